This is an optimization exercise on Yosys and OpenROAD, whose aim is a short achievable clock period and few clock cycles, not a production implementation.
RTL that was checked went through simulation tests only; none was proved equivalent to the original.
Runs are listed by start time; runs that overlapped did not see each other's results, and the first one shown may already differ from the original design.
The series may have gaps, and a smaller design here may also do less where the tests do not look.
Only the layout flow was run in run 2; the RTL was not checked for function there.
Power figures rest on the tool's default switching activity, not on a simulated workload.

$ cat flow/config.mk
export PLATFORM = sky130hd
export DESIGN_NAME = mips_cpu
export DESIGN_NICKNAME = mips_cpu
export VERILOG_FILES = /design/flow/design.v
export SDC_FILE = /design/flow/constraint.sdc
export NUM_CORES = 4
export LEC_CHECK = 0
export CAP_MARGIN = 20
export CORE_MARGIN = 2
export CORE_UTILIZATION = 40
export SLEW_MARGIN = 20
$ cat flow/constraint.sdc
create_clock -name core_clock -period 12.0 [get_ports {clk}]
set_input_delay 2.4000 -clock core_clock [delete_from_list [all_inputs] [get_ports {clk}]]
set_output_delay 2.4000 -clock core_clock [all_outputs]
set_load 0.01 [all_outputs]
$ cat flow/design.v
module Adder(
	input [31:0] in1,
	input [31:0] in2, 
	output [31:0] out);
	assign out = in1+in2;
endmodule 
module And(
	input a,
	input b,
	output c);
	assign c = a&b;
endmodule 
module BranchPC (
	input [31:0] pcPlus4,
	input [31:0] imm,
	output reg [31:0] branchPc);
	always @(pcPlus4 or imm) begin
		branchPc = pcPlus4 + (imm<<2);
	end
endmodule
module JumpPC(
	input [31:0] nextPc,
	input [31:0] inst,
	output reg [31:0] jumpPc);
	always @(nextPc or inst) begin
		jumpPc[1:0] = 2'b00;
		jumpPc[27:2] = inst[25:0];
		jumpPc[31:28] = nextPc[31:28];
	end 
endmodule 
module Mux5 (
	input [4:0] in1,
	input [4:0] in2, 
	input sel,
	output reg [4:0] out);
	always @(in1 or in2 or sel) begin
		if(sel == 0) begin out = in1; end
		else begin out = in2; end
	end
endmodule 
module Mux32 (
	input [31:0] in1,
	input [31:0] in2, 
	input sel,
	output reg [31:0] out);
	always @(in1 or in2 or sel) begin
		if(sel == 0) begin out = in1; end
		else begin out = in2; end
	end
endmodule 
module SignExtend16(
	input [15:0] in,
	output reg [31:0] out);
	always @(in) begin
		out[15:0] = in;
		out[31:16] = {32{in[15]}};
	end
endmodule
module ALU (
	input signed [31:0] in1,
	input signed [31:0] in2,
	input [5:0] CONTROL_ALU_BITS,
	output reg[31:0] out, 
	output reg zero);
	always @(*) begin
		out = 32'd0; zero = 1'b0;
		case(CONTROL_ALU_BITS) 
			6'b100000:    
				begin out = in1 + in2; zero = 1'b0; end
			6'b100001:    
				begin out = in1 + in2; zero = 1'b0; end 
			6'b100100:    
				begin out = in1 & in2; zero = 1'b0; end
			6'b100101:    
				begin out = in1 | in2; zero = 1'b0; end
			6'b100110:    
				begin out = in1 ^ in2; zero = 1'b0; end
			6'b100010:    
				begin out = in1 - in2; zero = 1'b0; end
			6'b100011:    
				begin out = in1 - in2; zero = 1'b0; end
			6'b000000, 6'b000100:    
				begin out = in1 << in2; zero = 1'b0; end
			6'b000011:    
				begin out = in1 >> in2; zero = 1'b0; end
			6'b000010:    
				begin out = in1 >> in2; zero = 1'b0; end
			6'b000110:    
				begin out = in1 >> in2; zero = 1'b0; end
			6'b101010:   
				begin if (in1<in2) begin out = 32'd1; end else begin out = 32'd0; end zero=1'b0; end
			6'b101011:    
				begin if ($unsigned(in1)<$unsigned(in2)) begin out = 32'd1; end else begin out = 32'd0; end zero=1'b0; end
			6'b001000:  
				begin out = in1; zero=1'b0; end
			6'b111000:  
				begin out = in2; zero=1'b0; end
			6'b110000:  
				begin out = 32'd0; zero = in1 == in2; end
			6'b110001:  
				begin out = 32'd0; zero = in1 != in2; end
			6'b110010:  
				begin out = 32'd0; zero = in1 > 32'd0; end
			6'b110011:  
				begin out = 32'd0; zero = in1 <= 32'd0; end
			6'b110100:  
				begin out = 32'd0; zero = in1 >= 32'd0; end
			6'b110101:  
				begin out = 32'd0; zero = in1 < 32'd0; end
			default: begin out = 32'd0; zero = 1'b0; end
		endcase
	end
endmodule 
module ALU_Control(
	input [5:0] opcode,
	input [5:0] funct,
	output reg[5:0] CONTROL_ALU_BITS);
	always @(opcode or funct) begin
		case(opcode)
			6'b000000:  
				begin CONTROL_ALU_BITS = funct; end
			6'b001000:  
				begin CONTROL_ALU_BITS = 6'b100000; end
			6'b001001:  
				begin CONTROL_ALU_BITS = 6'b100001; end
			6'b001100:  
				begin CONTROL_ALU_BITS = 6'b100100; end
			6'b001101:  
				begin CONTROL_ALU_BITS = 6'b100101; end
			6'b001010:  
				begin CONTROL_ALU_BITS = 6'b101010; end
			6'b001011:  
				begin CONTROL_ALU_BITS = 6'b101011; end
			6'b001110:  
				begin CONTROL_ALU_BITS = 6'b100110; end
			6'b100000, 6'b100011, 6'b101000, 6'b101011:  
				begin CONTROL_ALU_BITS = 6'b100001; end
			6'b001111:  
				begin CONTROL_ALU_BITS = 6'b111000; end
			6'b000100:  
				begin CONTROL_ALU_BITS = 6'b110000; end
			6'b000101:  
				begin CONTROL_ALU_BITS = 6'b110001; end
			6'b000111:  
				begin CONTROL_ALU_BITS = 6'b110010; end
			6'b000110:  
				begin CONTROL_ALU_BITS = 6'b110011; end
			6'b000001:  
				begin CONTROL_ALU_BITS = funct; end
			default: CONTROL_ALU_BITS = 6'b111111;
		endcase
	end
endmodule
module RegisterFile(
	input Clk,
	input [4:0] readReg1,
	input [4:0] readReg2,
	input [4:0] writeReg,
	input [31:0] writeData,
	input CONTROL_REG_WRITE,
	output reg[31:0] readData1,
	output reg[31:0] readData2);
	reg [31:0] memory[31:1];
	always @(*) begin
		readData1 = (readReg1 == 5'd0) ? 32'd0 : memory[readReg1];
		readData2 = (readReg2 == 5'd0) ? 32'd0 : memory[readReg2];
	end
	always @(posedge Clk) begin
		if(CONTROL_REG_WRITE == 1 && writeReg != 5'd0) begin memory[writeReg] <= writeData; end
	end
endmodule 
module Core
(
  input Clk,
  input Reset,
  input [31:0] instruction,
  input [31:0] regData1,
  input [31:0] regData2,
  input [31:0] ramOutput,
  output reg CONTROL_REG_WRITE,
  output reg CONTROL_MEM_READ,
  output reg CONTROL_MEM_WRITE,
  output reg CONTROL_BRANCH,
  output reg [4:0] readReg1,
  output reg [4:0] readReg2,
  output [4:0] writeReg,
  output [31:0] aluOutput,
  output [31:0] writeRegData,
  output reg [31:0] PC
);
	reg CONTROL_REG_DST, CONTROL_ALU_SRC, CONTROL_MEM_TO_REG;
	reg CONTROL_JUMP, CONTROL_JUMP_REGISTER, CONTROL_LINK;
	wire CONTROL_BRANCH_SELECT;
	wire [5:0] CONTROL_ALU_BITS;
	reg [5:0] funct;
	wire [31:0] aluInput1;
	wire [31:0] aluInput2;
	wire aluZero;
	wire [31:0] pcPlus4;
	wire [31:0] jumpPc;
	wire [31:0] branchPc;
	wire [31:0] afterBranchPc;
	wire [31:0] nextPc;
	wire [31:0] afterJumpPc;
	reg [5:0]opcode;reg [4:0]s;reg [4:0]t;reg [4:0]d;reg [15:0]immediate;reg [4:0] shift;
	wire [31:0] signExtendedImmediate;
	Mux5 writeRegMux(t, d, CONTROL_REG_DST, writeReg);
	Mux32 alu1Mux(regData1, 32'd0, 1'b0, aluInput1);
	Mux32 alu2Mux(regData2, signExtendedImmediate, CONTROL_ALU_SRC, aluInput2);
	SignExtend16 immSignExtend(immediate, signExtendedImmediate);
	ALU_Control aluControl(opcode, funct, CONTROL_ALU_BITS);
	ALU alu(aluInput1, aluInput2, CONTROL_ALU_BITS, aluOutput, aluZero);
	wire [31:0] tempPc = PC;
	wire [31:0] tempIns = instruction;
	Adder pcAdder(tempPc, 32'h00000004, pcPlus4);
	JumpPC gettingJumpPc(pcPlus4, tempIns, jumpPc);
	BranchPC gettingBranchPc(pcPlus4, signExtendedImmediate, branchPc);
	And branchAnd(aluZero, CONTROL_BRANCH, CONTROL_BRANCH_SELECT);
	Mux32 branchSelectPC(pcPlus4, branchPc, CONTROL_BRANCH_SELECT, afterBranchPc);
	Mux32 jumpSelectPC(afterBranchPc, jumpPc, CONTROL_JUMP, afterJumpPc);
	Mux32 jumpRegisterSelectPC(afterJumpPc, aluOutput, CONTROL_JUMP_REGISTER, nextPc);
	wire[31:0] afterMemOutput;
	Mux32 writeRegDataMux(aluOutput, ramOutput, CONTROL_MEM_TO_REG, afterMemOutput);
	Mux32 writeLinkPCMux(afterMemOutput, nextPc, CONTROL_LINK, writeRegData);
	always @(*) begin
		opcode = instruction[31:26];
		s = instruction[25:21];
		readReg1 = instruction[25:21];
		readReg2 = instruction[20:16];
		t = instruction[20:16];
		d = instruction[15:11];
		immediate = instruction[15:0];
		shift = instruction[10:6];
		funct = instruction[5:0];
		CONTROL_REG_DST = 0;
		CONTROL_ALU_SRC = 0;
		CONTROL_REG_WRITE = 0;
		CONTROL_MEM_TO_REG = 0;
		CONTROL_MEM_READ = 0;
		CONTROL_MEM_WRITE = 0;
		CONTROL_BRANCH = 0;
		CONTROL_JUMP = 0;
		CONTROL_LINK = 0;
		CONTROL_JUMP_REGISTER = 0;
		case(opcode)
			6'b000000:  begin      
				CONTROL_REG_DST = 1;
				CONTROL_ALU_SRC = 0;
				CONTROL_REG_WRITE = 1;
				CONTROL_MEM_TO_REG = 0;
				CONTROL_MEM_READ = 0;
				CONTROL_MEM_WRITE = 0;
				CONTROL_BRANCH = 0;
				CONTROL_JUMP = 0;
				CONTROL_LINK = 0;
				if(funct == 6'b001000) begin CONTROL_JUMP_REGISTER = 1'b1; CONTROL_REG_WRITE = 1'b0; end
				else begin CONTROL_JUMP_REGISTER = 1'b0; CONTROL_REG_WRITE = 1'b1; end
				end
			6'b001000, 6'b001001, 6'b001100, 6'b001101, 6'b001010, 6'b001011, 6'b001110:  begin      
				CONTROL_REG_DST = 0;
				CONTROL_ALU_SRC = 1;
				CONTROL_REG_WRITE = 1;
				CONTROL_MEM_TO_REG = 0;
				CONTROL_MEM_READ = 0;
				CONTROL_MEM_WRITE = 0;
				CONTROL_BRANCH = 0;
				CONTROL_JUMP = 0;
				CONTROL_LINK = 0;
				CONTROL_JUMP_REGISTER = 0;
				end
			6'b100000, 6'b100011: begin   
				CONTROL_REG_DST = 0;
				CONTROL_ALU_SRC = 1;
				CONTROL_REG_WRITE = 1;
				CONTROL_MEM_TO_REG = 1;
				CONTROL_MEM_READ = 1;
				CONTROL_MEM_WRITE = 0;
				CONTROL_BRANCH = 0;
				CONTROL_JUMP = 0;
				CONTROL_LINK = 0;
				CONTROL_JUMP_REGISTER = 0;
				end
			6'b101000, 6'b101011: begin   
				CONTROL_REG_DST = 0;
				CONTROL_ALU_SRC = 1;
				CONTROL_REG_WRITE = 0;
				CONTROL_MEM_TO_REG = 0;
				CONTROL_MEM_READ = 0;
				CONTROL_MEM_WRITE = 1;
				CONTROL_BRANCH = 0;
				CONTROL_JUMP = 0;
				CONTROL_LINK = 0;
				CONTROL_JUMP_REGISTER = 0;
				end
			6'b001111: begin   
				CONTROL_REG_DST = 0;
				CONTROL_ALU_SRC = 1;
				CONTROL_REG_WRITE = 1;
				CONTROL_MEM_TO_REG = 0;
				CONTROL_MEM_READ = 0;
				CONTROL_MEM_WRITE = 0;
				CONTROL_BRANCH = 0;
				CONTROL_JUMP = 0;
				CONTROL_LINK = 0;
				CONTROL_JUMP_REGISTER = 0;
				end
			6'b000010: begin   
				CONTROL_REG_DST = 0;
				CONTROL_ALU_SRC = 0;
				CONTROL_REG_WRITE = 0;
				CONTROL_MEM_TO_REG = 0;
				CONTROL_MEM_READ = 0;
				CONTROL_MEM_WRITE = 0;
				CONTROL_BRANCH = 0;
				CONTROL_JUMP = 1;
				CONTROL_LINK = 0;
				CONTROL_JUMP_REGISTER = 0;
				end
			6'b000011: begin  
				d = 5'h1f;
				CONTROL_REG_DST = 1;
				CONTROL_ALU_SRC = 0;
				CONTROL_REG_WRITE = 1;
				CONTROL_MEM_TO_REG = 0;
				CONTROL_MEM_READ = 0;
				CONTROL_MEM_WRITE = 0;
				CONTROL_BRANCH = 0;
				CONTROL_JUMP = 1;
				CONTROL_LINK = 1;
				CONTROL_JUMP_REGISTER = 0;
				end
			6'b000100, 6'b000111, 6'b000110, 6'b000101: begin  
				CONTROL_REG_DST = 0;
				CONTROL_ALU_SRC = 0;
				CONTROL_REG_WRITE = 0;
				CONTROL_MEM_TO_REG = 0;
				CONTROL_MEM_READ = 0;
				CONTROL_MEM_WRITE = 0;
				CONTROL_BRANCH = 1;
				CONTROL_JUMP = 0;
				CONTROL_LINK = 0;
				CONTROL_JUMP_REGISTER = 0;
				end
			6'b000001: begin  
				CONTROL_REG_DST = 0;
				CONTROL_ALU_SRC = 0;
				CONTROL_REG_WRITE = 0;
				CONTROL_MEM_TO_REG = 0;
				CONTROL_MEM_READ = 0;
				CONTROL_MEM_WRITE = 0;
				CONTROL_BRANCH = 1;
				CONTROL_JUMP = 0;
				CONTROL_LINK = 0;
				CONTROL_JUMP_REGISTER = 0;
				if (t==5'b00000) begin funct=6'b110100; end
				if (t==5'b00001) begin funct=6'b110101; end
				end
			default: ;
		endcase
	end
	always @(posedge Clk) begin
		if (Reset) PC <= 32'h00000000;
		else PC <= nextPc;
	end
endmodule
module mips_cpu (
	input         clk,
	input         rst,
	output [31:0] imem_addr,
	input  [31:0] imem_data,
	output [31:0] dmem_addr,
	output [31:0] dmem_wdata,
	output        dmem_we,
	output        dmem_re,
	input  [31:0] dmem_rdata
);
	wire [31:0] PC;
	wire [31:0] instruction = imem_data;
	wire [4:0] readReg1;
	wire [4:0] readReg2;
	wire [4:0] writeReg;
	wire [31:0] writeRegData;
	wire [31:0] regData1;
	wire [31:0] regData2; 
	wire [31:0] aluOutput;
	wire CONTROL_MEM_READ, CONTROL_MEM_WRITE, CONTROL_REG_WRITE, CONTROL_BRANCH;
	RegisterFile register(clk, readReg1, readReg2, writeReg, writeRegData, CONTROL_REG_WRITE, regData1, regData2);
	Core core(clk, rst, instruction, regData1, regData2, dmem_rdata, CONTROL_REG_WRITE, CONTROL_MEM_READ, CONTROL_MEM_WRITE,
  		CONTROL_BRANCH, readReg1, readReg2, writeReg, aluOutput, writeRegData, PC);
	assign imem_addr  = PC;
	assign dmem_addr  = aluOutput;
	assign dmem_wdata = regData2;
	assign dmem_we    = CONTROL_MEM_WRITE;
	assign dmem_re    = CONTROL_MEM_READ;
endmodule
$ cat flow/run.sh
#!/bin/bash
# synth_recipe.tcl (not shown) runs the flow's synth.tcl, then flattens the netlist and writes it again
# the make line also repeats each setting of config.mk as NAME=value (left out here)
make -C /OpenROAD-flow-scripts/flow DESIGN_CONFIG=/design/flow/config.mk WORK_HOME=/design/flow/orfs CLKGATE_MAP_FILE= SYNTH_SCRIPT=/design/flow/synth_recipe.tcl finish
==> results of run 1 <==
==> stage by stage <==
step / area (um2) / cells / setup WS, ns / util / total power, mW
floorplan: 61100 / 5018 / 1.27 / - / 5.21
global placement: 66900 / 7166 / 0.533 / 0.441 / 6.08
detailed placement: 67100 / 7170 / 0.573 / 0.441 / 6.06
CTS: 70400 / 7366 / 0.577 / 0.464 / 9.28
global route: 70500 / 7368 / 0.147 / 0.464 / 9.58
finish: 70500 / 7375 / 0.425 / 0.464 / 9.35
==> area by class of cell <==
type / count / area, um2 / share of cell area
Sequential cell: 1024 / 30400 / 0.432
Multi-Input combinational cell: 3470 / 29000 / 0.411
Timing Repair Buffer: 518 / 4650 / 0.0660
Clock buffer: 134 / 2800 / 0.0397
Tap cell: 2030 / 2540 / 0.0360
Clock inverter: 62 / 569 / 0.00808
Inverter: 129 / 484 / 0.00687
Antenna cell: 8 / 20.0 / 0.000284
==> power by group through the flow <==
stage	clock network (mW)	registers, mW	logic [mW]
2_1_floorplan	0	4.03	1.18
3_5_place_dp	0	4.03	2.03
4_1_cts	3.29	3.96	2.04
3_3_place_gp	0	4.03	2.04
6_report	3.27	3.96	2.13
5_1_grt	3.42	3.96	2.20
==> layout by cell type, fill, tap and decap left out, types with 35 or more instances in the layout <==
master                            instances
sky130_fd_sc_hd__a211oi_1                89
sky130_fd_sc_hd__a21o_1                  43
sky130_fd_sc_hd__a21oi_1                249
sky130_fd_sc_hd__a22o_1                  35
sky130_fd_sc_hd__a22oi_1                245
sky130_fd_sc_hd__a31oi_1                 39
sky130_fd_sc_hd__and3_1                  50
sky130_fd_sc_hd__buf_4                  331
sky130_fd_sc_hd__clkbuf_16              108
sky130_fd_sc_hd__clkdlybuf4s50_1        155
sky130_fd_sc_hd__edfxtp_1               992
sky130_fd_sc_hd__ha_1                   126
sky130_fd_sc_hd__inv_1                  120
sky130_fd_sc_hd__mux2_2                  37
sky130_fd_sc_hd__mux2i_1                479
sky130_fd_sc_hd__mux4_2                 264
sky130_fd_sc_hd__nand2_1                232
sky130_fd_sc_hd__nand3_1                152
sky130_fd_sc_hd__nand4_1                 50
sky130_fd_sc_hd__nor2_1                 276
sky130_fd_sc_hd__nor2_4                  35
sky130_fd_sc_hd__nor3_1                 100
sky130_fd_sc_hd__o211ai_1                47
sky130_fd_sc_hd__o21ai_0                194
sky130_fd_sc_hd__o22ai_1                 53
sky130_fd_sc_hd__xnor2_1                 55
==> cell families (layout without fill, tap and decap cells) <==
family | after synthesis | after routing
mux | 780 | 780
buf+inv | 524 | 843
fa+ha+maj | 129 | 129
xor+xnor | 69 | 69
compound gates | 1345 | 1345
simple gates | 1147 | 1147
flops | 1024 | 1024
other cells | 0 | 8
==> flip-flops by register name (all words and copies together) (netlist names) <==
name,flops
register.memory,992
core.PC,32
==> worst paths after layout <==
path / start / end / cells after the start
worst max-delay path: imem_data[16] / dmem_addr[8] / 18
worst min-delay path: core.PC[0]$_SDFF_PP0_ / core.PC[0]$_SDFF_PP0_ / 2
worst max register to register: register.memory[7][0]$_DFFE_PP_ / register.memory[18][14]$_DFFE_PP_ / 24
worst min register to register: core.PC[0]$_SDFF_PP0_ / core.PC[0]$_SDFF_PP0_ / 2
==> worst min-delay path: stages, from the launching register on <==
cell	delay [ns]
sky130_fd_sc_hd__dfxtp_1	0.31
sky130_fd_sc_hd__nand4b_1	0.08
sky130_fd_sc_hd__o21ai_0	0.08
==> layer usage <==
layer,vias to the layer above,wire length (um)
li1,20600,-
met1,25800,105000
met2,3806,125000
met3,926,32600
met4,18,20600
met5,-,126
==> run notes, run 1 <==
Yosys:
- The net count of the mapped netlist is 5213.
- Of the total synthesized cell area, the portion taken by AND, OR, NAND and NOR gates is 0.0931.
- The most numerous cell in the Yosys netlist is sky130_fd_sc_hd__edfxtp_1.
- Of the total synthesized cell area, the portion taken by XOR and XNOR cells is 0.00988.
- The commonest cells after synthesis are sky130_fd_sc_hd__edfxtp_1, sky130_fd_sc_hd__mux2i_1, sky130_fd_sc_hd__nor2_1, sky130_fd_sc_hd__mux4_2, sky130_fd_sc_hd__a21oi_1.
- The async set-or-reset flop fraction in the synthesized netlist is 0.
- Summed over all instances, the cell type with the most area after synthesis is sky130_fd_sc_hd__edfxtp_1.
- The synthesized-area fraction occupied by ao, oa, aoi and oai cells came to 0.152.
- Synthesis inferred 1024 register bits.
- In the synthesized netlist the dominant register cell turns out to be sky130_fd_sc_hd__edfxtp_1.
- The share of the Yosys chip area taken by registers is 0.498.
- The area of the mapped netlist is 0.0611 mm2.
- For this run, the number of Yosys warnings is 9.
- The proportion of synthesized area in mux cells is 0.182.
- The average footprint of a synthesized cell is 12.2 um2.
- Yosys mapped a number of flops with a built-in enable equal to 992.
- The post-synthesis share of cell area spent on full adders, half adders and majority gates is 0.0268.
- The count of mapped cells out of synthesis is 5018.
- After synthesis, the largest family of logic cells by area is multiplexers.
- The share of synthesized area in the top cell type comes to 0.487.
- After synthesis, the cell types taking the most area are sky130_fd_sc_hd__edfxtp_1, sky130_fd_sc_hd__mux4_2, sky130_fd_sc_hd__mux2i_1.
- The distinct cell type count of the synthesized netlist is 99.

Pwr:
- The total leakage power is 24.9 nW.
- The internal portion of total power is 6.42 mW.
- The power density over the cells is 133 mW/mm2.
- The share of total power dissipated in the clock network is 0.349.
- Of the total power, registers draw 0.423.
- The power share of the combinational group is 0.227.
- In this run the power spent charging and discharging nets is 2.93 mW.
- The maximum ir drop on the vdd rail is 0.000124 V.
- Of the total power, the share spent switching nets is 0.313.

Die:
- The die footprint is 0.156 mm2.
- For this design the top-level I/O count stands at 164.
- The width of the die is 395 um.
- The cell row count is 143.
- The overall die height is 395 um.
- For this configuration, the core starts out at a cell density of 0.403.
- The placeable core area is 0.152 mm2.

Place:
- The number of port buffers is 163.
- Detailed placement ended at an HPWL of 199 mm.
- At the end of routability-driven placement, the weighted congestion stood at 1.07.

Drt:
- The number of search-and-repair iterations in the first detailed-routing pass is 9.
- The wire length reported by the detailed router is 283 mm.
- The number of DRC violations after detailed-routing iteration 0 is 7704.
- The via density per instance is 6.93.
- The detail route stage leaves a number of antenna-violating nets equal to 0.
- In the routed design, unresolved DRC markers number 0.
- Dividing the detail-routed wire length by the instance count gives 38.4 um.
- The total number of vias is 51100.

Timing:
- The final max-slew violation count is 0.
- The setup TNS is 0 ns.
- The tightest hold path in the finished design has a slack of 0.525 ns.
- Dividing the final minimum period by the clock period gives 0.965.
- The worst pin sits at a relative slew slack of 0.137.
- The clock arrives with 0.0752 ns of skew.
- Setup repair after global routing left no endpoint under its margin.
- The post-layout minimum cycle time is 11.58 ns.
- For the pin with the worst max-slew slack, the measured transition is 1.30 ns.
- The maximum frequency from static timing analysis is 86.4 MHz.
- The final-report hold violation count is 0.
- The setup-violating endpoint count in the final report is 0.

Final layout:
- The area added between synthesis and finish is 15.3%.
- For this run, the post-layout net count is 5446.
- In the final layout, the share of cells above drive strength 1 is 0.180.
- After filler insertion, the fill cell instance count of the layout stands at 13600.

Worst setup path:
- For this design, the slowest cell found on the critical path is sky130_fd_sc_hd__or4_1.
- The most numerous cell type found on the critical path is sky130_fd_sc_hd__buf_4.
- The largest fanout of any net on the critical path is 60.
- Traced cell by cell, the critical path runs through buf_8 -> buf_12 -> buf_12 -> buf_4 -> mux2i_1 -> a22oi_1 -> and3_1 -> a31oi_1 -> buf_4 -> a31oi_1 -> or4b_1 -> or4_1 -> nor2_2 -> buf_4 -> a31oi_1 -> o41ai_1 -> buf_4 -> clkdlybuf4s50_1.
- The biggest cell delay along the critical path is 0.90 ns.
- The worst setup path is captured at a primary output.
- At the worst endpoint, the arrival time is 9.18 ns.
- The data required time of the worst path is 9.60 ns.
- The kind of cell with the highest combined delay on the critical path is buffers and inverters.
- The startpoint type of the worst setup path is an input pin.
- The critical path in this run is classified as input pin to primary output.
- The buffering stage count on the worst path with inverters included is 8.
- The slack of the worst reg-to-reg path is 4.93 ns.

Global route:
- The initial antenna violation count is 20.
- The global-route met2 utilization is 0.541.
- The first global-routing pass estimated 388 mm of wire.
- After global routing the overflow that remains totals 0.
- The fraction of met1 tracks used by global routing is 0.452.
- The number of global-route vias before repair was 48600.
- The busiest layer in global routing is met2.
- The met3 demand-to-capacity share in global routing is 0.0875.
- The total global-route track usage is 0.353.
- Entering global routing, the biggest net connects 80 pins.

Status:
- The flow ran to the end and the layout has no timing, DRC or antenna violations.

Clock tree:
- In this run, CTS created clock tree buffers numbering 108.
- At the later pin of the worst-skew pair, clock insertion delay measures 0.78 ns.
- The post-cts gate resize count is 0.
- After clock tree synthesis, the clock-pin slew on the worst setup and hold paths is 0.07 ns.
- The number of post-CTS setup repair buffers is 0.
- CTS saw 1024 sinks.
- The maximum level of the CTS H-tree is 3.
- The clock tree from TritonCTS is done.
- CTS placed an instance of sky130_fd_sc_hd__clkbuf_16 at the clock tree root.
- The maximum buffer depth of the clock tree is 3.
- The number of hold buffers added after CTS is 0.

Worst hold path:
- The class of the tightest hold or removal check is register to register.

Run:
- Max-cap violations in this run came to 0.
Testbench counts, summed over its fixed seeds: cycles 42,260.
==> run 2, diff against run 1 <==
==> flow/design.v (replaced) <==
module mips_cpu (
	input         clk,
	input         rst,
	output [31:0] imem_addr,
	input  [31:0] imem_data,
	output [31:0] dmem_addr,
	output [31:0] dmem_wdata,
	output        dmem_we,
	output        dmem_re,
	input  [31:0] dmem_rdata
);
	reg [31:0] pc;                  
	reg [31:0] ir, pcx, pc4x;       
	reg        vx, predx;           
	reg [31:0] m_res, m_wd;         
	reg        m_we, m_re, m_wen;   
	reg [4:0]  m_rd;                
	reg        btb_v;
	reg [31:0] btb_pc, btb_tgt;
	reg [31:0] rf [1:31];
	wire [5:0] op = ir[31:26];
	wire [5:0] fn = ir[5:0];
	wire [4:0] rs = ir[25:21];
	wire [4:0] rt = ir[20:16];
	wire [4:0] rd = ir[15:11];
	wire [31:0] se = {{16{ir[15]}}, ir[15:0]};
	wire is_r    = (op == 6'h00);
	wire is_jr   = is_r && (fn == 6'h08);
	wire is_ialu = (op[5:3] == 3'b001);
	wire is_lui  = (op == 6'h0F);
	wire is_ld   = (op == 6'h20) || (op == 6'h23);
	wire is_st   = (op == 6'h28) || (op == 6'h2B);
	wire is_b4   = (op[5:2] == 4'b0001);         
	wire is_bri  = (op == 6'h01);
	wire is_j    = (op == 6'h02);
	wire is_jal  = (op == 6'h03);
	wire [2:0] iop = op[2:0];
	wire r_add  = is_r && (fn == 6'h20 || fn == 6'h21 || fn == 6'h22 || fn == 6'h23);
	wire r_sub  = is_r && (fn == 6'h22 || fn == 6'h23 || fn == 6'h2A || fn == 6'h2B);
	wire sel_add  = r_add || (is_ialu && iop[2:1] == 2'b00) || is_ld || is_st;
	wire sel_slt  = (is_r && fn == 6'h2A) || (is_ialu && iop == 3'b010);
	wire sel_sltu = (is_r && fn == 6'h2B) || (is_ialu && iop == 3'b011);
	wire do_sub   = r_sub || (is_ialu && iop[2:1] == 2'b01);
	wire sel_and  = (is_r && fn == 6'h24) || (is_ialu && iop == 3'b100);
	wire sel_or   = (is_r && fn == 6'h25) || (is_ialu && iop == 3'b101);
	wire sel_xor  = (is_r && fn == 6'h26) || (is_ialu && iop == 3'b110);
	wire sel_sll  = is_r && (fn == 6'h00 || fn == 6'h04);
	wire sel_srl  = is_r && (fn == 6'h02 || fn == 6'h03 || fn == 6'h06);
	wire sel_b    = (is_r && fn == 6'h38) || is_lui;
	wire use_imm  = is_ialu || is_ld || is_st;
	wire use_rs = is_r || (is_ialu && !is_lui) || is_ld || is_st || is_b4 || is_bri;
	wire use_rt = is_r || (op == 6'h04) || (op == 6'h05) || is_bri;
	wire [4:0] dst = is_jal ? 5'd31 : (is_r ? rd : rt);
	wire wen = ((is_r && !is_jr) || is_ialu || is_ld || is_jal) && (dst != 5'd0);
	wire m_fwd = m_wen && !m_re;
	wire [31:0] rf_rs = (rs == 5'd0) ? 32'd0 : rf[rs];
	wire [31:0] rf_rt = (rt == 5'd0) ? 32'd0 : rf[rt];
	wire [31:0] a  = (m_fwd && m_rd == rs) ? m_res : rf_rs;
	wire [31:0] bv = (m_fwd && m_rd == rt) ? m_res : rf_rt;
	wire [31:0] b  = use_imm ? se : bv;
	wire ld_hit_rs = m_wen && m_re && (m_rd == rs);
	wire ld_hit_rt = m_wen && m_re && (m_rd == rt);
	wire stall = vx && ((use_rs && ld_hit_rs) || (use_rt && ld_hit_rt));
	wire [31:0] b_x = do_sub ? ~b : b;
	wire [32:0] sum = {1'b0, a} + {1'b0, b_x} + {32'd0, do_sub};
	wire lt_s = (a[31] != b[31]) ? a[31] : sum[31];
	wire lt_u = !sum[32];
	wire sh_big = |bv[31:5];
	wire [31:0] shl = a << bv[4:0];
	wire [31:0] shr = a >> bv[4:0];
	wire [31:0] jt = {pc4x[31:28], ir[25:0], 2'b00};
	wire [31:0] bt = pc4x + {se[29:0], 2'b00};
	wire [31:0] result =
		({32{sel_add}} & sum[31:0]) |
		({32{sel_and}} & (a & b)) |
		({32{sel_or}}  & (a | b)) |
		({32{sel_xor}} & (a ^ b)) |
		({32{sel_sll && !sh_big}} & shl) |
		({32{sel_srl && !sh_big}} & shr) |
		({32{sel_b}}   & b) |
		({32{is_jal}}  & jt) |
		{31'd0, (sel_slt && lt_s) || (sel_sltu && lt_u)};
	wire eq = (a == bv);
	wire nz = |a;
	reg cond;
	always @(*) begin
		case (op)
			6'h04: cond = eq;
			6'h05: cond = !eq;
			6'h07: cond = nz;
			6'h06: cond = !nz;
			6'h01:
				if (rt == 5'd0) cond = 1'b1;
				else if (rt == 5'd1) cond = 1'b0;
				else case (fn)
					6'h30: cond = eq;
					6'h31: cond = !eq;
					6'h32: cond = nz;
					6'h33: cond = !nz;
					6'h34: cond = 1'b1;
					default: cond = 1'b0;
				endcase
			default: cond = 1'b0;
		endcase
	end
	wire br_taken = (is_b4 || is_bri) && cond;
	wire taken = br_taken || is_j || is_jal || is_jr;
	wire [31:0] target = is_jr ? a : ((is_j || is_jal) ? jt : bt);
	wire redirect = vx && !stall && (taken != predx);
	wire [31:0] redirect_pc = taken ? target : pc4x;
	wire btb_hit = btb_v && (pc == btb_pc);
	wire [31:0] pc4 = pc + 32'd4;
	wire [31:0] st_data = (m_wen && m_re && m_rd == rt) ? dmem_rdata : bv;
	always @(posedge clk) begin
		if (rst) begin
			pc <= 32'd0;
			vx <= 1'b0;
			predx <= 1'b0;
			btb_v <= 1'b0;
			m_we <= 1'b0;
			m_re <= 1'b0;
			m_wen <= 1'b0;
		end else begin
			if (!stall) begin
				if (redirect) begin
					pc <= redirect_pc;
					vx <= 1'b0;
				end else begin
					pc <= btb_hit ? btb_tgt : pc4;
					ir <= imem_data;
					pcx <= pc;
					pc4x <= pc4;
					vx <= 1'b1;
					predx <= btb_hit;
				end
			end
			if (vx && !stall) begin
				m_res <= result;
				m_wd <= st_data;
				m_we <= is_st;
				m_re <= is_ld;
				m_wen <= wen;
				m_rd <= dst;
			end else begin
				m_we <= 1'b0;
				m_re <= 1'b0;
				m_wen <= 1'b0;
			end
			if (vx && !stall && br_taken && ir[15] && !predx) begin
				btb_v <= 1'b1;
				btb_pc <= pcx;
				btb_tgt <= bt;
			end
		end
	end
	always @(posedge clk) begin
		if (m_wen) rf[m_rd] <= m_re ? dmem_rdata : m_res;
	end
	assign imem_addr  = pc;
	assign dmem_addr  = m_res;
	assign dmem_wdata = m_wd;
	assign dmem_we    = m_we;
	assign dmem_re    = m_re;
endmodule
==> run notes, run 2 <==
Final layout:
- The area of all placed cells without fillers was 0.0776 mm2 (was 0.0705 mm2).
- The number of flip-flops in the largest register is 992 (unchanged).
- The register containing the most flip-flops in the final layout was rf (was register.memory).
- The area added between synthesis and finish was 13.0% (was 15.3%).
- The fraction of final layout cells sized beyond drive strength 1 was 0.192 (was 0.180).
- The most common library cell in the layout ignoring fill and taps is sky130_fd_sc_hd__edfxtp_1 (unchanged).
- The number of fill cells in the layout came to 15100 (was 13600).
- The non-filler instance count after layout is 7496 (was 7375).
- The layout net count is 5341 (was 5446).
- Most used cells in the layout excluding fill and tap cells: sky130_fd_sc_hd__edfxtp_1, sky130_fd_sc_hd__mux4_2, sky130_fd_sc_hd__nand2_1 (was sky130_fd_sc_hd__edfxtp_1, sky130_fd_sc_hd__mux2i_1, sky130_fd_sc_hd__buf_4).

Worst setup path:
- The largest fanout of any net on the critical path came to 73 (was 60).
- The biggest cell delay along the critical path was 1.09 ns (was 0.90 ns).
- The worst setup path category was register to register (was input pin to primary output).
- The data required time of the worst path is 12.69 ns (was 9.60 ns).
- The startpoint type of the worst setup path is a register (was input pin).
- The data arrival time of the worst path came to 8.94 ns (was 9.18 ns).
- The type of destination of the critical path is a register (was primary output).
- The cell with the largest stage delay on the worst path is sky130_fd_sc_hd__a2111oi_0 (was sky130_fd_sc_hd__or4_1).
- The slack of the worst reg-to-reg path came to 3.75 ns (was 4.93 ns).
- The most frequent cell on the critical path is sky130_fd_sc_hd__buf_4 (unchanged).
- Cells along the critical path: buf_4 -> nor2b_1 -> buf_4 -> a22oi_1 -> a21oi_1 -> a2111oi_0 -> a22o_1 -> xnor2_1 -> nand4_1 -> or4_4 -> o31ai_1 -> nand4b_1 -> nor2_4 -> buf_4 -> xnor2_4 -> a21oi_4 -> buf_4 -> mux2_2 (was buf_8 -> buf_12 -> buf_12 -> buf_4 -> mux2i_1 -> a22oi_1 -> and3_1 -> a31oi_1 -> buf_4 -> a31oi_1 -> or4b_1 -> or4_1 -> nor2_2 -> buf_4 -> a31oi_1 -> o41ai_1 -> buf_4 -> clkdlybuf4s50_1).
- The depth of the worst register-to-register path is 18 (was 24).

Place:
- The pre-CTS setup slack is 4.20 ns (was 0.573 ns).
- The routability congestion estimate is 1.00 (was 1.07).
- The detailed-placement wirelength estimate is 181 mm (was 199 mm).
- The number of placed cells counting well taps is 7238 (was 7170).
- The number of port buffers is 163 (unchanged).
- The cell area after placement is 0.0732 mm2 (was 0.0671 mm2).

Clock tree:
- The number of post-CTS setup repair buffers is 0 (unchanged).
- The clock slew seen by the registers of the worst setup and hold paths is 0.06 ns (was 0.07 ns).
- The maximum level of the CTS H-tree is 4 (was 3).
- The clock latency reported for the late side of the worst-skew pair was 0.81 ns (was 0.78 ns).
- The clock root buffer was sky130_fd_sc_hd__clkbuf_16 (unchanged).
- The number of buffers created by CTS was 138 (was 108).
- The maximum buffer depth of the clock tree is 3 (unchanged).
- The number of hold buffers added after CTS is 0 (unchanged).
- The post-cts gate resize count is 0 (unchanged).
- The clock tree from TritonCTS is done (unchanged).
- The total clock sinks is 1265 (was 1024).

Timing:
- The setup-violating endpoint count in the final report was 0 (unchanged).
- The post-route clock period utilization was 0.687 (was 0.965).
- The final-report hold violation count came to 0 (unchanged).
- The actual slew at the worst max-slew pin is 1.35 ns (was 1.30 ns).
- The largest clock skew in the final design was 0.0299 ns (was 0.0752 ns).
- The worst path setup slack after routing is 3.75 ns (was 0.425 ns).
- Setup repair after global routing missed its margin: false (unchanged).
- The maximum frequency from static timing analysis is 121 MHz (was 86.4 MHz).
- The post-layout minimum cycle time came to 8.25 ns (was 11.58 ns).
- The setup TNS is 0 ns (unchanged).
- The headroom to the max-slew limit came to 0.0990 (was 0.137).
- The final max-slew violation count is 0 (unchanged).

Drt:
- The post-detailed-route count of antenna-violating nets came to 0 (unchanged).
- The number of search-and-repair iterations in the first detailed-routing pass was 8 (was 9).
- The wire length reported by the detailed router is 277 mm (was 283 mm).
- The post-detailed-route wirelength per cell is 37.0 um (was 38.4 um).
- The via density per instance is 6.72 (was 6.93).
- The total number of vias is 50400 (was 51100).
- The number of remaining DRC errors is 0 (unchanged).
- The number of DRC violations after detailed-routing iteration 0 is 7546 (was 7704).

Die:
- The placeable core area is 0.171 mm2 (was 0.152 mm2).
- The overall die height is 418 um (was 395 um).
- The die footprint was 0.175 mm2 (was 0.156 mm2).
- The number of top-level pins came to 164 (unchanged).
- The cell row count is 152 (was 143).
- The initial cell density of the core was 0.401 (was 0.403).
- The width of the die came to 418 um (was 395 um).

Yosys:
- The leading register cell type out of synthesis was sky130_fd_sc_hd__edfxtp_1 (unchanged).
- Top cells by area in the synthesized netlist: sky130_fd_sc_hd__edfxtp_1, sky130_fd_sc_hd__mux4_2, sky130_fd_sc_hd__mux2i_1 (unchanged).
- The fraction of post-synthesis cell area in the top cell type by area is 0.532 (was 0.487).
- The cell type contributing the most total cell area after synthesis is sky130_fd_sc_hd__edfxtp_1 (unchanged).
- The number of synthesized flops with an enable pin was 1217 (was 992).
- The count of mapped cells out of synthesis is 5004 (was 5018).
- The register area share after synthesis is 0.546 (was 0.498).
- The average footprint of a synthesized cell is 13.7 um2 (was 12.2 um2).
- The net count of the mapped netlist is 5198 (was 5213).
- The async set-or-reset flop fraction in the synthesized netlist was 0 (unchanged).
- The most numerous cell in the Yosys netlist is sky130_fd_sc_hd__edfxtp_1 (unchanged).
- Synth top cells by count: sky130_fd_sc_hd__edfxtp_1, sky130_fd_sc_hd__mux4_2, sky130_fd_sc_hd__nor2_1, sky130_fd_sc_hd__nand2_1, sky130_fd_sc_hd__mux2i_1 (was sky130_fd_sc_hd__edfxtp_1, sky130_fd_sc_hd__mux2i_1, sky130_fd_sc_hd__nor2_1, sky130_fd_sc_hd__mux4_2, sky130_fd_sc_hd__a21oi_1).
- The distinct cell type count of the synthesized netlist is 98 (was 99).
- The area of the mapped netlist is 0.0687 mm2 (was 0.0611 mm2).
- The number of warnings issued by yosys is 1 (was 9).
- The register bit total from synthesis came to 1265 (was 1024).

Pwr:
- The total leakage power is 26.5 nW (was 24.9 nW).
- The total power draw is 12.2 mW (was 9.35 mW).
- The switching power came to 3.84 mW (was 2.93 mW).
- The internal portion of total power is 8.31 mW (was 6.42 mW).
- The power density over the cells is 157 mW/mm2 (was 133 mW/mm2).
- The fraction of power spent switching nets is 0.316 (was 0.313).
- The clock share of power is 0.346 (was 0.349).
- The portion of total power attributed to sequential cells was 0.417 (was 0.423).
- The maximum ir drop on the vdd rail is 0.000164 V (was 0.000124 V).
- The power share of the combinational group came to 0.238 (was 0.227).

Global route:
- The initial antenna violation count came to 10 (was 20).
- The total global-route track usage came to 0.312 (was 0.353).
- The residual overflow from global routing is 0 (unchanged).
- The global-route wire length before repair came to 381 mm (was 388 mm).
- The number of global-route vias before repair was 48200 (was 48600).
- The pin count of the biggest net entering global routing is 104 (was 80).

Worst hold path:
- The class of the tightest hold or removal check was register to register (unchanged).

Status:
- Status: timing/DRC/antenna clean (unchanged).

Run:
- The number of violations of the max-capacitance limit is 0 (unchanged).
## run 2: critical path: cells and delay by family, from the launching register on
family / cells / cell delay [ns]
xor+xnor: 2 / 0.39
mux: 1 / 0.45
buf+inv: 4 / 2.16
simple gates: 5 / 1.25
compound gates: 6 / 2.86
flops: 1 / 0.77
## run 2: cells by family after synthesis
family	Yosys count	synth area share
and+or+nand+nor	1098	0.0742
buffers and inverters	460	0.0320
AOI/OAI and AO/OA	1078	0.107
xor gates and xnor gates	180	0.0232
muxes	795	0.194
adders and majority gates	128	0.0235
DFF	1265	0.546
## run 2: power by group through the flow
stage	registers, mW	logic (mW)	clock network, mW
2_1_floorplan	5.07	1.79	0
3_3_place_gp	5.15	2.77	0
3_5_place_dp	5.15	2.78	0
4_1_cts	5.06	2.79	4.23
5_1_grt	5.06	3.01	4.40
6_report	5.06	2.89	4.20
## run 2: layout make-up
cell class,instances,area (um2),share of cell area
inverter,122,459,0.00592
antenna,10,25.0,0.000323
clock inverter,66,687,0.00885
timing repair buffer,341,3060,0.0394
sequential,1265,37500,0.484
multi-input combinational,3279,29400,0.379
clock buffer,180,3660,0.0472
tap,2233,2790,0.0360
## run 2: worst min-delay path by stage
| stage | slack [ns] | endpoint | start | cells after the start |
|---|---|---|---|---|
| floorplan | 0.40 | btb_pc[10]$_DFFE_PP_ | pcx[10]$_DFFE_PP_ | 0 |
| global placement | 0.40 | btb_pc[9]$_DFFE_PP_ | pcx[9]$_DFFE_PP_ | 0 |
| detailed placement | 0.40 | btb_pc[11]$_DFFE_PP_ | pcx[11]$_DFFE_PP_ | 0 |
| CTS | 0.42 | btb_pc[15]$_DFFE_PP_ | pcx[15]$_DFFE_PP_ | 0 |
| global route | 0.42 | btb_pc[18]$_DFFE_PP_ | pcx[18]$_DFFE_PP_ | 0 |
| finish | 0.41 | btb_pc[15]$_DFFE_PP_ | pcx[15]$_DFFE_PP_ | 0 |
## run 2: per-stage QoR
stage / util / hold slack [ns]
after floorplan: - / 0.400
after global placement: 0.427 / 0.400
after detailed placement: 0.428 / 0.405
after CTS: 0.453 / 0.417
final: 0.453 / 0.415
after global routing: 0.453 / 0.424
## run 2: per-layer routing
layer | global-route usage | wire, um | vias to the layer above
met3 | 0.0793 | 30700 | 884
met5 | 0 | 0 | -
met1 | 0.388 | 98900 | 25700
met4 | 0.206 | 21600 | 0
met2 | 0.482 | 126000 | 3546
li1 | - | - | 20300
==> run 3, diff against run 2 <==
==> flow/design.v (replaced) <==
module mips_cpu (
	input         clk,
	input         rst,
	output [31:0] imem_addr,
	input  [31:0] imem_data,
	output [31:0] dmem_addr,
	output [31:0] dmem_wdata,
	output        dmem_we,
	output        dmem_re,
	input  [31:0] dmem_rdata
);
	localparam BEQ = 0, BNE = 1, BNZ = 2, BZ = 3, BALW = 4;
	reg [31:0] pc;
	reg        vx;                        
	reg [31:0] xa, xb, xi;                
	reg        xa_m, xb_m;                
	reg        xa_use, xb_use;            
	reg        xb_imm;                    
	reg        sb_m, sb_r;                
	reg [31:0] x_pc4;
	reg        x_pred, x_br, x_jr;
	reg [4:0]  x_bk;
	reg        x_wen, x_st, x_ld;
	reg [4:0]  x_rd;
	reg        x_add, x_sub, x_slt, x_sltu, x_and, x_or, x_xor, x_sll, x_srl, x_b;
	reg [31:0] m_res, m_wd;
	reg        m_we, m_re, m_wen;
	reg [4:0]  m_rd;
	reg [31:0] rf [1:31];
	wire [31:0] ins = imem_data;
	wire [5:0] op = ins[31:26];
	wire [5:0] fn = ins[5:0];
	wire [4:0] rs = ins[25:21];
	wire [4:0] rt = ins[20:16];
	wire [4:0] rd = ins[15:11];
	wire [31:0] se = {{16{ins[15]}}, ins[15:0]};
	wire is_r    = (op == 6'h00);
	wire is_jr   = is_r && (fn == 6'h08);
	wire is_ialu = (op[5:3] == 3'b001);
	wire is_lui  = (op == 6'h0F);
	wire is_ld   = (op == 6'h20) || (op == 6'h23);
	wire is_st   = (op == 6'h28) || (op == 6'h2B);
	wire is_bri  = (op == 6'h01);
	wire is_br   = (op[5:2] == 4'b0001) || is_bri;
	wire is_j    = (op == 6'h02);
	wire is_jal  = (op == 6'h03);
	wire [2:0] iop = op[2:0];
	wire f_add  = (is_r && (fn == 6'h20 || fn == 6'h21 || fn == 6'h22 || fn == 6'h23)) ||
	              (is_ialu && iop[2:1] == 2'b00) || is_ld || is_st;
	wire f_sub  = (is_r && (fn == 6'h22 || fn == 6'h23 || fn == 6'h2A || fn == 6'h2B)) ||
	              (is_ialu && iop[2:1] == 2'b01);
	wire f_slt  = (is_r && fn == 6'h2A) || (is_ialu && iop == 3'b010);
	wire f_sltu = (is_r && fn == 6'h2B) || (is_ialu && iop == 3'b011);
	wire f_and  = (is_r && fn == 6'h24) || (is_ialu && iop == 3'b100);
	wire f_or   = (is_r && fn == 6'h25) || (is_ialu && iop == 3'b101);
	wire f_xor  = (is_r && fn == 6'h26) || (is_ialu && iop == 3'b110);
	wire f_sll  = is_r && (fn == 6'h00 || fn == 6'h04);
	wire f_srl  = is_r && (fn == 6'h02 || fn == 6'h03 || fn == 6'h06);
	wire f_b    = (is_r && fn == 6'h38) || is_lui || is_jal;
	wire use_imm = is_ialu || is_ld || is_st || is_jal;
	wire use_rs  = is_r || (is_ialu && !is_lui) || is_ld || is_st || is_br;
	wire use_rtb = is_r || (op == 6'h04) || (op == 6'h05) || (is_bri && rt[4:1] != 4'd0);    
	wire [4:0] dst = is_jal ? 5'd31 : (is_r ? rd : rt);
	wire f_wen = ((is_r && !is_jr) || is_ialu || is_ld || is_jal) && (dst != 5'd0);
	reg [4:0] bk;
	always @(*) begin
		bk = 5'd0;
		case (op)
			6'h04: bk[BEQ] = 1'b1;
			6'h05: bk[BNE] = 1'b1;
			6'h07: bk[BNZ] = 1'b1;
			6'h06: bk[BZ]  = 1'b1;
			6'h01:
				if (rt == 5'd0) bk[BALW] = 1'b1;
				else if (rt != 5'd1) case (fn)
					6'h30: bk[BEQ] = 1'b1;
					6'h31: bk[BNE] = 1'b1;
					6'h32: bk[BNZ] = 1'b1;
					6'h33: bk[BZ]  = 1'b1;
					6'h34: bk[BALW] = 1'b1;
					default: ;
				endcase
			default: ;
		endcase
	end
	wire same = (rs == rt);
	wire rs0  = (rs == 5'd0);
	wire [4:0] bkf;
	assign bkf[BEQ]  = bk[BEQ] && !same;
	assign bkf[BNE]  = bk[BNE] && !same;
	assign bkf[BNZ]  = bk[BNZ] && !rs0;
	assign bkf[BZ]   = bk[BZ]  && !rs0;
	assign bkf[BALW] = bk[BALW] || (bk[BEQ] && same) || (bk[BZ] && rs0);
	wire pred_br = is_br && (bkf[BALW] || ((|bkf[BZ:BEQ]) && (ins[15] || bkf[BNE] || bkf[BNZ])));
	wire [31:0] pc4 = pc + 32'd4;
	wire [23:0] hi   = pc4[31:8];
	wire [23:0] hi_p = hi + 24'd1;
	wire [23:0] hi_m = hi - 24'd1;
	wire pos_small = (ins[15:6] == 10'h000);
	wire neg_small = (ins[15:6] == 10'h3FF);
	wire [6:0] lo = {1'b0, pc4[7:2]} + {1'b0, ins[5:0]};
	wire [23:0] bt_hi = pos_small ? (lo[6] ? hi_p : hi) : (lo[6] ? hi : hi_m);
	wire [31:0] bt  = {bt_hi, lo[5:0], pc4[1:0]};
	wire [31:0] jt  = {pc4[31:28], ins[25:0], 2'b00};
	wire f_pred = pred_br && (pos_small || neg_small);
	wire f_selj = is_j || is_jal;
	wire f_selb = f_pred && !f_selj;
	wire f_sel4 = !f_selj && !f_pred;
	wire [31:0] m_val = m_re ? dmem_rdata : m_res;
	wire [31:0] rd_rs = (rs == 5'd0) ? 32'd0 : ((m_wen && m_rd == rs) ? m_val : rf[rs]);
	wire [31:0] rd_rt = (rt == 5'd0) ? 32'd0 : ((m_wen && m_rd == rt) ? m_val : rf[rt]);
	wire x_fw = vx && x_wen;
	wire fa_m = x_fw && (x_rd == rs);
	wire fb_m = x_fw && (x_rd == rt);
	wire [31:0] a  = xa_m ? m_res : xa;
	wire [31:0] bv = xb_m ? m_res : xb;
	wire [31:0] b  = ({32{xb_imm}} & xi) | ({32{sb_m}} & m_res) | ({32{sb_r}} & xb);
	wire stall = vx && m_re && ((xa_m && xa_use) || (xb_m && xb_use));
	wire [31:0] b_x = x_sub ? ~b : b;
	wire [32:0] sum = {1'b0, a} + {1'b0, b_x} + {32'd0, x_sub};
	wire lt_s = (a[31] != b[31]) ? a[31] : sum[31];
	wire lt_u = !sum[32];
	wire sh_big = |b[31:5];
	wire [31:0] shl = a << b[4:0];
	wire [31:0] shr = a >> b[4:0];
	wire [31:0] result =
		({32{x_add}} & sum[31:0]) |
		({32{x_and}} & (a & b)) |
		({32{x_or}}  & (a | b)) |
		({32{x_xor}} & (a ^ b)) |
		({32{x_sll && !sh_big}} & shl) |
		({32{x_srl && !sh_big}} & shr) |
		({32{x_b}}   & b) |
		{31'd0, (x_slt && lt_s) || (x_sltu && lt_u)};
	wire eq = (a == bv);
	wire nz = |a;
	wire cond = (x_bk[BEQ] && eq) || (x_bk[BNE] && !eq) || (x_bk[BNZ] && nz) ||
	            (x_bk[BZ] && !nz) || x_bk[BALW];
	wire redirect = vx && !stall && (x_jr || (x_br && (cond != x_pred)));
	wire [31:0] x_bt = x_pc4 + {xi[29:0], 2'b00};
	wire [31:0] redirect_pc = x_jr ? a : (x_pred ? x_pc4 : x_bt);
	wire go = !stall && !redirect;
	wire [31:0] pc_next = ({32{redirect}} & redirect_pc) | ({32{stall}} & pc) |
		({32{go && f_selj}} & jt) | ({32{go && f_selb}} & bt) | ({32{go && f_sel4}} & pc4);
	wire [31:0] st_data = xb_m ? m_val : xb;
	always @(posedge clk) begin
		if (rst) begin
			pc <= 32'd0;
			vx <= 1'b0;
			m_we <= 1'b0;
			m_re <= 1'b0;
			m_wen <= 1'b0;
		end else begin
			pc <= pc_next;
			if (stall) begin
				if (xa_m) xa <= dmem_rdata;
				if (xb_m) xb <= dmem_rdata;
				xa_m <= 1'b0;
				xb_m <= 1'b0;
				sb_r <= sb_r || sb_m;
				sb_m <= 1'b0;
			end else begin
				vx <= !redirect;
				xa <= rd_rs;
				xb <= rd_rt;
				xi <= is_jal ? jt : se;
				xa_m <= fa_m;
				xb_m <= fb_m;
				xa_use <= use_rs;
				xb_use <= use_rtb;
				xb_imm <= use_imm;
				sb_m <= !use_imm && fb_m;
				sb_r <= !use_imm && !fb_m;
				x_pc4 <= pc4;
				x_pred <= f_pred;
				x_br <= is_br;
				x_jr <= is_jr;
				x_bk <= bkf;
				x_wen <= f_wen;
				x_rd <= dst;
				x_st <= is_st;
				x_ld <= is_ld;
				x_add <= f_add;
				x_sub <= f_sub;
				x_slt <= f_slt;
				x_sltu <= f_sltu;
				x_and <= f_and;
				x_or <= f_or;
				x_xor <= f_xor;
				x_sll <= f_sll;
				x_srl <= f_srl;
				x_b <= f_b;
			end
			m_res <= result;
			m_wd <= st_data;
			m_rd <= x_rd;
			if (vx && !stall) begin
				m_we <= x_st;
				m_re <= x_ld;
				m_wen <= x_wen;
			end else begin
				m_we <= 1'b0;
				m_re <= 1'b0;
				m_wen <= 1'b0;
			end
		end
	end
	always @(posedge clk) begin
		if (m_wen) rf[m_rd] <= m_val;
	end
	assign imem_addr  = pc;
	assign dmem_addr  = m_res;
	assign dmem_wdata = m_wd;
	assign dmem_we    = m_we;
	assign dmem_re    = m_re;
endmodule
==> flow/flow/run.sh (new file) <==
#!/bin/bash
# The standard layout (standard synthesis, floorplan, placement, CTS, routing),
# with timing repair aimed at a shorter period than the constraint's: the
# constraint is unchanged, only the repair's setup margin is larger.
set -euo pipefail
bash standard.sh SETUP_SLACK_MARGIN=8.3 TNS_END_PERCENT=5 ABC_CLOCK_PERIOD_IN_PS=1000 finish > standard.log 2>&1
==> flow/standard.sh (new file) <==
#!/bin/bash
# synth_recipe.tcl (not shown) runs the flow's synth.tcl, then flattens the netlist and writes it again
# the make line also repeats each setting of config.mk as NAME=value (left out here)
make -C /OpenROAD-flow-scripts/flow DESIGN_CONFIG=/design/flow/config.mk WORK_HOME=/design/flow/orfs CLKGATE_MAP_FILE= SYNTH_SCRIPT=/design/flow/synth_recipe.tcl "${@:-finish}"
removed: flow/run.sh
==> run notes, run 3 <==
Worst setup path:
- The cell with the largest stage delay on the worst path is sky130_fd_sc_hd__edfxtp_1 (was sky130_fd_sc_hd__a2111oi_0).
- The startpoint of the lowest-slack register-to-register path is xa_m$_SDFFCE_PP0N_.
- The startpoint type of the worst setup path is a register (unchanged).
- The data arrival time of the worst path is 2.14 ns (was 8.94 ns).
- Cells along the critical path: clkdlybuf4s50_1 (was buf_4 -> nor2b_1 -> buf_4 -> a22oi_1 -> a21oi_1 -> a2111oi_0 -> a22o_1 -> xnor2_1 -> nand4_1 -> or4_4 -> o31ai_1 -> nand4b_1 -> nor2_4 -> buf_4 -> xnor2_4 -> a21oi_4 -> buf_4 -> mux2_2).
- The buffering stage count on the worst path with inverters included was 1 (was 4).
- The endpoint identified for the worst register-to-register timing path is m_res[4]$_DFFE_PN_.
- The slack of the worst reg-to-reg path is 7.65 ns (was 3.75 ns).
- The depth of the worst register-to-register path was 11 (was 18).
- The data required time of the worst path is 9.60 ns (was 12.69 ns).
- The worst setup path category was register to primary output (was register to register).
- The biggest cell delay along the critical path is 0.71 ns (was 1.09 ns).
- The type of destination of the critical path is a primary output (was register).
- The kind of cell with the highest combined delay on the critical path is flip-flops (was compound AO/OA/AOI/OAI gates).
- The largest fanout of any net on the critical path is 6 (was 73).

Drt:
- The number of search-and-repair iterations in the first detailed-routing pass is 10 (was 8).
- The total number of vias came to 54500 (was 50400).
- The number of DRC violations after detailed-routing iteration 0 is 8463 (was 7546).
- The number of remaining DRC errors is 0 (unchanged).
- The post-detailed-route wirelength per cell came to 36.7 um (was 37.0 um).
- The via density per instance was 6.75 (was 6.72).
- The post-detailed-route count of antenna-violating nets is 0 (unchanged).
- The wire length reported by the detailed router is 296 mm (was 277 mm).

Yosys:
- Top cells by area in the synthesized netlist: sky130_fd_sc_hd__edfxtp_1, sky130_fd_sc_hd__mux4_2, sky130_fd_sc_hd__mux2i_1 (unchanged).
- The register bit total from synthesis is 1258 (was 1265).
- The area of the mapped netlist was 0.0702 mm2 (was 0.0687 mm2).
- Synth top cells by count: sky130_fd_sc_hd__edfxtp_1, sky130_fd_sc_hd__mux4_2, sky130_fd_sc_hd__nand2_1, sky130_fd_sc_hd__a21oi_1, sky130_fd_sc_hd__nor2_1 (was sky130_fd_sc_hd__edfxtp_1, sky130_fd_sc_hd__mux4_2, sky130_fd_sc_hd__nor2_1, sky130_fd_sc_hd__nand2_1, sky130_fd_sc_hd__mux2i_1).
- The number of synthesized flops with an enable pin was 1222 (was 1217).
- The number of warnings issued by yosys is 1 (unchanged).
- The most numerous cell in the Yosys netlist is sky130_fd_sc_hd__edfxtp_1 (unchanged).
- The count of mapped cells out of synthesis came to 5280 (was 5004).
- The average footprint of a synthesized cell is 13.3 um2 (was 13.7 um2).
- The net count of the mapped netlist is 5488 (was 5198).
- The cell type contributing the most total cell area after synthesis is sky130_fd_sc_hd__edfxtp_1 (unchanged).
- The distinct cell type count of the synthesized netlist came to 94 (was 98).
- The leading register cell type out of synthesis was sky130_fd_sc_hd__edfxtp_1 (unchanged).
- The register area share after synthesis came to 0.533 (was 0.546).
- The async set-or-reset flop fraction in the synthesized netlist is 0 (unchanged).
- The fraction of post-synthesis cell area in the top cell type by area is 0.523 (was 0.532).

Pwr:
- The power share of the combinational group came to 0.224 (was 0.238).
- The switching power was 3.69 mW (was 3.84 mW).
- The maximum ir drop on the vdd rail is 0.000129 V (was 0.000164 V).
- The portion of total power attributed to sequential cells came to 0.427 (was 0.417).
- The power density over the cells is 145 mW/mm2 (was 157 mW/mm2).
- The fraction of power spent switching nets is 0.303 (was 0.316).
- The total power draw is 12.2 mW (about the same).
- The total leakage power is 28.9 nW (was 26.5 nW).
- The clock share of power is 0.349 (was 0.346).
- The internal portion of total power is 8.50 mW (was 8.31 mW).

Clock tree:
- The clock latency reported for the late side of the worst-skew pair is 0.78 ns (was 0.81 ns).
- The total clock sinks is 1258 (was 1265).
- The clock tree from TritonCTS is done (unchanged).
- The maximum level of the CTS H-tree was 4 (unchanged).
- The number of hold buffers added after CTS was 0 (unchanged).
- The maximum buffer depth of the clock tree came to 3 (unchanged).
- The clock slew seen by the registers of the worst setup and hold paths is 0.06 ns (about the same).
- The clock root buffer was sky130_fd_sc_hd__clkbuf_16 (unchanged).
- The number of buffers created by CTS was 140 (was 138).

Die:
- The placeable core area is 0.174 mm2 (was 0.171 mm2).
- The cell row count is 153 (was 152).
- The overall die height was 423 um (was 418 um).
- The width of the die is 423 um (was 418 um).
- The number of top-level pins came to 164 (unchanged).
- The die footprint came to 0.179 mm2 (was 0.175 mm2).
- The initial cell density of the core is 0.403 (was 0.401).

Global route:
- The total global-route track usage is 0.314 (was 0.312).
- The global-route wire length before repair came to 398 mm (was 381 mm).
- The pin count of the biggest net entering global routing is 78 (was 104).
- The residual overflow from global routing was 0 (unchanged).
- The initial antenna violation count is 20 (was 10).
- The number of global-route vias before repair is 51200 (was 48200).

Timing:
- The headroom to the max-slew limit came to 0.200 (was 0.0990).
- Setup repair after global routing missed its margin: true (was false).
- The post-layout minimum cycle time came to 4.54 ns (was 8.25 ns).
- The actual slew at the worst max-slew pin is 1.20 ns (was 1.35 ns).
- The maximum frequency from static timing analysis is 220 MHz (was 121 MHz).
- The setup-violating endpoint count in the final report is 0 (unchanged).
- The post-route clock period utilization is 0.379 (was 0.687).
- The final max-slew violation count is 0 (unchanged).
- The final hold slack is 0.456 ns (was 0.415 ns).
- The final-report hold violation count is 0 (unchanged).
- The largest clock skew in the final design is 0.0331 ns (was 0.0299 ns).
- The setup TNS came to 0 ns (unchanged).

Worst hold path:
- The end point of the worst hold path is x_pc4[0]$_DFFE_PP_ (was btb_pc[15]$_DFFE_PP_).
- The launch point of the worst hold path is pc[0]$_SDFF_PP0_ (was pcx[15]$_DFFE_PP_).
- The class of the tightest hold or removal check is register to register (unchanged).
- The hold-critical path depth came to 0 (unchanged).

Final layout:
- Most used cells in the layout excluding fill and tap cells: sky130_fd_sc_hd__edfxtp_1, sky130_fd_sc_hd__mux4_2, sky130_fd_sc_hd__nand2_1 (unchanged).
- The number of flip-flops in the largest register came to 992 (unchanged).
- The register containing the most flip-flops in the final layout is rf (unchanged).
- The area added between synthesis and finish is 20.2% (was 13.0%).
- The fraction of final layout cells sized beyond drive strength 1 is 0.246 (was 0.192).
- The most common library cell in the layout ignoring fill and taps was sky130_fd_sc_hd__edfxtp_1 (unchanged).
- The layout net count was 5825 (was 5341).

Status:
- Status: timing/DRC/antenna clean (unchanged).

Place:
- The detailed-placement wirelength estimate was 174 mm (was 181 mm).
- The number of port buffers is 163 (unchanged).
- The routability congestion estimate is 1.01 (was 1.00).

Run:
- The number of violations of the max-capacitance limit came to 0 (unchanged).
-- run 3: changes by cell type after synthesis, moves of 45 or more --
cell and delta:
sky130_fd_sc_hd__a21oi_1 +108, sky130_fd_sc_hd__buf_1 +59, sky130_fd_sc_hd__clkbuf_1 +80, sky130_fd_sc_hd__mux2i_1 +47
sky130_fd_sc_hd__o21ai_0 +144, sky130_fd_sc_hd__o221ai_1 +71, sky130_fd_sc_hd__o22ai_1 -59, sky130_fd_sc_hd__xnor2_1 +45
-- run 3: power groups by stage --
stage	registers (mW)	logic [mW]	clock network, mW
3_5_place_dp	5.33	2.18	0
2_1_floorplan	5.22	1.40	0
3_3_place_gp	5.33	2.17	0
4_1_cts	5.19	2.56	4.27
5_1_grt	5.20	2.84	4.46
6_report	5.20	2.73	4.26
-- run 3: cells by family after synthesis --
logic type      share of synthesized area
buf+inv                            0.0292
fa+ha+maj                          0.0256
compound gates                      0.109
simple gates                       0.0715
xor+xnor                           0.0266
mux                                 0.205
flops                               0.533
-- run 3: worst max path at each step --
stage,start,endpoint,depth (start not counted)
4_1_cts,imem_data[0],pc[17]$_SDFF_PP0_,17
2_1_floorplan,imem_data[0],pc[28]$_SDFF_PP0_,13
3_3_place_gp,imem_data[16],pc[21]$_SDFF_PP0_,11
6_report,m_res[22]$_DFFE_PN_,dmem_addr[22],1
3_5_place_dp,imem_data[21],pc[3]$_SDFF_PP0_,12
5_1_grt,imem_data[0],pc[17]$_SDFF_PP0_,17
-- run 3: cell type report --
| class | instances | area (um2) |
|---|---|---|
| Antenna cell | 13 | 32.5 |
| Fill cell | 15000 | 89700 |
| Multi-Input combinational cell | 3509 | 32100 |
| Sequential cell | 1258 | 37400 |
| Tap cell | 2325 | 2910 |
| Clock inverter | 69 | 702 |
| Timing Repair inverter | 1 | 8.76 |
| Timing Repair Buffer | 580 | 6940 |
| Clock buffer | 182 | 3730 |
| Inverter | 127 | 529 |
-- run 3: per-stage QoR --
stage / util / instance area [um2] / std cells / setup slack [ns]
after floorplan: - / 70300 / 5280 / 7.14
after global placement: 0.428 / 74600 / 7507 / 5.56
after detailed placement: 0.429 / 74600 / 7510 / 5.51
after CTS: 0.477 / 83000 / 7976 / 7.52
after global routing: 0.485 / 84300 / 8059 / 7.41
final: 0.485 / 84300 / 8064 / 7.46
-- run 3: per-layer routing --
metal,global-route usage,share of wire,up-vias
met5,0,0.00033,-
met4,0.196,0.076,14
met3,0.0807,0.12,993
met2,0.487,0.45,4090
met1,0.394,0.35,27600
li1,-,-,21800
-- run 3: timing repair --
item	4_1_cts	5_1_grt
setup endpoints to repair	413	369
pin swaps	93	39
cloned	41	23
setup buffers	174	52
resized for setup	342	108
Testbench counts for the RTL of run 3, summed over its fixed seeds: cycles 44,254.
==> run 4, diff against run 3 <==
==> flow/design.v (replaced) <==
module mips_cpu (
	input         clk,
	input         rst,
	output [31:0] imem_addr,
	input  [31:0] imem_data,
	output [31:0] dmem_addr,
	output [31:0] dmem_wdata,
	output        dmem_we,
	output        dmem_re,
	input  [31:0] dmem_rdata
);
	localparam BEQ = 0, BNE = 1, BNZ = 2, BZ = 3, BALW = 4;
	reg [31:0] pc;
	reg        vx;                        
	reg [31:0] xa, xb, xi;                
	reg        xa_m, xb_m;                
	reg        xb_imm;                    
	reg        sb_m, sb_r;                
	reg [31:0] x_pc4;
	reg        x_pred, x_br, x_jr;
	reg [4:0]  x_bk;
	reg        x_wen, x_st, x_ld;
	reg [4:0]  x_rd;
	reg        x_add, x_sub, x_slt, x_sltu, x_and, x_or, x_xor, x_sll, x_srl, x_b;
	reg [31:0] m_res, m_wd;
	reg        m_we, m_re, m_wen;
	reg [4:0]  m_rd;
	reg [31:0] rf [1:31];
	wire [31:0] ins = imem_data;
	wire [5:0] op = ins[31:26];
	wire [5:0] fn = ins[5:0];
	wire [4:0] rs = ins[25:21];
	wire [4:0] rt = ins[20:16];
	wire [4:0] rd = ins[15:11];
	wire [31:0] se = {{16{ins[15]}}, ins[15:0]};
	wire is_r    = (op == 6'h00);
	wire is_jr   = is_r && (fn == 6'h08);
	wire is_ialu = (op[5:3] == 3'b001);
	wire is_lui  = (op == 6'h0F);
	wire is_ld   = (op == 6'h20) || (op == 6'h23);
	wire is_st   = (op == 6'h28) || (op == 6'h2B);
	wire is_bri  = (op == 6'h01);
	wire is_br   = (op[5:2] == 4'b0001) || is_bri;
	wire is_j    = (op == 6'h02);
	wire is_jal  = (op == 6'h03);
	wire [2:0] iop = op[2:0];
	wire f_add  = (is_r && (fn == 6'h20 || fn == 6'h21 || fn == 6'h22 || fn == 6'h23)) ||
	              (is_ialu && iop[2:1] == 2'b00) || is_ld || is_st;
	wire f_sub  = (is_r && (fn == 6'h22 || fn == 6'h23 || fn == 6'h2A || fn == 6'h2B)) ||
	              (is_ialu && iop[2:1] == 2'b01);
	wire f_slt  = (is_r && fn == 6'h2A) || (is_ialu && iop == 3'b010);
	wire f_sltu = (is_r && fn == 6'h2B) || (is_ialu && iop == 3'b011);
	wire f_and  = (is_r && fn == 6'h24) || (is_ialu && iop == 3'b100);
	wire f_or   = (is_r && fn == 6'h25) || (is_ialu && iop == 3'b101);
	wire f_xor  = (is_r && fn == 6'h26) || (is_ialu && iop == 3'b110);
	wire f_sll  = is_r && (fn == 6'h00 || fn == 6'h04);
	wire f_srl  = is_r && (fn == 6'h02 || fn == 6'h03 || fn == 6'h06);
	wire f_b    = (is_r && fn == 6'h38) || is_lui || is_jal;
	wire use_imm = is_ialu || is_ld || is_st || is_jal;
	wire [4:0] dst = is_jal ? 5'd31 : (is_r ? rd : rt);
	wire f_wen = ((is_r && !is_jr) || is_ialu || is_ld || is_jal) && (dst != 5'd0);
	wire [31:0] pc4 = pc + 32'd4;
	wire [23:0] hi_p = pc4[31:8] + 24'd1;
	wire [23:0] hi_m = pc4[31:8] - 24'd1;
	wire [31:0] jt  = {pc4[31:28], ins[25:0], 2'b00};
	wire [4:0] bkf;
	wire f_pred;
	wire [31:0] pc_next;
	wire [31:0] m_val = m_re ? dmem_rdata : m_res;
	wire [31:0] rd_rs = (rs == 5'd0) ? 32'd0 : ((m_wen && m_rd == rs) ? m_val : rf[rs]);
	wire [31:0] rd_rt = (rt == 5'd0) ? 32'd0 : ((m_wen && m_rd == rt) ? m_val : rf[rt]);
	wire x_fw = vx && x_wen;
	wire fa_m = x_fw && (x_rd == rs);
	wire fb_m = x_fw && (x_rd == rt);
	wire [31:0] a  = xa_m ? m_res : xa;
	wire [31:0] bv = xb_m ? m_res : xb;
	wire [31:0] b  = ({32{xb_imm}} & xi) | ({32{sb_m}} & m_res) | ({32{sb_r}} & xb);
	wire [31:0] b_x = x_sub ? ~b : b;
	wire [32:0] sum = {1'b0, a} + {1'b0, b_x} + {32'd0, x_sub};
	wire lt_s = (a[31] != b[31]) ? a[31] : sum[31];
	wire lt_u = !sum[32];
	wire sh_big = |b[31:5];
	wire [31:0] shl = a << b[4:0];
	wire [31:0] shr = a >> b[4:0];
	wire [31:0] result =
		({32{x_add}} & sum[31:0]) |
		({32{x_and}} & (a & b)) |
		({32{x_or}}  & (a | b)) |
		({32{x_xor}} & (a ^ b)) |
		({32{x_sll && !sh_big}} & shl) |
		({32{x_srl && !sh_big}} & shr) |
		({32{x_b}}   & b) |
		{31'd0, (x_slt && lt_s) || (x_sltu && lt_u)};
	wire eq_rr = (xa == xb);
	wire eq_mr = (m_res == xb);
	wire eq_rm = (xa == m_res);
	wire eq = xa_m ? (xb_m || eq_mr) : (xb_m ? eq_rm : eq_rr);
	wire nz = xa_m ? (|m_res) : (|xa);
	wire cond = (x_bk[BEQ] && eq) || (x_bk[BNE] && !eq) || (x_bk[BNZ] && nz) ||
	            (x_bk[BZ] && !nz) || x_bk[BALW];
	wire redirect = vx && (x_jr || (x_br && (cond != x_pred)));
	wire [31:0] x_bt = x_pc4 + {xi[29:0], 2'b00};
	wire [31:0] redirect_pc = x_jr ? a : (x_pred ? x_pc4 : x_bt);
	wire [4:0] ld_rd = (vx && x_ld && x_wen) ? x_rd : 5'd0;
	wire hazard;
	mips_next_pc next_pc (.ins(ins), .pc(pc), .pc4(pc4), .hi_p(hi_p), .hi_m(hi_m),
		.ld_rd(ld_rd), .redirect(redirect), .redirect_pc(redirect_pc),
		.bkf(bkf), .f_pred(f_pred), .hazard(hazard), .pc_next(pc_next));
	wire [31:0] st_data = xb_m ? m_val : xb;
	always @(posedge clk) begin
		if (rst) begin
			pc <= 32'd0;
			vx <= 1'b0;
			m_we <= 1'b0;
			m_re <= 1'b0;
			m_wen <= 1'b0;
		end else begin
			pc <= pc_next;
			vx <= !redirect && !hazard;
			m_we <= vx && x_st;
			m_re <= vx && x_ld;
			m_wen <= vx && x_wen;
		end
	end
	always @(posedge clk) begin
		xa <= rd_rs;
		xb <= rd_rt;
		xi <= is_jal ? jt : se;
		xa_m <= fa_m;
		xb_m <= fb_m;
		xb_imm <= use_imm;
		sb_m <= !use_imm && fb_m;
		sb_r <= !use_imm && !fb_m;
		x_pc4 <= pc4;
		x_pred <= f_pred;
		x_br <= is_br;
		x_jr <= is_jr;
		x_bk <= bkf;
		x_wen <= f_wen;
		x_rd <= dst;
		x_st <= is_st;
		x_ld <= is_ld;
		x_add <= f_add;
		x_sub <= f_sub;
		x_slt <= f_slt;
		x_sltu <= f_sltu;
		x_and <= f_and;
		x_or <= f_or;
		x_xor <= f_xor;
		x_sll <= f_sll;
		x_srl <= f_srl;
		x_b <= f_b;
		m_res <= result;
		m_wd <= st_data;
		m_rd <= x_rd;
	end
	always @(posedge clk) begin
		if (m_wen) rf[m_rd] <= m_val;
	end
	assign imem_addr  = pc;
	assign dmem_addr  = m_res;
	assign dmem_wdata = m_wd;
	assign dmem_we    = m_we;
	assign dmem_re    = m_re;
endmodule
module mips_next_pc (
	input  [31:0] ins,
	input  [31:0] pc,
	input  [31:0] pc4,
	input  [23:0] hi_p,
	input  [23:0] hi_m,
	input  [4:0]  ld_rd,
	input         redirect,
	input  [31:0] redirect_pc,
	output [4:0]  bkf,
	output        f_pred,
	output        hazard,
	output [31:0] pc_next
);
	localparam BEQ = 0, BNE = 1, BNZ = 2, BZ = 3, BALW = 4;
	wire [5:0] op = ins[31:26];
	wire [5:0] fn = ins[5:0];
	wire [4:0] rs = ins[25:21];
	wire [4:0] rt = ins[20:16];
	wire is_br  = (op[5:2] == 4'b0001) || (op == 6'h01);
	wire f_selj = (op == 6'h02) || (op == 6'h03);
	reg [4:0] bk;
	always @(*) begin
		bk = 5'd0;
		case (op)
			6'h04: bk[BEQ] = 1'b1;
			6'h05: bk[BNE] = 1'b1;
			6'h07: bk[BNZ] = 1'b1;
			6'h06: bk[BZ]  = 1'b1;
			6'h01:
				if (rt == 5'd0) bk[BALW] = 1'b1;
				else if (rt != 5'd1) case (fn)
					6'h30: bk[BEQ] = 1'b1;
					6'h31: bk[BNE] = 1'b1;
					6'h32: bk[BNZ] = 1'b1;
					6'h33: bk[BZ]  = 1'b1;
					6'h34: bk[BALW] = 1'b1;
					default: ;
				endcase
			default: ;
		endcase
	end
	wire same = (rs == rt);
	wire rs0  = (rs == 5'd0);
	assign bkf[BEQ]  = bk[BEQ] && !same;
	assign bkf[BNE]  = bk[BNE] && !same;
	assign bkf[BNZ]  = bk[BNZ] && !rs0;
	assign bkf[BZ]   = bk[BZ]  && !rs0;
	assign bkf[BALW] = bk[BALW] || (bk[BEQ] && same) || (bk[BZ] && rs0);
	wire pred_br = is_br && (bkf[BALW] || ((|bkf[BZ:BEQ]) && (ins[15] || bkf[BNE] || bkf[BNZ])));
	wire pos_small = (ins[15:6] == 10'h000);
	wire neg_small = (ins[15:6] == 10'h3FF);
	wire [6:0] lo = {1'b0, pc4[7:2]} + {1'b0, ins[5:0]};
	wire [23:0] bt_hi = pos_small ? (lo[6] ? hi_p : pc4[31:8]) : (lo[6] ? pc4[31:8] : hi_m);
	wire [31:0] bt = {bt_hi, lo[5:0], pc4[1:0]};
	wire [31:0] jt = {pc4[31:28], ins[25:0], 2'b00};
	assign f_pred = pred_br && (pos_small || neg_small);
	wire f_selb = f_pred && !f_selj;
	wire f_sel4 = !f_selj && !f_pred;
	wire is_r   = (op == 6'h00);
	wire is_lui = (op == 6'h0F);
	wire use_rs = is_r || (op[5:3] == 3'b001 && !is_lui) || (op == 6'h20) || (op == 6'h23) ||
	              (op == 6'h28) || (op == 6'h2B) || is_br;
	wire use_rt = is_r || (op == 6'h04) || (op == 6'h05) || (op == 6'h01 && rt[4:1] != 4'd0);
	assign hazard = (ld_rd != 5'd0) && ((use_rs && rs == ld_rd) || (use_rt && rt == ld_rd));
	wire hold = hazard && !redirect;
	wire go = !hazard && !redirect;
	assign pc_next = ({32{redirect}} & redirect_pc) | ({32{hold}} & pc) |
		({32{go && f_selj}} & jt) | ({32{go && f_selb}} & bt) | ({32{go && f_sel4}} & pc4);
endmodule
--- a/flow/config.mk
+++ b/flow/config.mk
@@ -11 +11,3 @@
 export SLEW_MARGIN = 20
+export SYNTH_HIERARCHICAL = 1
+export SYNTH_MINIMUM_KEEP_SIZE = 0
==> run notes, run 4 <==
Yosys:
- The post-synthesis share of cell area spent on and, or, nand and nor gates is 0.0714 (was 0.0715).
- Top cells by area in the synthesized netlist: sky130_fd_sc_hd__edfxtp_1, sky130_fd_sc_hd__mux4_2, sky130_fd_sc_hd__dfxtp_1 (was sky130_fd_sc_hd__edfxtp_1, sky130_fd_sc_hd__mux4_2, sky130_fd_sc_hd__mux2i_1).
- The cell type contributing the most total cell area after synthesis is sky130_fd_sc_hd__edfxtp_1 (unchanged).
- The fraction of post-synthesis cell area in the top cell type by area is 0.436 (was 0.523).
- The area of the mapped netlist is 0.0683 mm2 (was 0.0702 mm2).
- The register area share after synthesis is 0.514 (was 0.533).
- The distinct cell type count of the synthesized netlist is 99 (was 94).
- The post-synthesis share of cell area spent on full adders, half adders and majority gates is 0.0263 (was 0.0256).
- The async set-or-reset flop fraction in the synthesized netlist is 0 (unchanged).
- The average footprint of a synthesized cell was 13.0 um2 (was 13.3 um2).
- The proportion of synthesized area in mux cells came to 0.210 (was 0.205).
- Synth top cells by count: sky130_fd_sc_hd__edfxtp_1, sky130_fd_sc_hd__mux4_2, sky130_fd_sc_hd__mux2i_1, sky130_fd_sc_hd__nor2_1, sky130_fd_sc_hd__a21oi_1 (was sky130_fd_sc_hd__edfxtp_1, sky130_fd_sc_hd__mux4_2, sky130_fd_sc_hd__nand2_1, sky130_fd_sc_hd__a21oi_1, sky130_fd_sc_hd__nor2_1).
- The leading register cell type out of synthesis was sky130_fd_sc_hd__edfxtp_1 (unchanged).
- The largest family of logic cells by synthesized area is multiplexers (unchanged).
- The number of warnings issued by yosys came to 8 (was 1).
- The register bit total from synthesis is 1256 (was 1258).
- The number of synthesized flops with an enable pin is 992 (was 1222).
- The net count of the mapped netlist is 5449 (was 5488).
- The share of the synthesized netlist area taken by xor and xnor gates is 0.0324 (was 0.0266).
- The count of mapped cells out of synthesis came to 5241 (was 5280).
- The synthesized-area fraction occupied by ao, oa, aoi and oai cells is 0.114 (was 0.109).
- The most numerous cell in the Yosys netlist is sky130_fd_sc_hd__edfxtp_1 (unchanged).

Final layout:
- The number of fill cells in the layout was 14600 (was 15000).
- The most common library cell in the layout ignoring fill and taps was sky130_fd_sc_hd__edfxtp_1 (unchanged).
- The number of flip-flops in the largest register is 992 (unchanged).
- The area added between synthesis and finish came to 18.9% (was 20.2%).
- The register containing the most flip-flops in the final layout is rf (unchanged).
- The layout net count came to 5708 (was 5825).
- Most used cells in the layout excluding fill and tap cells: sky130_fd_sc_hd__edfxtp_1, sky130_fd_sc_hd__mux4_2, sky130_fd_sc_hd__mux2i_1 (was sky130_fd_sc_hd__edfxtp_1, sky130_fd_sc_hd__mux4_2, sky130_fd_sc_hd__nand2_1).
- The fraction of final layout cells sized beyond drive strength 1 is 0.239 (was 0.246).

Drt:
- The number of remaining DRC errors is 0 (unchanged).
- The number of DRC violations after detailed-routing iteration 0 is 8187 (was 8463).
- The via density per instance is 6.76 (was 6.75).
- The number of search-and-repair iterations in the first detailed-routing pass is 9 (was 10).
- The wire length reported by the detailed router is 280 mm (was 296 mm).
- The post-detailed-route count of antenna-violating nets was 0 (unchanged).
- The detailed-routed wire length on met2 is 122 mm (was 134 mm).
- The total number of vias is 53000 (was 54500).
- The post-detailed-route wirelength per cell is 35.8 um (was 36.7 um).
- The highest metal layer with signal wires is met5 (unchanged).
- The met3 routed wirelength is 33.7 mm (was 36.5 mm).
- The post-route met1 wirelength is 101 mm (was 103 mm).

Run:
- The number of violations of the max-capacitance limit was 0 (unchanged).

Worst setup path:
- The worst setup path category is input pin to register (was register to primary output).
- The data required time of the worst path is 12.65 ns (was 9.60 ns).
- The type of destination of the critical path is a register (was primary output).
- The data arrival time of the worst path is 5.11 ns (was 2.14 ns).
- The startpoint type of the worst setup path is an input pin (was register).
- The largest fanout of any net on the critical path is 34 (was 6).
- The slack of the worst reg-to-reg path is 7.68 ns (was 7.65 ns).

Clock tree:
- The clock root buffer is sky130_fd_sc_hd__clkbuf_16 (unchanged).
- The total clock sinks is 1256 (was 1258).
- The maximum level of the CTS H-tree is 4 (unchanged).
- The number of hold buffers added after CTS is 0 (unchanged).
- The clock latency reported for the late side of the worst-skew pair is 0.82 ns (was 0.78 ns).
- The maximum buffer depth of the clock tree was 3 (unchanged).
- The clock slew seen by the registers of the worst setup and hold paths is 0.06 ns (about the same).
- The clock tree from TritonCTS is done (unchanged).
- The number of buffers created by CTS is 140 (unchanged).

Pwr:
- The power density over the cells is 142 mW/mm2 (was 145 mW/mm2).
- The total leakage power is 28.9 nW (about the same).
- The maximum ir drop on the vdd rail is 0.000123 V (was 0.000129 V).

Place:
- The number of port buffers is 163 (unchanged).
- The detailed-placement wirelength estimate came to 164 mm (was 174 mm).
- The routability congestion estimate is 0.979 (was 1.01).
- The pre-CTS setup slack came to 5.59 ns (was 5.51 ns).

Global route:
- The initial antenna violation count is 16 (was 20).
- The pin count of the biggest net entering global routing was 104 (was 78).
- The total global-route track usage is 0.315 (was 0.314).
- The residual overflow from global routing was 0 (unchanged).
- The global-route wire length before repair came to 388 mm (was 398 mm).
- The number of global-route vias before repair is 50500 (was 51200).

Die:
- The number of top-level pins came to 164 (unchanged).
- The overall die height is 417 um (was 423 um).
- The width of the die is 417 um (was 423 um).
- The initial cell density of the core came to 0.403 (about the same).
- The die footprint was 0.174 mm2 (was 0.179 mm2).
- The cell row count is 151 (was 153).
- The placeable core area is 0.169 mm2 (was 0.174 mm2).

Timing:
- The post-layout minimum cycle time is 4.46 ns (was 4.54 ns).
- The post-route clock period utilization is 0.372 (was 0.379).
- Setup repair after global routing missed its margin: true (unchanged).
- The largest clock skew in the final design is 0.0485 ns (was 0.0331 ns).
- The setup TNS is 0 ns (unchanged).
- The maximum frequency from static timing analysis is 224 MHz (was 220 MHz).
- The final max-slew violation count is 0 (unchanged).
- The worst path setup slack after routing was 7.54 ns (was 7.46 ns).
- The headroom to the max-slew limit came to 0.175 (was 0.200).
- The actual slew at the worst max-slew pin is 1.24 ns (was 1.20 ns).
- The setup-violating endpoint count in the final report came to 0 (unchanged).
- The final-report hold violation count came to 0 (unchanged).

Worst hold path:
- The class of the tightest hold or removal check is register to register (unchanged).

Status:
- Status: timing/DRC/antenna clean (unchanged).
==> run 4: changes by cell type after synthesis, moves of 21 or more <==
cell	change
sky130_fd_sc_hd__a221oi_1	+59
sky130_fd_sc_hd__o22ai_1	+36
sky130_fd_sc_hd__dfxtp_1	+228
sky130_fd_sc_hd__inv_1	+37
sky130_fd_sc_hd__a211oi_1	+21
sky130_fd_sc_hd__xor2_1	+50
sky130_fd_sc_hd__nor2_1	-38
sky130_fd_sc_hd__nand2_1	-101
sky130_fd_sc_hd__mux2i_1	+50
sky130_fd_sc_hd__nor2b_1	+62
sky130_fd_sc_hd__a21oi_1	-66
sky130_fd_sc_hd__o21ai_0	-124
sky130_fd_sc_hd__edfxtp_1	-230
sky130_fd_sc_hd__o221ai_1	-23
==> run 4: cell type report <==
type | instances | area (um2) | area share
multi-input combinational | 3439 | 32200 | 0.396
clock inverter | 70 | 661 | 0.00813
tap | 2218 | 2780 | 0.0342
sequential | 1256 | 35300 | 0.434
timing repair buffer | 500 | 5820 | 0.0716
clock buffer | 187 | 3880 | 0.0478
inverter | 163 | 636 | 0.00783
antenna | 5 | 12.5 | 0.000154
==> run 4: logic make-up after synthesis <==
| group | count (synthesis) |
|---|---|
| flops | 1256 |
| compound gates | 1154 |
| simple gates | 1009 |
| mux | 877 |
| buf+inv | 550 |
| xor+xnor | 253 |
| fa+ha+maj | 142 |
==> run 4: worst max-delay path: stages <==
cell	delay (ns)
sky130_fd_sc_hd__buf_4	0.23
sky130_fd_sc_hd__buf_8	0.45
sky130_fd_sc_hd__or2_2	0.51
sky130_fd_sc_hd__buf_4	0.46
sky130_fd_sc_hd__nor3_2	0.08
sky130_fd_sc_hd__buf_4	0.26
sky130_fd_sc_hd__a211oi_1	0.58
==> run 4: metrics by stage <==
step,utilization,cell area [um2],std cells,hold slack [ns],total power [mW]
after floorplan,-,68600,5241,0.360,6.17
after global placement,0.430,72800,7391,0.375,6.93
after detailed placement,0.430,72800,7392,0.378,6.94
after CTS,0.475,80500,7791,0.391,11.4
after global routing,0.479,81200,7834,0.403,11.8
final,0.479,81200,7838,0.391,11.5
==> run 4: worst paths after layout <==
| path | from | end | cells after the start |
|---|---|---|---|
| max | imem_data[24] | xa[27]$_SDFF_PN0_ | 7 |
| min reg2reg | pc[0]$_SDFF_PP0_ | x_pc4[0]$_DFF_P_ | 0 |
| min | pc[0]$_SDFF_PP0_ | x_pc4[0]$_DFF_P_ | 0 |
| max reg2reg | xb_imm$_DFF_P_ | m_res[20]$_DFF_P_ | 19 |
==> run 4: repair_timing <==
item / CTS / global route
cloned: 38 / 3
setup endpoints to repair: 396 / 506
resized for setup: 396 / 60
setup buffers: 104 / 38
pin swaps: 54 / 50
==> run 4: metal layers <==
metal | track usage | vias to the layer above
met5 | 0 | -
met4 | 0.216 | 16
met3 | 0.0837 | 929
met2 | 0.471 | 3891
met1 | 0.401 | 26800
li1 | - | 21300
==> run 4: report_power, final <==
part	total, mW	switching [mW]	internal [mW]
Combinational	2.21	1.36	0.854
Sequential	4.97	0.149	4.82
Clock	4.31	1.86	2.45
Total	11.5	3.37	8.13
==> run 4: Yosys stat by module, one instance, submodules excluded <==
module	cells	times used	area, um2
mips_cpu	4904	1	66000
mips_next_pc	337	1	2250
Testbench counts for the RTL of run 4, summed over its fixed seeds: cycles 44,254.
==> run 5, diff against run 4 <==
--- a/flow/design.v
+++ b/flow/design.v
@@ -61,2 +61,31 @@
 	wire f_wen = ((is_r && !is_jr) || is_ialu || is_ld || is_jal) && (dst != 5'd0);
+	reg [4:0] bk;
+	wire [4:0] bkf;
+	always @(*) begin
+		bk = 5'd0;
+		case (op)
+			6'h04: bk[BEQ] = 1'b1;
+			6'h05: bk[BNE] = 1'b1;
+			6'h07: bk[BNZ] = 1'b1;
+			6'h06: bk[BZ]  = 1'b1;
+			6'h01:
+				if (rt == 5'd0) bk[BALW] = 1'b1;
+				else if (rt != 5'd1) case (fn)
+					6'h30: bk[BEQ] = 1'b1;
+					6'h31: bk[BNE] = 1'b1;
+					6'h32: bk[BNZ] = 1'b1;
+					6'h33: bk[BZ]  = 1'b1;
+					6'h34: bk[BALW] = 1'b1;
+					default: ;
+				endcase
+			default: ;
+		endcase
+	end
+	wire same = (rs == rt);
+	wire rs0  = (rs == 5'd0);
+	assign bkf[BEQ]  = bk[BEQ] && !same;
+	assign bkf[BNE]  = bk[BNE] && !same;
+	assign bkf[BNZ]  = bk[BNZ] && !rs0;
+	assign bkf[BZ]   = bk[BZ]  && !rs0;
+	assign bkf[BALW] = bk[BALW] || (bk[BEQ] && same) || (bk[BZ] && rs0);
 	wire [31:0] pc4 = pc + 32'd4;
@@ -65,3 +94,2 @@
 	wire [31:0] jt  = {pc4[31:28], ins[25:0], 2'b00};
-	wire [4:0] bkf;
 	wire f_pred;
@@ -103,2 +131,6 @@
 	wire [31:0] redirect_pc = x_jr ? a : (x_pred ? x_pc4 : x_bt);
+	wire [31:0] axb = a ^ b;
+	wire [31:0] aob = a | b;
+	wire x_zero = (axb == {aob[30:0], 1'b0});
+	wire [4:0] xz_rd = (vx && x_wen && x_add && !x_sub && !x_ld) ? x_rd : 5'd0;
 	wire [4:0] ld_rd = (vx && x_ld && x_wen) ? x_rd : 5'd0;
@@ -106,4 +138,4 @@
 	mips_next_pc next_pc (.ins(ins), .pc(pc), .pc4(pc4), .hi_p(hi_p), .hi_m(hi_m),
-		.ld_rd(ld_rd), .redirect(redirect), .redirect_pc(redirect_pc),
-		.bkf(bkf), .f_pred(f_pred), .hazard(hazard), .pc_next(pc_next));
+		.ld_rd(ld_rd), .xz_rd(xz_rd), .x_zero(x_zero), .redirect(redirect), .redirect_pc(redirect_pc),
+		.f_pred(f_pred), .hazard(hazard), .pc_next(pc_next));
 	wire [31:0] st_data = xb_m ? m_val : xb;
@@ -172,5 +204,6 @@
 	input  [4:0]  ld_rd,
+	input  [4:0]  xz_rd,
+	input         x_zero,
 	input         redirect,
 	input  [31:0] redirect_pc,
-	output [4:0]  bkf,
 	output        f_pred,
@@ -186,31 +219,6 @@
 	wire f_selj = (op == 6'h02) || (op == 6'h03);
-	reg [4:0] bk;
-	always @(*) begin
-		bk = 5'd0;
-		case (op)
-			6'h04: bk[BEQ] = 1'b1;
-			6'h05: bk[BNE] = 1'b1;
-			6'h07: bk[BNZ] = 1'b1;
-			6'h06: bk[BZ]  = 1'b1;
-			6'h01:
-				if (rt == 5'd0) bk[BALW] = 1'b1;
-				else if (rt != 5'd1) case (fn)
-					6'h30: bk[BEQ] = 1'b1;
-					6'h31: bk[BNE] = 1'b1;
-					6'h32: bk[BNZ] = 1'b1;
-					6'h33: bk[BZ]  = 1'b1;
-					6'h34: bk[BALW] = 1'b1;
-					default: ;
-				endcase
-			default: ;
-		endcase
-	end
 	wire same = (rs == rt);
 	wire rs0  = (rs == 5'd0);
-	assign bkf[BEQ]  = bk[BEQ] && !same;
-	assign bkf[BNE]  = bk[BNE] && !same;
-	assign bkf[BNZ]  = bk[BNZ] && !rs0;
-	assign bkf[BZ]   = bk[BZ]  && !rs0;
-	assign bkf[BALW] = bk[BALW] || (bk[BEQ] && same) || (bk[BZ] && rs0);
-	wire pred_br = is_br && (bkf[BALW] || ((|bkf[BZ:BEQ]) && (ins[15] || bkf[BNE] || bkf[BNZ])));
+	wire pred_br = is_br && (ins[15] || (op == 6'h04 && same) || (op == 6'h05 && !same) ||
+	                         (op == 6'h07 && !rs0) || (op == 6'h06 && rs0) || (op == 6'h01 && !rt[0]));
 	wire pos_small = (ins[15:6] == 10'h000);
@@ -221,10 +229,9 @@
 	wire [31:0] jt = {pc4[31:28], ins[25:0], 2'b00};
-	assign f_pred = pred_br && (pos_small || neg_small);
+	wire zk = (op == 6'h07 || op == 6'h06) && (xz_rd != 5'd0) && (rs == xz_rd);
+	wire z_taken = op[0] ? !x_zero : x_zero;
+	assign f_pred = (zk ? z_taken : pred_br) && (pos_small || neg_small);
 	wire f_selb = f_pred && !f_selj;
 	wire f_sel4 = !f_selj && !f_pred;
-	wire is_r   = (op == 6'h00);
-	wire is_lui = (op == 6'h0F);
-	wire use_rs = is_r || (op[5:3] == 3'b001 && !is_lui) || (op == 6'h20) || (op == 6'h23) ||
-	              (op == 6'h28) || (op == 6'h2B) || is_br;
-	wire use_rt = is_r || (op == 6'h04) || (op == 6'h05) || (op == 6'h01 && rt[4:1] != 4'd0);
+	wire use_rs = !(op == 6'h02 || op == 6'h03 || op == 6'h0F);
+	wire use_rt = (op == 6'h00) || (op == 6'h04) || (op == 6'h05) || (op == 6'h01);
 	assign hazard = (ld_rd != 5'd0) && ((use_rs && rs == ld_rd) || (use_rt && rt == ld_rd));
==> flow/flow/run.sh (replaced) <==
#!/bin/bash
# The standard layout (standard synthesis, floorplan, placement, CTS, routing),
# with timing repair aimed at a shorter period than the constraint's: the
# constraint is unchanged, only the repair's setup margin is larger. The resizer
# may change a cell's footprint, and ports are buffered with buf_8.
set -euo pipefail
bash standard.sh SETUP_SLACK_MARGIN=8.3 TNS_END_PERCENT=30 ABC_CLOCK_PERIOD_IN_PS=1000 \
  MATCH_CELL_FOOTPRINT=0 "BUFFER_PORTS_ARGS=-buffer_cell sky130_fd_sc_hd__buf_8" finish > standard.log 2>&1
==> run notes, run 5 <==
Yosys:
- Synth top cells by count: sky130_fd_sc_hd__edfxtp_1, sky130_fd_sc_hd__mux4_2, sky130_fd_sc_hd__nor2_1, sky130_fd_sc_hd__dfxtp_1, sky130_fd_sc_hd__mux2i_1 (was sky130_fd_sc_hd__edfxtp_1, sky130_fd_sc_hd__mux4_2, sky130_fd_sc_hd__mux2i_1, sky130_fd_sc_hd__nor2_1, sky130_fd_sc_hd__a21oi_1).
- Top cells by area in the synthesized netlist: sky130_fd_sc_hd__edfxtp_1, sky130_fd_sc_hd__mux4_2, sky130_fd_sc_hd__dfxtp_1 (unchanged).
- The leading register cell type out of synthesis is sky130_fd_sc_hd__edfxtp_1 (unchanged).
- The average footprint of a synthesized cell is 13.5 um2 (was 13.0 um2).
- The count of mapped cells out of synthesis is 5046 (was 5241).
- The fraction of post-synthesis cell area in the top cell type by area was 0.436 (about the same).
- The register bit total from synthesis was 1256 (unchanged).
- The number of warnings issued by yosys came to 7 (was 8).
- The number of synthesized flops with an enable pin is 992 (unchanged).
- The most numerous cell in the Yosys netlist is sky130_fd_sc_hd__edfxtp_1 (unchanged).
- The area of the mapped netlist is 0.0684 mm2 (was 0.0683 mm2).
- The cell type contributing the most total cell area after synthesis was sky130_fd_sc_hd__edfxtp_1 (unchanged).
- The async set-or-reset flop fraction in the synthesized netlist is 0 (unchanged).
- The distinct cell type count of the synthesized netlist came to 94 (was 99).
- The register area share after synthesis is 0.513 (was 0.514).
- The net count of the mapped netlist is 5254 (was 5449).

Worst setup path:
- The kind of cell with the highest combined delay on the critical path is compound AO/OA/AOI/OAI gates (was buffers and inverters).
- The data required time of the worst path is 12.62 ns (was 12.65 ns).
- The startpoint type of the worst setup path is a register (was input pin).
- The worst setup path category is register to register (was input pin to register).
- Cells along the critical path: buf_12 -> a222oi_1 -> bufbuf_16 -> buf_16 -> mux2_4 -> fa_2 -> a21o_1 -> a21o_1 -> a21o_1 -> nand2_2 -> o211ai_1 -> a211o_1 -> a21oi_4 -> xnor2_1 -> nand2_1 -> o2111ai_2 (was buf_4 -> buf_8 -> or2_2 -> buf_4 -> nor3_2 -> buf_4 -> a211oi_1).
- The buffering stage count on the worst path with inverters included was 3 (was 4).
- The most frequent cell on the critical path is sky130_fd_sc_hd__a21o_1 (was sky130_fd_sc_hd__buf_4).
- The type of destination of the critical path is a register (unchanged).
- The data arrival time of the worst path is 4.72 ns (was 5.11 ns).
- The largest fanout of any net on the critical path is 3 (was 34).
- The biggest cell delay along the critical path is 0.42 ns (was 0.58 ns).
- The cell with the largest stage delay on the worst path was sky130_fd_sc_hd__a211o_1 (was sky130_fd_sc_hd__a211oi_1).

Global route:
- The pin count of the biggest net entering global routing came to 73 (was 104).
- The residual overflow from global routing is 0 (unchanged).
- The total global-route track usage came to 0.309 (was 0.315).
- The number of global-route vias before repair came to 49100 (was 50500).
- The global-route wire length before repair is 381 mm (was 388 mm).
- The initial antenna violation count was 5 (was 16).

Pwr:
- The power density over the cells is 142 mW/mm2 (about the same).
- The maximum ir drop on the vdd rail is 0.000159 V (was 0.000123 V).
- The total leakage power is 29.3 nW (was 28.9 nW).
- The total power draw is 11.8 mW (was 11.5 mW).

Final layout:
- The register containing the most flip-flops in the final layout is rf (unchanged).
- The fraction of final layout cells sized beyond drive strength 1 is 0.310 (was 0.239).
- The layout net count is 5570 (was 5708).
- The area added between synthesis and finish was 22.1% (was 18.9%).
- The most common library cell in the layout ignoring fill and taps is sky130_fd_sc_hd__edfxtp_1 (unchanged).
- The footprint of the flip-flops and latches was 0.0352 mm2 (was 0.0353 mm2).
- The area of all placed cells without fillers is 0.0835 mm2 (was 0.0812 mm2).
- Most used cells in the layout excluding fill and tap cells: sky130_fd_sc_hd__edfxtp_1, sky130_fd_sc_hd__mux4_2, sky130_fd_sc_hd__nor2_1 (was sky130_fd_sc_hd__edfxtp_1, sky130_fd_sc_hd__mux4_2, sky130_fd_sc_hd__mux2i_1).
- The non-filler instance count after layout was 7693 (was 7838).
- The number of flip-flops in the largest register is 992 (unchanged).
- The post-route core utilization was 0.492 (was 0.479).
- The multi-input gate area in the final layout is 0.0333 mm2 (was 0.0322 mm2).
- The number of fill cells in the layout is 14400 (was 14600).

Drt:
- The wire length reported by the detailed router is 276 mm (was 280 mm).
- The highest metal layer with signal wires was met5 (unchanged).
- The post-detailed-route count of antenna-violating nets is 0 (unchanged).
- The detailed-routed wire length on met2 is 127 mm (was 122 mm).
- The via density per instance is 6.67 (was 6.76).
- The met3 routed wirelength is 27.2 mm (was 33.7 mm).
- The number of remaining DRC errors is 0 (unchanged).
- The total number of vias was 51300 (was 53000).
- The post-route met1 wirelength is 98.8 mm (was 101 mm).
- The number of DRC violations after detailed-routing iteration 0 is 7043 (was 8187).
- The post-detailed-route wirelength per cell was 35.8 um (about the same).
- The number of search-and-repair iterations in the first detailed-routing pass is 9 (unchanged).

Timing:
- The headroom to the max-slew limit was 0.192 (was 0.175).
- The setup-violating endpoint count in the final report is 0 (unchanged).
- The final-report hold violation count is 0 (unchanged).
- The actual slew at the worst max-slew pin came to 1.20 ns (was 1.24 ns).
- The post-layout minimum cycle time is 4.10 ns (was 4.46 ns).
- The setup TNS is 0 ns (unchanged).
- The worst path setup slack after routing came to 7.90 ns (was 7.54 ns).
- The post-route clock period utilization is 0.341 (was 0.372).
- The final hold slack is 0.426 ns (was 0.391 ns).
- The largest clock skew in the final design is 0.0285 ns (was 0.0485 ns).
- Setup repair after global routing missed its margin: true (unchanged).
- The maximum frequency from static timing analysis came to 244 MHz (was 224 MHz).
- The final max-slew violation count is 0 (unchanged).

Die:
- The die footprint was 0.174 mm2 (about the same).
- The placeable core area is 0.170 mm2 (was 0.169 mm2).
- The cell row count is 151 (unchanged).
- The width of the die came to 417 um (about the same).
- The number of top-level pins is 164 (unchanged).
- The overall die height is 417 um (about the same).
- The initial cell density of the core is 0.403 (about the same).

Place:
- The pre-CTS setup slack came to 5.81 ns (was 5.59 ns).
- The number of placed cells counting well taps was 7188 (was 7392).
- The detailed-placement wirelength estimate is 159 mm (was 164 mm).
- The cell area after placement is 0.0735 mm2 (was 0.0728 mm2).
- The number of port buffers was 163 (unchanged).
- The routability congestion estimate is 1.03 (was 0.979).

Clock tree:
- The clock slew seen by the registers of the worst setup and hold paths came to 0.06 ns (about the same).
- The clock root buffer is sky130_fd_sc_hd__clkbuf_16 (unchanged).
- The total clock sinks is 1256 (unchanged).
- The clock tree from TritonCTS was done (unchanged).
- The number of hold buffers added after CTS came to 0 (unchanged).
- The maximum buffer depth of the clock tree was 3 (unchanged).
- The clock latency reported for the late side of the worst-skew pair was 0.81 ns (was 0.82 ns).
- The number of buffers created by CTS is 136 (was 140).
- The maximum level of the CTS H-tree is 4 (unchanged).

Worst hold path:
- The class of the tightest hold or removal check is register to register (unchanged).

Status:
- Status: timing/DRC/antenna clean (unchanged).

Run:
- The number of violations of the max-capacitance limit is 0 (unchanged).
[run 5: cell count changes after synthesis, moves of 30 or more]
cell / change
sky130_fd_sc_hd__mux2i_1: -105
sky130_fd_sc_hd__buf_2: -45
sky130_fd_sc_hd__mux4_2: +106
sky130_fd_sc_hd__mux2_2: -63
sky130_fd_sc_hd__a211oi_1: +121
sky130_fd_sc_hd__nor2_1: +33
sky130_fd_sc_hd__a221oi_1: -66
sky130_fd_sc_hd__xnor2_1: +51
sky130_fd_sc_hd__nand2_1: -30
sky130_fd_sc_hd__o22ai_1: -72
sky130_fd_sc_hd__a21oi_1: -54
sky130_fd_sc_hd__o221ai_1: -53
sky130_fd_sc_hd__a222oi_1: +49
[run 5: path summary, 6_finish.rpt]
path                    from                 to  slack, ns  cells after the start
max             sb_m$_DFF_P_  m_res[22]$_DFF_P_       7.90                     16
min          x_rd[3]$_DFF_P_    m_rd[3]$_DFF_P_       0.43                      0
max reg2reg     sb_m$_DFF_P_  m_res[22]$_DFF_P_       7.90                     16
min reg2reg  x_rd[3]$_DFF_P_    m_rd[3]$_DFF_P_       0.43                      0
[run 5: per-layer routing]
metal | vias to the layer above | global-route usage
li1 | 20800 | -
met1 | 26300 | 0.384
met2 | 3281 | 0.489
met3 | 906 | 0.0650
met4 | 4 | 0.207
met5 | - | 0
[run 5: report_power, final]
part           internal, mW  switching, mW  total (mW)
Clock                  2.46           1.85        4.32
Combinational          1.03           1.46        2.49
Sequential             4.83          0.195        5.02
[run 5: layout make-up]
type,instances,share of cell area
sequential,1256,0.422
tap,2218,0.0333
timing repair buffer,539,0.0835
antenna,1,0.0000300
inverter,184,0.00856
multi-input combinational,3245,0.398
clock buffer,183,0.0454
clock inverter,67,0.00897
[run 5: kinds of logic after synthesis]
logic type,synth area share
AND/OR/NAND/NOR,0.0687
buffers and inverters,0.0323
flip-flops,0.513
adder cells (fa/ha/maj),0.0263
XOR/XNOR,0.0374
AO/OA/AOI/OAI,0.103
multiplexers,0.219
[run 5: Yosys stat by module (local to each module, per instance)]
module | flops+latches | area [um2]
mips_next_pc | 0 | 2250
mips_cpu | 1256 | 66100
[run 5: timing repair]
item,CTS,global route
pin swaps,96,67
cloned,51,7
resized for setup,416,125
setup buffers,143,53
endpoints found under the setup margin,211,211
Testbench counts for the RTL of run 5, summed over its fixed seeds: cycles 43,327.
==> run 6, diff against run 5 <==
--- a/flow/design.v
+++ b/flow/design.v
@@ -25,2 +25,4 @@
 	reg [31:0] m_res, m_wd;
+	reg [31:0] m_addr;                    
+	reg        m_ld;                      
 	reg        m_we, m_re, m_wen;
@@ -96,3 +98,3 @@
 	wire [31:0] pc_next;
-	wire [31:0] m_val = m_re ? dmem_rdata : m_res;
+	wire [31:0] m_val = m_ld ? dmem_rdata : m_res;
 	wire [31:0] rd_rs = (rs == 5'd0) ? 32'd0 : ((m_wen && m_rd == rs) ? m_val : rf[rs]);
@@ -102,34 +104,13 @@
 	wire fb_m = x_fw && (x_rd == rt);
-	wire [31:0] a  = xa_m ? m_res : xa;
-	wire [31:0] bv = xb_m ? m_res : xb;
-	wire [31:0] b  = ({32{xb_imm}} & xi) | ({32{sb_m}} & m_res) | ({32{sb_r}} & xb);
-	wire [31:0] b_x = x_sub ? ~b : b;
-	wire [32:0] sum = {1'b0, a} + {1'b0, b_x} + {32'd0, x_sub};
-	wire lt_s = (a[31] != b[31]) ? a[31] : sum[31];
-	wire lt_u = !sum[32];
-	wire sh_big = |b[31:5];
-	wire [31:0] shl = a << b[4:0];
-	wire [31:0] shr = a >> b[4:0];
-	wire [31:0] result =
-		({32{x_add}} & sum[31:0]) |
-		({32{x_and}} & (a & b)) |
-		({32{x_or}}  & (a | b)) |
-		({32{x_xor}} & (a ^ b)) |
-		({32{x_sll && !sh_big}} & shl) |
-		({32{x_srl && !sh_big}} & shr) |
-		({32{x_b}}   & b) |
-		{31'd0, (x_slt && lt_s) || (x_sltu && lt_u)};
-	wire eq_rr = (xa == xb);
-	wire eq_mr = (m_res == xb);
-	wire eq_rm = (xa == m_res);
-	wire eq = xa_m ? (xb_m || eq_mr) : (xb_m ? eq_rm : eq_rr);
-	wire nz = xa_m ? (|m_res) : (|xa);
-	wire cond = (x_bk[BEQ] && eq) || (x_bk[BNE] && !eq) || (x_bk[BNZ] && nz) ||
-	            (x_bk[BZ] && !nz) || x_bk[BALW];
-	wire redirect = vx && (x_jr || (x_br && (cond != x_pred)));
-	wire [31:0] x_bt = x_pc4 + {xi[29:0], 2'b00};
-	wire [31:0] redirect_pc = x_jr ? a : (x_pred ? x_pc4 : x_bt);
-	wire [31:0] axb = a ^ b;
-	wire [31:0] aob = a | b;
-	wire x_zero = (axb == {aob[30:0], 1'b0});
+	wire [31:0] a, result, addr;
+	wire x_zero;
+	mips_alu alu (.xa(xa), .xb(xb), .xi(xi), .m_res(m_res), .xa_m(xa_m), .xb_imm(xb_imm),
+		.sb_m(sb_m), .sb_r(sb_r), .x_add(x_add), .x_sub(x_sub), .x_slt(x_slt), .x_sltu(x_sltu),
+		.x_and(x_and), .x_or(x_or), .x_xor(x_xor), .x_sll(x_sll), .x_srl(x_srl), .x_b(x_b),
+		.x_mem(x_st || x_ld), .a(a), .result(result), .addr(addr), .x_zero(x_zero));
+	wire redirect;
+	wire [31:0] redirect_pc;
+	mips_branch branch (.vx(vx), .xa(xa), .xb(xb), .m_res(m_res), .a(a), .xa_m(xa_m), .xb_m(xb_m),
+		.x_bk(x_bk), .x_pred(x_pred), .x_br(x_br), .x_jr(x_jr), .x_pc4(x_pc4), .xi(xi),
+		.redirect(redirect), .redirect_pc(redirect_pc));
 	wire [4:0] xz_rd = (vx && x_wen && x_add && !x_sub && !x_ld) ? x_rd : 5'd0;
@@ -185,2 +166,4 @@
 		m_res <= result;
+		m_addr <= addr;
+		m_ld <= x_ld;
 		m_wd <= st_data;
@@ -192,3 +175,3 @@
 	assign imem_addr  = pc;
-	assign dmem_addr  = m_res;
+	assign dmem_addr  = m_addr;
 	assign dmem_wdata = m_wd;
@@ -242 +225,55 @@
 endmodule
+module mips_alu (
+	input  [31:0] xa, xb, xi, m_res,
+	input         xa_m, xb_imm, sb_m, sb_r,
+	input         x_add, x_sub, x_slt, x_sltu, x_and, x_or, x_xor, x_sll, x_srl, x_b, x_mem,
+	output [31:0] a,
+	output [31:0] result,
+	output [31:0] addr,
+	output        x_zero
+);
+	assign a = xa_m ? m_res : xa;
+	wire [31:0] b = ({32{xb_imm}} & xi) | ({32{sb_m}} & m_res) | ({32{sb_r}} & xb);
+	wire [31:0] b_x = x_sub ? ~b : b;
+	wire [32:0] sum = {1'b0, a} + {1'b0, b_x} + {32'd0, x_sub};
+	wire lt_s = (a[31] != b[31]) ? a[31] : sum[31];
+	wire lt_u = !sum[32];
+	wire sh_big = |b[31:5];
+	wire [31:0] shl = a << b[4:0];
+	wire [31:0] shr = a >> b[4:0];
+	assign result =
+		({32{x_add}} & sum[31:0]) |
+		({32{x_and}} & (a & b)) |
+		({32{x_or}}  & (a | b)) |
+		({32{x_xor}} & (a ^ b)) |
+		({32{x_sll && !sh_big}} & shl) |
+		({32{x_srl && !sh_big}} & shr) |
+		({32{x_b}}   & b) |
+		{31'd0, (x_slt && lt_s) || (x_sltu && lt_u)};
+	assign addr = {32{x_mem}} & sum[31:0];
+	wire [31:0] axb = a ^ b;
+	wire [31:0] aob = a | b;
+	assign x_zero = (axb == {aob[30:0], 1'b0});
+endmodule
+module mips_branch (
+	input         vx,
+	input  [31:0] xa, xb, m_res, a,
+	input         xa_m, xb_m,
+	input  [4:0]  x_bk,
+	input         x_pred, x_br, x_jr,
+	input  [31:0] x_pc4, xi,
+	output        redirect,
+	output [31:0] redirect_pc
+);
+	localparam BEQ = 0, BNE = 1, BNZ = 2, BZ = 3, BALW = 4;
+	wire eq_rr = (xa == xb);
+	wire eq_mr = (m_res == xb);
+	wire eq_rm = (xa == m_res);
+	wire eq = xa_m ? (xb_m || eq_mr) : (xb_m ? eq_rm : eq_rr);
+	wire nz = xa_m ? (|m_res) : (|xa);
+	wire cond = (x_bk[BEQ] && eq) || (x_bk[BNE] && !eq) || (x_bk[BNZ] && nz) ||
+	            (x_bk[BZ] && !nz) || x_bk[BALW];
+	assign redirect = vx && (x_jr || (x_br && (cond != x_pred)));
+	wire [31:0] x_bt = x_pc4 + {xi[29:0], 2'b00};
+	assign redirect_pc = x_jr ? a : (x_pred ? x_pc4 : x_bt);
+endmodule
==> run notes, run 6 <==
Clock tree:
- The maximum buffer depth of the clock tree is 3 (unchanged).
- The clock tree from TritonCTS is done (unchanged).
- The maximum level of the CTS H-tree is 4 (unchanged).
- The clock root buffer is sky130_fd_sc_hd__clkbuf_16 (unchanged).
- The total clock sinks is 1289 (was 1256).
- The number of buffers created by CTS is 138 (was 136).
- The clock slew seen by the registers of the worst setup and hold paths was 0.06 ns (about the same).
- The clock latency reported for the late side of the worst-skew pair was 0.82 ns (was 0.81 ns).

Timing:
- The final-report hold violation count is 0 (unchanged).
- The final max-slew violation count was 0 (unchanged).
- The maximum frequency from static timing analysis is 247 MHz (was 244 MHz).
- Setup repair after global routing missed its margin: true (unchanged).
- The post-layout minimum cycle time is 4.04 ns (was 4.10 ns).
- The largest clock skew in the final design is 0.0342 ns (was 0.0285 ns).
- The actual slew at the worst max-slew pin is 1.07 ns (was 1.20 ns).
- The headroom to the max-slew limit is 0.290 (was 0.192).
- The setup TNS is 0 ns (unchanged).
- The setup-violating endpoint count in the final report is 0 (unchanged).
- The post-route clock period utilization is 0.337 (was 0.341).

Worst hold path:
- The hold-critical path depth is 0 (unchanged).
- The class of the tightest hold or removal check is register to register (unchanged).

Yosys:
- Top cells by area in the synthesized netlist: sky130_fd_sc_hd__edfxtp_1, sky130_fd_sc_hd__mux4_2, sky130_fd_sc_hd__dfxtp_1 (unchanged).
- The number of warnings issued by yosys is 7 (unchanged).
- The distinct cell type count of the synthesized netlist is 112 (was 94).
- The register area share after synthesis came to 0.507 (was 0.513).
- The most numerous cell in the Yosys netlist is sky130_fd_sc_hd__edfxtp_1 (unchanged).
- The leading register cell type out of synthesis is sky130_fd_sc_hd__edfxtp_1 (unchanged).
- The area of the mapped netlist is 0.0705 mm2 (was 0.0684 mm2).
- The async set-or-reset flop fraction in the synthesized netlist is 0 (unchanged).
- Synth top cells by count: sky130_fd_sc_hd__edfxtp_1, sky130_fd_sc_hd__mux4_2, sky130_fd_sc_hd__nor2_1, sky130_fd_sc_hd__dfxtp_1, sky130_fd_sc_hd__mux2i_1 (unchanged).
- The cell type contributing the most total cell area after synthesis is sky130_fd_sc_hd__edfxtp_1 (unchanged).
- The count of mapped cells out of synthesis is 5253 (was 5046).
- The fraction of post-synthesis cell area in the top cell type by area is 0.423 (was 0.436).
- The register bit total from synthesis came to 1289 (was 1256).
- The average footprint of a synthesized cell is 13.4 um2 (was 13.5 um2).
- The net count of the mapped netlist is 5461 (was 5254).
- The number of synthesized flops with an enable pin came to 992 (unchanged).

Place:
- The detailed-placement wirelength estimate is 164 mm (was 159 mm).
- The number of port buffers came to 163 (unchanged).
- The routability congestion estimate is 1.06 (was 1.03).

Worst setup path:
- The startpoint type of the worst setup path is an input pin (was register).
- The type of destination of the critical path is a register (unchanged).
- The depth of the worst register-to-register path is 13 (was 16).
- The largest fanout of any net on the critical path is 5 (was 3).
- The worst setup path category is input pin to register (was register to register).
- The critical path startpoint is imem_data[0] (was sb_m$_DFF_P_).
- The critical path endpoint is pc[25]$_SDFF_PP0_ (was m_res[22]$_DFF_P_).
- The slack of the worst reg-to-reg path came to 8.01 ns (was 7.90 ns).
- The startpoint of the lowest-slack register-to-register path is sb_r$_DFF_P_ (was sb_m$_DFF_P_).
- The data required time of the worst path came to 12.75 ns (was 12.62 ns).
- The endpoint of the lowest-slack register-to-register path is m_res[29]$_DFF_P_ (was m_res[22]$_DFF_P_).
- The data arrival time of the worst path is 4.79 ns (was 4.72 ns).

Die:
- The placeable core area was 0.176 mm2 (was 0.170 mm2).
- The number of top-level pins came to 164 (unchanged).
- The width of the die is 424 um (was 417 um).
- The initial cell density of the core is 0.401 (was 0.403).
- The overall die height is 424 um (was 417 um).
- The cell row count is 154 (was 151).
- The die footprint was 0.180 mm2 (was 0.174 mm2).

Pwr:
- The maximum ir drop on the vdd rail is 0.000123 V (was 0.000159 V).
- The total power draw is 12.1 mW (was 11.8 mW).
- The power density over the cells is 141 mW/mm2 (was 142 mW/mm2).
- The total leakage power is 30.2 nW (was 29.3 nW).

Drt:
- The via density per instance is 6.63 (was 6.67).
- The total number of vias is 53300 (was 51300).
- The wire length reported by the detailed router is 284 mm (was 276 mm).
- The number of remaining DRC errors was 0 (unchanged).
- The number of DRC violations after detailed-routing iteration 0 is 7426 (was 7043).
- The detailed-routed wire length on met2 is 130 mm (was 127 mm).
- The post-route met1 wirelength is 101 mm (was 98.8 mm).
- The met3 routed wirelength is 29.5 mm (was 27.2 mm).
- The number of search-and-repair iterations in the first detailed-routing pass is 14 (was 9).
- The post-detailed-route count of antenna-violating nets is 0 (unchanged).
- The highest metal layer with signal wires was met5 (unchanged).
- The post-detailed-route wirelength per cell was 35.3 um (was 35.8 um).

Global route:
- The initial antenna violation count was 8 (was 5).
- The global-route wire length before repair came to 390 mm (was 381 mm).
- The residual overflow from global routing is 0 (unchanged).
- The total global-route track usage is 0.307 (was 0.309).
- The number of global-route vias before repair is 50700 (was 49100).
- The pin count of the biggest net entering global routing is 71 (was 73).

Status:
- Status: timing/DRC/antenna clean (unchanged).

Final layout:
- The most common library cell in the layout ignoring fill and taps is sky130_fd_sc_hd__edfxtp_1 (unchanged).
- The register containing the most flip-flops in the final layout is rf (unchanged).
- The layout net count is 5783 (was 5570).
- The post-route core utilization was 0.489 (was 0.492).
- The multi-input gate area in the final layout was 0.0343 mm2 (was 0.0333 mm2).
- The footprint of the flip-flops and latches came to 0.0358 mm2 (was 0.0352 mm2).
- Most used cells in the layout excluding fill and tap cells: sky130_fd_sc_hd__edfxtp_1, sky130_fd_sc_hd__mux4_2, sky130_fd_sc_hd__nor2_1 (unchanged).
- The number of fill cells in the layout is 15000 (was 14400).
- The number of flip-flops in the largest register is 992 (unchanged).
- The fraction of final layout cells sized beyond drive strength 1 is 0.303 (was 0.310).
- The area added between synthesis and finish came to 21.8% (was 22.1%).

Run:
- The number of violations of the max-capacitance limit came to 0 (unchanged).
## run 6: cell type report
class                           instances  area share
Timing Repair Buffer                  559      0.0863
Inverter                              179     0.00926
Timing Repair inverter                  2    0.000262
Antenna cell                            1   0.0000292
Clock buffer                          189      0.0439
Tap cell                             2340      0.0341
Clock inverter                         65     0.00943
Multi-Input combinational cell       3406       0.399
Sequential cell                      1289       0.417
## run 6: critical path, stage by stage
cell and delay, ns:
sky130_fd_sc_hd__buf_12 0.10, sky130_fd_sc_hd__ha_4 0.15, sky130_fd_sc_hd__fa_2 0.34, sky130_fd_sc_hd__a211oi_2 0.27, sky130_fd_sc_hd__o21bai_2 0.12, sky130_fd_sc_hd__a211o_4 0.35
sky130_fd_sc_hd__buf_12 0.15, sky130_fd_sc_hd__a221oi_4 0.22, sky130_fd_sc_hd__buf_6 0.19, sky130_fd_sc_hd__clkbuf_16 0.17, sky130_fd_sc_hd__o221ai_2 0.09, sky130_fd_sc_hd__nand2_1 0.10
sky130_fd_sc_hd__nor2b_4 0.13
## run 6: logic make-up (layout without fill, tap and decap cells)
logic type	Yosys count	after routing	share of synthesized area
buffers and inverters	561	994	0.0333
AO/OA/AOI/OAI	1025	1025	0.105
flip-flops	1289	1289	0.507
other	0	1	0
multiplexers	844	844	0.216
AND/OR/NAND/NOR	1099	1102	0.0762
adder cells (fa/ha/maj)	142	142	0.0255
XOR/XNOR	293	293	0.0366
## run 6: how the worst min path moves through the flow
stage,startpoint,end,slack [ns]
3_3_place_gp,pc[1]$_SDFF_PP0_,x_pc4[1]$_DFF_P_,0.40
4_1_cts,pc[1]$_SDFF_PP0_,x_pc4[1]$_DFF_P_,0.39
5_1_grt,pc[1]$_SDFF_PP0_,x_pc4[1]$_DFF_P_,0.41
2_1_floorplan,pc[0]$_SDFF_PP0_,x_pc4[0]$_DFF_P_,0.36
3_5_place_dp,pc[1]$_SDFF_PP0_,x_pc4[1]$_DFF_P_,0.40
6_report,pc[1]$_SDFF_PP0_,x_pc4[1]$_DFF_P_,0.40
## run 6: what timing repair did
item,CTS,global route
resized for setup,355,169
gates cloned,58,12
pin swaps,59,65
buffers inserted,99,100
hold buffers,0,0
setup endpoints to repair,246,185
## run 6: per-layer routing
metal / up-vias / global-route usage
li1: 21600 / -
met4: 8 / 0.193
met5: - / 0
met1: 27200 / 0.383
met2: 3597 / 0.485
met3: 899 / 0.0672
## run 6: modules after synthesis (local to each module, per instance)
| module | flops+latches | area, um2 | copies in the design |
|---|---|---|---|
| mips_alu | 0 | 8620 | 1 |
| mips_branch | 0 | 3340 | 1 |
| mips_cpu | 1289 | 56200 | 1 |
| mips_next_pc | 0 | 2250 | 1 |
## run 6: metrics by stage
stage	setup slack, ns	std cells	hold slack (ns)	cell area (um2)
finish	7.96	8030	0.402	85800
global route	7.88	8029	0.406	85800
floorplan	7.52	5253	0.360	71300
global placement	5.24	7506	0.398	75700
CTS	8.04	7917	0.393	84000
detailed placement	5.20	7506	0.399	75700
## run 6: report_power, final
part           internal, mW  total, mW  switching [mW]
clock                  2.45       4.34            1.90
combinational          1.08       2.65            1.57
sequential             4.95       5.14           0.187
total                  8.48       12.1            3.65
Testbench counts for the RTL of run 6, summed over its fixed seeds: cycles 43,327.
==> run 7, diff against run 6 <==
--- a/flow/design.v
+++ b/flow/design.v
@@ -16,4 +16,4 @@
 	reg        xa_m, xb_m;                
-	reg        xb_imm;                    
-	reg        sb_m, sb_r;                
+	reg [31:0] xbi, xbix;                 
+	reg        sb_m;                      
 	reg [31:0] x_pc4;
@@ -101,2 +101,3 @@
 	wire [31:0] rd_rt = (rt == 5'd0) ? 32'd0 : ((m_wen && m_rd == rt) ? m_val : rf[rt]);
+	wire [31:0] f_bi = use_imm ? (is_jal ? jt : se) : rd_rt;
 	wire x_fw = vx && x_wen;
@@ -106,4 +107,4 @@
 	wire x_zero;
-	mips_alu alu (.xa(xa), .xb(xb), .xi(xi), .m_res(m_res), .xa_m(xa_m), .xb_imm(xb_imm),
-		.sb_m(sb_m), .sb_r(sb_r), .x_add(x_add), .x_sub(x_sub), .x_slt(x_slt), .x_sltu(x_sltu),
+	mips_alu alu (.xa(xa), .xb(xb), .xbi(xbi), .xbix(xbix), .m_res(m_res), .xa_m(xa_m),
+		.sb_m(sb_m), .x_add(x_add), .x_sub(x_sub), .x_slt(x_slt), .x_sltu(x_sltu),
 		.x_and(x_and), .x_or(x_or), .x_xor(x_xor), .x_sll(x_sll), .x_srl(x_srl), .x_b(x_b),
@@ -115,3 +116,3 @@
 		.redirect(redirect), .redirect_pc(redirect_pc));
-	wire [4:0] xz_rd = (vx && x_wen && x_add && !x_sub && !x_ld) ? x_rd : 5'd0;
+	wire [4:0] xz_rd = (vx && x_wen && x_add && !x_sub && !x_ld && !xa_m && !sb_m) ? x_rd : 5'd0;
 	wire [4:0] ld_rd = (vx && x_ld && x_wen) ? x_rd : 5'd0;
@@ -143,5 +144,5 @@
 		xb_m <= fb_m;
-		xb_imm <= use_imm;
+		xbi <= f_bi;
+		xbix <= f_bi ^ {32{f_sub}};
 		sb_m <= !use_imm && fb_m;
-		sb_r <= !use_imm && !fb_m;
 		x_pc4 <= pc4;
@@ -226,4 +227,4 @@
 module mips_alu (
-	input  [31:0] xa, xb, xi, m_res,
-	input         xa_m, xb_imm, sb_m, sb_r,
+	input  [31:0] xa, xb, xbi, xbix, m_res,
+	input         xa_m, sb_m,
 	input         x_add, x_sub, x_slt, x_sltu, x_and, x_or, x_xor, x_sll, x_srl, x_b, x_mem,
@@ -235,12 +236,12 @@
 	assign a = xa_m ? m_res : xa;
-	wire [31:0] b = ({32{xb_imm}} & xi) | ({32{sb_m}} & m_res) | ({32{sb_r}} & xb);
-	wire [31:0] b_x = x_sub ? ~b : b;
-	wire [32:0] sum = {1'b0, a} + {1'b0, b_x} + {32'd0, x_sub};
+	wire [31:0] b  = sb_m ? m_res : xbi;
+	wire [31:0] bx = sb_m ? (m_res ^ {32{x_sub}}) : xbix;    
+	wire [32:0] sum = {1'b0, a} + {1'b0, bx} + {32'd0, x_sub};
 	wire lt_s = (a[31] != b[31]) ? a[31] : sum[31];
 	wire lt_u = !sum[32];
-	wire sh_big = |b[31:5];
-	wire [31:0] shl = a << b[4:0];
-	wire [31:0] shr = a >> b[4:0];
-	assign result =
-		({32{x_add}} & sum[31:0]) |
+	wire [4:0] sh = sb_m ? m_res[4:0] : xb[4:0];
+	wire sh_big = sb_m ? (|m_res[31:5]) : (|xb[31:5]);
+	wire [31:0] shl = a << sh;
+	wire [31:0] shr = a >> sh;
+	wire [31:0] others =
 		({32{x_and}} & (a & b)) |
@@ -250,7 +251,8 @@
 		({32{x_srl && !sh_big}} & shr) |
-		({32{x_b}}   & b) |
-		{31'd0, (x_slt && lt_s) || (x_sltu && lt_u)};
+		({32{x_b}}   & b);
+	wire slt = (x_slt && lt_s) || (x_sltu && lt_u);
+	assign result = x_add ? sum[31:0] : {others[31:1], others[0] | slt};
 	assign addr = {32{x_mem}} & sum[31:0];
-	wire [31:0] axb = a ^ b;
-	wire [31:0] aob = a | b;
+	wire [31:0] axb = xa ^ xbi;
+	wire [31:0] aob = xa | xbi;
 	assign x_zero = (axb == {aob[30:0], 1'b0});
==> run notes, run 7 <==
Clock tree:
- The clock latency reported for the late side of the worst-skew pair is 0.83 ns (was 0.82 ns).
- The clock root buffer is sky130_fd_sc_hd__clkbuf_16 (unchanged).
- The clock slew seen by the registers of the worst setup and hold paths came to 0.06 ns (about the same).
- The clock tree from TritonCTS is done (unchanged).
- The maximum buffer depth of the clock tree is 3 (unchanged).
- The maximum level of the CTS H-tree is 4 (unchanged).
- The number of hold buffers added after CTS was 0 (unchanged).
- The total clock sinks is 1349 (was 1289).
- The number of buffers created by CTS is 151 (was 138).

Final layout:
- The area of all placed cells without fillers is 0.0900 mm2 (was 0.0858 mm2).
- The layout net count is 6253 (was 5783).
- The post-route core utilization is 0.486 (was 0.489).
- The register containing the most flip-flops in the final layout is rf (unchanged).
- The non-filler instance count after layout was 8632 (was 8030).
- The most common library cell in the layout ignoring fill and taps is sky130_fd_sc_hd__edfxtp_1 (unchanged).
- The area added between synthesis and finish is 20.8% (was 21.8%).
- The number of flip-flops in the largest register was 992 (unchanged).
- Most used cells in the layout excluding fill and tap cells: sky130_fd_sc_hd__edfxtp_1, sky130_fd_sc_hd__mux4_2, sky130_fd_sc_hd__nand2_1 (was sky130_fd_sc_hd__edfxtp_1, sky130_fd_sc_hd__mux4_2, sky130_fd_sc_hd__nor2_1).
- The fraction of final layout cells sized beyond drive strength 1 was 0.293 (was 0.303).

Timing:
- The maximum frequency from static timing analysis is 243 MHz (was 247 MHz).
- The actual slew at the worst max-slew pin is 1.08 ns (was 1.07 ns).
- Setup repair after global routing missed its margin: true (unchanged).
- The final max-slew violation count is 0 (unchanged).
- The worst path setup slack after routing is 7.88 ns (was 7.96 ns).
- The headroom to the max-slew limit is 0.263 (was 0.290).
- The largest clock skew in the final design is 0.0637 ns (was 0.0342 ns).
- The setup TNS was 0 ns (unchanged).
- The final hold slack was 0.409 ns (was 0.402 ns).
- The post-route clock period utilization is 0.343 (was 0.337).
- The setup-violating endpoint count in the final report is 0 (unchanged).
- The post-layout minimum cycle time is 4.12 ns (was 4.04 ns).
- The final-report hold violation count is 0 (unchanged).

Yosys:
- The area of the mapped netlist is 0.0745 mm2 (was 0.0705 mm2).
- The number of warnings issued by yosys is 7 (unchanged).
- The net count of the mapped netlist is 5957 (was 5461).
- The count of mapped cells out of synthesis was 5723 (was 5253).
- The average footprint of a synthesized cell is 13.0 um2 (was 13.4 um2).

Worst setup path:
- The buffering stage count on the worst path with inverters included is 3 (was 4).
- The biggest cell delay along the critical path is 0.54 ns (was 0.35 ns).
- The startpoint type of the worst setup path is an input pin (unchanged).
- The data arrival time of the worst path is 4.80 ns (was 4.79 ns).
- The kind of cell with the highest combined delay on the critical path is multiplexers (was compound AO/OA/AOI/OAI gates).
- Cells along the critical path: buf_16 -> buf_16 -> clkbuf_16 -> mux4_2 -> mux4_2 -> mux2i_4 -> o21ai_2 -> a22o_1 -> xnor2_1 (was buf_12 -> ha_4 -> fa_2 -> a211oi_2 -> o21bai_2 -> a211o_4 -> buf_12 -> a221oi_4 -> buf_6 -> clkbuf_16 -> o221ai_2 -> nand2_1 -> nor2b_4).
- The worst setup path category is input pin to register (unchanged).
- The type of destination of the critical path is a register (unchanged).
- The cell with the largest stage delay on the worst path is sky130_fd_sc_hd__mux4_2 (was sky130_fd_sc_hd__a211o_4).
- The data required time of the worst path is 12.68 ns (was 12.75 ns).
- The largest fanout of any net on the critical path is 6 (was 5).

Worst hold path:
- The class of the tightest hold or removal check is register to register (unchanged).

Status:
- Status: timing/DRC/antenna clean (unchanged).

Place:
- The routability congestion estimate is 0.999 (was 1.06).
- The cell area after placement is 0.0795 mm2 (was 0.0757 mm2).
- The number of placed cells counting well taps is 8088 (was 7506).
- The number of port buffers is 163 (unchanged).
- The pre-CTS setup slack is 5.45 ns (was 5.20 ns).
- The detailed-placement wirelength estimate is 178 mm (was 164 mm).

Pwr:
- The internal portion of total power is 8.87 mW (was 8.48 mW).
- The total leakage power is 32.2 nW (was 30.2 nW).
- The fraction of power spent switching nets came to 0.297 (was 0.301).
- The clock share of power is 0.376 (was 0.358).
- The switching power was 3.75 mW (was 3.65 mW).
- The power density over the cells is 140 mW/mm2 (was 141 mW/mm2).
- The power share of the combinational group is 0.201 (was 0.219).
- The total power draw is 12.6 mW (was 12.1 mW).
- The maximum ir drop on the vdd rail is 0.000160 V (was 0.000123 V).
- The portion of total power attributed to sequential cells is 0.423 (about the same).

Run:
- The number of violations of the max-capacitance limit is 0 (unchanged).

Global route:
- The total global-route track usage is 0.305 (was 0.307).
- The global-route wire length before repair is 414 mm (was 390 mm).
- The number of global-route vias before repair was 53500 (was 50700).
- The initial antenna violation count was 13 (was 8).
- The residual overflow from global routing came to 0 (unchanged).
- The pin count of the biggest net entering global routing was 85 (was 71).

Drt:
- The via density per instance is 6.51 (was 6.63).
- The wire length reported by the detailed router was 307 mm (was 284 mm).
- The post-detailed-route count of antenna-violating nets is 0 (unchanged).
- The number of search-and-repair iterations in the first detailed-routing pass was 6 (was 14).
- The total number of vias was 56200 (was 53300).
- The post-detailed-route wirelength per cell came to 35.5 um (was 35.3 um).
- The number of remaining DRC errors is 0 (unchanged).
- The number of DRC violations after detailed-routing iteration 0 is 7781 (was 7426).

Die:
- The initial cell density of the core is 0.402 (was 0.401).
- The die footprint is 0.190 mm2 (was 0.180 mm2).
- The number of top-level pins is 164 (unchanged).
- The width of the die is 436 um (was 424 um).
- The placeable core area is 0.185 mm2 (was 0.176 mm2).
- The overall die height is 436 um (was 424 um).
- The cell row count is 158 (was 154).
run 7: final timing paths:
check / start / to / slack [ns] / cells past startpoint
max reg2reg: m_res[21]$_DFF_P_ / pc[18]$_SDFF_PP0_ / 8.02 / 11
min reg2reg: pc[1]$_SDFF_PP0_ / x_pc4[1]$_DFF_P_ / 0.41 / 0
min: pc[1]$_SDFF_PP0_ / x_pc4[1]$_DFF_P_ / 0.41 / 0
max: imem_data[16] / xbix[29]$_DFF_P_ / 7.88 / 9
run 7: layout make-up:
class / instances / area, um2
Clock buffer: 196 / 4110
Multi-Input combinational cell: 3756 / 36400
Timing Repair Buffer: 545 / 7560
Clock inverter: 81 / 950
Tap cell: 2480 / 3100
Sequential cell: 1349 / 37000
Inverter: 215 / 836
Fill cell: 16000 / 95200
Antenna cell: 9 / 22.5
Timing Repair inverter: 1 / 5.00
run 7: metal layers:
metal  vias up  part of all wire  track usage
met2      3843              0.45        0.476
met4        14             0.078        0.191
met3       927              0.11       0.0644
li1      22900                 -            -
met5         -           0.00050            0
met1     28600              0.36        0.389
run 7: power groups by stage:
stage	clock network, mW	registers [mW]	logic, mW
global route	4.97	5.33	2.65
global placement	0	5.42	2.19
floorplan	0	5.32	1.39
CTS	4.77	5.32	2.36
finish	4.75	5.33	2.54
detailed placement	0	5.41	2.20
run 7: what timing repair did:
item                       CTS  global route
gates resized for setup    275           176
pin swaps                   33            56
gates cloned                54            32
buffers inserted            78            94
setup endpoints to repair  265           240
Testbench counts for the RTL of run 7, summed over its fixed seeds: cycles 43,327.
==> run 8, diff against run 7 <==
--- a/flow/config.mk
+++ b/flow/config.mk
@@ -9,3 +9,3 @@
 export CORE_MARGIN = 2
-export CORE_UTILIZATION = 40
+export CORE_UTILIZATION = 60
 export SLEW_MARGIN = 20
==> run notes, run 8 <==
Global route:
- The residual overflow from global routing is 0 (unchanged).
- The pin count of the biggest net entering global routing is 68 (was 85).
- The number of global-route vias before repair is 54800 (was 53500).
- The global-route wire length before repair is 410 mm (was 414 mm).
- The initial antenna violation count is 16 (was 13).
- The total global-route track usage is 0.461 (was 0.305).

Drt:
- The number of remaining DRC errors is 0 (unchanged).
- The number of search-and-repair iterations in the first detailed-routing pass is 12 (was 6).
- The wire length reported by the detailed router was 300 mm (was 307 mm).
- The via density per instance is 7.47 (was 6.51).
- The post-detailed-route count of antenna-violating nets is 0 (unchanged).
- The total number of vias is 58000 (was 56200).
- The number of DRC violations after detailed-routing iteration 0 is 9716 (was 7781).
- The post-detailed-route wirelength per cell is 38.7 um (was 35.5 um).

Worst setup path:
- The worst setup path category is input pin to register (unchanged).
- The data arrival time of the worst path was 4.80 ns (about the same).
- The startpoint type of the worst setup path is an input pin (unchanged).
- The largest fanout of any net on the critical path is 5 (was 6).
- The data required time of the worst path came to 12.72 ns (was 12.68 ns).
- The type of destination of the critical path is a register (unchanged).

Worst hold path:
- The class of the tightest hold or removal check was register to register (unchanged).

Timing:
- The worst path setup slack after routing came to 7.92 ns (was 7.88 ns).
- The actual slew at the worst max-slew pin was 1.10 ns (was 1.08 ns).
- The final-report hold violation count came to 0 (unchanged).
- The post-route clock period utilization was 0.340 (was 0.343).
- The final max-slew violation count was 0 (unchanged).
- The setup-violating endpoint count in the final report is 0 (unchanged).
- The headroom to the max-slew limit was 0.264 (was 0.263).
- The largest clock skew in the final design is 0.0354 ns (was 0.0637 ns).
- The setup TNS came to 0 ns (unchanged).
- The post-layout minimum cycle time is 4.08 ns (was 4.12 ns).
- The final hold slack came to 0.417 ns (was 0.409 ns).
- Setup repair after global routing missed its margin: true (unchanged).
- The maximum frequency from static timing analysis is 245 MHz (was 243 MHz).

Place:
- The number of placed cells counting well taps came to 7232 (was 8088).
- The cell area after placement is 0.0783 mm2 (was 0.0795 mm2).
- The detailed-placement wirelength estimate came to 174 mm (was 178 mm).
- The pre-CTS setup slack is 5.78 ns (was 5.45 ns).
- The number of port buffers was 163 (unchanged).
- The routability congestion estimate was 1.02 (was 0.999).

Yosys:
- The count of mapped cells out of synthesis was 5723 (unchanged).
- The area of the mapped netlist is 0.0745 mm2 (unchanged).
- The average footprint of a synthesized cell is 13.0 um2 (unchanged).
- The net count of the mapped netlist came to 5957 (unchanged).
- The number of warnings issued by yosys was 7 (unchanged).

Clock tree:
- The maximum buffer depth of the clock tree came to 3 (unchanged).
- The clock tree from TritonCTS is done (unchanged).
- The maximum level of the CTS H-tree was 4 (unchanged).
- The clock slew seen by the registers of the worst setup and hold paths came to 0.06 ns (about the same).
- The clock latency reported for the late side of the worst-skew pair is 0.81 ns (was 0.83 ns).
- The total clock sinks came to 1349 (unchanged).
- The number of buffers created by CTS is 142 (was 151).
- The clock root buffer is sky130_fd_sc_hd__clkbuf_16 (unchanged).

Final layout:
- The layout net count came to 6241 (was 6253).
- The non-filler instance count after layout came to 7765 (was 8632).
- The register containing the most flip-flops in the final layout was rf (unchanged).
- Most used cells in the layout excluding fill and tap cells: sky130_fd_sc_hd__edfxtp_1, sky130_fd_sc_hd__mux4_2, sky130_fd_sc_hd__nand2_1 (unchanged).
- The most common library cell in the layout ignoring fill and taps is sky130_fd_sc_hd__edfxtp_1 (unchanged).
- The area of all placed cells without fillers was 0.0888 mm2 (was 0.0900 mm2).
- The footprint of the flip-flops and latches is 0.0370 mm2 (about the same).
- The multi-input gate area in the final layout is 0.0365 mm2 (was 0.0364 mm2).
- The area added between synthesis and finish is 19.2% (was 20.8%).
- The number of flip-flops in the largest register is 992 (unchanged).
- The fraction of final layout cells sized beyond drive strength 1 was 0.296 (was 0.293).
- The number of fill cells in the layout is 7990 (was 16000).

Die:
- The overall die height is 356 um (was 436 um).
- The cell row count was 129 (was 158).
- The width of the die is 356 um (was 436 um).
- The initial cell density of the core is 0.604 (was 0.402).
- The placeable core area came to 0.123 mm2 (was 0.185 mm2).
- The number of top-level pins came to 164 (unchanged).
- The die footprint is 0.127 mm2 (was 0.190 mm2).

Pwr:
- The power density over the cells is 140 mW/mm2 (about the same).
- The maximum ir drop on the vdd rail is 0.000172 V (was 0.000160 V).
- The total leakage power is 31.9 nW (was 32.2 nW).

Status:
- Status: timing/DRC/antenna clean (unchanged).

Run:
- The number of violations of the max-capacitance limit is 0 (unchanged).
==> run 8: power by group <==
part           leakage, nW  switching [mW]  internal [mW]  total [mW]
logic                 17.5            1.55           1.01        2.56
clock network         2.30            1.95           2.58        4.52
registers             12.1           0.190           5.15        5.34
==> run 8: metal layers <==
layer | vias to the layer above | share of wire | wire, um | global-route usage
li1 | 22900 | - | - | -
met1 | 28400 | 0.33 | 100000 | 0.584
met2 | 5432 | 0.43 | 129000 | 0.677
met3 | 1372 | 0.14 | 42500 | 0.134
met4 | 8 | 0.096 | 28800 | 0.340
met5 | - | 0.00018 | 55 | 0
==> run 8: repair_timing <==
item                                    4_1_cts  5_1_grt
cloned                                       66       18
hold buffers                                  0        0
setup buffers                               107       77
endpoints found under the setup margin      261      207
resized for setup                           366      165
pin swaps                                    42       46
==> run 8: worst paths after layout <==
| path | from | endpoint | slack [ns] | depth (start not counted) |
|---|---|---|---|---|
| min reg2reg | pc[1]$_SDFF_PP0_ | x_pc4[1]$_DFF_P_ | 0.42 | 0 |
| max reg2reg | xb_m$_DFF_P_ | pc[17]$_SDFF_PP0_ | 8.04 | 13 |
| min | pc[1]$_SDFF_PP0_ | x_pc4[1]$_DFF_P_ | 0.42 | 0 |
| max | imem_data[0] | pc[8]$_SDFF_PP0_ | 7.92 | 13 |
==> run 8: worst max-delay path, cell delays in order <==
cell                        delay, ns
sky130_fd_sc_hd__buf_12          0.10
sky130_fd_sc_hd__ha_4            0.15
sky130_fd_sc_hd__fa_2            0.35
sky130_fd_sc_hd__a211oi_2        0.28
sky130_fd_sc_hd__o21bai_2        0.11
sky130_fd_sc_hd__a211o_4         0.35
sky130_fd_sc_hd__buf_12          0.15
sky130_fd_sc_hd__a221oi_4        0.22
sky130_fd_sc_hd__buf_6           0.19
sky130_fd_sc_hd__clkbuf_16       0.17
sky130_fd_sc_hd__o221ai_2        0.09
sky130_fd_sc_hd__nand2_1         0.10
sky130_fd_sc_hd__nor2b_4         0.12
==> run 8: final cells by class <==
type                            instances  share of cell area
Antenna cell                            8            0.000225
Sequential cell                      1349               0.417
Timing Repair Buffer                  544              0.0864
Timing Repair inverter                  1           0.0000845
Multi-Input combinational cell       3754               0.411
Inverter                              215             0.00975
Clock buffer                          180              0.0440
Clock inverter                         77             0.00900
Tap cell                             1637              0.0231
==> run 8: metrics by stage <==
| step | power (mW) | utilization |
|---|---|---|
| 4_1_cts | 12.2 | 0.705 |
| 3_5_place_dp | 7.56 | 0.634 |
| 5_1_grt | 12.7 | 0.719 |
| 6_report | 12.4 | 0.719 |
| 3_3_place_gp | 7.55 | 0.634 |
| 2_1_floorplan | 6.71 | - |
==> run 9, diff against run 8 <==
--- a/flow/design.v
+++ b/flow/design.v
@@ -16,4 +16,4 @@
 	reg        xa_m, xb_m;                
-	reg [31:0] xbi, xbix;                 
-	reg        sb_m;                      
+	reg [31:0] xix;                       
+	reg        sb_m, sb_i, sb_r, sb_rn;   
 	reg [31:0] x_pc4;
@@ -101,3 +101,2 @@
 	wire [31:0] rd_rt = (rt == 5'd0) ? 32'd0 : ((m_wen && m_rd == rt) ? m_val : rf[rt]);
-	wire [31:0] f_bi = use_imm ? (is_jal ? jt : se) : rd_rt;
 	wire x_fw = vx && x_wen;
@@ -107,4 +106,4 @@
 	wire x_zero;
-	mips_alu alu (.xa(xa), .xb(xb), .xbi(xbi), .xbix(xbix), .m_res(m_res), .xa_m(xa_m),
-		.sb_m(sb_m), .x_add(x_add), .x_sub(x_sub), .x_slt(x_slt), .x_sltu(x_sltu),
+	mips_alu alu (.xa(xa), .xb(xb), .xi(xi), .xix(xix), .m_res(m_res), .xa_m(xa_m),
+		.sb_m(sb_m), .sb_i(sb_i), .sb_r(sb_r), .sb_rn(sb_rn), .x_add(x_add), .x_sub(x_sub), .x_slt(x_slt), .x_sltu(x_sltu),
 		.x_and(x_and), .x_or(x_or), .x_xor(x_xor), .x_sll(x_sll), .x_srl(x_srl), .x_b(x_b),
@@ -144,5 +143,7 @@
 		xb_m <= fb_m;
-		xbi <= f_bi;
-		xbix <= f_bi ^ {32{f_sub}};
+		xix <= (is_jal ? jt : se) ^ {32{f_sub}};
 		sb_m <= !use_imm && fb_m;
+		sb_i <= use_imm;
+		sb_r <= !use_imm && !fb_m && !f_sub;
+		sb_rn <= !use_imm && !fb_m && f_sub;
 		x_pc4 <= pc4;
@@ -227,4 +228,4 @@
 module mips_alu (
-	input  [31:0] xa, xb, xbi, xbix, m_res,
-	input         xa_m, sb_m,
+	input  [31:0] xa, xb, xi, xix, m_res,
+	input         xa_m, sb_m, sb_i, sb_r, sb_rn,
 	input         x_add, x_sub, x_slt, x_sltu, x_and, x_or, x_xor, x_sll, x_srl, x_b, x_mem,
@@ -236,4 +237,5 @@
 	assign a = xa_m ? m_res : xa;
-	wire [31:0] b  = sb_m ? m_res : xbi;
-	wire [31:0] bx = sb_m ? (m_res ^ {32{x_sub}}) : xbix;    
+	wire [31:0] b  = ({32{sb_m}} & m_res) | ({32{sb_i}} & xi) | ({32{sb_r || sb_rn}} & xb);
+	wire [31:0] bx = ({32{sb_m}} & (m_res ^ {32{x_sub}})) | ({32{sb_i}} & xix) |
+	                 ({32{sb_r}} & xb) | ({32{sb_rn}} & ~xb);
 	wire [32:0] sum = {1'b0, a} + {1'b0, bx} + {32'd0, x_sub};
@@ -255,5 +257,7 @@
 	assign addr = {32{x_mem}} & sum[31:0];
-	wire [31:0] axb = xa ^ xbi;
-	wire [31:0] aob = xa | xbi;
-	assign x_zero = (axb == {aob[30:0], 1'b0});
+	wire [31:0] axi = xa ^ xi;
+	wire [31:0] aoi = xa | xi;
+	wire [31:0] axr = xa ^ xb;
+	wire [31:0] aor = xa | xb;
+	assign x_zero = sb_i ? (axi == {aoi[30:0], 1'b0}) : (axr == {aor[30:0], 1'b0});
 endmodule
--- a/flow/config.mk
+++ b/flow/config.mk
@@ -9,3 +9,3 @@
 export CORE_MARGIN = 2
-export CORE_UTILIZATION = 60
+export CORE_UTILIZATION = 40
 export SLEW_MARGIN = 20
==> run notes, run 9 <==
Final layout:
- The layout net count is 6169 (was 6241).
- The register containing the most flip-flops in the final layout is rf (unchanged).
- The most common library cell in the layout ignoring fill and taps is sky130_fd_sc_hd__edfxtp_1 (unchanged).
- The footprint of the flip-flops and latches was 0.0365 mm2 (was 0.0370 mm2).
- The multi-input gate area in the final layout is 0.0364 mm2 (was 0.0365 mm2).
- The fraction of final layout cells sized beyond drive strength 1 is 0.288 (was 0.296).
- The area of all placed cells without fillers is 0.0887 mm2 (was 0.0888 mm2).
- The area added between synthesis and finish is 19.2% (about the same).
- The number of flip-flops in the largest register is 992 (unchanged).
- The non-filler instance count after layout is 8506 (was 7765).
- The number of fill cells in the layout is 16100 (was 7990).
- Most used cells in the layout excluding fill and tap cells: sky130_fd_sc_hd__edfxtp_1, sky130_fd_sc_hd__mux4_2, sky130_fd_sc_hd__nand2_1 (unchanged).

Place:
- The number of placed cells counting well taps is 8017 (was 7232).
- The number of port buffers is 163 (unchanged).
- The pre-CTS setup slack was 5.88 ns (was 5.78 ns).
- The cell area after placement was 0.0795 mm2 (was 0.0783 mm2).
- The detailed-placement wirelength estimate came to 179 mm (was 174 mm).
- The routability congestion estimate came to 1.02 (about the same).

Worst setup path:
- The kind of cell with the highest combined delay on the critical path was compound AO/OA/AOI/OAI gates (unchanged).
- The most frequent cell on the critical path is sky130_fd_sc_hd__buf_12 (unchanged).
- The data arrival time of the worst path is 4.77 ns (was 4.80 ns).
- The cell with the largest stage delay on the worst path is sky130_fd_sc_hd__a211o_4 (was sky130_fd_sc_hd__fa_2).
- The data required time of the worst path is 12.72 ns (about the same).
- The worst setup path category is input pin to register (unchanged).
- The slack of the worst reg-to-reg path was 8.02 ns (was 8.04 ns).
- The endpoint of the lowest-slack register-to-register path is pc[18]$_SDFF_PP0_ (was pc[17]$_SDFF_PP0_).
- The largest fanout of any net on the critical path is 5 (unchanged).
- The startpoint type of the worst setup path is an input pin (unchanged).
- Cells along the critical path: buf_12 -> ha_4 -> fa_2 -> a211oi_2 -> o21bai_2 -> a211o_4 -> buf_12 -> a221oi_4 -> buf_6 -> buf_12 -> o221ai_4 -> nand2_1 -> nor2b_1 (was buf_12 -> ha_4 -> fa_2 -> a211oi_2 -> o21bai_2 -> a211o_4 -> buf_12 -> a221oi_4 -> buf_6 -> clkbuf_16 -> o221ai_2 -> nand2_1 -> nor2b_4).
- The buffering stage count on the worst path with inverters included was 4 (unchanged).
- The biggest cell delay along the critical path is 0.37 ns (was 0.35 ns).
- The type of destination of the critical path is a register (unchanged).
- The startpoint of the lowest-slack register-to-register path is xb[3]$_SDFF_PN0_ (was xb_m$_DFF_P_).
- The depth of the worst register-to-register path was 16 (was 13).

Yosys:
- For this run, asynchronously set or reset flops after synthesis account for 0.
- The commonest cells after synthesis are sky130_fd_sc_hd__edfxtp_1, sky130_fd_sc_hd__mux4_2, sky130_fd_sc_hd__nand2_1, sky130_fd_sc_hd__dfxtp_1, sky130_fd_sc_hd__a211oi_1.
- By area, the combinational part of the netlist is dominated by multiplexers.
- The distinct cell type count of the synthesized netlist is 126.
- The cell type contributing the most total cell area after synthesis is sky130_fd_sc_hd__edfxtp_1.
- The number of synthesized flops with an enable pin is 992.
- The register area share after synthesis is 0.489.
- The average footprint of a synthesized cell is 13.2 um2 (was 13.0 um2).
- The net count of the mapped netlist came to 5922 (was 5957).
- By area the synthesized netlist is led by sky130_fd_sc_hd__edfxtp_1, sky130_fd_sc_hd__mux4_2, sky130_fd_sc_hd__dfxtp_1.
- The leading register cell type out of synthesis is sky130_fd_sc_hd__edfxtp_1.
- The count of mapped cells out of synthesis is 5657 (was 5723).
- Of the total synthesized cell area, the portion taken by AND, OR, NAND and NOR gates is 0.0772.
- By instance count, the leading cell after synthesis is sky130_fd_sc_hd__edfxtp_1.
- Of the total synthesized cell area, the portion taken by XOR and XNOR cells is 0.0395.
- The number of warnings issued by yosys is 7 (unchanged).
- The proportion of synthesized area in mux cells is 0.211.
- The synthesized-area fraction occupied by ao, oa, aoi and oai cells is 0.109.
- Counting flops and latches in the post-synthesis netlist gives 1322.
- The area of the mapped netlist is 0.0744 mm2 (was 0.0745 mm2).
- The fraction of post-synthesis cell area in the top cell type by area is 0.400.
- Of the total synthesized cell area, the portion taken by full adders, half adders and majority gates is 0.0339.

Pwr:
- The power density over the cells came to 138 mW/mm2 (was 140 mW/mm2).
- The internal portion of total power was 8.67 mW (was 8.74 mW).
- The clock share of power is 0.374 (was 0.364).
- The maximum ir drop on the vdd rail is 0.000150 V (was 0.000172 V).
- The switching power is 3.57 mW (was 3.69 mW).
- The total leakage power is 31.9 nW (about the same).
- The portion of total power attributed to sequential cells is 0.429 (was 0.430).
- The power share of the combinational group came to 0.197 (was 0.206).
- The fraction of power spent switching nets is 0.292 (was 0.297).

Worst hold path:
- The class of the tightest hold or removal check is register to register (unchanged).
- The launch point of the worst hold path is pc[0]$_SDFF_PP0_ (was pc[1]$_SDFF_PP0_).
- The hold-critical path depth is 0 (unchanged).
- The end point of the worst hold path is x_pc4[0]$_DFF_P_ (was x_pc4[1]$_DFF_P_).

Clock tree:
- The clock slew seen by the registers of the worst setup and hold paths is 0.05 ns (was 0.06 ns).
- The maximum level of the CTS H-tree is 4 (unchanged).
- The maximum buffer depth of the clock tree is 3 (unchanged).
- The clock root buffer was sky130_fd_sc_hd__clkbuf_16 (unchanged).
- The number of buffers created by CTS is 145 (was 142).
- The number of hold buffers added after CTS came to 0 (unchanged).
- The total clock sinks is 1322 (was 1349).
- The clock tree from TritonCTS is done (unchanged).
- The clock latency reported for the late side of the worst-skew pair was 0.81 ns (about the same).

Die:
- The number of top-level pins is 164 (unchanged).
- The placeable core area is 0.185 mm2 (was 0.123 mm2).
- The cell row count is 158 (was 129).
- The initial cell density of the core was 0.402 (was 0.604).
- The die footprint was 0.190 mm2 (was 0.127 mm2).
- The width of the die is 435 um (was 356 um).
- The overall die height is 435 um (was 356 um).

Timing:
- The largest clock skew in the final design is 0.0348 ns (was 0.0354 ns).
- The setup TNS is 0 ns (unchanged).
- The maximum frequency from static timing analysis is 247 MHz (was 245 MHz).
- The final-report hold violation count was 0 (unchanged).
- The final hold slack is 0.424 ns (was 0.417 ns).
- Setup repair after global routing missed its margin: true (unchanged).
- The post-route clock period utilization is 0.337 (was 0.340).
- The actual slew at the worst max-slew pin came to 1.17 ns (was 1.10 ns).
- The post-layout minimum cycle time is 4.05 ns (was 4.08 ns).
- The worst path setup slack after routing came to 7.95 ns (was 7.92 ns).
- The headroom to the max-slew limit is 0.215 (was 0.264).
- The final max-slew violation count was 0 (unchanged).
- The setup-violating endpoint count in the final report is 0 (unchanged).

Drt:
- The wire length reported by the detailed router is 304 mm (was 300 mm).
- The number of search-and-repair iterations in the first detailed-routing pass came to 9 (was 12).
- The number of remaining DRC errors is 0 (unchanged).
- The number of DRC violations after detailed-routing iteration 0 was 7439 (was 9716).
- The post-detailed-route wirelength per cell is 35.7 um (was 38.7 um).
- The via density per instance is 6.56 (was 7.47).
- The total number of vias is 55800 (was 58000).
- The post-detailed-route count of antenna-violating nets came to 0 (unchanged).

Global route:
- The global-route wire length before repair is 413 mm (was 410 mm).
- The total global-route track usage is 0.308 (was 0.461).
- The number of global-route vias before repair is 53100 (was 54800).
- The pin count of the biggest net entering global routing is 67 (was 68).
- The residual overflow from global routing is 0 (unchanged).
- The initial antenna violation count is 7 (was 16).

Status:
- Status: timing/DRC/antenna clean (unchanged).

Run:
- The number of violations of the max-capacitance limit is 0 (unchanged).
[run 9: cell count changes in the layout (fill, tap and decap cells not counted), sizes merged, moves of 23 or more]
| cell | change |
|---|---|
| a221o | +42 |
| o21ai | -88 |
| buf | -23 |
| xnor2 | -50 |
| a211oi | +167 |
| nor2 | -29 |
| o31ai | -28 |
| ha | +31 |
| mux2 | -78 |
| dfxtp | -27 |
| and2 | -47 |
| xor2 | +66 |
| a21oi | -67 |
| inv | +39 |
[run 9: worst max path at each step]
| stage | start | to | slack (ns) | cells after the start |
|---|---|---|---|---|
| global route | imem_data[0] | pc[18]$_SDFF_PP0_ | 7.92 | 13 |
| global placement | imem_data[16] | xb[9]$_SDFF_PN0_ | 5.84 | 9 |
| floorplan | imem_data[0] | pc[12]$_SDFF_PP0_ | 7.53 | 11 |
| CTS | imem_data[0] | pc[18]$_SDFF_PP0_ | 8.01 | 13 |
| finish | imem_data[0] | pc[18]$_SDFF_PP0_ | 7.95 | 13 |
| detailed placement | imem_data[16] | xb[9]$_SDFF_PN0_ | 5.88 | 9 |
[run 9: per-layer routing]
layer  wire length, um  global-route usage  up-vias
met5                36                   0        -
met4             25000               0.217        6
met3             31200              0.0600      943
met2            139000               0.484     3869
met1            108000               0.382    28200
li1                  -                   -    22800
[run 9: cell type report]
type	count	area share
flip-flops and latches	1322	0.412
multi-input cells	3666	0.410
repair buffers	509	0.0765
clock buffers	188	0.0446
well taps	2480	0.0350
inverters	260	0.0117
clock inverters	76	0.00994
diodes	5	0.000141
[run 9: power by group through the flow]
stage	sequential [mW]	combinational, mW	clock (mW)
4_1_cts	5.24	2.30	4.64
3_3_place_gp	5.33	2.10	0
2_1_floorplan	5.21	1.37	0
5_1_grt	5.24	2.53	4.81
6_report	5.25	2.41	4.58
3_5_place_dp	5.32	2.11	0
[run 9: per-module statistics from Yosys, one instance, submodules excluded]
module | cells | copies in the design | cell area [um2] | flip-flops and latches
mips_branch | 447 | 1 | 3340 | 0
mips_cpu | 3339 | 1 | 57600 | 1322
mips_next_pc | 284 | 1 | 2250 | 0
mips_alu | 1587 | 1 | 11200 | 0
[run 9: cell families after synthesis]
family                     after synthesis
and+or+nand+nor                       1128
AOI/OAI and AO/OA                     1107
muxes                                  897
DFF                                   1322
adders and majority gates              199
xor gates and xnor gates               334
buffers and inverters                  670
[run 9: per-stage QoR]
stage                     power [mW]  utilization
final                           12.2        0.479
after global routing            12.6        0.479
after CTS                       12.2        0.472
after detailed placement        7.43        0.429
after global placement          7.42        0.429
after floorplan                 6.58            -
[run 9: timing repair]
item | in CTS | in global routing
gates resized for setup | 300 | 114
gates cloned | 45 | 14
setup buffers | 88 | 72
setup endpoints to repair | 277 | 182
pin swaps | 45 | 33
Testbench counts for the RTL of run 9, summed over its fixed seeds: cycles 43,327.
==> run 10, diff against run 9 <==
--- a/flow/design.v
+++ b/flow/design.v
@@ -210,3 +210,17 @@
 	wire neg_small = (ins[15:6] == 10'h3FF);
-	wire [6:0] lo = {1'b0, pc4[7:2]} + {1'b0, ins[5:0]};
+	wire [5:0] la = pc4[7:2];
+	wire [5:0] lb = ins[5:0];
+	wire [5:0] lg = la & lb;
+	wire [5:0] lt = la | lb;
+	wire [6:0] lc;
+	assign lc[0] = 1'b0;
+	assign lc[1] = lg[0];
+	assign lc[2] = lg[1] | (lt[1] & lg[0]);
+	assign lc[3] = lg[2] | (lt[2] & lg[1]) | (lt[2] & lt[1] & lg[0]);
+	assign lc[4] = lg[3] | (lt[3] & lg[2]) | (lt[3] & lt[2] & lg[1]) | (lt[3] & lt[2] & lt[1] & lg[0]);
+	assign lc[5] = lg[4] | (lt[4] & lg[3]) | (lt[4] & lt[3] & lg[2]) | (lt[4] & lt[3] & lt[2] & lg[1]) |
+	               (lt[4] & lt[3] & lt[2] & lt[1] & lg[0]);
+	assign lc[6] = lg[5] | (lt[5] & lg[4]) | (lt[5] & lt[4] & lg[3]) | (lt[5] & lt[4] & lt[3] & lg[2]) |
+	               (lt[5] & lt[4] & lt[3] & lt[2] & lg[1]) | (lt[5] & lt[4] & lt[3] & lt[2] & lt[1] & lg[0]);
+	wire [6:0] lo = {lc[6], la ^ lb ^ lc[5:0]};
 	wire [23:0] bt_hi = pos_small ? (lo[6] ? hi_p : pc4[31:8]) : (lo[6] ? pc4[31:8] : hi_m);
--- a/flow/flow/run.sh
+++ b/flow/flow/run.sh
@@ -6,3 +6,3 @@
 set -euo pipefail
-bash standard.sh SETUP_SLACK_MARGIN=8.3 TNS_END_PERCENT=30 ABC_CLOCK_PERIOD_IN_PS=1000 \
+bash standard.sh SETUP_SLACK_MARGIN=8.3 TNS_END_PERCENT=100 ABC_CLOCK_PERIOD_IN_PS=1000 \
   MATCH_CELL_FOOTPRINT=0 "BUFFER_PORTS_ARGS=-buffer_cell sky130_fd_sc_hd__buf_8" finish > standard.log 2>&1
==> run notes, run 10 <==
Status:
- Status: timing/DRC/antenna clean (unchanged).

Drt:
- The number of DRC violations after detailed-routing iteration 0 is 8344 (was 7439).
- The post-detailed-route wirelength per cell is 36.4 um (was 35.7 um).
- The post-detailed-route count of antenna-violating nets is 0 (unchanged).
- The number of search-and-repair iterations in the first detailed-routing pass is 10 (was 9).
- The via density per instance was 6.66 (was 6.56).
- The total number of vias is 58400 (was 55800).
- The wire length reported by the detailed router is 319 mm (was 304 mm).
- The number of remaining DRC errors is 0 (unchanged).

Die:
- The number of top-level pins came to 164 (unchanged).
- The die footprint is 0.189 mm2 (was 0.190 mm2).
- The initial cell density of the core is 0.404 (was 0.402).
- The overall die height is 434 um (was 435 um).
- The width of the die is 434 um (was 435 um).
- The placeable core area came to 0.183 mm2 (was 0.185 mm2).
- The cell row count is 157 (was 158).

Timing:
- The post-route clock period utilization is 0.343 (was 0.337).
- The largest clock skew in the final design was 0.0643 ns (was 0.0348 ns).
- The final max-slew violation count came to 0 (unchanged).
- The setup TNS is 0 ns (unchanged).
- The actual slew at the worst max-slew pin is 1.18 ns (was 1.17 ns).
- The maximum frequency from static timing analysis is 243 MHz (was 247 MHz).
- The final hold slack is 0.480 ns (was 0.424 ns).
- The final-report hold violation count was 0 (unchanged).
- The setup-violating endpoint count in the final report came to 0 (unchanged).
- Setup repair after global routing missed its margin: true (unchanged).
- The post-layout minimum cycle time is 4.12 ns (was 4.05 ns).
- The headroom to the max-slew limit is 0.212 (was 0.215).

Clock tree:
- The number of buffers created by CTS is 150 (was 145).
- The number of hold buffers added after CTS is 0 (unchanged).
- The clock tree from TritonCTS is done (unchanged).
- The clock slew seen by the registers of the worst setup and hold paths is 0.07 ns (was 0.05 ns).
- The total clock sinks came to 1322 (unchanged).
- The clock latency reported for the late side of the worst-skew pair is 0.85 ns (was 0.81 ns).
- The maximum buffer depth of the clock tree is 3 (unchanged).
- The maximum level of the CTS H-tree is 4 (unchanged).
- The clock root buffer is sky130_fd_sc_hd__clkbuf_16 (unchanged).

Yosys:
- Synth top cells by count: sky130_fd_sc_hd__edfxtp_1, sky130_fd_sc_hd__mux4_2, sky130_fd_sc_hd__nand2_1, sky130_fd_sc_hd__nor2_1, sky130_fd_sc_hd__dfxtp_1 (was sky130_fd_sc_hd__edfxtp_1, sky130_fd_sc_hd__mux4_2, sky130_fd_sc_hd__nand2_1, sky130_fd_sc_hd__dfxtp_1, sky130_fd_sc_hd__a211oi_1).
- The area of the mapped netlist is 0.0741 mm2 (was 0.0744 mm2).
- The fraction of post-synthesis cell area in the top cell type by area came to 0.402 (was 0.400).
- The number of warnings issued by yosys is 7 (unchanged).
- The register bit total from synthesis is 1322 (unchanged).
- The cell type contributing the most total cell area after synthesis was sky130_fd_sc_hd__edfxtp_1 (unchanged).
- The net count of the mapped netlist is 6048 (was 5922).
- The leading register cell type out of synthesis was sky130_fd_sc_hd__edfxtp_1 (unchanged).
- The count of mapped cells out of synthesis is 5778 (was 5657).
- Top cells by area in the synthesized netlist: sky130_fd_sc_hd__edfxtp_1, sky130_fd_sc_hd__mux4_2, sky130_fd_sc_hd__dfxtp_1 (unchanged).
- The distinct cell type count of the synthesized netlist is 114 (was 126).
- The async set-or-reset flop fraction in the synthesized netlist came to 0 (unchanged).
- The number of synthesized flops with an enable pin was 992 (unchanged).
- The register area share after synthesis was 0.491 (was 0.489).
- The most numerous cell in the Yosys netlist is sky130_fd_sc_hd__edfxtp_1 (unchanged).
- The average footprint of a synthesized cell is 12.8 um2 (was 13.2 um2).

Global route:
- The total global-route track usage came to 0.325 (was 0.308).
- The global-route wire length before repair is 430 mm (was 413 mm).
- The pin count of the biggest net entering global routing came to 87 (was 67).
- The residual overflow from global routing is 0 (unchanged).
- The number of global-route vias before repair came to 55800 (was 53100).
- The initial antenna violation count was 10 (was 7).

Pwr:
- The fraction of power spent switching nets is 0.297 (was 0.292).
- The portion of total power attributed to sequential cells is 0.418 (was 0.429).
- The power share of the combinational group was 0.206 (was 0.197).
- The maximum ir drop on the vdd rail is 0.0000994 V (was 0.000150 V).
- The power density over the cells is 136 mW/mm2 (was 138 mW/mm2).
- The internal portion of total power is 8.80 mW (was 8.67 mW).
- The switching power is 3.72 mW (was 3.57 mW).
- The clock share of power was 0.377 (was 0.374).
- The total leakage power was 33.1 nW (was 31.9 nW).

Worst hold path:
- The hold-critical path depth is 0 (unchanged).
- The end point of the worst hold path was m_rd[4]$_DFF_P_ (was x_pc4[0]$_DFF_P_).
- The launch point of the worst hold path was x_rd[4]$_DFF_P_ (was pc[0]$_SDFF_PP0_).
- The class of the tightest hold or removal check is register to register (unchanged).

Place:
- The routability congestion estimate is 1.01 (was 1.02).
- The number of port buffers was 163 (unchanged).
- The number of placed cells counting well taps is 8134 (was 8017).
- The detailed-placement wirelength estimate was 182 mm (was 179 mm).

Worst setup path:
- The data arrival time of the worst path is 4.83 ns (was 4.77 ns).
- The startpoint type of the worst setup path is an input pin (unchanged).
- The worst setup path category is input pin to register (unchanged).
- The startpoint of the lowest-slack register-to-register path was xi[0]$_DFF_P_ (was xb[3]$_SDFF_PN0_).
- The data required time of the worst path is 12.72 ns (about the same).
- The type of destination of the critical path was a register (unchanged).
- The largest fanout of any net on the critical path came to 6 (was 5).
- The depth of the worst register-to-register path is 13 (was 16).
- The critical path startpoint is imem_data[23] (was imem_data[0]).
- The slack of the worst reg-to-reg path came to 8.05 ns (was 8.02 ns).
- The endpoint of the lowest-slack register-to-register path is pc[30]$_SDFF_PP0_ (was pc[18]$_SDFF_PP0_).

Final layout:
- Most used cells in the layout excluding fill and tap cells: sky130_fd_sc_hd__edfxtp_1, sky130_fd_sc_hd__mux4_2, sky130_fd_sc_hd__nand2_1 (unchanged).
- The layout net count came to 6441 (was 6169).
- The footprint of the flip-flops and latches was 0.0367 mm2 (was 0.0365 mm2).
- The fraction of final layout cells sized beyond drive strength 1 is 0.315 (was 0.288).
- The register containing the most flip-flops in the final layout is rf (unchanged).
- The most common library cell in the layout ignoring fill and taps is sky130_fd_sc_hd__edfxtp_1 (unchanged).
- The number of fill cells in the layout was 15700 (was 16100).
- The number of flip-flops in the largest register is 992 (unchanged).
- The non-filler instance count after layout came to 8768 (was 8506).
- The area added between synthesis and finish came to 24.0% (was 19.2%).
- The multi-input gate area in the final layout came to 0.0373 mm2 (was 0.0364 mm2).

Run:
- The number of violations of the max-capacitance limit came to 0 (unchanged).
==> run 10: cell types whose count changed in the layout (fill, tap and decap cells not counted), sizes merged, moves of 20 or more <==
cell    delta
buf      +125
o21ai     +34
a21oi     +52
mux2i     -41
o31ai     +23
a211oi    -84
nor2      +60
a22o      +20
a31oi     +32
clkbuf    +29
==> run 10: area by class of cell <==
class | instances | area share
Sequential cell | 1322 | 0.400
Tap cell | 2464 | 0.0336
Clock buffer | 208 | 0.0452
Timing Repair Buffer | 642 | 0.0946
Antenna cell | 7 | 0.000191
Inverter | 266 | 0.0117
Multi-Input combinational cell | 3788 | 0.406
Timing Repair inverter | 1 | 0.0000545
Clock inverter | 70 | 0.00918
==> run 10: per-layer routing <==
| layer | wire, um | vias up | GRT usage |
|---|---|---|---|
| met4 | 24200 | 8 | 0.198 |
| met3 | 38100 | 1078 | 0.0908 |
| met5 | 98 | - | 0 |
| li1 | - | 23400 | - |
| met2 | 144000 | 4296 | 0.504 |
| met1 | 113000 | 29600 | 0.403 |
==> run 10: worst max-delay path by stage <==
stage	end	slack, ns
after floorplan	pc[4]$_SDFF_PP0_	7.43
after global placement	xb[0]$_SDFF_PN0_	5.68
after detailed placement	xb[0]$_SDFF_PN0_	5.61
after CTS	pc[2]$_SDFF_PP0_	8.02
after global routing	pc[12]$_SDFF_PP0_	7.87
final	pc[8]$_SDFF_PP0_	7.88
==> run 10: per-module statistics from Yosys, one instance, submodules excluded <==
module / flip-flops and latches / area [um2]
mips_cpu: 1322 / 57300
mips_alu: 0 / 11100
mips_branch: 0 / 3340
mips_next_pc: 0 / 2290
==> run 10: power by group through the flow <==
stage,Clock (mW),Combinational (mW),Sequential [mW]
3_5_place_dp,0,2.12,5.31
3_3_place_gp,0,2.11,5.31
2_1_floorplan,0,1.40,5.21
5_1_grt,4.93,2.69,5.22
4_1_cts,4.74,2.37,5.21
6_report,4.72,2.58,5.23
==> run 10: worst max-delay path, cell delays in order <==
cell                      delay [ns]
sky130_fd_sc_hd__buf_16         0.11
sky130_fd_sc_hd__or4_4          0.58
sky130_fd_sc_hd__buf_6          0.15
sky130_fd_sc_hd__o41ai_4        0.20
sky130_fd_sc_hd__a21o_1         0.19
sky130_fd_sc_hd__nor3_4         0.08
sky130_fd_sc_hd__buf_6          0.14
sky130_fd_sc_hd__buf_12         0.12
sky130_fd_sc_hd__o31a_4         0.35
sky130_fd_sc_hd__o31ai_2        0.24
sky130_fd_sc_hd__o21ai_1        0.12
sky130_fd_sc_hd__nor2b_1        0.14
==> run 10: cell families (layout without fill, tap and decap cells) <==
kind of cell / count (synthesis) / after routing / share of synthesized area
muxes: 865 / 866 / 0.206
AOI/OAI and AO/OA: 1155 / 1161 / 0.109
xor gates and xnor gates: 331 / 331 / 0.0397
adders and majority gates: 204 / 204 / 0.0349
and+or+nand+nor: 1221 / 1226 / 0.0810
other: 0 / 7 / 0
DFF: 1322 / 1322 / 0.491
buffers and inverters: 680 / 1187 / 0.0383
==> run 10: per-stage QoR <==
step	setup WS (ns)	total power [mW]	instance area (um2)	util
after floorplan	7.43	6.60	75600	-
after global placement	5.68	7.43	79800	0.435
after detailed placement	5.61	7.43	79800	0.435
after CTS	8.02	12.3	89400	0.487
after global routing	7.87	12.8	91800	0.500
final	7.88	12.5	91800	0.500
==> run 10: repair_timing <==
item | 4_1_cts | 5_1_grt
resized for setup | 489 | 214
pin swaps | 51 | 69
endpoints found under the setup margin | 274 | 169
buffers inserted | 156 | 103
cloned | 63 | 27
Testbench counts for the RTL of run 10, summed over its fixed seeds: cycles 43,327.
==> run 11, diff against run 10 <==
--- a/flow/design.v
+++ b/flow/design.v
@@ -118,3 +118,3 @@
 	wire hazard;
-	mips_next_pc next_pc (.ins(ins), .pc(pc), .pc4(pc4), .hi_p(hi_p), .hi_m(hi_m),
+	mips_next_pc next_pc (.ins(ins), .rst(rst), .pc(pc), .pc4(pc4), .hi_p(hi_p), .hi_m(hi_m),
 		.ld_rd(ld_rd), .xz_rd(xz_rd), .x_zero(x_zero), .redirect(redirect), .redirect_pc(redirect_pc),
@@ -123,4 +123,4 @@
 	always @(posedge clk) begin
+		pc <= pc_next;    
 		if (rst) begin
-			pc <= 32'd0;
 			vx <= 1'b0;
@@ -130,3 +130,2 @@
 		end else begin
-			pc <= pc_next;
 			vx <= !redirect && !hazard;
@@ -184,2 +183,3 @@
 	input  [31:0] ins,
+	input         rst,
 	input  [31:0] pc,
@@ -195,19 +195,30 @@
 	output        hazard,
-	output [31:0] pc_next
+	output [31:0] pc_next         
+);
+	wire pos_small, neg_small, c6;
+	wire [5:0] lo;
+	wire s_red, s_hold, s_j, s_b, s_4;
+	mips_f_small f_small (.x(ins[15:6]), .zeros(pos_small), .ones(neg_small));
+	mips_f_carry f_carry (.la(pc4[7:2]), .lb(ins[5:0]), .lo(lo), .c6(c6));
+	mips_f_sel f_sel (.ins(ins), .rst(rst), .ld_rd(ld_rd), .xz_rd(xz_rd), .x_zero(x_zero),
+		.redirect(redirect), .short_off(pos_small || neg_small), .f_pred(f_pred), .hazard(hazard),
+		.s_red(s_red), .s_hold(s_hold), .s_j(s_j), .s_b(s_b), .s_4(s_4));
+	mips_pc_mux pc_mux (.s_red(s_red), .s_hold(s_hold), .s_j(s_j), .s_4(s_4), .s_b(s_b),
+		.b_pos(pos_small), .b_c6(c6), .b_lo(lo), .redirect_pc(redirect_pc), .pc(pc), .pc4(pc4),
+		.hi_p(hi_p), .hi_m(hi_m), .ins_j(ins[25:0]), .pc_next(pc_next));
+endmodule
+module mips_f_small (
+	input  [9:0] x,
+	output       zeros,
+	output       ones
+);
+	assign zeros = (x == 10'h000);
+	assign ones  = (x == 10'h3FF);
+endmodule
+module mips_f_carry (
+	input  [5:0] la,
+	input  [5:0] lb,
+	output [5:0] lo,
+	output       c6
 );
-	localparam BEQ = 0, BNE = 1, BNZ = 2, BZ = 3, BALW = 4;
-	wire [5:0] op = ins[31:26];
-	wire [5:0] fn = ins[5:0];
-	wire [4:0] rs = ins[25:21];
-	wire [4:0] rt = ins[20:16];
-	wire is_br  = (op[5:2] == 4'b0001) || (op == 6'h01);
-	wire f_selj = (op == 6'h02) || (op == 6'h03);
-	wire same = (rs == rt);
-	wire rs0  = (rs == 5'd0);
-	wire pred_br = is_br && (ins[15] || (op == 6'h04 && same) || (op == 6'h05 && !same) ||
-	                         (op == 6'h07 && !rs0) || (op == 6'h06 && rs0) || (op == 6'h01 && !rt[0]));
-	wire pos_small = (ins[15:6] == 10'h000);
-	wire neg_small = (ins[15:6] == 10'h3FF);
-	wire [5:0] la = pc4[7:2];
-	wire [5:0] lb = ins[5:0];
 	wire [5:0] lg = la & lb;
@@ -224,11 +235,29 @@
 	               (lt[5] & lt[4] & lt[3] & lt[2] & lg[1]) | (lt[5] & lt[4] & lt[3] & lt[2] & lt[1] & lg[0]);
-	wire [6:0] lo = {lc[6], la ^ lb ^ lc[5:0]};
-	wire [23:0] bt_hi = pos_small ? (lo[6] ? hi_p : pc4[31:8]) : (lo[6] ? pc4[31:8] : hi_m);
-	wire [31:0] bt = {bt_hi, lo[5:0], pc4[1:0]};
-	wire [31:0] jt = {pc4[31:28], ins[25:0], 2'b00};
+	assign lo = la ^ lb ^ lc[5:0];
+	assign c6 = lc[6];
+endmodule
+module mips_f_sel (
+	input  [31:0] ins,
+	input         rst,
+	input  [4:0]  ld_rd,
+	input  [4:0]  xz_rd,
+	input         x_zero,
+	input         redirect,
+	input         short_off,
+	output        f_pred,
+	output        hazard,
+	output        s_red, s_hold, s_j, s_b, s_4
+);
+	wire [5:0] op = ins[31:26];
+	wire [4:0] rs = ins[25:21];
+	wire [4:0] rt = ins[20:16];
+	wire is_br  = (op[5:2] == 4'b0001) || (op == 6'h01);
+	wire f_selj = (op == 6'h02) || (op == 6'h03);
+	wire same = (rs == rt);
+	wire rs0  = (rs == 5'd0);
+	wire pred_br = is_br && (ins[15] || (op == 6'h04 && same) || (op == 6'h05 && !same) ||
+	                         (op == 6'h07 && !rs0) || (op == 6'h06 && rs0) || (op == 6'h01 && !rt[0]));
 	wire zk = (op == 6'h07 || op == 6'h06) && (xz_rd != 5'd0) && (rs == xz_rd);
 	wire z_taken = op[0] ? !x_zero : x_zero;
-	assign f_pred = (zk ? z_taken : pred_br) && (pos_small || neg_small);
-	wire f_selb = f_pred && !f_selj;
-	wire f_sel4 = !f_selj && !f_pred;
+	assign f_pred = (zk ? z_taken : pred_br) && short_off;
 	wire use_rs = !(op == 6'h02 || op == 6'h03 || op == 6'h0F);
@@ -236,6 +265,24 @@
 	assign hazard = (ld_rd != 5'd0) && ((use_rs && rs == ld_rd) || (use_rt && rt == ld_rd));
-	wire hold = hazard && !redirect;
-	wire go = !hazard && !redirect;
-	assign pc_next = ({32{redirect}} & redirect_pc) | ({32{hold}} & pc) |
-		({32{go && f_selj}} & jt) | ({32{go && f_selb}} & bt) | ({32{go && f_sel4}} & pc4);
+	wire go = !hazard && !redirect && !rst;
+	assign s_red  = redirect && !rst;
+	assign s_hold = hazard && !redirect && !rst;
+	assign s_j = go && f_selj;
+	assign s_b = go && f_pred && !f_selj;
+	assign s_4 = go && !f_selj && !f_pred;
+endmodule
+module mips_pc_mux (
+	input         s_red, s_hold, s_j, s_4, s_b, b_pos, b_c6,
+	input  [5:0]  b_lo,
+	input  [31:0] redirect_pc, pc, pc4,
+	input  [23:0] hi_p, hi_m,
+	input  [25:0] ins_j,
+	output [31:0] pc_next
+);
+	wire [31:0] jt = {pc4[31:28], ins_j, 2'b00};
+	wire [31:0] base = ({32{s_red}} & redirect_pc) | ({32{s_hold}} & pc) |
+		({32{s_j}} & jt) | ({32{s_4}} & pc4);
+	wire [23:0] bt_c1 = b_pos ? hi_p : pc4[31:8];
+	wire [23:0] bt_c0 = b_pos ? pc4[31:8] : hi_m;
+	wire [23:0] bt_hi = b_c6 ? bt_c1 : bt_c0;
+	assign pc_next = base | ({32{s_b}} & {bt_hi, b_lo, pc4[1:0]});
 endmodule
==> run notes, run 11 <==
Worst setup path:
- The slack of the worst reg-to-reg path is 8.01 ns (was 8.05 ns).
- The type of destination of the critical path is a register (unchanged).
- The most frequent cell on the critical path is sky130_fd_sc_hd__or2_4 (was sky130_fd_sc_hd__buf_6).
- The startpoint of the lowest-slack register-to-register path is xb_m$_DFF_P_ (was xi[0]$_DFF_P_).
- The buffering stage count on the worst path with inverters included is 2 (was 4).
- The largest fanout of any net on the critical path is 4 (was 6).
- The depth of the worst register-to-register path is 14 (was 13).
- The cell with the largest stage delay on the worst path is sky130_fd_sc_hd__or4_4 (unchanged).
- The endpoint of the lowest-slack register-to-register path was pc[29]$_DFF_P_ (was pc[30]$_SDFF_PP0_).
- The worst setup path category was input pin to register (unchanged).
- The biggest cell delay along the critical path is 0.54 ns (was 0.58 ns).
- Cells along the critical path: buf_12 -> or4_4 -> nor4_4 -> or2_4 -> nand2_2 -> nand4_1 -> a31oi_4 -> clkbuf_16 -> or2_4 -> a222oi_1 -> o221ai_1 (was buf_16 -> or4_4 -> buf_6 -> o41ai_4 -> a21o_1 -> nor3_4 -> buf_6 -> buf_12 -> o31a_4 -> o31ai_2 -> o21ai_1 -> nor2b_1).
- The kind of cell with the highest combined delay on the critical path is simple AND/OR/NAND/NOR gates (was compound AO/OA/AOI/OAI gates).
- The startpoint type of the worst setup path is an input pin (unchanged).
- The data required time of the worst path is 12.66 ns (was 12.72 ns).
- The data arrival time of the worst path is 4.75 ns (was 4.83 ns).

Yosys:
- The register area share after synthesis is 0.493 (was 0.491).
- The most numerous cell in the Yosys netlist was sky130_fd_sc_hd__edfxtp_1 (unchanged).
- The leading register cell type out of synthesis is sky130_fd_sc_hd__edfxtp_1 (unchanged).
- The net count of the mapped netlist is 5955 (was 6048).
- The area of the mapped netlist is 0.0738 mm2 (was 0.0741 mm2).
- The count of mapped cells out of synthesis was 5683 (was 5778).
- The async set-or-reset flop fraction in the synthesized netlist is 0 (unchanged).
- The distinct cell type count of the synthesized netlist is 116 (was 114).
- Synth top cells by count: sky130_fd_sc_hd__edfxtp_1, sky130_fd_sc_hd__mux4_2, sky130_fd_sc_hd__a211oi_1, sky130_fd_sc_hd__nand2_1, sky130_fd_sc_hd__mux2i_1 (was sky130_fd_sc_hd__edfxtp_1, sky130_fd_sc_hd__mux4_2, sky130_fd_sc_hd__nand2_1, sky130_fd_sc_hd__nor2_1, sky130_fd_sc_hd__dfxtp_1).
- Top cells by area in the synthesized netlist: sky130_fd_sc_hd__edfxtp_1, sky130_fd_sc_hd__mux4_2, sky130_fd_sc_hd__dfxtp_1 (unchanged).
- The number of synthesized flops with an enable pin is 992 (unchanged).
- The number of warnings issued by yosys is 7 (unchanged).
- The average footprint of a synthesized cell is 13.0 um2 (was 12.8 um2).
- The fraction of post-synthesis cell area in the top cell type by area is 0.404 (was 0.402).
- The cell type contributing the most total cell area after synthesis is sky130_fd_sc_hd__edfxtp_1 (unchanged).
- The register bit total from synthesis is 1322 (unchanged).

Final layout:
- The register containing the most flip-flops in the final layout is rf (unchanged).
- The number of flip-flops in the largest register is 992 (unchanged).
- Most used cells in the layout excluding fill and tap cells: sky130_fd_sc_hd__edfxtp_1, sky130_fd_sc_hd__mux4_2, sky130_fd_sc_hd__nand2_1 (unchanged).
- The post-route core utilization came to 0.492 (was 0.500).
- The layout net count is 6271 (was 6441).
- The area added between synthesis and finish is 22.2% (was 24.0%).
- The fraction of final layout cells sized beyond drive strength 1 is 0.308 (was 0.315).
- The most common library cell in the layout ignoring fill and taps is sky130_fd_sc_hd__edfxtp_1 (unchanged).

Global route:
- The met3 demand-to-capacity share in global routing is 0.0646 (was 0.0908).
- The total global-route track usage is 0.316 (was 0.325).
- The number of global-route vias before repair came to 54200 (was 55800).
- The initial antenna violation count is 7 (was 10).
- The fraction of met1 tracks used by global routing came to 0.383 (was 0.403).
- The global-route met2 utilization is 0.508 (was 0.504).
- The global-route wire length before repair is 418 mm (was 430 mm).
- The pin count of the biggest net entering global routing is 65 (was 87).
- The residual overflow from global routing is 0 (unchanged).
- The busiest layer in global routing was met2 (unchanged).

Timing:
- The worst path setup slack after routing is 7.92 ns (was 7.88 ns).
- The post-layout minimum cycle time is 4.08 ns (was 4.12 ns).
- The setup TNS is 0 ns (unchanged).
- The final-report hold violation count was 0 (unchanged).
- Setup repair after global routing missed its margin: true (unchanged).
- The setup-violating endpoint count in the final report was 0 (unchanged).
- The actual slew at the worst max-slew pin is 1.14 ns (was 1.18 ns).
- The final max-slew violation count was 0 (unchanged).
- The largest clock skew in the final design came to 0.0478 ns (was 0.0643 ns).
- The post-route clock period utilization is 0.340 (was 0.343).
- The final hold slack is 0.452 ns (was 0.480 ns).
- The headroom to the max-slew limit came to 0.239 (was 0.212).
- The maximum frequency from static timing analysis is 245 MHz (was 243 MHz).

Die:
- The number of top-level pins was 164 (unchanged).
- The width of the die is 434 um (about the same).
- The cell row count is 157 (unchanged).
- The overall die height came to 434 um (about the same).
- The initial cell density of the core came to 0.403 (was 0.404).
- The placeable core area is 0.183 mm2 (about the same).
- The die footprint is 0.188 mm2 (was 0.189 mm2).

Place:
- The detailed-placement wirelength estimate is 178 mm (was 182 mm).
- The routability congestion estimate is 0.999 (was 1.01).
- The pre-CTS setup slack is 5.08 ns (was 5.61 ns).
- The number of port buffers came to 163 (unchanged).

Clock tree:
- The maximum level of the CTS H-tree was 4 (unchanged).
- The total clock sinks is 1322 (unchanged).
- The clock root buffer was sky130_fd_sc_hd__clkbuf_16 (unchanged).
- The clock slew seen by the registers of the worst setup and hold paths is 0.06 ns (was 0.07 ns).
- The clock latency reported for the late side of the worst-skew pair is 0.83 ns (was 0.85 ns).
- The number of buffers created by CTS came to 144 (was 150).
- The clock tree from TritonCTS was done (unchanged).
- The maximum buffer depth of the clock tree is 3 (unchanged).

Drt:
- The number of remaining DRC errors is 0 (unchanged).
- The total number of vias is 56800 (was 58400).
- The via density per instance came to 6.62 (was 6.66).
- The wire length reported by the detailed router came to 305 mm (was 319 mm).
- The post-detailed-route count of antenna-violating nets was 0 (unchanged).
- The post-detailed-route wirelength per cell is 35.6 um (was 36.4 um).
- The number of search-and-repair iterations in the first detailed-routing pass was 6 (was 10).
- The number of DRC violations after detailed-routing iteration 0 came to 7154 (was 8344).

Worst hold path:
- The launch point of the worst hold path is x_ld$_DFF_P_ (was x_rd[4]$_DFF_P_).
- The end point of the worst hold path is m_ld$_DFF_P_ (was m_rd[4]$_DFF_P_).
- The class of the tightest hold or removal check is register to register (unchanged).
- The hold-critical path depth is 0 (unchanged).

Pwr:
- The total power draw is 12.3 mW (was 12.5 mW).
- The total leakage power is 32.2 nW (was 33.1 nW).
- The power density over the cells came to 136 mW/mm2 (about the same).
- The maximum ir drop on the vdd rail is 0.000154 V (was 0.0000994 V).

Run:
- The number of violations of the max-capacitance limit is 0 (unchanged).

Status:
- Status: timing/DRC/antenna clean (unchanged).
## run 11: changes by cell type in the layout (fill, tap and decap cells not counted), sizes merged, moves of 34 or more
cell    before  now
a211oi     231  347
buf        580  515
mux2i      288  344
a31oi       58   22
nand2      367  333
nor2b       64   30
o21ai      169  135
## run 11: cell families after synthesis
kind of cell,after synthesis,synth area share
xor+xnor,344,0.0409
mux,906,0.211
compound gates,1115,0.109
buf+inv,681,0.0381
fa+ha+maj,206,0.0353
flops,1322,0.493
simple gates,1109,0.0727
## run 11: per-module statistics from Yosys, one instance, submodules excluded
module,cells,cell area (um2),flip-flops and latches,times used
mips_f_sel,72,519,0,1
mips_alu,1618,11100,0,1
mips_branch,447,3340,0,1
mips_cpu,3327,57100,1322,1
mips_f_small,7,48.8,0,1
mips_f_carry,42,345,0,1
mips_next_pc,1,6.26,0,1
mips_pc_mux,169,1390,0,1
## run 11: cell type report
class / count / area (um2)
fill: 15600 / 93100
sequential: 1322 / 36800
multi-input combinational: 3683 / 36700
timing repair buffer: 575 / 7730
clock buffer: 181 / 3810
tap: 2464 / 3080
inverter: 273 / 1050
clock inverter: 83 / 1010
antenna: 3 / 7.51
## run 11: layer usage
| layer | part of all wire | up-vias |
|---|---|---|
| met4 | 0.080 | 8 |
| met5 | 0.00019 | - |
| met3 | 0.094 | 1030 |
| li1 | - | 23000 |
| met1 | 0.36 | 29000 |
| met2 | 0.47 | 3758 |
## run 11: timing repair
item                                    in CTS  in global routing
cloned                                      59                 12
resized for setup                          544                118
buffers inserted                           140                 56
hold endpoints to repair                     0                  0
endpoints found under the setup margin     279                160
pin swaps                                   66                 57
hold buffers                                 0                  0
## run 11: where the power goes
part | switching [mW] | internal (mW)
Sequential | 0.174 | 5.03
Combinational | 1.53 | 1.02
Clock | 1.97 | 2.57
## run 11: metrics by stage
stage	instances	instance area [um2]
5_1_grt	8581	90200
2_1_floorplan	5683	75300
6_report	8584	90200
4_1_cts	8513	88900
3_3_place_gp	8050	79600
3_5_place_dp	8050	79600
## run 11: how the worst max path moves through the flow
stage | startpoint | to | cells after the start
after floorplan | imem_data[12] | pc[29]$_DFF_P_ | 10
after global placement | imem_data[22] | pc[30]$_DFF_P_ | 10
after detailed placement | imem_data[22] | pc[30]$_DFF_P_ | 10
after CTS | imem_data[14] | pc[29]$_DFF_P_ | 11
after global routing | xb_m$_DFF_P_ | pc[29]$_DFF_P_ | 15
final | imem_data[10] | pc[29]$_DFF_P_ | 11
Testbench counts for the RTL of run 11, summed over its fixed seeds: cycles 43,327.
==> run 12, diff against run 11 <==
--- a/flow/design.v
+++ b/flow/design.v
@@ -197,22 +197,13 @@
 );
-	wire pos_small, neg_small, c6;
+	wire c6;
 	wire [5:0] lo;
 	wire s_red, s_hold, s_j, s_b, s_4;
-	mips_f_small f_small (.x(ins[15:6]), .zeros(pos_small), .ones(neg_small));
 	mips_f_carry f_carry (.la(pc4[7:2]), .lb(ins[5:0]), .lo(lo), .c6(c6));
 	mips_f_sel f_sel (.ins(ins), .rst(rst), .ld_rd(ld_rd), .xz_rd(xz_rd), .x_zero(x_zero),
-		.redirect(redirect), .short_off(pos_small || neg_small), .f_pred(f_pred), .hazard(hazard),
+		.redirect(redirect), .f_pred(f_pred), .hazard(hazard),
 		.s_red(s_red), .s_hold(s_hold), .s_j(s_j), .s_b(s_b), .s_4(s_4));
 	mips_pc_mux pc_mux (.s_red(s_red), .s_hold(s_hold), .s_j(s_j), .s_4(s_4), .s_b(s_b),
-		.b_pos(pos_small), .b_c6(c6), .b_lo(lo), .redirect_pc(redirect_pc), .pc(pc), .pc4(pc4),
+		.b_pos(!ins[15]), .b_c6(c6), .b_lo(lo), .redirect_pc(redirect_pc), .pc(pc), .pc4(pc4),
 		.hi_p(hi_p), .hi_m(hi_m), .ins_j(ins[25:0]), .pc_next(pc_next));
 endmodule
-module mips_f_small (
-	input  [9:0] x,
-	output       zeros,
-	output       ones
-);
-	assign zeros = (x == 10'h000);
-	assign ones  = (x == 10'h3FF);
-endmodule
 module mips_f_carry (
@@ -245,3 +236,2 @@
 	input         redirect,
-	input         short_off,
 	output        f_pred,
@@ -261,3 +251,3 @@
 	wire z_taken = op[0] ? !x_zero : x_zero;
-	assign f_pred = (zk ? z_taken : pred_br) && short_off;
+	assign f_pred = zk ? z_taken : pred_br;
 	wire use_rs = !(op == 6'h02 || op == 6'h03 || op == 6'h0F);
@@ -285,4 +275,14 @@
 	wire [23:0] bt_c0 = b_pos ? pc4[31:8] : hi_m;
+	mips_pc_last pc_last (.s_b(s_b), .b_c6(b_c6), .bt_c1(bt_c1), .bt_c0(bt_c0),
+		.bt_lo({b_lo, pc4[1:0]}), .base(base), .pc_next(pc_next));
+endmodule
+module mips_pc_last (
+	input         s_b, b_c6,
+	input  [23:0] bt_c1, bt_c0,
+	input  [7:0]  bt_lo,
+	input  [31:0] base,
+	output [31:0] pc_next
+);
 	wire [23:0] bt_hi = b_c6 ? bt_c1 : bt_c0;
-	assign pc_next = base | ({32{s_b}} & {bt_hi, b_lo, pc4[1:0]});
+	assign pc_next = s_b ? {bt_hi, bt_lo} : base;
 endmodule
@@ -342,5 +342,6 @@
 	            (x_bk[BZ] && !nz) || x_bk[BALW];
-	assign redirect = vx && (x_jr || (x_br && (cond != x_pred)));
+	wire x_short = (xi[15:6] == 10'h000) || (xi[15:6] == 10'h3FF);
+	assign redirect = vx && (x_jr || (x_br && ((cond != x_pred) || (x_pred && !x_short))));
 	wire [31:0] x_bt = x_pc4 + {xi[29:0], 2'b00};
-	assign redirect_pc = x_jr ? a : (x_pred ? x_pc4 : x_bt);
+	assign redirect_pc = x_jr ? a : ((x_pred && x_short) ? x_pc4 : (x_pred ? (cond ? x_bt : x_pc4) : x_bt));
 endmodule
--- a/flow/flow/run.sh
+++ b/flow/flow/run.sh
@@ -6,3 +6,3 @@
 set -euo pipefail
-bash standard.sh SETUP_SLACK_MARGIN=8.3 TNS_END_PERCENT=100 ABC_CLOCK_PERIOD_IN_PS=1000 \
+bash standard.sh SETUP_SLACK_MARGIN=8.3 TNS_END_PERCENT=30 ABC_CLOCK_PERIOD_IN_PS=1000 \
   MATCH_CELL_FOOTPRINT=0 "BUFFER_PORTS_ARGS=-buffer_cell sky130_fd_sc_hd__buf_8" finish > standard.log 2>&1
==> run notes, run 12 <==
Worst setup path:
- The slack of the worst reg-to-reg path came to 7.87 ns (was 8.01 ns).
- The kind of cell with the highest combined delay on the critical path is simple AND/OR/NAND/NOR gates (unchanged).
- Cells along the critical path: xnor2_1 -> nand4_1 -> nor4_1 -> a41o_1 -> a32oi_4 -> mux2_4 -> a21oi_4 -> mux2i_2 -> o21ai_4 -> or4_4 -> and3b_4 -> buf_4 -> o21ai_0 -> nand2_1 -> nor2_1 -> a21oi_1 (was buf_12 -> or4_4 -> nor4_4 -> or2_4 -> nand2_2 -> nand4_1 -> a31oi_4 -> clkbuf_16 -> or2_4 -> a222oi_1 -> o221ai_1).
- The biggest cell delay along the critical path came to 0.72 ns (was 0.54 ns).
- The cell with the largest stage delay on the worst path is sky130_fd_sc_hd__dfxtp_1 (was sky130_fd_sc_hd__or4_4).
- The data required time of the worst path was 12.73 ns (was 12.66 ns).
- The data arrival time of the worst path came to 4.86 ns (was 4.75 ns).
- The startpoint type of the worst setup path is a register (was input pin).
- The buffering stage count on the worst path with inverters included is 1 (was 2).
- The logic depth of the worst setup path including buffers was 16 (was 11).
- The type of destination of the critical path is a register (unchanged).
- The worst setup path category is register to register (was input pin to register).
- The depth of the worst register-to-register path is 16 (was 14).
- The largest fanout of any net on the critical path came to 8 (was 4).

Timing:
- The worst path setup slack after routing is 7.87 ns (was 7.92 ns).
- The actual slew at the worst max-slew pin was 1.17 ns (was 1.14 ns).
- The post-route clock period utilization is 0.344 (was 0.340).
- Setup repair after global routing missed its margin: true (unchanged).
- The headroom to the max-slew limit is 0.215 (was 0.239).
- The largest clock skew in the final design is 0.0401 ns (was 0.0478 ns).
- The setup TNS came to 0 ns (unchanged).
- The post-layout minimum cycle time is 4.13 ns (was 4.08 ns).
- The final-report hold violation count is 0 (unchanged).
- The maximum frequency from static timing analysis is 242 MHz (was 245 MHz).
- The setup-violating endpoint count in the final report is 0 (unchanged).
- The final max-slew violation count is 0 (unchanged).

Drt:
- The number of search-and-repair iterations in the first detailed-routing pass is 7 (was 6).
- The via density per instance is 6.51 (was 6.62).
- The post-detailed-route wirelength per cell was 35.0 um (was 35.6 um).
- The total number of vias is 55500 (was 56800).
- The number of DRC violations after detailed-routing iteration 0 came to 6924 (was 7154).
- The wire length reported by the detailed router was 298 mm (was 305 mm).
- The post-detailed-route count of antenna-violating nets is 0 (unchanged).
- The number of remaining DRC errors came to 0 (unchanged).

Final layout:
- The register containing the most flip-flops in the final layout is rf (unchanged).
- The layout net count came to 6201 (was 6271).
- Most used cells in the layout excluding fill and tap cells: sky130_fd_sc_hd__edfxtp_1, sky130_fd_sc_hd__mux4_2, sky130_fd_sc_hd__nand2_1 (unchanged).
- The most common library cell in the layout ignoring fill and taps is sky130_fd_sc_hd__edfxtp_1 (unchanged).
- The number of flip-flops in the largest register came to 992 (unchanged).
- The area added between synthesis and finish was 18.6% (was 22.2%).
- The post-route core utilization is 0.476 (was 0.492).
- The area of all placed cells without fillers is 0.0881 mm2 (was 0.0902 mm2).
- The fraction of final layout cells sized beyond drive strength 1 was 0.269 (was 0.308).

Yosys:
- The distinct cell type count of the synthesized netlist is 99 (was 116).
- The number of warnings issued by yosys is 7 (unchanged).
- The area of the mapped netlist is 0.0743 mm2 (was 0.0738 mm2).
- The async set-or-reset flop fraction in the synthesized netlist is 0 (unchanged).
- Top cells by area in the synthesized netlist: sky130_fd_sc_hd__edfxtp_1, sky130_fd_sc_hd__mux4_2, sky130_fd_sc_hd__dfxtp_1 (unchanged).
- The average footprint of a synthesized cell came to 13.0 um2 (about the same).
- The number of synthesized flops with an enable pin was 992 (unchanged).
- The register bit total from synthesis is 1322 (unchanged).
- The most numerous cell in the Yosys netlist is sky130_fd_sc_hd__edfxtp_1 (unchanged).
- The cell type contributing the most total cell area after synthesis is sky130_fd_sc_hd__edfxtp_1 (unchanged).
- The net count of the mapped netlist is 6003 (was 5955).
- The count of mapped cells out of synthesis is 5731 (was 5683).
- The register area share after synthesis is 0.490 (was 0.493).
- The leading register cell type out of synthesis is sky130_fd_sc_hd__edfxtp_1 (unchanged).
- Synth top cells by count: sky130_fd_sc_hd__edfxtp_1, sky130_fd_sc_hd__mux4_2, sky130_fd_sc_hd__mux2i_1, sky130_fd_sc_hd__nand2_1, sky130_fd_sc_hd__a211oi_1 (was sky130_fd_sc_hd__edfxtp_1, sky130_fd_sc_hd__mux4_2, sky130_fd_sc_hd__a211oi_1, sky130_fd_sc_hd__nand2_1, sky130_fd_sc_hd__mux2i_1).
- The fraction of post-synthesis cell area in the top cell type by area is 0.401 (was 0.404).

Place:
- The routability congestion estimate is 0.978 (was 0.999).
- The pre-CTS setup slack came to 5.56 ns (was 5.08 ns).
- The cell area after placement is 0.0799 mm2 (was 0.0796 mm2).
- The detailed-placement wirelength estimate is 177 mm (was 178 mm).
- The number of port buffers was 163 (unchanged).

Die:
- The cell row count is 158 (was 157).
- The overall die height is 435 um (was 434 um).
- The width of the die is 435 um (was 434 um).
- The die footprint is 0.189 mm2 (was 0.188 mm2).
- The placeable core area is 0.185 mm2 (was 0.183 mm2).
- The initial cell density of the core was 0.402 (was 0.403).
- The number of top-level pins was 164 (unchanged).

Pwr:
- The total power draw is 12.4 mW (was 12.3 mW).
- The power density over the cells is 141 mW/mm2 (was 136 mW/mm2).
- The maximum ir drop on the vdd rail is 0.000129 V (was 0.000154 V).
- The total leakage power is 31.8 nW (was 32.2 nW).

Clock tree:
- The clock root buffer was sky130_fd_sc_hd__clkbuf_16 (unchanged).
- The number of hold buffers added after CTS came to 0 (unchanged).
- The clock tree from TritonCTS is done (unchanged).
- The total clock sinks came to 1322 (unchanged).
- The number of buffers created by CTS is 146 (was 144).
- The clock latency reported for the late side of the worst-skew pair is 0.83 ns (about the same).
- The maximum buffer depth of the clock tree came to 3 (unchanged).
- The clock slew seen by the registers of the worst setup and hold paths is 0.06 ns (about the same).
- The maximum level of the CTS H-tree was 4 (unchanged).

Global route:
- The number of global-route vias before repair is 53200 (was 54200).
- The global-route wire length before repair came to 412 mm (was 418 mm).
- The initial antenna violation count is 8 (was 7).
- The total global-route track usage was 0.305 (was 0.316).
- The residual overflow from global routing is 0 (unchanged).
- The pin count of the biggest net entering global routing is 83 (was 65).

Worst hold path:
- The class of the tightest hold or removal check is register to register (unchanged).
- The hold-critical path depth is 0 (unchanged).

Status:
- Status: timing/DRC/antenna clean (unchanged).

Run:
- The number of violations of the max-capacitance limit is 0 (unchanged).
## run 12: worst paths after layout
check | from | endpoint
hold reg to reg | pc[1]$_DFF_P_ | x_pc4[1]$_DFF_P_
setup reg to reg | m_res[22]$_DFF_P_ | pc[29]$_DFF_P_
setup / recovery | m_res[22]$_DFF_P_ | pc[29]$_DFF_P_
hold / removal | pc[1]$_DFF_P_ | x_pc4[1]$_DFF_P_
## run 12: layer usage
metal | GRT usage | vias up | share of wire
met4 | 0.193 | 14 | 0.078
li1 | - | 22800 | -
met2 | 0.484 | 3531 | 0.46
met3 | 0.0673 | 912 | 0.098
met5 | 0 | - | 0.00031
met1 | 0.380 | 28300 | 0.36
## run 12: Yosys stat by module (local to each module, per instance)
module,flip-flops and latches,cell area (um2)
mips_f_sel,0,427
mips_next_pc,0,3.75
mips_pc_last,0,624
mips_f_carry,0,345
mips_pc_mux,0,1280
mips_alu,0,11200
mips_cpu,1322,57100
mips_branch,0,3400
## run 12: layout make-up
type,instances,area (um2)
clock inverter,77,912
sequential,1322,36500
antenna,3,7.51
inverter,269,1050
clock buffer,192,4100
multi-input combinational,3734,36500
tap,2480,3100
fill,16300,96900
timing repair buffer,456,6000
## run 12: logic make-up (layout without fill, tap and decap cells)
logic type,Yosys count,in the layout,synth area share
flip-flops,1322,1322,0.490
multiplexers,987,987,0.224
buffers and inverters,679,994,0.0379
XOR/XNOR,349,349,0.0411
adder cells (fa/ha/maj),206,206,0.0351
AND/OR/NAND/NOR,1100,1104,0.0701
AO/OA/AOI/OAI,1088,1088,0.102
other,0,3,0
## run 12: stage by stage
stage / hold slack (ns) / std cells
finish: 0.430 / 8533
floorplan: 0.372 / 5731
global route: 0.441 / 8530
global placement: 0.408 / 8106
CTS: 0.427 / 8492
detailed placement: 0.415 / 8108
## run 12: timing repair
| action | in CTS | in global routing |
|---|---|---|
| cloned | 39 | 5 |
| pin swaps | 23 | 9 |
| endpoints found under the setup margin | 295 | 189 |
| setup buffers | 76 | 32 |
| gates resized for setup | 275 | 70 |
## run 12: report_power, final
| group | internal [mW] | total [mW] | switching, mW |
|---|---|---|---|
| registers | 5.04 | 5.27 | 0.234 |
| logic | 0.978 | 2.43 | 1.45 |
| clock network | 2.73 | 4.71 | 1.98 |
| total | 8.75 | 12.4 | 3.66 |
## run 12: worst reg2reg max path, delay by kind of cell (launching register included)
| kind | cells | cell delay [ns] |
|---|---|---|
| simple gates | 6 | 1.57 |
| compound gates | 6 | 0.80 |
| flops | 1 | 0.72 |
| mux | 2 | 0.62 |
| xor+xnor | 1 | 0.19 |
| buf+inv | 1 | 0.17 |
Testbench counts for the RTL of run 12, summed over its fixed seeds: cycles 43,327.
==> run 13, diff against run 12 <==
==> flow/design.v: back to that of run 9 <==
--- a/flow/config.mk
+++ b/flow/config.mk
@@ -9,3 +9,3 @@
 export CORE_MARGIN = 2
-export CORE_UTILIZATION = 40
+export CORE_UTILIZATION = 60
 export SLEW_MARGIN = 20
==> run notes, run 13 <==
Place:
- The routability congestion estimate is 1.07 (was 0.978).
- The pre-CTS setup slack is 5.71 ns (was 5.56 ns).
- The cell area after placement is 0.0784 mm2 (was 0.0799 mm2).
- The detailed-placement wirelength estimate came to 169 mm (was 177 mm).
- The number of placed cells counting well taps is 7178 (was 8108).
- The number of port buffers was 163 (unchanged).

Timing:
- The largest clock skew in the final design was 0.0597 ns (was 0.0401 ns).
- The post-route clock period utilization is 0.333 (was 0.344).
- The setup-violating endpoint count in the final report was 0 (unchanged).
- The final max-slew violation count came to 0 (unchanged).
- The maximum frequency from static timing analysis is 250 MHz (was 242 MHz).
- The worst path setup slack after routing is 8.00 ns (was 7.87 ns).
- The actual slew at the worst max-slew pin is 1.22 ns (was 1.17 ns).
- The setup TNS is 0 ns (unchanged).
- Setup repair after global routing missed its margin: true (unchanged).
- The final-report hold violation count is 0 (unchanged).
- The headroom to the max-slew limit is 0.180 (was 0.215).
- The final hold slack is 0.419 ns (was 0.430 ns).
- The post-layout minimum cycle time is 4.00 ns (was 4.13 ns).

Clock tree:
- The total clock sinks is 1322 (unchanged).
- The maximum buffer depth of the clock tree was 3 (unchanged).
- The maximum level of the CTS H-tree is 4 (unchanged).
- The number of buffers created by CTS is 141 (was 146).
- The clock latency reported for the late side of the worst-skew pair came to 0.82 ns (was 0.83 ns).
- The clock root buffer is sky130_fd_sc_hd__clkbuf_16 (unchanged).
- The clock tree from TritonCTS is done (unchanged).
- The clock slew seen by the registers of the worst setup and hold paths is 0.06 ns (about the same).

Final layout:
- The fraction of final layout cells sized beyond drive strength 1 is 0.277 (was 0.269).
- The area of all placed cells without fillers is 0.0870 mm2 (was 0.0881 mm2).
- The area added between synthesis and finish is 16.9% (was 18.6%).
- The post-route core utilization is 0.706 (was 0.476).
- The register containing the most flip-flops in the final layout is rf (unchanged).
- The layout net count is 6128 (was 6201).
- The number of flip-flops in the largest register is 992 (unchanged).
- Most used cells in the layout excluding fill and tap cells: sky130_fd_sc_hd__edfxtp_1, sky130_fd_sc_hd__mux4_2, sky130_fd_sc_hd__nand2_1 (unchanged).
- The most common library cell in the layout ignoring fill and taps is sky130_fd_sc_hd__edfxtp_1 (unchanged).
- The non-filler instance count after layout is 7623 (was 8533).

Worst setup path:
- The slack of the worst reg-to-reg path is 8.10 ns (was 7.87 ns).
- The buffering stage count on the worst path with inverters included was 4 (was 1).
- The kind of cell with the highest combined delay on the critical path is compound AO/OA/AOI/OAI gates (was simple AND/OR/NAND/NOR gates).
- The depth of the worst register-to-register path is 13 (was 16).
- The startpoint type of the worst setup path is an input pin (was register).
- The cell with the largest stage delay on the worst path was sky130_fd_sc_hd__fa_2 (was sky130_fd_sc_hd__dfxtp_1).
- The data arrival time of the worst path is 4.75 ns (was 4.86 ns).
- The startpoint of the lowest-slack register-to-register path is m_res[25]$_DFF_P_ (was m_res[22]$_DFF_P_).
- The largest fanout of any net on the critical path came to 5 (was 8).
- Cells along the critical path: buf_12 -> ha_4 -> fa_2 -> a211oi_2 -> o21bai_2 -> a211o_1 -> buf_12 -> a221oi_4 -> buf_6 -> buf_12 -> o221ai_4 -> nand2_1 -> nor2b_4 (was xnor2_1 -> nand4_1 -> nor4_1 -> a41o_1 -> a32oi_4 -> mux2_4 -> a21oi_4 -> mux2i_2 -> o21ai_4 -> or4_4 -> and3b_4 -> buf_4 -> o21ai_0 -> nand2_1 -> nor2_1 -> a21oi_1).
- The biggest cell delay along the critical path is 0.35 ns (was 0.72 ns).
- The logic depth of the worst setup path including buffers is 13 (was 16).
- The data required time of the worst path came to 12.75 ns (was 12.73 ns).
- The endpoint of the lowest-slack register-to-register path is m_res[30]$_DFF_P_ (was pc[29]$_DFF_P_).
- In this design, the critical path's most frequently occurring cell is sky130_fd_sc_hd__buf_12.
- The type of destination of the critical path was a register (unchanged).
- The worst setup path category is input pin to register (was register to register).

Yosys:
- The leading register cell type out of synthesis is sky130_fd_sc_hd__edfxtp_1 (unchanged).
- The distinct cell type count of the synthesized netlist is 126 (was 99).
- The fraction of post-synthesis cell area in the top cell type by area came to 0.400 (was 0.401).
- The most numerous cell in the Yosys netlist is sky130_fd_sc_hd__edfxtp_1 (unchanged).
- The number of synthesized flops with an enable pin is 992 (unchanged).
- The number of warnings issued by yosys is 7 (unchanged).
- The area of the mapped netlist is 0.0744 mm2 (was 0.0743 mm2).
- The register bit total from synthesis was 1322 (unchanged).
- The cell type contributing the most total cell area after synthesis was sky130_fd_sc_hd__edfxtp_1 (unchanged).
- Top cells by area in the synthesized netlist: sky130_fd_sc_hd__edfxtp_1, sky130_fd_sc_hd__mux4_2, sky130_fd_sc_hd__dfxtp_1 (unchanged).
- Synth top cells by count: sky130_fd_sc_hd__edfxtp_1, sky130_fd_sc_hd__mux4_2, sky130_fd_sc_hd__nand2_1, sky130_fd_sc_hd__dfxtp_1, sky130_fd_sc_hd__a211oi_1 (was sky130_fd_sc_hd__edfxtp_1, sky130_fd_sc_hd__mux4_2, sky130_fd_sc_hd__mux2i_1, sky130_fd_sc_hd__nand2_1, sky130_fd_sc_hd__a211oi_1).
- The async set-or-reset flop fraction in the synthesized netlist came to 0 (unchanged).
- The register area share after synthesis is 0.489 (was 0.490).
- The net count of the mapped netlist is 5922 (was 6003).
- The count of mapped cells out of synthesis is 5657 (was 5731).
- The average footprint of a synthesized cell was 13.2 um2 (was 13.0 um2).

Die:
- The die footprint came to 0.127 mm2 (was 0.189 mm2).
- The overall die height came to 356 um (was 435 um).
- The number of top-level pins is 164 (unchanged).
- The width of the die came to 356 um (was 435 um).
- The initial cell density of the core is 0.604 (was 0.402).
- The placeable core area is 0.123 mm2 (was 0.185 mm2).
- The cell row count is 129 (was 158).

Global route:
- The residual overflow from global routing is 0 (unchanged).
- The global-route wire length before repair was 402 mm (was 412 mm).
- The initial antenna violation count is 10 (was 8).
- The total global-route track usage is 0.451 (was 0.305).
- The number of global-route vias before repair is 54300 (was 53200).
- The pin count of the biggest net entering global routing is 70 (was 83).

Pwr:
- The power density over the cells came to 139 mW/mm2 (was 141 mW/mm2).
- The maximum ir drop on the vdd rail is 0.000173 V (was 0.000129 V).
- The total leakage power is 31.6 nW (was 31.8 nW).
- The total power draw is 12.1 mW (was 12.4 mW).

Drt:
- The via density per instance was 7.46 (was 6.51).
- The number of DRC violations after detailed-routing iteration 0 came to 9441 (was 6924).
- The number of remaining DRC errors is 0 (unchanged).
- The number of search-and-repair iterations in the first detailed-routing pass came to 9 (was 7).
- The total number of vias is 56900 (was 55500).
- The post-detailed-route wirelength per cell is 38.3 um (was 35.0 um).
- The post-detailed-route count of antenna-violating nets is 0 (unchanged).
- The wire length reported by the detailed router is 292 mm (was 298 mm).

Worst hold path:
- The launch point of the worst hold path is pc[0]$_SDFF_PP0_ (was pc[1]$_DFF_P_).
- The end point of the worst hold path is x_pc4[0]$_DFF_P_ (was x_pc4[1]$_DFF_P_).
- The class of the tightest hold or removal check is register to register (unchanged).
- The hold-critical path depth is 0 (unchanged).

Run:
- The number of violations of the max-capacitance limit came to 0 (unchanged).

Status:
- Status: timing/DRC/antenna clean (unchanged).
==> run 13: modules after synthesis (local to each module, per instance) <==
module / cell area (um2) / times used / cells inside / flip-flops and latches
mips_alu: 11200 / 1 / 1587 / 0
mips_branch: 3340 / 1 / 447 / 0
mips_cpu: 57600 / 1 / 3339 / 1322
mips_next_pc: 2250 / 1 / 284 / 0
==> run 13: layer usage <==
| metal | up-vias | routed length [um] | global-route usage |
|---|---|---|---|
| met5 | - | 58 | 0 |
| met4 | 8 | 23900 | 0.299 |
| met3 | 1219 | 39800 | 0.134 |
| met2 | 4712 | 130000 | 0.680 |
| met1 | 28200 | 98500 | 0.569 |
| li1 | 22700 | - | - |
==> run 13: final cells by class <==
class,count,area [um2]
well taps,1637,2050
clock inverters,68,880
multi-input cells,3666,36200
fillers,8376,36300
diodes,5,12.5
clock buffers,193,3920
inverters,260,1010
repair buffers,472,6440
flip-flops and latches,1322,36500
==> run 13: what timing repair did <==
item / in CTS / in global routing
cloned: 39 / 17
setup endpoints to repair: 237 / 193
gates resized for setup: 273 / 97
pin swaps: 44 / 32
setup buffers: 79 / 44
hold buffers: 0 / 0
==> run 13: kinds of logic after synthesis <==
logic type,count (synthesis),share of synthesized area
AO/OA/AOI/OAI,1107,0.109
multiplexers,897,0.211
flip-flops,1322,0.489
buffers and inverters,670,0.0403
adder cells (fa/ha/maj),199,0.0339
XOR/XNOR,334,0.0395
AND/OR/NAND/NOR,1128,0.0772
==> run 13: power breakdown <==
group	internal (mW)	total (mW)	switching, mW
clock network	2.60	4.51	1.91
registers	5.03	5.27	0.234
logic	0.939	2.34	1.40
total	8.57	12.1	3.55
==> run 13: worst max path at each step <==
stage / startpoint / slack [ns] / to
3_5_place_dp: imem_data[16] / 5.71 / xb[24]$_SDFF_PN0_
6_report: imem_data[0] / 8.00 / pc[18]$_SDFF_PP0_
4_1_cts: imem_data[0] / 8.03 / pc[18]$_SDFF_PP0_
5_1_grt: imem_data[0] / 7.95 / pc[14]$_SDFF_PP0_
2_1_floorplan: imem_data[0] / 7.53 / pc[12]$_SDFF_PP0_
3_3_place_gp: imem_data[16] / 5.78 / xb[24]$_SDFF_PN0_
==> run 13: worst reg2reg max path, delay by kind of cell (launching register included) <==
family | cells | cell delay (ns)
adder cells (fa/ha/maj) | 1 | 0.42
AO/OA/AOI/OAI | 5 | 1.15
XOR/XNOR | 1 | 0.18
AND/OR/NAND/NOR | 1 | 0.15
buffers and inverters | 4 | 0.94
flip-flops | 1 | 0.78
multiplexers | 1 | 0.18
Testbench counts for the RTL of run 13, summed over its fixed seeds: cycles 43,327.
==> run 14, diff against run 13 <==
--- a/flow/design.v
+++ b/flow/design.v
@@ -17,2 +17,3 @@
 	reg [31:0] xix;                       
+	reg        sh_m, sa_m;                
 	reg        sb_m, sb_i, sb_r, sb_rn;   
@@ -107,3 +108,3 @@
 	mips_alu alu (.xa(xa), .xb(xb), .xi(xi), .xix(xix), .m_res(m_res), .xa_m(xa_m),
-		.sb_m(sb_m), .sb_i(sb_i), .sb_r(sb_r), .sb_rn(sb_rn), .x_add(x_add), .x_sub(x_sub), .x_slt(x_slt), .x_sltu(x_sltu),
+		.sh_m(sh_m), .sa_m(sa_m), .sb_m(sb_m), .sb_i(sb_i), .sb_r(sb_r), .sb_rn(sb_rn), .x_add(x_add), .x_sub(x_sub), .x_slt(x_slt), .x_sltu(x_sltu),
 		.x_and(x_and), .x_or(x_or), .x_xor(x_xor), .x_sll(x_sll), .x_srl(x_srl), .x_b(x_b),
@@ -146,2 +147,4 @@
 		sb_i <= use_imm;
+		sh_m <= (f_sll || f_srl) && fb_m;
+		sa_m <= (f_sll || f_srl) && fa_m;
 		sb_r <= !use_imm && !fb_m && !f_sub;
@@ -204,9 +207,20 @@
 	wire f_selj = (op == 6'h02) || (op == 6'h03);
-	wire same = (rs == rt);
-	wire rs0  = (rs == 5'd0);
-	wire pred_br = is_br && (ins[15] || (op == 6'h04 && same) || (op == 6'h05 && !same) ||
-	                         (op == 6'h07 && !rs0) || (op == 6'h06 && rs0) || (op == 6'h01 && !rt[0]));
+	wire pred_br = is_br && (ins[15] || op == 6'h05 || op == 6'h07 || (op == 6'h01 && !rt[0]));
 	wire pos_small = (ins[15:6] == 10'h000);
 	wire neg_small = (ins[15:6] == 10'h3FF);
-	wire [6:0] lo = {1'b0, pc4[7:2]} + {1'b0, ins[5:0]};
+	wire [5:0] la = pc4[7:2];
+	wire [5:0] lb = ins[5:0];
+	wire [5:0] lg = la & lb;
+	wire [5:0] lt = la | lb;
+	wire [6:0] lc;
+	assign lc[0] = 1'b0;
+	assign lc[1] = lg[0];
+	assign lc[2] = lg[1] | (lt[1] & lg[0]);
+	assign lc[3] = lg[2] | (lt[2] & lg[1]) | (lt[2] & lt[1] & lg[0]);
+	assign lc[4] = lg[3] | (lt[3] & lg[2]) | (lt[3] & lt[2] & lg[1]) | (lt[3] & lt[2] & lt[1] & lg[0]);
+	assign lc[5] = lg[4] | (lt[4] & lg[3]) | (lt[4] & lt[3] & lg[2]) | (lt[4] & lt[3] & lt[2] & lg[1]) |
+	               (lt[4] & lt[3] & lt[2] & lt[1] & lg[0]);
+	assign lc[6] = lg[5] | (lt[5] & lg[4]) | (lt[5] & lt[4] & lg[3]) | (lt[5] & lt[4] & lt[3] & lg[2]) |
+	               (lt[5] & lt[4] & lt[3] & lt[2] & lg[1]) | (lt[5] & lt[4] & lt[3] & lt[2] & lt[1] & lg[0]);
+	wire [6:0] lo = {lc[6], la ^ lb ^ lc[5:0]};
 	wire [23:0] bt_hi = pos_small ? (lo[6] ? hi_p : pc4[31:8]) : (lo[6] ? pc4[31:8] : hi_m);
@@ -229,3 +243,3 @@
 	input  [31:0] xa, xb, xi, xix, m_res,
-	input         xa_m, sb_m, sb_i, sb_r, sb_rn,
+	input         xa_m, sh_m, sa_m, sb_m, sb_i, sb_r, sb_rn,
 	input         x_add, x_sub, x_slt, x_sltu, x_and, x_or, x_xor, x_sll, x_srl, x_b, x_mem,
@@ -243,6 +257,7 @@
 	wire lt_u = !sum[32];
-	wire [4:0] sh = sb_m ? m_res[4:0] : xb[4:0];
-	wire sh_big = sb_m ? (|m_res[31:5]) : (|xb[31:5]);
-	wire [31:0] shl = a << sh;
-	wire [31:0] shr = a >> sh;
+	wire [4:0] sh = sh_m ? m_res[4:0] : xb[4:0];
+	wire sh_big = sh_m ? (|m_res[31:5]) : (|xb[31:5]);
+	wire [31:0] a_sh = sa_m ? m_res : xa;
+	wire [31:0] shl = a_sh << sh;
+	wire [31:0] shr = a_sh >> sh;
 	wire [31:0] others =
==> run notes, run 14 <==
Status:
- Status: timing/DRC/antenna clean (unchanged).

Global route:
- The initial antenna violation count is 13 (was 10).
- The residual overflow from global routing was 0 (unchanged).
- The total global-route track usage is 0.451 (about the same).
- The pin count of the biggest net entering global routing is 76 (was 70).
- The number of global-route vias before repair came to 54900 (was 54300).
- The global-route wire length before repair is 402 mm (about the same).

Worst setup path:
- The startpoint of the lowest-slack register-to-register path is xa[15]$_SDFF_PN0_ (was m_res[25]$_DFF_P_).
- The depth of the worst register-to-register path is 13 (unchanged).
- The buffering stage count on the worst path with inverters included was 3 (was 4).
- The largest fanout of any net on the critical path is 20 (was 5).
- The data arrival time of the worst path is 4.57 ns (was 4.75 ns).
- The logic depth of the worst setup path including buffers was 7 (was 13).
- The kind of cell with the highest combined delay on the critical path is multiplexers (was compound AO/OA/AOI/OAI gates).
- The cell with the largest stage delay on the worst path is sky130_fd_sc_hd__mux4_2 (was sky130_fd_sc_hd__fa_2).
- The biggest cell delay along the critical path came to 0.59 ns (was 0.35 ns).
- Cells along the critical path: buf_16 -> buf_4 -> clkbuf_16 -> mux4_2 -> mux4_2 -> a211oi_1 -> a211oi_1 (was buf_12 -> ha_4 -> fa_2 -> a211oi_2 -> o21bai_2 -> a211o_1 -> buf_12 -> a221oi_4 -> buf_6 -> buf_12 -> o221ai_4 -> nand2_1 -> nor2b_4).
- The data required time of the worst path was 12.69 ns (was 12.75 ns).
- The slack of the worst reg-to-reg path is 8.18 ns (was 8.10 ns).
- The type of destination of the critical path is a register (unchanged).
- The startpoint type of the worst setup path is an input pin (unchanged).
- The worst setup path category is input pin to register (unchanged).
- The endpoint of the lowest-slack register-to-register path is m_addr[26]$_DFF_P_ (was m_res[30]$_DFF_P_).

Die:
- The die footprint is 0.127 mm2 (about the same).
- The overall die height is 357 um (was 356 um).
- The placeable core area is 0.123 mm2 (about the same).
- The cell row count is 129 (unchanged).
- The number of top-level pins was 164 (unchanged).
- The initial cell density of the core is 0.604 (about the same).
- The width of the die is 357 um (was 356 um).

Pwr:
- The power share of the combinational group is 0.195 (was 0.193).
- The maximum ir drop on the vdd rail is 0.000170 V (was 0.000173 V).
- The total leakage power was 31.8 nW (was 31.6 nW).
- The power density over the cells is 137 mW/mm2 (was 139 mW/mm2).
- The fraction of power spent switching nets came to 0.294 (was 0.293).
- The clock share of power is 0.369 (was 0.372).
- The switching power is 3.55 mW (about the same).
- The portion of total power attributed to sequential cells came to 0.436 (was 0.435).
- The internal portion of total power is 8.50 mW (was 8.57 mW).

Worst hold path:
- The launch point of the worst hold path is pc[1]$_SDFF_PP0_ (was pc[0]$_SDFF_PP0_).
- The hold-critical path depth is 0 (unchanged).
- The class of the tightest hold or removal check was register to register (unchanged).
- The end point of the worst hold path is x_pc4[1]$_DFF_P_ (was x_pc4[0]$_DFF_P_).

Clock tree:
- The number of buffers created by CTS came to 139 (was 141).
- The clock tree from TritonCTS is done (unchanged).
- The clock latency reported for the late side of the worst-skew pair was 0.82 ns (about the same).
- The number of hold buffers added after CTS came to 0 (unchanged).
- The clock root buffer is sky130_fd_sc_hd__clkbuf_16 (unchanged).
- The maximum buffer depth of the clock tree is 3 (unchanged).
- The clock slew seen by the registers of the worst setup and hold paths was 0.06 ns (about the same).
- The maximum level of the CTS H-tree came to 4 (unchanged).
- The total clock sinks was 1324 (was 1322).

Yosys:
- The register bit total from synthesis came to 1324 (was 1322).
- The leading register cell type out of synthesis is sky130_fd_sc_hd__edfxtp_1 (unchanged).
- The average footprint of a synthesized cell is 12.9 um2 (was 13.2 um2).
- The distinct cell type count of the synthesized netlist is 120 (was 126).
- The fraction of post-synthesis cell area in the top cell type by area was 0.399 (was 0.400).
- Top cells by area in the synthesized netlist: sky130_fd_sc_hd__edfxtp_1, sky130_fd_sc_hd__mux4_2, sky130_fd_sc_hd__dfxtp_1 (unchanged).
- The number of warnings issued by yosys is 7 (unchanged).
- Synth top cells by count: sky130_fd_sc_hd__edfxtp_1, sky130_fd_sc_hd__mux4_2, sky130_fd_sc_hd__nand2_1, sky130_fd_sc_hd__dfxtp_1, sky130_fd_sc_hd__a211oi_1 (unchanged).
- The most numerous cell in the Yosys netlist was sky130_fd_sc_hd__edfxtp_1 (unchanged).
- The async set-or-reset flop fraction in the synthesized netlist is 0 (unchanged).
- The area of the mapped netlist came to 0.0746 mm2 (was 0.0744 mm2).
- The net count of the mapped netlist is 6032 (was 5922).
- The cell type contributing the most total cell area after synthesis is sky130_fd_sc_hd__edfxtp_1 (unchanged).
- The count of mapped cells out of synthesis came to 5762 (was 5657).
- The number of synthesized flops with an enable pin is 992 (unchanged).
- The register area share after synthesis is 0.489 (about the same).

Final layout:
- The area added between synthesis and finish came to 18.2% (was 16.9%).
- The footprint of the flip-flops and latches came to 0.0367 mm2 (was 0.0365 mm2).
- The number of flip-flops in the largest register is 992 (unchanged).
- The most common library cell in the layout ignoring fill and taps is sky130_fd_sc_hd__edfxtp_1 (unchanged).
- The fraction of final layout cells sized beyond drive strength 1 is 0.290 (was 0.277).
- The layout net count was 6289 (was 6128).
- The number of fill cells in the layout is 8176 (was 8376).
- Most used cells in the layout excluding fill and tap cells: sky130_fd_sc_hd__edfxtp_1, sky130_fd_sc_hd__mux4_2, sky130_fd_sc_hd__nand2_1 (unchanged).
- The register containing the most flip-flops in the final layout was rf (unchanged).
- The multi-input gate area in the final layout is 0.0368 mm2 (was 0.0362 mm2).

Timing:
- The setup TNS was 0 ns (unchanged).
- The worst path setup slack after routing is 8.12 ns (was 8.00 ns).
- The final-report hold violation count came to 0 (unchanged).
- The largest clock skew in the final design is 0.0498 ns (was 0.0597 ns).
- Setup repair after global routing missed its margin: true (unchanged).
- The post-layout minimum cycle time is 3.88 ns (was 4.00 ns).
- The post-route clock period utilization is 0.324 (was 0.333).
- The maximum frequency from static timing analysis is 258 MHz (was 250 MHz).
- The setup-violating endpoint count in the final report is 0 (unchanged).
- The final max-slew violation count is 0 (unchanged).
- The final hold slack was 0.400 ns (was 0.419 ns).
- The headroom to the max-slew limit is 0.136 (was 0.180).
- The actual slew at the worst max-slew pin is 1.26 ns (was 1.22 ns).

Drt:
- The number of search-and-repair iterations in the first detailed-routing pass is 7 (was 9).
- The wire length reported by the detailed router is 294 mm (was 292 mm).
- The number of DRC violations after detailed-routing iteration 0 came to 9115 (was 9441).
- The via density per instance was 7.44 (was 7.46).
- The total number of vias was 57900 (was 56900).
- The post-detailed-route count of antenna-violating nets is 0 (unchanged).
- The number of remaining DRC errors is 0 (unchanged).
- The post-detailed-route wirelength per cell is 37.8 um (was 38.3 um).

Place:
- The number of port buffers is 163 (unchanged).
- The pre-CTS setup slack is 5.56 ns (was 5.71 ns).
- The detailed-placement wirelength estimate is 174 mm (was 169 mm).
- The routability congestion estimate was 1.09 (was 1.07).

Run:
- The number of violations of the max-capacitance limit is 0 (unchanged).
-- run 14: cell count changes after synthesis, moves of 21 or more --
cell                       previous run  this run
sky130_fd_sc_hd__nor2_1             270       312
sky130_fd_sc_hd__inv_1              253       278
sky130_fd_sc_hd__mux4_2             512       533
sky130_fd_sc_hd__clkbuf_1           231       258
sky130_fd_sc_hd__nor3_1              45        67
sky130_fd_sc_hd__buf_2               95        65
sky130_fd_sc_hd__a21oi_1            167       188
sky130_fd_sc_hd__buf_1               35        56
-- run 14: metal layers --
metal	track usage	up-vias	part of all wire
met5	0	-	0.00029
met4	0.308	14	0.084
met3	0.140	1290	0.13
met2	0.693	4757	0.45
met1	0.550	28700	0.33
li1	-	23100	-
-- run 14: cell families (layout without fill, tap and decap cells) --
logic type                 count (synthesis)  count (layout)  synth area share
other                                      0               5                 0
AOI/OAI and AO/OA                       1126            1127             0.109
adders and majority gates                204             204            0.0346
xor gates and xnor gates                 323             323            0.0379
DFF                                     1324            1324             0.489
muxes                                    913             913             0.214
and+or+nand+nor                         1186            1192            0.0780
buffers and inverters                    686            1055            0.0380
-- run 14: per-stage QoR --
stage | std cells | instance area [um2] | utilization | power [mW]
finish | 7780 | 88100 | 0.714 | 12.0
global route | 7775 | 88100 | 0.713 | 12.3
CTS | 7663 | 86200 | 0.698 | 11.8
detailed placement | 7318 | 79200 | 0.642 | 7.38
global placement | 7318 | 79200 | 0.642 | 7.36
floorplan | 5762 | 75500 | - | 6.57
-- run 14: per-module statistics from Yosys (local to each module, per instance) --
| module | flops+latches | cells | area [um2] | times used |
|---|---|---|---|---|
| mips_cpu | 1324 | 3351 | 57300 | 1 |
| mips_branch | 0 | 447 | 3340 | 1 |
| mips_alu | 0 | 1647 | 11700 | 1 |
| mips_next_pc | 0 | 317 | 2220 | 1 |
-- run 14: worst max path at each step --
stage	startpoint	slack, ns	endpoint
after floorplan	imem_data[1]	7.73	pc[17]$_SDFF_PP0_
after global placement	imem_data[21]	5.62	xa[14]$_SDFF_PN0_
after detailed placement	imem_data[21]	5.56	xa[14]$_SDFF_PN0_
after CTS	pc[15]$_SDFF_PP0_	8.04	imem_addr[15]
after global routing	imem_data[2]	8.12	pc[8]$_SDFF_PP0_
final	imem_data[21]	8.12	xa[6]$_SDFF_PN0_
-- run 14: area by class of cell --
cell class | count | share of cell area
Multi-Input combinational cell | 3759 | 0.418
Sequential cell | 1324 | 0.417
Timing Repair Buffer | 516 | 0.0766
Clock buffer | 192 | 0.0443
Tap cell | 1637 | 0.0232
Inverter | 279 | 0.0123
Clock inverter | 68 | 0.00889
Antenna cell | 5 | 0.000142
-- run 14: power groups by stage --
stage                     sequential (mW)  clock, mW  combinational, mW
after global placement               5.32          0               2.04
after global routing                 5.23       4.64               2.45
final                                5.25       4.45               2.35
after detailed placement             5.32          0               2.06
after CTS                            5.23       4.44               2.18
after floorplan                      5.21          0               1.36
-- run 14: what timing repair did --
action | 4_1_cts | 5_1_grt
cloned | 40 | 15
gates resized for setup | 287 | 209
endpoints found under the setup margin | 243 | 236
pin swaps | 23 | 50
buffers inserted | 45 | 97
Testbench counts for the RTL of run 14, summed over its fixed seeds: cycles 43,458.
==> run 15, diff against run 14 <==
--- a/flow/design.v
+++ b/flow/design.v
@@ -119,3 +119,3 @@
 	wire hazard;
-	mips_next_pc next_pc (.ins(ins), .pc(pc), .pc4(pc4), .hi_p(hi_p), .hi_m(hi_m),
+	mips_next_pc next_pc (.ins(ins), .pc(x_pc4), .pc4(pc4), .hi_p(hi_p), .hi_m(hi_m),
 		.ld_rd(ld_rd), .xz_rd(xz_rd), .x_zero(x_zero), .redirect(redirect), .redirect_pc(redirect_pc),
@@ -187,3 +187,3 @@
 	input  [31:0] ins,
-	input  [31:0] pc,
+	input  [31:0] pc,             
 	input  [31:0] pc4,
==> run notes, run 15 <==
Status:
- Status: timing/DRC/antenna clean (unchanged).

Timing:
- Setup repair after global routing missed its margin: true (unchanged).
- The headroom to the max-slew limit is 0.221 (was 0.136).
- The largest clock skew in the final design came to 0.0553 ns (was 0.0498 ns).
- The actual slew at the worst max-slew pin was 1.16 ns (was 1.26 ns).
- The setup TNS is 0 ns (unchanged).
- The maximum frequency from static timing analysis was 254 MHz (was 258 MHz).
- The post-route clock period utilization is 0.328 (was 0.324).
- The worst path setup slack after routing came to 8.07 ns (was 8.12 ns).
- The final max-slew violation count was 0 (unchanged).
- The setup-violating endpoint count in the final report is 0 (unchanged).
- The final-report hold violation count is 0 (unchanged).
- The post-layout minimum cycle time is 3.93 ns (was 3.88 ns).

Die:
- The overall die height is 357 um (unchanged).
- The number of top-level pins is 164 (unchanged).
- The cell row count came to 129 (unchanged).
- The die footprint is 0.127 mm2 (unchanged).
- The placeable core area was 0.123 mm2 (unchanged).
- The width of the die is 357 um (unchanged).
- The initial cell density of the core is 0.604 (unchanged).

Worst setup path:
- The buffering stage count on the worst path with inverters included is 1 (was 3).
- The kind of cell with the highest combined delay on the critical path is compound AO/OA/AOI/OAI gates (was multiplexers).
- The data required time of the worst path was 12.68 ns (was 12.69 ns).
- Cells along the critical path: inv_1 -> o21ai_1 -> ha_1 -> and4_1 -> nand2_1 -> o2bb2ai_1 -> o21ai_2 -> a2111oi_2 -> o31a_1 -> o211ai_1 (was buf_16 -> buf_4 -> clkbuf_16 -> mux4_2 -> mux4_2 -> a211oi_1 -> a211oi_1).
- The cell with the largest stage delay on the worst path is sky130_fd_sc_hd__o21ai_1 (was sky130_fd_sc_hd__mux4_2).
- The worst setup path category is register to register (was input pin to register).
- The largest fanout of any net on the critical path is 5 (was 20).
- The data arrival time of the worst path was 4.62 ns (was 4.57 ns).
- The startpoint type of the worst setup path is a register (was input pin).
- The type of destination of the critical path is a register (unchanged).
- The biggest cell delay along the critical path is 0.94 ns (was 0.59 ns).

Final layout:
- The number of fill cells in the layout is 8110 (was 8176).
- The register containing the most flip-flops in the final layout is rf (unchanged).
- The non-filler instance count after layout is 7745 (was 7780).
- Most used cells in the layout excluding fill and tap cells: sky130_fd_sc_hd__edfxtp_1, sky130_fd_sc_hd__mux4_2, sky130_fd_sc_hd__nand2_1 (unchanged).
- The layout net count came to 6250 (was 6289).
- The number of flip-flops in the largest register is 992 (unchanged).
- The area added between synthesis and finish was 18.5% (was 18.2%).
- The fraction of final layout cells sized beyond drive strength 1 is 0.288 (was 0.290).
- The area of all placed cells without fillers was 0.0883 mm2 (was 0.0881 mm2).
- The most common library cell in the layout ignoring fill and taps is sky130_fd_sc_hd__edfxtp_1 (unchanged).

Drt:
- The via density per instance is 7.50 (was 7.44).
- The number of search-and-repair iterations in the first detailed-routing pass is 8 (was 7).
- The number of DRC violations after detailed-routing iteration 0 is 9328 (was 9115).
- The post-detailed-route count of antenna-violating nets is 0 (unchanged).
- The total number of vias is 58100 (was 57900).
- The wire length reported by the detailed router is 294 mm (about the same).
- The post-detailed-route wirelength per cell is 38.0 um (was 37.8 um).
- The number of remaining DRC errors is 0 (unchanged).

Yosys:
- The async set-or-reset flop fraction in the synthesized netlist is 0 (unchanged).
- Synth top cells by count: sky130_fd_sc_hd__edfxtp_1, sky130_fd_sc_hd__mux4_2, sky130_fd_sc_hd__nand2_1, sky130_fd_sc_hd__dfxtp_1, sky130_fd_sc_hd__a211oi_1 (unchanged).
- Top cells by area in the synthesized netlist: sky130_fd_sc_hd__edfxtp_1, sky130_fd_sc_hd__mux4_2, sky130_fd_sc_hd__dfxtp_1 (unchanged).
- The leading register cell type out of synthesis is sky130_fd_sc_hd__edfxtp_1 (unchanged).
- The number of warnings issued by yosys is 7 (unchanged).
- The net count of the mapped netlist is 6032 (unchanged).
- The most numerous cell in the Yosys netlist is sky130_fd_sc_hd__edfxtp_1 (unchanged).
- The average footprint of a synthesized cell was 12.9 um2 (unchanged).
- The area of the mapped netlist is 0.0746 mm2 (unchanged).
- The count of mapped cells out of synthesis came to 5762 (unchanged).
- The number of synthesized flops with an enable pin is 992 (unchanged).
- The fraction of post-synthesis cell area in the top cell type by area is 0.399 (unchanged).
- The register area share after synthesis came to 0.489 (unchanged).
- The register bit total from synthesis is 1324 (unchanged).
- The distinct cell type count of the synthesized netlist was 120 (unchanged).
- The cell type contributing the most total cell area after synthesis is sky130_fd_sc_hd__edfxtp_1 (unchanged).

Place:
- The pre-CTS setup slack is 5.76 ns (was 5.56 ns).
- The cell area after placement is 0.0793 mm2 (was 0.0792 mm2).
- The detailed-placement wirelength estimate came to 171 mm (was 174 mm).
- The number of port buffers came to 163 (unchanged).
- The routability congestion estimate is 1.07 (was 1.09).
- The number of placed cells counting well taps is 7316 (was 7318).

Clock tree:
- The number of buffers created by CTS is 141 (was 139).
- The total clock sinks is 1324 (unchanged).
- The clock root buffer is sky130_fd_sc_hd__clkbuf_16 (unchanged).
- The clock latency reported for the late side of the worst-skew pair is 0.81 ns (was 0.82 ns).
- The maximum buffer depth of the clock tree is 3 (unchanged).
- The maximum level of the CTS H-tree is 4 (unchanged).
- The number of hold buffers added after CTS is 0 (unchanged).
- The clock slew seen by the registers of the worst setup and hold paths was 0.06 ns (about the same).
- The clock tree from TritonCTS is done (unchanged).

Pwr:
- The total power draw came to 12.1 mW (was 12.0 mW).
- The power density over the cells is 137 mW/mm2 (about the same).
- The total leakage power is 31.9 nW (was 31.8 nW).
- The maximum ir drop on the vdd rail came to 0.000198 V (was 0.000170 V).

Global route:
- The residual overflow from global routing is 0 (unchanged).
- The number of global-route vias before repair is 54900 (about the same).
- The total global-route track usage is 0.450 (was 0.451).
- The initial antenna violation count is 11 (was 13).
- The global-route wire length before repair is 401 mm (was 402 mm).
- The pin count of the biggest net entering global routing is 76 (unchanged).

Worst hold path:
- The class of the tightest hold or removal check is register to register (unchanged).

Run:
- The number of violations of the max-capacitance limit came to 0 (unchanged).
-- run 15: cell counts after synthesis --
No cell type changed its count.
-- run 15: worst reg2reg max path: cells and delay by family (launching register included) --
| kind | cells | cell delay, ns |
|---|---|---|
| simple gates | 2 | 0.37 |
| fa+ha+maj | 1 | 0.43 |
| flops | 1 | 0.47 |
| buf+inv | 1 | 0.22 |
| compound gates | 6 | 2.35 |
-- run 15: Yosys stat by module (local to each module, per instance) --
module        times used  flops+latches  cells inside  area [um2]
mips_cpu               1           1324          3351       57300
mips_branch            1              0           447        3340
mips_next_pc           1              0           317        2220
mips_alu               1              0          1647       11700
-- run 15: what timing repair did --
action                                  CTS  global route
setup buffers                            37            55
gates cloned                             48            18
pin swaps                                29            70
gates resized for setup                 301           213
endpoints found under the setup margin  200           242
-- run 15: final cells by class --
class,count,area [um2],area share
antenna,9,22.5,0.000255
clock buffer,181,3870,0.0438
clock inverter,81,926,0.0105
inverter,279,1060,0.0120
multi-input combinational,3759,37200,0.421
sequential,1324,36600,0.415
tap,1637,2050,0.0232
timing repair buffer,475,6540,0.0741
-- run 15: through the flow --
step | hold slack, ns | util
CTS | 0.403 | 0.700
global placement | 0.382 | 0.642
floorplan | 0.345 | -
finish | 0.406 | 0.715
global route | 0.412 | 0.715
detailed placement | 0.395 | 0.642
-- run 15: logic make-up (layout without fill, tap and decap cells) --
kind of cell,after synthesis,count (layout),share of synthesized area
compound gates,1126,1127,0.109
xor+xnor,323,323,0.0379
fa+ha+maj,204,204,0.0346
buf+inv,686,1016,0.0380
flops,1324,1324,0.489
mux,913,913,0.214
other cells,0,9,0
simple gates,1186,1192,0.0780
-- run 15: worst paths after layout --
kind	start	end	slack, ns	cells past startpoint
min	pc[1]$_SDFF_PP0_	x_pc4[1]$_DFF_P_	0.41	0
min reg2reg	pc[1]$_SDFF_PP0_	x_pc4[1]$_DFF_P_	0.41	0
max reg2reg	xa[21]$_SDFF_PN0_	m_res[0]$_DFF_P_	8.07	10
max	xa[21]$_SDFF_PN0_	m_res[0]$_DFF_P_	8.07	10
-- run 15: report_power, final --
part	leakage [nW]	switching [mW]	total [mW]	internal, mW
logic	17.6	1.42	2.36	0.938
clock network	2.34	1.96	4.53	2.58
registers	11.9	0.210	5.25	5.04
-- run 15: per-layer routing --
metal | vias up | share of wire | GRT usage | routed length (um)
li1 | 23100 | - | - | -
met1 | 28900 | 0.34 | 0.564 | 99000
met2 | 4836 | 0.44 | 0.669 | 129000
met3 | 1324 | 0.14 | 0.145 | 41400
met4 | 18 | 0.085 | 0.301 | 25000
met5 | - | 0.0015 | 0.0178 | 456
Testbench counts for the RTL of run 15, summed over its fixed seeds: cycles 43,458.
==> run 16, diff against run 15 <==
--- a/flow/design.v
+++ b/flow/design.v
@@ -100,4 +100,12 @@
 	wire [31:0] m_val = m_ld ? dmem_rdata : m_res;
-	wire [31:0] rd_rs = (rs == 5'd0) ? 32'd0 : ((m_wen && m_rd == rs) ? m_val : rf[rs]);
-	wire [31:0] rd_rt = (rt == 5'd0) ? 32'd0 : ((m_wen && m_rd == rt) ? m_val : rf[rt]);
+	wire [31:0] rows [0:31];
+	assign rows[0] = 32'd0;
+	genvar gi;
+	generate
+		for (gi = 1; gi < 32; gi = gi + 1) begin : g_rows
+			assign rows[gi] = (m_wen && m_rd == gi) ? m_val : rf[gi];
+		end
+	endgenerate
+	wire [31:0] rd_rs = rows[rs];
+	wire [31:0] rd_rt = rows[rt];
 	wire x_fw = vx && x_wen;
==> run notes, run 16 <==
Yosys:
- The most numerous cell in the Yosys netlist is sky130_fd_sc_hd__nand2_1 (was sky130_fd_sc_hd__edfxtp_1).
- The largest family of logic cells by synthesized area is compound AO/OA/AOI/OAI gates (was multiplexers).
- The register area share after synthesis is 0.466 (was 0.489).
- The proportion of synthesized area in mux cells is 0.0373 (was 0.214).
- The share of the synthesized netlist area taken by xor and xnor gates is 0.0363 (was 0.0379).
- The number of warnings issued by yosys came to 7 (unchanged).
- The count of mapped cells out of synthesis is 8563 (was 5762).
- The synthesized-area fraction occupied by ao, oa, aoi and oai cells came to 0.217 (was 0.109).
- The leading register cell type out of synthesis is sky130_fd_sc_hd__edfxtp_1 (unchanged).
- The area of the mapped netlist is 0.0781 mm2 (was 0.0746 mm2).
- The post-synthesis share of cell area spent on full adders, half adders and majority gates was 0.0330 (was 0.0346).
- Synth top cells by count: sky130_fd_sc_hd__nand2_1, sky130_fd_sc_hd__edfxtp_1, sky130_fd_sc_hd__o22ai_1, sky130_fd_sc_hd__nor2_1, sky130_fd_sc_hd__o21ai_0 (was sky130_fd_sc_hd__edfxtp_1, sky130_fd_sc_hd__mux4_2, sky130_fd_sc_hd__nand2_1, sky130_fd_sc_hd__dfxtp_1, sky130_fd_sc_hd__a211oi_1).
- The net count of the mapped netlist is 8833 (was 6032).
- The cell type contributing the most total cell area after synthesis is sky130_fd_sc_hd__edfxtp_1 (unchanged).
- The average footprint of a synthesized cell is 9.13 um2 (was 12.9 um2).
- Top cells by area in the synthesized netlist: sky130_fd_sc_hd__edfxtp_1, sky130_fd_sc_hd__dfxtp_1, sky130_fd_sc_hd__o22ai_1 (was sky130_fd_sc_hd__edfxtp_1, sky130_fd_sc_hd__mux4_2, sky130_fd_sc_hd__dfxtp_1).
- The distinct cell type count of the synthesized netlist is 122 (was 120).
- The fraction of post-synthesis cell area in the top cell type by area is 0.381 (was 0.399).
- The post-synthesis share of cell area spent on and, or, nand and nor gates is 0.159 (was 0.0780).
- The number of synthesized flops with an enable pin is 992 (unchanged).
- The async set-or-reset flop fraction in the synthesized netlist is 0 (unchanged).
- The register bit total from synthesis came to 1324 (unchanged).

Global route:
- The pin count of the biggest net entering global routing is 69.
- The residual overflow from global routing is 1.
- In the global route stage, overall resource usage came out at 0.710.

Place:
- The routability congestion estimate is 1.08 (was 1.07).
- The cell area after placement was 0.0829 mm2 (was 0.0793 mm2).
- The detailed-placement wirelength estimate was 246 mm (was 171 mm).
- The number of port buffers was 163 (unchanged).

Clock tree:
- The maximum buffer depth of the clock tree is 3 (unchanged).
- The maximum level of the CTS H-tree came to 4 (unchanged).
- The total clock sinks was 1324 (unchanged).
- The number of buffers created by CTS is 140 (was 141).
- The clock root buffer is sky130_fd_sc_hd__clkbuf_16 (unchanged).

Status:
- The first error in the log reads "[ERROR GRT-0232] Routing congestion too high. Check the congestion heatmap in the GUI".
- The stage where the flow stopped is global routing.
- Status: did not finish (was timing/DRC/antenna clean).

Die:
- The cell row count is 132 (was 129).
- The initial cell density of the core is 0.604 (about the same).
- The overall die height was 365 um (was 357 um).
- The width of the die was 365 um (was 357 um).
- The number of top-level pins is 164 (unchanged).
## run 16: cell types whose count changed after synthesis, moves of 94 or more
| cell | delta |
|---|---|
| sky130_fd_sc_hd__mux4_2 | -524 |
| sky130_fd_sc_hd__mux2i_1 | -94 |
| sky130_fd_sc_hd__a211oi_1 | -281 |
| sky130_fd_sc_hd__clkbuf_1 | +330 |
| sky130_fd_sc_hd__nor4_1 | +222 |
| sky130_fd_sc_hd__nand2_1 | +690 |
| sky130_fd_sc_hd__nor2_1 | +433 |
| sky130_fd_sc_hd__a21oi_1 | +387 |
| sky130_fd_sc_hd__o21ai_0 | +572 |
| sky130_fd_sc_hd__o22ai_1 | +821 |
## run 16: power groups by stage
stage / clock [mW] / sequential (mW) / combinational [mW]
after floorplan: 0 / 5.24 / 1.35
after global placement: 0 / 5.41 / 2.17
after detailed placement: 0 / 5.41 / 2.20
after CTS: 4.45 / 5.32 / 2.40
## run 16: timing repair
item,CTS
pin swaps,73
setup endpoints to repair,455
hold buffers,0
buffers inserted,234
hold endpoints to repair,0
resized for setup,542
gates cloned,69
## run 16: worst max path at each step
stage	from	end	slack [ns]	cells after the start
after floorplan	imem_data[29]	pc[6]$_SDFF_PP0_	7.74	8
after global placement	imem_data[17]	xb[4]$_DFF_P_	6.65	7
after detailed placement	imem_data[17]	xb[4]$_DFF_P_	6.63	7
after CTS	pc[14]$_SDFF_PP0_	imem_addr[14]	8.05	1
## run 16: cell families after synthesis
group                      after synthesis
buffers and inverters                  998
and+or+nand+nor                       2697
AOI/OAI and AO/OA                     2744
xor gates and xnor gates               323
adders and majority gates              204
muxes                                  273
DFF                                   1324
## run 16: metrics by stage
step | hold WS, ns | cells | total power, mW | setup WS [ns] | utilization
after floorplan | 0.345 | 8563 | 6.59 | 7.74 | -
after global placement | 0.380 | 9985 | 7.58 | 6.65 | 0.640
after detailed placement | 0.382 | 9987 | 7.61 | 6.63 | 0.641
after CTS | 0.391 | 10500 | 12.2 | 8.05 | 0.717
## run 16: routing by layer
metal,overflow,global-route usage
met1,0,0.727
met2,1,0.857
met3,0,0.557
met4,0,0.676
met5,0,0.380
## run 16: per-module statistics from Yosys, one instance, submodules excluded
| module | copies in the design | flip-flops and latches |
|---|---|---|
| mips_cpu | 1 | 1324 |
| mips_branch | 1 | 0 |
| mips_alu | 1 | 0 |
| mips_next_pc | 1 | 0 |
Testbench counts for the RTL of run 16, summed over its fixed seeds: cycles 43,458.
==> run 17, diff against run 16 <==
--- a/flow/design.v
+++ b/flow/design.v
@@ -100,12 +100,4 @@
 	wire [31:0] m_val = m_ld ? dmem_rdata : m_res;
-	wire [31:0] rows [0:31];
-	assign rows[0] = 32'd0;
-	genvar gi;
-	generate
-		for (gi = 1; gi < 32; gi = gi + 1) begin : g_rows
-			assign rows[gi] = (m_wen && m_rd == gi) ? m_val : rf[gi];
-		end
-	endgenerate
-	wire [31:0] rd_rs = rows[rs];
-	wire [31:0] rd_rt = rows[rt];
+	wire [31:0] rd_rs = (rs == 5'd0) ? 32'd0 : ((m_wen && m_rd == rs) ? m_val : rf[rs]);
+	wire [31:0] rd_rt = (rt == 5'd0) ? 32'd0 : ((m_wen && m_rd == rt) ? m_val : rf[rt]);
 	wire x_fw = vx && x_wen;
@@ -127,3 +119,3 @@
 	wire hazard;
-	mips_next_pc next_pc (.ins(ins), .pc(x_pc4), .pc4(pc4), .hi_p(hi_p), .hi_m(hi_m),
+	mips_next_pc next_pc (.ins(ins), .pc(pc), .pc4(pc4), .hi_p(hi_p), .hi_m(hi_m),
 		.ld_rd(ld_rd), .xz_rd(xz_rd), .x_zero(x_zero), .redirect(redirect), .redirect_pc(redirect_pc),
@@ -195,3 +187,3 @@
 	input  [31:0] ins,
-	input  [31:0] pc,             
+	input  [31:0] pc,
 	input  [31:0] pc4,
--- a/flow/config.mk
+++ b/flow/config.mk
@@ -9,3 +9,3 @@
 export CORE_MARGIN = 2
-export CORE_UTILIZATION = 60
+export CORE_UTILIZATION = 50
 export SLEW_MARGIN = 20
==> run notes, run 17 <==
Final layout:
- The area added between synthesis and finish is 19.8%.
- The register with the most flip-flops in the layout has 992 of them.
- The area of all placed cells without fillers is 0.0893 mm2.
- The most common library cell in the layout ignoring fill and taps is sky130_fd_sc_hd__edfxtp_1.
- The post-route core utilization is 0.604.
- Excluding fillers, the count of instances in the completed layout stands at 8114.
- The fraction of final layout cells sized beyond drive strength 1 is 0.296.
- In the layout the commonest cells are sky130_fd_sc_hd__edfxtp_1, sky130_fd_sc_hd__mux4_2, sky130_fd_sc_hd__nand2_1.
- The layout net count is 6319.
- More flip-flops sit in one register than any other, and that register is rf.
- Counting the fill cells in the layout gives 11500.

Worst setup path:
- At the worst endpoint, the required time is 12.71 ns.
- The cell that appears most often on the critical path is sky130_fd_sc_hd__clkbuf_16.
- The data arrival time of the worst path is 4.56 ns.
- Traced cell by cell, the critical path runs through buf_12 -> inv_6 -> ha_4 -> nand2b_4 -> a221oi_4 -> o41ai_4 -> clkbuf_16 -> or2_4 -> a21boi_4 -> clkbuf_16 -> nor2_4 -> o221ai_2 -> nor2b_4.
- The worst setup path is captured at a register.
- Grouping stages by cell kind, the critical path spends the most delay in compound AO/OA/AOI/OAI gates.
- The largest fanout of any net on the critical path is 7.
- The worst register-to-register path begins at sa_m$_DFF_P_.
- The logic depth of the worst setup path including buffers is 13.
- By startpoint and endpoint, the worst setup path is classified as input pin to register.
- The number of cells on the worst reg-to-reg path is 10.
- The worst setup path is launched from an input pin.
- The largest single stage delay on the critical path is 0.33 ns.
- The endpoint identified for the worst register-to-register timing path is m_res[25]$_DFF_P_.
- The buffering stage count on the worst path with inverters included is 4.
- The cell with the largest stage delay on the worst path is sky130_fd_sc_hd__or2_4.
- The most critical setup path has its endpoint at pc[22]$_SDFF_PP0_.
- The slack of the worst reg-to-reg path is 8.19 ns.
- The critical path startpoint is imem_data[1].

Die:
- The width of the die is 390 um (was 365 um).
- The overall die height came to 390 um (was 365 um).
- The number of top-level pins is 164 (unchanged).
- The cell row count is 141 (was 132).
- The placeable core area is 0.148 mm2.
- The initial cell density of the core is 0.504 (was 0.604).
- The floorplan step defined a die boundary enclosing 0.152 mm2.

Clock tree:
- The maximum buffer depth of the clock tree is 3 (unchanged).
- The later pin in the worst-skew pair is clocked with a latency of 0.80 ns.
- The clock root buffer is sky130_fd_sc_hd__clkbuf_16 (unchanged).
- Clock-pin slew was measured on the worst setup and hold paths at 0.06 ns.
- The clock tree from TritonCTS is done.
- The number of buffers created by CTS was 144 (was 140).
- The total clock sinks is 1324 (unchanged).
- The number of hold buffers added after CTS is 0 (unchanged).
- The maximum level of the CTS H-tree came to 4 (unchanged).

Yosys:
- The distinct cell type count of the synthesized netlist is 120 (was 122).
- The count of mapped cells out of synthesis came to 5762 (was 8563).
- Top cells by area in the synthesized netlist: sky130_fd_sc_hd__edfxtp_1, sky130_fd_sc_hd__mux4_2, sky130_fd_sc_hd__dfxtp_1 (was sky130_fd_sc_hd__edfxtp_1, sky130_fd_sc_hd__dfxtp_1, sky130_fd_sc_hd__o22ai_1).
- The most numerous cell in the Yosys netlist is sky130_fd_sc_hd__edfxtp_1 (was sky130_fd_sc_hd__nand2_1).
- The number of warnings issued by yosys came to 7 (unchanged).
- Synth top cells by count: sky130_fd_sc_hd__edfxtp_1, sky130_fd_sc_hd__mux4_2, sky130_fd_sc_hd__nand2_1, sky130_fd_sc_hd__dfxtp_1, sky130_fd_sc_hd__a211oi_1 (was sky130_fd_sc_hd__nand2_1, sky130_fd_sc_hd__edfxtp_1, sky130_fd_sc_hd__o22ai_1, sky130_fd_sc_hd__nor2_1, sky130_fd_sc_hd__o21ai_0).
- The average footprint of a synthesized cell is 12.9 um2 (was 9.13 um2).
- The leading register cell type out of synthesis is sky130_fd_sc_hd__edfxtp_1 (unchanged).
- The cell type contributing the most total cell area after synthesis was sky130_fd_sc_hd__edfxtp_1 (unchanged).
- The register bit total from synthesis is 1324 (unchanged).
- The fraction of post-synthesis cell area in the top cell type by area is 0.399 (was 0.381).
- The async set-or-reset flop fraction in the synthesized netlist is 0 (unchanged).
- The net count of the mapped netlist is 6032 (was 8833).
- The register area share after synthesis is 0.489 (was 0.466).
- The area of the mapped netlist was 0.0746 mm2 (was 0.0781 mm2).
- The number of synthesized flops with an enable pin is 992 (unchanged).

Timing:
- The final max-slew violation count is 0.
- Dividing the final minimum period by the clock period gives 0.321.
- The largest clock skew in the final design is 0.0459 ns.
- The actual slew at the worst max-slew pin is 1.21 ns.
- The setup-violating endpoint count in the final report is 0.
- Based on the critical path, the design can be clocked at up to 260 MHz.
- Setup total negative slack on the finished layout was measured at 0 ns.
- Setup repair after global routing could not meet its margin everywhere.
- The final-report hold violation count was 0.
- In this run the tightest slew margin relative to its limit is 0.189.
- The post-layout minimum cycle time is 3.85 ns.

Place:
- The number of placed cells counting well taps is 7623 (was 9987).
- The number of port buffers is 163 (unchanged).
- The cell area after placement was 0.0797 mm2 (was 0.0829 mm2).
- The detailed-placement wirelength estimate is 184 mm (was 246 mm).
- The routability congestion estimate is 0.988 (was 1.08).

Global route:
- The number of global-route vias before repair is 53900.
- The total global-route track usage is 0.396.
- The initial antenna violation count was 15.
- Summed over all layers, the global routing overflow is 0.
- The pin count of the biggest net entering global routing is 69.
- The global-route wire length before repair is 419 mm.

Worst hold path:
- The worst hold path passes through 0 cells.
- The path class of the tightest hold or removal check is register to register.

Pwr:
- The power density over the cells is 137 mW/mm2.
- The maximum ir drop on the vdd rail is 0.000133 V.
- The total power draw is 12.2 mW.
- The total leakage power is 32.2 nW.

Drt:
- In this run the remaining antenna-violating nets after routing total 0.
- In this run, the number of DRC markers left after iteration 0 of detailed routing was 7377.
- The number of search-and-repair iterations in the first detailed-routing pass is 10.
- The post-detailed-route wirelength per cell is 37.7 um.
- The number of remaining DRC errors is 0.
- For this block, the routed nets add up to 306 mm of wire.
- The total number of vias is 56800.
- The via density per instance is 7.00.

Run:
- The number of violations of the max-capacitance limit is 0.

Status:
- Status: timing/DRC/antenna clean (was did not finish).
==> run 17: cell count changes after synthesis, moves of 25 or more <==
cell	delta
sky130_fd_sc_hd__a211o_1	-25
sky130_fd_sc_hd__a211oi_1	+281
sky130_fd_sc_hd__a21oi_1	-387
sky130_fd_sc_hd__clkbuf_1	-330
sky130_fd_sc_hd__mux2i_1	+94
sky130_fd_sc_hd__mux4_2	+524
sky130_fd_sc_hd__nand2_1	-690
sky130_fd_sc_hd__nand4_1	-67
sky130_fd_sc_hd__nor2_1	-433
sky130_fd_sc_hd__nor3_1	-29
sky130_fd_sc_hd__nor4_1	-222
sky130_fd_sc_hd__o21ai_0	-572
sky130_fd_sc_hd__o22ai_1	-821
sky130_fd_sc_hd__o2bb2ai_1	-46
==> run 17: worst min path at each step <==
| stage | startpoint | endpoint |
|---|---|---|
| finish | pc[0]$_SDFF_PP0_ | x_pc4[0]$_DFF_P_ |
| global route | pc[1]$_SDFF_PP0_ | x_pc4[1]$_DFF_P_ |
| CTS | pc[0]$_SDFF_PP0_ | x_pc4[0]$_DFF_P_ |
| detailed placement | pc[0]$_SDFF_PP0_ | x_pc4[0]$_DFF_P_ |
| global placement | pc[1]$_SDFF_PP0_ | x_pc4[1]$_DFF_P_ |
| floorplan | pc[0]$_SDFF_PP0_ | x_pc4[0]$_DFF_P_ |
==> run 17: cell type report <==
type / count / area, um2 / area share
Inverter: 279 / 1090 / 0.0122
Clock inverter: 78 / 953 / 0.0107
Tap cell: 1930 / 2410 / 0.0270
Antenna cell: 14 / 35.0 / 0.000392
Multi-Input combinational cell: 3760 / 37100 / 0.415
Clock buffer: 189 / 3960 / 0.0443
Sequential cell: 1324 / 36700 / 0.411
Timing Repair Buffer: 540 / 7090 / 0.0794
==> run 17: what timing repair did <==
action	4_1_cts	5_1_grt
setup buffers	77	68
gates cloned	59	6
resized for setup	329	192
pin swaps	44	47
endpoints found under the setup margin	219	277
==> run 17: kinds of logic (layout without fill, tap and decap cells) <==
kind of cell	after synthesis	after routing	share of synthesized area
multiplexers	913	913	0.214
AO/OA/AOI/OAI	1126	1127	0.109
other	0	14	0
adder cells (fa/ha/maj)	204	204	0.0346
buffers and inverters	686	1086	0.0380
flip-flops	1324	1324	0.489
AND/OR/NAND/NOR	1186	1193	0.0780
XOR/XNOR	323	323	0.0379
==> run 17: Yosys stat by module (local to each module, per instance) <==
module        area (um2)  flops+latches  times used  cells
mips_branch         3340              0           1    447
mips_next_pc        2220              0           1    317
mips_cpu           57300           1324           1   3351
mips_alu           11700              0           1   1647
==> run 17: power by group <==
part | switching, mW | internal [mW] | leakage, nW | total [mW]
registers | 0.187 | 5.04 | 11.9 | 5.23
clock network | 1.97 | 2.62 | 2.38 | 4.59
logic | 1.46 | 0.949 | 17.9 | 2.41
==> run 17: layer usage <==
metal | vias to the layer above | share of wire | GRT usage
met5 | - | 0.00099 | 0
li1 | 23200 | - | -
met1 | 28900 | 0.37 | 0.508
met2 | 3723 | 0.45 | 0.614
met4 | 8 | 0.074 | 0.236
met3 | 988 | 0.10 | 0.0914
==> run 17: metrics by stage <==
| step | hold WS, ns | worst slack, ns |
|---|---|---|
| 5_1_grt | 0.426 | 8.10 |
| 3_5_place_dp | 0.405 | 5.59 |
| 3_3_place_gp | 0.399 | 5.54 |
| 2_1_floorplan | 0.360 | 7.73 |
| 4_1_cts | 0.414 | 8.03 |
| 6_report | 0.416 | 8.15 |
Testbench counts for the RTL of run 17, summed over its fixed seeds: cycles 43,458.

## port drivers added, routing unchanged
The results above use ideal ports. As a check the final layouts listed here were re-extracted and re-timed, cells and wires unchanged.
Step 1 assumes that a clkbuf_16 drives the clock port and a buf_2 every other input.
Step 2 adds t to the input delays and takes it off the output delays; t is the mean of the earliest and latest rising clock arrival at the registers after step 1. Input paths then give back, and output paths get back, about the clock's delay inside the block.
a / b / c = ideal ports / drivers / drivers and shift; a / b = the first two.
run	t (ns)	slack for setup (ns)	slew at the worst register clock pin (ns)	worst data-port slew with drivers (ns)
run 1	0.819	0.425 / 0.369 / 0.369	0.10 / 0.10	0.13
run 2	0.879	3.751 / 3.751 / 3.751	0.07 / 0.07	0.05
run 3	0.849	7.456 / 7.278 / 6.428	0.07 / 0.07	0.36
run 4	0.887	7.537 / 7.541 / 6.654	0.07 / 0.07	0.41
run 5	0.886	7.902 / 7.832 / 6.946	0.07 / 0.07	0.50
run 6	0.897	7.958 / 7.985 / 7.089	0.07 / 0.07	0.41
run 7	0.877	7.880 / 7.451 / 6.574	0.07 / 0.07	0.61
run 8	0.877	7.923 / 7.621 / 6.743	0.07 / 0.07	0.52
run 9	0.887	7.952 / 7.996 / 7.109	0.07 / 0.07	0.40
run 10	0.901	7.884 / 7.745 / 6.844	0.07 / 0.07	0.49
run 11	0.891	7.918 / 7.860 / 6.969	0.07 / 0.07	0.46
run 12	0.896	7.874 / 7.759 / 6.863	0.09 / 0.09	0.44
run 13	0.863	8.001 / 7.927 / 7.065	0.07 / 0.07	0.42
run 14	0.882	8.117 / 7.861 / 6.979	0.07 / 0.07	0.54
run 15	0.859	8.067 / 7.915 / 7.056	0.07 / 0.07	0.52
run 17	0.853	8.149 / 7.925 / 7.073	0.07 / 0.07	0.38
After both steps every run listed still meets setup and hold. The setup slack of run 7, which loses most, moves by -0.429 ns with the drivers and by -1.306 ns with both steps.
